Source: an optimization exercise on an open RTL-to-GDS flow (aim: small area). Production flows keep margins and buffers that such runs may drop.
Where RTL was checked, it was by simulation tests only, not by an equivalence proof against the original.
The runs stand in the order in which they began. Some may have run side by side, so a run need not build on the results above it, and the first need not be the original design.
The series may have gaps, and a smaller design here may also do less where the tests do not look.
Only the layout flow was run in runs 4 to 7 and 12; the RTL was not checked for function there.
No activity file was given, so power comes from the tool's default toggle rates.

$ cat config.mk
export PLATFORM = sky130hd
export DESIGN_NAME = AVS
export DESIGN_NICKNAME = AVS
export VERILOG_FILES = /design/flow/design.v
export SDC_FILE = /design/flow/constraint.sdc
export NUM_CORES = 4
export LEC_CHECK = 0
export CAP_MARGIN = 20
export CORE_MARGIN = 2
export CORE_UTILIZATION = 40
export PLACE_DENSITY = 0.6
export SLEW_MARGIN = 20
$ cat constraint.sdc
create_clock -name core_clock -period 20.0 [get_ports {clk}]
set_input_delay 4.0000 -clock core_clock [delete_from_list [all_inputs] [get_ports {clk}]]
set_output_delay 4.0000 -clock core_clock [all_outputs]
set_load 0.01 [all_outputs]
$ cat design.v
module AVS(
	clk,
	rst,
	rx,
	led_data,
	servo_out,
	hexout0,
	hexout1,
	hexout2,
	hexout3,
	knight
	);
	input clk;
	input rst;
	input rx;
	output reg 	[7:0] led_data;
	output 		[5:0] servo_out;
	output  	[6:0] hexout0;
	output		[6:0] hexout1;
	output		[6:0] hexout2;
	output		[6:0] hexout3;
	output		[9:0] knight;
	wire [5:0] 	servo_out_reg;
	reg	 [7:0]	sv1_pos, sv2_pos, sv3_pos, sv4_pos, sv5_pos, sv6_pos;
	reg  [3:0]	sv_no, sv_pos;
	localparam TOW1 = 8'h40 , TOW2 = 8'hC0;
	localparam RECYC1 = 8'h00, DISP1 = 8'hFF, HOME = 8'h88;
	localparam RECYC2 = 8'hFF, DISP2 = 8'h00;
	wire [7:0]	rx_data;
	wire		rx_new_data;
	reg [7:0]	fsm_mode;
	reg 	[3:0] state_c;
	wire 	[3:0] state_q;
	parameter IDLE = 4'b0000, SORT = 4'b0001, RUN = 4'b0010, SVRD = 4'b0011;
	reg [7:0] rx_data_sort;
	reg [7:0] rx_data_run;
	wire [6:0] hexdisp;
	reg en;
	serial_rx 	rx1(.clk(clk), .rst(rst), .rx(rx), .data(rx_data), .new_data(rx_new_data));
	Servo		sv1(.clk(clk), .rst(rst), .svr_pos(sv1_pos), .svr_out(servo_out_reg[0]));
	Servo		sv2(.clk(clk), .rst(rst), .svr_pos(sv2_pos), .svr_out(servo_out_reg[1]));
	Servo		sv3(.clk(clk), .rst(rst), .svr_pos(sv3_pos), .svr_out(servo_out_reg[2]));
	Servo		sv4(.clk(clk), .rst(rst), .svr_pos(sv4_pos), .svr_out(servo_out_reg[3]));
	Servo		sv5(.clk(clk), .rst(rst), .svr_pos(sv5_pos), .svr_out(servo_out_reg[4]));
	Servo		sv6(.clk(clk), .rst(rst), .svr_pos(sv6_pos), .svr_out(servo_out_reg[5]));
	sev_seg		ss1(.data_in(state_q), .sevenseg_out(hexdisp));
	kitt		kr1(.clk(clk), .rst(rst), .en(en), .led_out(knight));
	assign servo_out  = servo_out_reg;
	assign state_q = state_c;
	assign hexout0 = hexdisp;
	assign hexout1 = hexdisp;
	assign hexout2 = hexdisp;
	assign hexout3 = hexdisp;
	always @(posedge clk)
	begin
		if(rst)
		begin
			state_c <= IDLE;
			led_data <= 8'h00;
			en <= 0;
			sv1_pos <= HOME;
			sv2_pos <= HOME;
			sv3_pos <= HOME;
			sv4_pos <= HOME;
			sv5_pos <= HOME;
			sv6_pos <= HOME;
		end
		else
		case(state_c)
			IDLE:	 
			begin
				en <= 0;
				if(rx_new_data)
				begin
					led_data <= rx_data;
					fsm_mode = rx_data;
					case(fsm_mode)
					8'hAA:
						begin
							sv2_pos <= HOME;
							sv3_pos <= HOME;
							state_c <= SORT;
						end
					8'hBB:
						begin
							sv1_pos <= HOME;
							state_c <= RUN;
						end
					default: 
						begin
							state_c <= SVRD;
						end
					endcase
				end
			end	
			SORT:  
			begin
				en <= 0;
				if(rx_new_data) 
				begin
					sv2_pos <= HOME;
					sv3_pos <= HOME;
					led_data <= rx_data;
					rx_data_sort = rx_data;
					case(rx_data_sort)
						8'hAA: 
						begin
							sv1_pos <= HOME;
							sv2_pos <= HOME;
							sv3_pos <= HOME;
						end
						8'h1F: 
						begin
							sv1_pos <= TOW1;
						end
						8'hF1: 
						begin
							sv1_pos <= TOW2;
						end
						8'hFF: 
						begin
							sv1_pos <= HOME;
							state_c <= IDLE;
						end
						8'hBB:
						begin
							state_c <= RUN;
						end
						default: 
						begin
							sv1_pos <= HOME;							
							state_c <= SORT;
						end
					endcase
				end
			end
			RUN:  
			begin
				en <= 1;
				if(rx_new_data)
				begin
					led_data <= rx_data;
					rx_data_run = rx_data;
					sv1_pos <= HOME;
					case(rx_data_run)
						8'hBB: 
						begin
							sv2_pos <= HOME; 
							sv3_pos <= HOME;
						end
						8'hFF: 
						begin
							sv2_pos <= DISP1; 
							sv3_pos <= DISP2;
						end
						8'hF0: 
						begin
							sv2_pos <= DISP1; 
							sv3_pos <= RECYC2;
						end
						8'h0F: 
						begin							
							sv2_pos <= RECYC1; 
							sv3_pos <= DISP2;
						end
						8'h00: 
						begin
							sv2_pos <= RECYC1; 
							sv3_pos <= RECYC2;
						end
						8'hF8:
						begin
							sv2_pos <= DISP1;
							sv3_pos <= HOME;
						end
						8'h08:
						begin
							sv2_pos <= RECYC1;
							sv3_pos <= HOME;
						end
						8'h8F:
						begin
							sv2_pos <= HOME;
							sv3_pos <= DISP2;
						end
						8'h80:
						begin
							sv2_pos <= HOME;
							sv3_pos <= RECYC2;
						end
						8'h99: 
						begin
							sv1_pos <= HOME;
							sv2_pos <= HOME;
							sv3_pos <= HOME;
							state_c <= IDLE;
						end
						default:
						begin
							sv2_pos <= HOME;
							sv3_pos <= HOME;
							state_c <= RUN;
						end
					endcase
				end
			end
		SVRD:
			begin
				en <= 0;
				sv_no  = rx_data[7:4];
				sv_pos = rx_data[3:0];
				case(sv_no)
					4'b0001: 
					begin
						sv1_pos <= {sv_pos, 4'b0000};  
						state_c <= IDLE;
					end
					4'b0010: 
					begin
						sv2_pos <= {sv_pos, 4'b0000};  
						state_c <= IDLE;
					end
					4'b0011: 
					begin
						sv3_pos <= {sv_pos, 4'b0000};  
						state_c <= IDLE;
					end
					4'b0100: 
					begin
						sv4_pos <= {sv_pos, 4'b0000};  
						state_c <= IDLE;
					end
					4'b0101: 
					begin
						sv5_pos <= {sv_pos, 4'b0000};  
						state_c <= IDLE;
					end
					4'b0110: 
					begin
						sv6_pos <= {sv_pos, 4'b0000};  
						state_c <= IDLE;
					end
					4'hE:  
					begin
						sv1_pos <= 8'd255;
						sv2_pos <= 8'd255;
						sv3_pos <= 8'd255;
						sv4_pos <= 8'd255;
						sv5_pos <= 8'd255;
						sv6_pos <= 8'd255;
						state_c <= IDLE;
					end
					4'b0000:  
					begin
						sv1_pos <= 8'd0;
						sv2_pos <= 8'd0;
						sv3_pos <= 8'd0;
						sv4_pos <= 8'd0;
						sv5_pos <= 8'd0;
						sv6_pos <= 8'd0;
						state_c <= IDLE;
					end
				endcase
			end
		default: 
			begin
				state_c <= IDLE;
			end
		endcase
	end
endmodule
module Servo
	(
		clk,
		rst,
		svr_pos,
		svr_out
	);
	input clk;
	input rst;
	input [7:0] svr_pos;
	output reg svr_out;
	parameter clkDiv = 390;
	reg [7:0] 	svr_pos_reg;
	reg [11:0]	pulseCount;
	reg [8:0]	clkCount;
	reg [7:0]	svr_out_reg;
	reg clkTick;
	always@(posedge clk)
	if(rst)
	begin
		clkTick <= 0;
		clkCount <= 0;
		pulseCount <= 0;
		svr_out_reg <= 0;
		svr_out <= 0;
	end
	else
	begin
		clkTick <= (clkCount == clkDiv -2);
		if(clkTick)
		begin
			clkCount <= 0;
		end
		else
		begin
			clkCount <= clkCount +1;
		end
		if(clkTick)
		begin
			if(pulseCount != 2564)
			begin
				pulseCount <= pulseCount + 1;
			end
			else 
			begin
				pulseCount <= 0;
			end
		end
		if(pulseCount == 0)
		begin
			svr_out_reg <= svr_pos;
		end
		svr_out <= (pulseCount < (50 + svr_out_reg));
	end
endmodule
module serial_rx #(
		parameter CLK_PER_BIT = 434
	)(
		input clk,
		input rst,
		input rx,
		output [7:0] data,
		output new_data
	);
	parameter CTR_SIZE = $clog2(CLK_PER_BIT);
	localparam STATE_SIZE = 2;
	localparam IDLE = 2'd0,
		WAIT_HALF = 2'd1,
		WAIT_FULL = 2'd2,
		WAIT_HIGH = 2'd3;
	reg [CTR_SIZE-1:0] ctr_d, ctr_q;
	reg [2:0] bit_ctr_d, bit_ctr_q;
	reg [7:0] data_d, data_q;
	reg new_data_d, new_data_q;
	reg [STATE_SIZE-1:0] state_d, state_q;
	reg rx_d, rx_q;
	assign new_data = new_data_q;
	assign data = data_q;
	always @(*) begin
		rx_d = rx;
		state_d = state_q;
		ctr_d = ctr_q;
		bit_ctr_d = bit_ctr_q;
		data_d = data_q;
		new_data_d = 1'b0;
		case (state_q)
		IDLE: begin
			bit_ctr_d = 3'b0;
			ctr_d = 1'b0;
			if (rx_q == 1'b0) begin
			state_d = WAIT_HALF;
			end
		end
		WAIT_HALF: begin
			ctr_d = ctr_q + 1'b1;
			if (ctr_q == (CLK_PER_BIT >> 1)) begin
			ctr_d = 1'b0;
			state_d = WAIT_FULL;
			end
		end
		WAIT_FULL: begin
			ctr_d = ctr_q + 1'b1;
			if (ctr_q == CLK_PER_BIT - 1) begin
			data_d = {rx_q, data_q[7:1]};
			bit_ctr_d = bit_ctr_q + 1'b1;
			ctr_d = 1'b0;
			if (bit_ctr_q == 3'd7) begin
				state_d = WAIT_HIGH;
				new_data_d = 1'b1;
			end
			end
		end
		WAIT_HIGH: begin
			if (rx_q == 1'b1) begin
			state_d = IDLE;
			end
		end
		default: begin
			state_d = IDLE;
		end
		endcase
	end
	always @(posedge clk) begin
		if (rst) begin
		ctr_q <= 1'b0;
		bit_ctr_q <= 3'b0;
		new_data_q <= 1'b0;
		state_q <= IDLE;
		end else begin
		ctr_q <= ctr_d;
		bit_ctr_q <= bit_ctr_d;
		new_data_q <= new_data_d;
		state_q <= state_d;
		end
		if (rst) begin
		rx_q <= 1'b1;
		data_q <= 8'h00;
		end else begin
		rx_q <= rx_d;
		data_q <= data_d;
		end
	end
endmodule
module sev_seg
(
	data_in,
	sevenseg_out
);
	input 		[3:0] data_in;
	output 	reg [6:0] sevenseg_out;
	parameter IDLE = 4'b0000, SORT = 4'b0001, RUN = 4'b0010, SVRD = 4'b0011;
	always @(*)
	begin
		case(data_in) 
			IDLE: sevenseg_out = 7'b1001111;
			RUN	: sevenseg_out = 7'b0010010;
			SORT: sevenseg_out = 7'b0000110;
			SVRD: sevenseg_out = 7'b1001100;
			default: sevenseg_out = 7'b1111111;
		endcase
	end
endmodule
module kitt
(
	clk,
	rst,
	en,
	led_out
);
	parameter clkcount = 5000000;
	input 	clk;
	input 	rst;
	input 	en;
	output	[9:0] led_out;
	reg [23:0] count;
	reg 	   direction;
	parameter LEDS_init = 10'b1100000000;
	parameter DIR_init = 1;
	reg [9:0] leds;
	reg [3:0] position;
	assign led_out = leds;
	always@(posedge clk)
	begin
		if(rst)
		begin
			leds <= LEDS_init;
			position <= DIR_init*8;
			count = 0;
		end
		else if(en == 1)
		begin
			if(count == clkcount)
			begin
				if(direction == 0)
				begin
					leds <= leds << 1;
				end
				else
				begin
					leds <= leds >> 1;
				end
				position <= position +1;
				count = 0;
			end
			else
			begin
				count = count + 1;
			end
		end
	end
	always@(*)
	begin
		if(position < 8)
		begin
			direction = 0;
		end
		else 
		begin
			direction = 1;
		end
	end
endmodule
$ cat run.sh
#!/bin/bash
# synth_recipe.tcl (not shown) runs the flow's synth.tcl, then flattens the netlist and writes it again
# the make line also repeats each setting of config.mk as NAME=value (left out here)
make -C /OpenROAD-flow-scripts/flow DESIGN_CONFIG=/design/flow/config.mk WORK_HOME=/design/flow/orfs CLKGATE_MAP_FILE= SYNTH_SCRIPT=/design/flow/synth_recipe.tcl finish
==> results of run 1 <==
## final timing paths
path                       to  slack (ns)
max                hexout2[5]       13.27
min          rx1.bit_ctr_q[1]        0.46
max reg2reg        sv2_pos[4]       17.22
min reg2reg  rx1.bit_ctr_q[1]        0.46
## logic make-up after synthesis
kind of cell / synth area share [%]
AOI/OAI and AO/OA: 9.67
xor gates and xnor gates: 8.41
adders and majority gates: 8.61
buffers and inverters: 4.39
DFF: 40.6
muxes: 4.81
and+or+nand+nor: 23.5
## critical path, cell delays in order (launching register included)
cell,delay (ns)
dfxtp_1,0.38
inv_1,0.11
ha_1,0.39
nor4_1,0.69
clkdlybuf4s50_1,0.66
## cell type report
cell class	count	area, µm²	area share [%]
clock inverter	15	144	0.913
sequential	283	5670	36.0
clock buffer	46	947	6.01
timing repair buffer	57	564	3.58
tap	455	569	3.61
inverter	51	191	1.22
multi-input combinational	1172	7670	48.7
## power groups by stage
stage          Combinational (µW)  Sequential, µW  Clock [µW]
3_3_place_gp                  126             601           0
6_report                      127             589         598
4_1_cts                       129             589         618
2_1_floorplan                 100             596           0
3_5_place_dp                  128             602           0
5_1_grt                       140             591         639
## per-layer routing
layer  GRT usage [%]  wire (µm)
met2            25.2      12600
met3            2.56       1060
met5               0          0
met4            4.62        585
met1            20.9      13800
## per-stage QoR
step / hold WS, ns / util (%) / setup slack (ns) / power [µW] / area [µm²]
after floorplan: 0.420 / - / 14.14 / 696 / 14000
after global placement: 0.442 / 42.5 / 13.77 / 727 / 14700
after detailed placement: 0.449 / 42.5 / 13.73 / 730 / 14700
after CTS: 0.457 / 45.7 / 13.21 / 1340 / 15700
after global routing: 0.481 / 45.7 / 13.05 / 1370 / 15800
final: 0.455 / 45.7 / 13.27 / 1310 / 15800
## placed cells by master (no fill, tap or decap), types with 7 or more instances in the layout
master	Yosys	layout
clkbuf_1	45	8
mux2i_1	67	67
dfxtp_1	283	283
nand2_1	123	123
xnor2_1	40	40
o311ai_0	8	8
clkbuf_16	0	35
or3_1	35	35
nor2b_1	11	11
a31oi_1	7	7
inv_1	51	51
nor4_1	16	16
nor3_1	22	22
ha_1	96	96
clkinv_2	0	7
nand3_1	74	74
and3_1	19	19
and2_1	11	11
a21o_1	15	15
nand2b_1	18	18
nor2_1	242	242
xor2_1	94	94
and4b_1	8	8
clkdlybuf4s50_1	0	53
o21ai_0	43	43
a211oi_1	26	26
nand4_1	41	41
or2_2	10	10
a21oi_1	66	66
nand3b_1	8	8
==> reports/metrics.yaml, run 1 <==
run_status:
  status: "timing/DRC/antenna clean"
die:
  start_util_pct: 40.5
  num_io_pins: 55
  fp.dieH_um: 191
  design.core.area_mm2: 0.0345
  die-area_mm2: 0.0364
  dieWidth_um: 191
  fp-row-count: 68
pwr:
  clock_power_share_pct: 45.5
  power_frac_seq_pct: 44.9
  p_sw_share_pct: 24.4
  power_density_mw_per_mm2: 83.4
  peakVddDrop_mv: 0.0490
  p_int_uw: 993
  pwr-share-comb_pct: 9.7
  p_switching_uw: 321
  power_leakage_uw: 0.00621
routing:
  wl_mm: 28.0
  drc: 0
  vias: 10800
  dr.first_iter.drc_count: 470
  viasPerCell: 5.18
  dr.pass1.iters: 5
  wl_per_cell_um: 13.5
  ant_nets: 0
worst_setup_path:
  path_class: "flip-flop to output port"
  crit_start: "state_c[0]"
  cp-end-kind: "output port"
  reg2reg_from: "rx1.data_q[5]"
  worst_ep_required_time_ns: 16.00
  r2r_cells: 6
  critPathArrivalTime_ns: 2.73
  start_kind: "flip-flop"
  path_max_fanout: 15
cts:
  clk_pin_slew_ns: 0.06
  cts_tree: "yes"
  post_cts_buffers: 0
  hold_buffers: 0
  ctsLongestPathBuffers: 3
  clock_latency_ns: 0.50
  htreeDepth: 2
  ctsRootBufferMaster: "clkbuf_16"
  clock_sinks: 283
  cts_resized: 0
  cts_buffers: 35
min_path:
  hp-start: "rx1.bit_ctr_q[1]"
  hold_class: "flip-flop to flip-flop"
  holdPathStages: 2
yosys:
  yosysSeqAreaShare_pct: 40.6
  synth_edf_count: 0
  syn-cell-area_mm2: 0.0140
  ys_types: 59
  ys_ff_latch: 283
  synthArstFlopShare_pct: 0
  ys_warn_count: 5
  netlist_top_cells_area: "dfxtp_1 41%, ha_1 8.6%, nor2_1 6.5%"
  syn_inst: 1589
  yosysTopAreaCellShare_pct: 40.6
  post-synth-top-area-cell: "dfxtp_1"
  post_synth.cell_area_avg_um2: 8.78
  synth_most_common_cell: "dfxtp_1"
  synth_ff_type: "dfxtp_1"
  synth_common_cells: "283 x dfxtp_1, 242 x nor2_1, 123 x nand2_1"
global_route:
  overflow: 0
  antenna_found_initial: 0
  grt_start_max_net_pins: 81
  grt_usage_pct: 15.5
  grt_pass1_vias: 10200
  grt_pass1_wl_mm: 48.0
placed_design:
  placedCellCount: 2017
  hpwlAfterDp_mm: 19.2
  place.gp.congestion: 0.773
  place.port_buffers: 54
layout:
  fill_cells: 3352
  antenna_cells: 0
  area_delta_synth_final_pct: 12.9
  largest_reg_flops: 24
  final_nets: 1699
  finalNonFillerCells: 2079
  layout-drive-gt1-share_pct: 4.80
sta:
  rsz0062_at_grt: "no"
  slew_headroom_pct: 38.1
  finalHoldViolCount: 0
  slew_violations: 0
  setup_viol: 0
  tightestPinTransition_ns: 0.927
  tns_ns: 0
  fmax_mhz: 149
  fin_crit_sh_pct: 33.7
  finClkSkew_ns: 0.0136
  finalCriticalPeriod_ns: 6.73
job:
  maxCapViolCount: 0
==> inputs of run 2 (changes only) <==
==> design.v (replaced) <==
module AVS(
	clk,
	rst,
	rx,
	led_data,
	servo_out,
	hexout0,
	hexout1,
	hexout2,
	hexout3,
	knight
	);
	input clk;
	input rst;
	input rx;
	output reg	[7:0] led_data;
	output		[5:0] servo_out;
	output		[6:0] hexout0;
	output		[6:0] hexout1;
	output		[6:0] hexout2;
	output		[6:0] hexout3;
	output		[9:0] knight;
	localparam R_IDLE = 2'd0, R_HALF = 2'd1, R_FULL = 2'd2, R_HIGH = 2'd3;
	reg		rx_q;
	reg [1:0]	rs;
	reg [8:0]	ctr;
	reg [2:0]	bit_ctr;
	reg [7:0]	rx_data;
	wire ctr_end = ctr[8] & ctr[7] & ctr[5] & ctr[4] & ctr[0];
	wire new_data = (rs == R_HIGH) & ~ctr[0];
	always @(posedge clk) begin
		if (rst) begin
			rx_q <= 1'b1;
			rs <= R_IDLE;
		end else begin
			rx_q <= rx;
			case (rs)
			R_IDLE: if (!rx_q) rs <= R_HALF;
			R_HALF: if (ctr_end) rs <= R_FULL;
			R_FULL: if (ctr_end && bit_ctr == 3'd7) rs <= R_HIGH;
			R_HIGH: if (rx_q) rs <= R_IDLE;
			endcase
		end
		case (rs)
		R_IDLE: begin
			ctr <= 9'd216;
			bit_ctr <= 3'd0;
		end
		R_HIGH: ctr <= 9'd1;
		default: begin
			ctr <= ctr_end ? 9'd0 : ctr + 9'd1;
			if (rs == R_FULL && ctr_end) begin
				bit_ctr <= bit_ctr + 3'd1;
				rx_data <= {rx_q, rx_data[7:1]};
			end
		end
		endcase
	end
	localparam IDLE = 2'd0, SORT = 2'd1, RUN = 2'd2, SVRD = 2'd3;
	reg [1:0]	state;
	reg		en;
	reg [3:0]	ph [0:5];	 
	reg [5:0]	ps;		 
	wire [3:0] dh = rx_data[7:4];
	wire [3:0] dl = rx_data[3:0];
	wire hi_0 = dh == 4'h0, hi_8 = dh == 4'h8, hi_F = dh == 4'hF;
	wire lo_0 = dl == 4'h0, lo_8 = dl == 4'h8, lo_F = dl == 4'hF;
	wire is_AA = rx_data == 8'hAA;
	wire is_BB = rx_data == 8'hBB;
	wire is_99 = rx_data == 8'h99;
	wire is_FF = hi_F & lo_F;
	wire is_1F = dh == 4'h1 && lo_F;
	wire is_F1 = hi_F && dl == 4'h1;
	wire run_cmd = (hi_0 | hi_8 | hi_F) & (lo_0 | lo_8 | lo_F);
	wire sv_act = ~dh[3] & ~(dh[2] & dh[1] & dh[0]) | (dh == 4'hE);
	integer i;
	always @(posedge clk) begin
		if (rst) begin
			state <= IDLE;
			led_data <= 8'h00;
			en <= 1'b0;
			for (i = 0; i < 6; i = i + 1)
				ph[i] <= 4'h8;
			ps <= 6'b111111;
		end else begin
			en <= state == RUN;
			case (state)
			IDLE: if (new_data) begin
				led_data <= rx_data;
				if (is_AA) begin
					ph[1] <= 4'h8; ps[1] <= 1'b1;
					ph[2] <= 4'h8; ps[2] <= 1'b1;
					state <= SORT;
				end else if (is_BB) begin
					ph[0] <= 4'h8; ps[0] <= 1'b1;
					state <= RUN;
				end else
					state <= SVRD;
			end
			SORT: if (new_data) begin
				led_data <= rx_data;
				ph[1] <= 4'h8; ps[1] <= 1'b1;
				ph[2] <= 4'h8; ps[2] <= 1'b1;
				if (is_1F) begin
					ph[0] <= 4'h4; ps[0] <= 1'b0;
				end else if (is_F1) begin
					ph[0] <= 4'hC; ps[0] <= 1'b0;
				end else if (is_BB)
					state <= RUN;
				else begin
					ph[0] <= 4'h8; ps[0] <= 1'b1;
					if (is_FF)
						state <= IDLE;
				end
			end
			RUN: if (new_data) begin
				led_data <= rx_data;
				ph[0] <= 4'h8; ps[0] <= 1'b1;
				ps[1] <= 1'b1;
				ps[2] <= 1'b1;
				if (run_cmd) begin
					ph[1] <= dh;
					ph[2] <= lo_8 ? 4'h8 : ~dl;
				end else begin
					ph[1] <= 4'h8;
					ph[2] <= 4'h8;
				end
				if (is_99)
					state <= IDLE;
			end
			SVRD: if (sv_act) begin
				state <= IDLE;
				for (i = 0; i < 6; i = i + 1)
					if (dh == i + 1 || dh == 4'h0 || dh == 4'hE) begin
						ph[i] <= (dh == 4'h0) ? 4'h0 :
						         (dh == 4'hE) ? 4'hF : dl;
						ps[i] <= dh == 4'hE;
					end
			end
			endcase
		end
	end
	reg [8:0]	pre;
	reg [11:0]	fc;
	reg [3:0]	lh [0:5];	 
	reg [5:0]	ls;
	wire tick = pre[8] & pre[7] & pre[2] & pre[0];		 
	wire fc_end = fc[11] & fc[9] & fc[7] & fc[6] & fc[4] & fc[1];	 
	wire fc_start = fc == 12'd206;
	wire below = fc[11:8] == 4'd0;
	wire window = fc[11:8] == 4'd1;
	wire [3:0] qh = fc[7:4];
	wire [3:0] ql = fc[3:0];
	always @(posedge clk) begin
		if (rst) begin
			pre <= 9'd389;
			fc <= 12'd2770;
		end else begin
			pre <= tick ? 9'd0 : pre + 9'd1;
			if (tick)
				fc <= fc_end ? 12'd206 : fc + 12'd1;
		end
		if (fc_start && !tick)
			for (i = 0; i < 6; i = i + 1) begin
				lh[i] <= ph[i];
				ls[i] <= ps[i];
			end
	end
	genvar g;
	generate for (g = 0; g < 6; g = g + 1) begin : sv
		wire lo_lt = ls[g] & lh[g][3] & (~ql[3] | (lh[g][0] & ~(&ql[2:0])));
		assign servo_out[g] = below | window & ((qh < lh[g]) | (qh == lh[g]) & lo_lt);
	end endgenerate
	reg [6:0] hexdisp;
	always @(*)
		case (state)
		IDLE: hexdisp = 7'b1001111;
		SORT: hexdisp = 7'b0000110;
		RUN:  hexdisp = 7'b0010010;
		default: hexdisp = 7'b1001100;
		endcase
	assign hexout0 = hexdisp;
	assign hexout1 = hexdisp;
	assign hexout2 = hexdisp;
	assign hexout3 = hexdisp;
	reg [22:0]	kcount;
	reg [3:0]	pos;
	wire k_end = kcount[22] & kcount[19] & kcount[18] & kcount[14] &
	             kcount[11] & kcount[9] & kcount[8] & kcount[6];
	always @(posedge clk)
		if (rst) begin
			kcount <= 23'd0;
			pos <= 4'd8;
		end else if (en) begin
			if (k_end) begin
				kcount <= 23'd0;
				pos <= pos + 4'd1;
			end else
				kcount <= kcount + 23'd1;
		end
	wire [3:0] j = pos[3] ? (5'd16 - {1'b0, pos}) : pos;
	genvar b;
	generate for (b = 0; b < 10; b = b + 1) begin : kl
		assign knight[b] = (j == b) | (j == b - 1);
	end endgenerate
endmodule
==> reports/metrics.yaml, run 2 <==
worst_setup_path:
  start_kind: "flip-flop"
  path_class: "flip-flop to output port"
  cp-end-kind: "output port"
  worst_ep_required_time_ns: 16.00  # about the same
  critPathArrivalTime_ns: 3.04  # +0.31 ns
  rrSetupSlack_ns: 17.84  # +0.62 ns
  path_max_fanout: 13  # -2
  r2r_cells: 5  # -1
  reg2reg_from: "rx_data[6]"
  r2r-end: "ps[0]"
routing:
  m1WireLength_mm: 7.13  # -48%
  dr.max_layer_used: "met4"
  wl_mm: 14.1  # -50%
  wl_per_cell_um: 13.6  # +0.83%
  ant_nets: 0  # unchanged
  viasPerCell: 5.09  # -1.7%
  drc: 0  # unchanged
  dr.pass1.iters: 4  # -1
  met2_wirelength_mm: 6.25  # -50%
  wl_met3_um: 486  # -54%
  vias: 5290  # -51%
  dr.first_iter.drc_count: 253  # -46%
yosys:
  ys_types: 73  # +24%
  syn_inst: 778  # -51%
  synth_most_common_cell: "dfxtp_1"
  netlist_top_cells_area: "dfxtp_1 28%, edfxtp_1 17%, ha_1 7.7%"
  ys_ff_latch: 142  # -50%
  synthArstFlopShare_pct: 0  # unchanged
  synth_common_cells: "101 x dfxtp_1, 72 x nor2_1, 65 x nand2_1"
  syn-cell-area_mm2: 0.00735  # -47%
  synth_edf_count: 41  # +41
  yosysTopAreaCellShare_pct: 27.5  # -13 points
  post-synth-top-area-cell: "dfxtp_1"
  synth_ff_type: "dfxtp_1"
  yosysSeqAreaShare_pct: 44.3  # +3.6 points
  ys_warn_count: 3  # -2
  post_synth.cell_area_avg_um2: 9.45  # +7.6%
sta:
  slew_violations: 0  # unchanged
  slew_headroom_pct: 54.2  # +16 points
  setup_viol: 0  # unchanged
  finalCriticalPeriod_ns: 7.04  # +0.310 ns
  finalHoldViolCount: 0  # unchanged
  fmax_mhz: 142  # -4.4%
  finClkSkew_ns: 0.00734  # -0.00625 ns
  finalWorstSetupSlack_ns: 12.96  # -0.310 ns
  tns_ns: 0  # unchanged
  fin_crit_sh_pct: 35.2  # +1.6 points
  rsz0062_at_grt: "no"
  tightestPinTransition_ns: 0.683  # -0.244 ns
placed_design:
  hpwlAfterDp_mm: 9.98  # -48%
  place.gp.congestion: 0.789  # +2.1%
  dp_slack_ns: 13.40  # -0.330 ns
  place_area_mm2: 0.00784  # -47%
  place.port_buffers: 50  # -7.4%
  placedCellCount: 1007  # -50%
die:
  die-area_mm2: 0.0195  # -46%
  fp.dieH_um: 140  # -27%
  fp-row-count: 49  # -28%
  design.core.area_mm2: 0.0180  # -48%
  start_util_pct: 40.8  # +0.29 points
  dieWidth_um: 140  # -27%
  num_io_pins: 55  # unchanged
pwr:
  p_switching_uw: 219  # -32%
  peakVddDrop_mv: 0.0694  # +42%
  power_frac_seq_pct: 43.1  # -1.8 points
  clock_power_share_pct: 39.1  # -6.4 points
  power_density_mw_per_mm2: 94.8  # +14%
  p_sw_share_pct: 27.4  # +3.0 points
  pwr-share-comb_pct: 17.8  # +8.1 points
  p_int_uw: 579  # -42%
  power_leakage_uw: 0.00309  # -50%
cts:
  clock_latency_ns: 0.42  # -0.08 ns
  htreeDepth: 4  # +2
  clock_sinks: 142  # -50%
  ctsLongestPathBuffers: 2  # -1
  cts_resized: 0  # unchanged
  cts_buffers: 17  # -51%
  post_cts_buffers: 0  # unchanged
  cts_tree: "yes"
  hold_buffers: 0  # unchanged
  clk_pin_slew_ns: 0.06  # about the same
  ctsRootBufferMaster: "clkbuf_16"
min_path:
  hold_end: "lh[3][0]"
  hold_class: "flip-flop to flip-flop"
  holdPathStages: 0  # -2
  hp-start: "ph[3][0]"
layout:
  finalNonFillerCells: 1039  # -50%
  final_cell_mix: "101 x dfxtp_1, 72 x nor2_1, 65 x nand2_1, 49 x clkdlybuf4s50_1, 45 x ha_1"
  layout_commonest_cell: "dfxtp_1"
  area_delta_synth_final_pct: 14.6
  reg.largest.list: "lh: 24 flops, ph: 24 flops, kcount: 23 flops"
  final_nets: 845  # -50%
  fin_util_pct: 46.7  # +0.99 points
  final_cell_area_mm2: 0.00842  # -47%
  layout-drive-gt1-share_pct: 7.28  # +2.5 points
  antenna_cells: 0  # unchanged
global_route:
  overflow: 0  # unchanged
  grt_pass1_vias: 4962  # -51%
  grt_start_max_net_pins: 46  # -43%
  antenna_found_initial: 0  # unchanged
  grt_usage_pct: 15.2  # -0.30 points
  grt_pass1_wl_mm: 24.2  # -50%
job:
  maxCapViolCount: 0  # unchanged
run_status:
  status: "timing/DRC/antenna clean"
[run 2: metal layers]
| layer | track usage (%) | up-vias |
|---|---|---|
| met5 | 0 | - |
| li1 | - | 2758 |
| met4 | 4.74 | 0 |
| met2 | 23.2 | 79 |
| met3 | 3.96 | 17 |
| met1 | 21.1 | 2436 |
[run 2: kinds of logic after synthesis]
family,count (synthesis),synth area share [%]
AND/OR/NAND/NOR,287,20.5
AO/OA/AOI/OAI,144,13.3
flip-flops,142,44.3
buffers and inverters,99,6.72
adder cells (fa/ha/maj),45,7.66
XOR/XNOR,41,4.89
multiplexers,19,2.60
other,1,0.0510
[run 2: power by group through the flow]
| stage | clock [µW] | combinational, µW | sequential, µW |
|---|---|---|---|
| floorplan | 0 | 113 | 341 |
| global placement | 0 | 142 | 350 |
| detailed placement | 0 | 143 | 350 |
| CTS | 319 | 145 | 344 |
| global route | 331 | 161 | 349 |
| finish | 312 | 142 | 344 |
[run 2: worst max path at each step]
stage / start / endpoint / slack [ns]
4_1_cts: pos[0] / knight[4] / 12.95
2_1_floorplan: pos[0] / knight[4] / 13.77
3_3_place_gp: pos[0] / knight[4] / 13.45
6_report: pos[0] / knight[4] / 12.96
3_5_place_dp: pos[0] / knight[4] / 13.40
5_1_grt: pos[0] / knight[4] / 12.72
[run 2: layout make-up]
cell class	count	area [µm²]
repair buffers	52	510
clock inverters	11	114
inverters	44	165
well taps	229	287
flip-flops and latches	142	3250
clock buffers	21	472
multi-input cells	540	3620
fillers	1735	9600
[run 2: per-stage QoR]
step	hold slack, ns	total power [µW]
6_report	0.431	798
5_1_grt	0.446	841
4_1_cts	0.433	808
2_1_floorplan	0.402	454
3_3_place_gp	0.418	492
3_5_place_dp	0.419	493
[run 2: critical path, cell delays in order, from the launching register on]
cell,delay (ns)
dfxtp_1,0.56
inv_1,0.22
ha_1,0.56
nand3b_1,0.20
o21ai_0,0.14
nand2_1,0.10
o41ai_1,0.08
mux2_2,0.28
clkdlybuf4s50_1,0.48
==> inputs of run 3 (changes only) <==
--- a/config.mk
+++ b/config.mk
@@ -8,5 +8,8 @@
 export CAP_MARGIN = 20
 export CORE_MARGIN = 2
 export CORE_UTILIZATION = 40
+export CTS_BUF_LIST = sky130_fd_sc_hd__clkbuf_4
+export CTS_CLUSTER_DIAMETER = 100
+export CTS_CLUSTER_SIZE = 40
 export PLACE_DENSITY = 0.6
 export SLEW_MARGIN = 20
==> reports/metrics.yaml, run 3 <==
run_status:
  status: "timing/DRC/antenna clean"
routing:
  wl_mm: 14.0  # -0.63%
  ant_nets: 0  # unchanged
  vias: 5316  # +0.49%
  drc: 0  # unchanged
  dr.first_iter.drc_count: 249  # -1.6%
  viasPerCell: 5.11  # +0.39%
  dr.pass1.iters: 6  # +2
  wl_per_cell_um: 13.5  # -0.73%
die:
  num_io_pins: 55  # unchanged
  fp.dieH_um: 140  # unchanged
  die-area_mm2: 0.0195  # unchanged
  design.core.area_mm2: 0.0180  # unchanged
  dieWidth_um: 140  # unchanged
  start_util_pct: 40.8  # unchanged
  fp-row-count: 49  # unchanged
min_path:
  hp-start: "ph[0][1]"
  hold_class: "flip-flop to flip-flop"
  holdPathStages: 0  # unchanged
  hold_end: "lh[0][1]"
placed_design:
  place.gp.congestion: 0.789  # unchanged
  place.port_buffers: 50  # unchanged
  hpwlAfterDp_mm: 9.98  # unchanged
sta:
  finalHoldViolCount: 0  # unchanged
  tns_ns: 0  # unchanged
  fin_crit_sh_pct: 35.8  # +0.64 points
  finClkSkew_ns: 0.0159  # +0.00852 ns
  setup_viol: 0  # unchanged
  slew_headroom_pct: 55.7  # +1.5 points
  slew_violations: 0  # unchanged
  rsz0062_at_grt: "no"
  finalCriticalPeriod_ns: 7.17  # +0.129 ns
  fmax_mhz: 139  # -1.8%
  tightestPinTransition_ns: 0.661  # -0.0222 ns
worst_setup_path:
  r2r_cells: 6  # +1
  cp_num_buf_inv: 2  # unchanged
  path_max_fanout: 13  # unchanged
  cpPeakStageDelay_ns: 0.58  # +0.02 ns
  cp_top_family: "buffers and inverters"
  worst_ep_required_time_ns: 16.00  # about the same
  cp_cell_sequence: "inv_1 -> ha_1 -> nand3b_1 -> o21ai_0 -> nand2_1 -> o41ai_1 -> mux2_2 -> clkdlybuf4s50_1"
  cp_slowest_cell: "dfxtp_1"
  reg2reg_from: "state[0]"
  start_kind: "flip-flop"
  r2r-end: "ph[0][3]"
  cp-end-kind: "output port"
  critPathArrivalTime_ns: 3.17  # +0.13 ns
  path_class: "flip-flop to output port"
  rrSetupSlack_ns: 17.82  # -0.02 ns
yosys:
  syn-cell-area_mm2: 0.00735  # unchanged
  yosysTopAreaCellShare_pct: 27.5  # unchanged
  synthArstFlopShare_pct: 0  # unchanged
  ys_warn_count: 3  # unchanged
  synth_edf_count: 41  # unchanged
  post-synth-top-area-cell: "dfxtp_1"
  synth_common_cells: "101 x dfxtp_1, 72 x nor2_1, 65 x nand2_1"
  netlist_top_cells_area: "dfxtp_1 28%, edfxtp_1 17%, ha_1 7.7%"
  ys_types: 73  # unchanged
  syn_inst: 778  # unchanged
  ys_ff_latch: 142  # unchanged
  yosysSeqAreaShare_pct: 44.3  # unchanged
  synth_ff_type: "dfxtp_1"
  post_synth.cell_area_avg_um2: 9.45  # unchanged
  synth_most_common_cell: "dfxtp_1"
pwr:
  power_leakage_uw: 0.00296  # -4.1%
  power_density_mw_per_mm2: 83.1  # -12%
  total_power_uw: 675  # -15%
  peakVddDrop_mv: 0.0694  # about the same
global_route:
  grt_pass1_vias: 4906  # -1.1%
  antenna_found_initial: 1  # +1
  overflow: 0  # unchanged
  grt_usage_pct: 15.0  # -0.11 points
  grt_start_max_net_pins: 46  # unchanged
  grt_pass1_wl_mm: 24.1  # -0.54%
cts:
  ctsRootBufferMaster: "clkbuf_4"
  clock_latency_ns: 0.54  # +0.12 ns
  post_cts_buffers: 0  # unchanged
  clock_sinks: 142  # unchanged
  hold_buffers: 0  # unchanged
  cts_resized: 0  # unchanged
  cts_tree: "yes"
  ctsLongestPathBuffers: 2  # unchanged
  cts_buffers: 17  # unchanged
  htreeDepth: 4  # unchanged
  clk_pin_slew_ns: 0.12  # +0.06 ns
layout:
  area_delta_synth_final_pct: 10.6
  layout-drive-gt1-share_pct: 7.41  # +0.12 points
  layout_commonest_cell: "dfxtp_1"
  fill_cells: 1775  # +2.3%
  final_nets: 845  # unchanged
  reg.largest.list: "lh: 24 flops, ph: 24 flops, kcount: 23 flops"
  final_cell_mix: "101 x dfxtp_1, 72 x nor2_1, 65 x nand2_1, 49 x clkdlybuf4s50_1, 45 x ha_1"
job:
  maxCapViolCount: 0  # unchanged
[run 3: cell counts after synthesis]
No cell type changed its count.
[run 3: cell families (layout without fill, tap and decap cells)]
kind of cell	count (synthesis)	count (layout)	share of synthesized area (%)
compound gates	144	144	13.3
mux	19	19	2.60
other cells	1	5	0.0510
fa+ha+maj	45	45	7.66
flops	142	142	44.3
simple gates	287	287	20.5
xor+xnor	41	41	4.89
buf+inv	99	128	6.72
[run 3: where the power goes]
group	internal, µW	switching (µW)
Sequential	320	23.5
Clock	88.0	102
Combinational	65.6	76.2
[run 3: worst max-delay path by stage]
stage,cells past startpoint,end,from,slack [ns]
6_report,8,knight[4],pos[0],12.83
4_1_cts,8,knight[4],pos[0],12.78
3_5_place_dp,8,knight[4],pos[0],13.40
5_1_grt,8,knight[4],pos[0],12.53
2_1_floorplan,6,knight[4],pos[0],13.77
3_3_place_gp,8,knight[4],pos[0],13.45
[run 3: metal layers]
layer / share of wire, % / track usage [%] / up-vias
met1: 52 / 21.1 / 2465
li1: - / - / 2759
met5: 0 / 0 / -
met2: 44 / 23.1 / 84
met3: 3.5 / 3.92 / 8
met4: 0.90 / 4.00 / 0
[run 3: per-stage QoR]
step | setup WS (ns) | instances | hold slack, ns | cell area (µm²) | util (%)
finish | 12.83 | 1040 | 0.436 | 8130 | 45.1
global route | 12.53 | 1040 | 0.458 | 8130 | 45.1
CTS | 12.78 | 1039 | 0.438 | 8130 | 45.1
detailed placement | 13.40 | 1007 | 0.419 | 7840 | 43.5
global placement | 13.45 | 1007 | 0.418 | 7840 | 43.5
floorplan | 13.77 | 781 | 0.402 | 7360 | -
[run 3: cell type report]
class / count / area, µm² / share of cell area (%)
Sequential cell: 142 / 3250 / 40.0
Timing Repair Buffer: 52 / 510 / 6.28
Clock buffer: 19 / 143 / 1.75
Inverter: 44 / 165 / 2.03
Tap cell: 229 / 287 / 3.53
Multi-Input combinational cell: 540 / 3620 / 44.5
Antenna cell: 1 / 2.50 / 0.0308
Clock inverter: 13 / 148 / 1.82
==> inputs of run 4 (changes only) <==
--- a/design.v
+++ b/design.v
@@ -26,7 +26,9 @@
 	reg [8:0]	ctr;
 	reg [2:0]	bit_ctr;
 	reg [7:0]	rx_data;
-	wire ctr_end = ctr[8] & ctr[7] & ctr[5] & ctr[4] & ctr[0];
+	localparam [8:0] C0 = 9'h00c, C216 = 9'h0d0, C433 = 9'h10f, CMASK = 9'h0f7;
+	wire ctr_end = (ctr & CMASK) == (C433 & CMASK);
+	wire [8:0] ctr_nx = {ctr[7:0], ~(ctr[8] ^ ctr[4])};
 	wire new_data = (rs == R_HIGH) & ~ctr[0];
 	always @(posedge clk) begin
 		if (rst) begin
@@ -43,12 +45,12 @@
 		end
 		case (rs)
 		R_IDLE: begin
-			ctr <= 9'd216;
+			ctr <= C216;
 			bit_ctr <= 3'd0;
 		end
 		R_HIGH: ctr <= 9'd1;
 		default: begin
-			ctr <= ctr_end ? 9'd0 : ctr + 9'd1;
+			ctr <= ctr_end ? C0 : ctr_nx;
 			if (rs == R_FULL && ctr_end) begin
 				bit_ctr <= bit_ctr + 3'd1;
 				rx_data <= {rx_q, rx_data[7:1]};
@@ -144,7 +146,9 @@
 	reg [11:0]	fc;
 	reg [3:0]	lh [0:5];	 
 	reg [5:0]	ls;
-	wire tick = pre[8] & pre[7] & pre[2] & pre[0];		 
+	localparam [8:0] P0 = 9'h004, P389 = 9'h0e3, PMASK = 9'h1bb;
+	wire tick = (pre & PMASK) == (P389 & PMASK);
+	wire [8:0] pre_nx = {pre[7:0], ~(pre[8] ^ pre[4])};
 	wire fc_end = fc[11] & fc[9] & fc[7] & fc[6] & fc[4] & fc[1];	 
 	wire fc_start = fc == 12'd206;
 	wire below = fc[11:8] == 4'd0;
@@ -153,12 +157,11 @@
 	wire [3:0] ql = fc[3:0];
 	always @(posedge clk) begin
 		if (rst) begin
-			pre <= 9'd389;
+			pre <= P389;
 			fc <= 12'd2770;
 		end else begin
-			pre <= tick ? 9'd0 : pre + 9'd1;
-			if (tick)
-				fc <= fc_end ? 12'd206 : fc + 12'd1;
+			pre <= tick ? P0 : pre_nx;
+			fc <= (tick & fc_end) ? 12'd206 : fc + {11'd0, tick};
 		end
 		if (fc_start && !tick)
 			for (i = 0; i < 6; i = i + 1) begin
@@ -169,7 +172,12 @@
 	genvar g;
 	generate for (g = 0; g < 6; g = g + 1) begin : sv
 		wire lo_lt = ls[g] & lh[g][3] & (~ql[3] | (lh[g][0] & ~(&ql[2:0])));
-		assign servo_out[g] = below | window & ((qh < lh[g]) | (qh == lh[g]) & lo_lt);
+		wire [3:0] a = qh, b = lh[g];
+		wire lt = ~a[3] & b[3] | (~a[3] | b[3]) & (
+		          ~a[2] & b[2] | (~a[2] | b[2]) & (
+		          ~a[1] & b[1] | (~a[1] | b[1]) & (
+		          ~a[0] & b[0] | (~a[0] | b[0]) & lo_lt)));
+		assign servo_out[g] = below | window & lt;
 	end endgenerate
 	reg [6:0] hexdisp;
 	always @(*)
@@ -191,12 +199,9 @@
 		if (rst) begin
 			kcount <= 23'd0;
 			pos <= 4'd8;
-		end else if (en) begin
-			if (k_end) begin
-				kcount <= 23'd0;
-				pos <= pos + 4'd1;
-			end else
-				kcount <= kcount + 23'd1;
+		end else begin
+			kcount <= (en & k_end) ? 23'd0 : kcount + {22'd0, en};
+			pos <= pos + {3'd0, en & k_end};
 		end
 	wire [3:0] j = pos[3] ? (5'd16 - {1'b0, pos}) : pos;
 	genvar b;
--- a/config.mk
+++ b/config.mk
@@ -8,8 +8,7 @@
 export CAP_MARGIN = 20
 export CORE_MARGIN = 2
 export CORE_UTILIZATION = 40
-export CTS_BUF_LIST = sky130_fd_sc_hd__clkbuf_4
-export CTS_CLUSTER_DIAMETER = 100
-export CTS_CLUSTER_SIZE = 40
+export CTS_BUF_LIST = sky130_fd_sc_hd__clkbuf_8
+export CTS_CLUSTER_SIZE = 30
 export PLACE_DENSITY = 0.6
 export SLEW_MARGIN = 20
==> reports/metrics.yaml, run 4 <==
run_status:
  status: "timing/DRC/antenna clean"
cts:
  cts_tree: "yes"
  post_cts_buffers: 0  # unchanged
  cts_resized: 0  # unchanged
  ctsRootBufferMaster: "clkbuf_8"
  clock_latency_ns: 0.44  # -0.10 ns
  hold_buffers: 0  # unchanged
  clock_sinks: 142  # unchanged
  htreeDepth: 4  # unchanged
  clk_pin_slew_ns: 0.07  # -0.05 ns
  ctsLongestPathBuffers: 2  # unchanged
  cts_buffers: 17  # unchanged
sta:
  slew_headroom_pct: 43.9  # -12 points
  finClkSkew_ns: 0.0157  # -0.000138 ns
  tns_ns: 0  # unchanged
  fmax_mhz: 149  # +6.9%
  finalCriticalPeriod_ns: 6.71  # -0.464 ns
  tightestPinTransition_ns: 0.837  # +0.176 ns
  setup_viol: 0  # unchanged
  rsz0062_at_grt: "no"
  slew_violations: 0  # unchanged
  fin_crit_sh_pct: 33.5  # -2.3 points
  finalHoldViolCount: 0  # unchanged
yosys:
  synth_most_common_cell: "dfxtp_1"
  synthAdderAreaFrac_pct: 5.38  # -2.3 points
  synth_ff_type: "dfxtp_1"
  synth_top_family_by_area: "simple AND/OR/NAND/NOR gates"
  synth_common_cells: "101 x dfxtp_1, 80 x nor2_1, 59 x nand2_1"
  synthSimpleGateAreaFrac_pct: 21.0  # +0.51 points
  yosysTopAreaCellShare_pct: 29.8  # +2.2 points
  ys_types: 69  # -5.5%
  ys_ff_latch: 142  # unchanged
  post-synth-top-area-cell: "dfxtp_1"
  synth_compound_area_share_pct: 12.2  # -1.2 points
  synthArstFlopShare_pct: 0  # unchanged
  synth_edf_count: 41  # unchanged
  syn_inst: 712  # -8.5%
  synthMuxAreaShare_pct: 2.80  # +0.19 points
  post_synth.cell_area_avg_um2: 9.54  # +1.0%
  syn-cell-area_mm2: 0.00680  # -7.6%
  netlist_top_cells_area: "dfxtp_1 30%, edfxtp_1 18%, nor2_1 4.4%"
  synth_xor_area_share_pct: 4.25  # -0.63 points
  yosysSeqAreaShare_pct: 47.9  # +3.6 points
  ys_warn_count: 3  # unchanged
die:
  num_io_pins: 55  # unchanged
  fp-row-count: 47  # -4.1%
  start_util_pct: 41.0  # +0.19 points
  fp.dieH_um: 134  # -3.7%
  design.core.area_mm2: 0.0166  # -8.0%
  dieWidth_um: 134  # -3.7%
  die-area_mm2: 0.0180  # -7.3%
min_path:
  holdPathStages: 1  # +1
  hold_class: "flip-flop to flip-flop"
  hp-start: "pre[6]"
  hold_end: "pre[7]"
worst_setup_path:
  worst_ep_required_time_ns: 16.00  # about the same
  path_class: "flip-flop to output port"
  r2r_cells: 7  # +1
  start_kind: "flip-flop"
  rrSetupSlack_ns: 17.41  # -0.41 ns
  r2r-end: "ph[0][3]"
  path_max_fanout: 12  # -1
  cp-end-kind: "output port"
  reg2reg_from: "state[0]"
  critPathArrivalTime_ns: 2.71  # -0.46 ns
global_route:
  antenna_found_initial: 0  # -1
  grt_pass1_wl_mm: 23.6  # -2.1%
  use_met2_pct: 26.1  # +3.0 points
  grt_usage_pct: 16.2  # +1.2 points
  grt_pass1_vias: 4985  # +1.6%
  overflow: 0  # unchanged
  grt_start_max_net_pins: 58  # +26%
  use_met3_pct: 3.74  # -0.18 points
  met1_usage_pct: 20.9  # -0.24 points
  grt_busiest_layer: "met2"
placed_design:
  place.gp.congestion: 0.867  # +9.8%
  place.port_buffers: 50  # unchanged
  place_area_mm2: 0.00728  # -7.1%
  hpwlAfterDp_mm: 9.99  # +0.14%
routing:
  viasPerCell: 5.26  # +3.0%
  wl_mm: 14.1  # +0.84%
  ant_nets: 0  # unchanged
  dr.first_iter.drc_count: 247  # -0.80%
  vias: 5070  # -4.6%
  drc: 0  # unchanged
  wl_per_cell_um: 14.7  # +8.9%
  dr.pass1.iters: 5  # -1
pwr:
  power_density_mw_per_mm2: 89.9  # +8.2%
  peakVddDrop_mv: 0.0652  # -6.1%
  power_leakage_uw: 0.00282  # -4.7%
layout:
  antenna_cells: 0  # -1
  final_nets: 753  # -11%
  reg.largest.list: "lh: 24 flops, ph: 24 flops, kcount: 23 flops"
  layout-drive-gt1-share_pct: 7.81  # +0.40 points
  final_cell_area_mm2: 0.00771  # -5.1%
  layout_commonest_cell: "dfxtp_1"
  final_cell_mix: "101 x dfxtp_1, 80 x nor2_1, 59 x nand2_1, 49 x clkdlybuf4s50_1, 41 x edfxtp_1"
  area_delta_synth_final_pct: 13.5
job:
  maxCapViolCount: 0  # unchanged
-- run 4: cell families (layout without fill, tap and decap cells) --
| kind of cell | count (synthesis) | count (layout) |
|---|---|---|
| DFF | 142 | 142 |
| and+or+nand+nor | 277 | 277 |
| buffers and inverters | 88 | 116 |
| muxes | 19 | 19 |
| xor gates and xnor gates | 33 | 33 |
| AOI/OAI and AO/OA | 121 | 121 |
| adders and majority gates | 31 | 31 |
| other | 1 | 4 |
-- run 4: how the worst max path moves through the flow --
stage	from	endpoint	slack, ns	cells past startpoint
final	fc[4]	servo_out[2]	13.29	6
after global routing	fc[4]	servo_out[2]	13.16	6
after CTS	fc[4]	servo_out[2]	13.25	6
after detailed placement	fc[4]	servo_out[2]	13.76	6
after global placement	fc[4]	servo_out[0]	13.78	6
after floorplan	fc[5]	servo_out[0]	14.38	5
-- run 4: layer usage --
layer  part of all wire, %  up-vias
li1                      -     2523
met3                   4.3       22
met2                    46      135
met1                    47     2390
met5                     0        -
met4                   2.0        0
-- run 4: per-stage QoR --
stage	util [%]	power [µW]	setup WS [ns]	hold slack [ns]	cells
2_1_floorplan	-	423	14.38	0.403	715
3_5_place_dp	43.9	453	13.76	0.415	931
4_1_cts	46.5	701	13.25	0.430	963
3_3_place_gp	43.9	450	13.78	0.411	931
6_report	46.5	693	13.29	0.428	963
5_1_grt	46.5	725	13.16	0.450	963
-- run 4: critical path, stage by stage, from the launching register on --
cell	delay, ns
dfxtp_1	0.56
nor2b_1	0.10
maj3_2	0.32
maj3_2	0.31
maj3_1	0.34
o21a_1	0.18
clkdlybuf4s50_1	0.47
-- run 4: layout make-up --
class	count	area, µm²
clock buffers	19	262
flip-flops and latches	142	3250
inverters	32	120
clock inverters	13	173
multi-input cells	485	3120
fillers	1588	8870
repair buffers	52	510
well taps	220	275
-- run 4: where the power goes --
group          switching (µW)  internal [µW]  leakage [µW]
logic                    61.9           54.3       0.00138
registers                14.4            317       0.00121
clock network             105            141      0.000228
==> inputs of run 5 (changes only) <==
--- a/config.mk
+++ b/config.mk
@@ -8,7 +8,6 @@
 export CAP_MARGIN = 20
 export CORE_MARGIN = 2
 export CORE_UTILIZATION = 40
-export CTS_BUF_LIST = sky130_fd_sc_hd__clkbuf_8
-export CTS_CLUSTER_SIZE = 30
+export CTS_BUF_LIST = sky130_fd_sc_hd__clkbuf_4 sky130_fd_sc_hd__clkbuf_8
 export PLACE_DENSITY = 0.6
 export SLEW_MARGIN = 20
==> reports/metrics.yaml, run 5 <==
run_status:
  status: "timing/DRC/antenna clean"
yosys:
  synthSimpleGateAreaFrac_pct: 21.0  # unchanged
  yosysSeqAreaShare_pct: 47.9  # unchanged
  synth_common_cells: "101 x dfxtp_1, 80 x nor2_1, 59 x nand2_1"
  synth_most_common_cell: "dfxtp_1"
  ys_ff_latch: 142  # unchanged
  synthAdderAreaFrac_pct: 5.38  # unchanged
  synthMuxAreaShare_pct: 2.80  # unchanged
  syn_inst: 712  # unchanged
  synth_edf_count: 41  # unchanged
  synth_compound_area_share_pct: 12.2  # unchanged
  post-synth-top-area-cell: "dfxtp_1"
  synth_top_family_by_area: "simple AND/OR/NAND/NOR gates"
  netlist_top_cells_area: "dfxtp_1 30%, edfxtp_1 18%, nor2_1 4.4%"
  yosysTopAreaCellShare_pct: 29.8  # unchanged
  synth_ff_type: "dfxtp_1"
  syn-cell-area_mm2: 0.00680  # unchanged
  synthArstFlopShare_pct: 0  # unchanged
  ys_types: 69  # unchanged
  post_synth.cell_area_avg_um2: 9.54  # unchanged
  ys_warn_count: 3  # unchanged
  synth_xor_area_share_pct: 4.25  # unchanged
cts:
  htreeDepth: 4  # unchanged
  clock_sinks: 142  # unchanged
  ctsRootBufferMaster: "clkbuf_8"
  ctsLongestPathBuffers: 2  # unchanged
  clock_latency_ns: 0.44  # about the same
  cts_buffers: 17  # unchanged
  post_cts_buffers: 0  # unchanged
  cts_resized: 0  # unchanged
  clk_pin_slew_ns: 0.07  # about the same
  hold_buffers: 0  # unchanged
  cts_tree: "yes"
die:
  fp-row-count: 47  # unchanged
  die-area_mm2: 0.0180  # unchanged
  start_util_pct: 41.0  # unchanged
  num_io_pins: 55  # unchanged
  fp.dieH_um: 134  # unchanged
  dieWidth_um: 134  # unchanged
  design.core.area_mm2: 0.0166  # unchanged
routing:
  dr.pass1.iters: 5  # unchanged
  ant_nets: 0  # unchanged
  viasPerCell: 5.26  # unchanged
  dr.first_iter.drc_count: 272  # +10%
  vias: 5070  # unchanged
  drc: 0  # unchanged
  wl_per_cell_um: 14.7  # +0.11%
  wl_mm: 14.1  # +0.11%
global_route:
  grt_pass1_wl_mm: 23.6  # +0.17%
  antenna_found_initial: 0  # unchanged
  grt_start_max_net_pins: 58  # unchanged
  overflow: 0  # unchanged
  grt_pass1_vias: 4993  # +0.16%
  grt_usage_pct: 16.2  # +0.024 points
sta:
  tns_ns: 0  # unchanged
  setup_viol: 0  # unchanged
  fin_crit_sh_pct: 33.5  # about the same
  rsz0062_at_grt: "no"
  fmax_mhz: 149  # about the same
  finalCriticalPeriod_ns: 6.71  # +0.00340 ns
  slew_headroom_pct: 44.0  # about the same
  hold-worst-slack_ns: 0.427  # -0.000125 ns
  slew_violations: 0  # unchanged
  tightestPinTransition_ns: 0.836  # -0.000607 ns
  finClkSkew_ns: 0.0170  # +0.00127 ns
  finalHoldViolCount: 0  # unchanged
worst_setup_path:
  critPathArrivalTime_ns: 2.71  # about the same
  path_max_fanout: 12  # unchanged
  path_common_cell: "maj3_2"
  cp-end-kind: "output port"
  cpPeakStageDelay_ns: 0.56  # about the same
  r2r_cells: 7  # unchanged
  rrSetupSlack_ns: 17.41  # about the same
  start_kind: "flip-flop"
  r2r-end: "ph[0][3]"
  worst_ep_required_time_ns: 16.00  # about the same
  cp_slowest_cell: "dfxtp_1"
  reg2reg_from: "state[0]"
  path_class: "flip-flop to output port"
  cp_cell_sequence: "nor2b_1 -> maj3_2 -> maj3_2 -> maj3_1 -> o21a_1 -> clkdlybuf4s50_1"
min_path:
  hold_end: "pre[7]"
  hp-start: "pre[6]"
  hold_class: "flip-flop to flip-flop"
  holdPathStages: 1  # unchanged
layout:
  area_delta_synth_final_pct: 13.6  # about the same
  final_nets: 753  # unchanged
  final_cell_mix: "101 x dfxtp_1, 80 x nor2_1, 59 x nand2_1, 49 x clkdlybuf4s50_1, 41 x edfxtp_1"
  reg.largest.list: "lh: 24 flops, ph: 24 flops, kcount: 23 flops"
  layout_commonest_cell: "dfxtp_1"
  antenna_cells: 0  # unchanged
  layout-drive-gt1-share_pct: 8.08  # +0.27 points
job:
  maxCapViolCount: 0  # unchanged
placed_design:
  place.port_buffers: 50  # unchanged
  place.gp.congestion: 0.867  # unchanged
  hpwlAfterDp_mm: 9.99  # unchanged
pwr:
  power_density_mw_per_mm2: 90.3  # +0.44%
  power_leakage_uw: 0.00282  # about the same
  peakVddDrop_mv: 0.0652  # about the same
==> run 5: cell counts after synthesis <==
No cell type changed its count.
==> run 5: how the worst max path moves through the flow <==
stage,depth (start not counted),endpoint,from
after global routing,6,servo_out[2],fc[4]
final,6,servo_out[2],fc[4]
after CTS,6,servo_out[2],fc[4]
after detailed placement,6,servo_out[2],fc[4]
after global placement,6,servo_out[0],fc[4]
after floorplan,5,servo_out[0],fc[5]
==> run 5: cell type report <==
type,count,area (µm²)
Clock inverter,11,165
Sequential cell,142,3250
Multi-Input combinational cell,485,3120
Inverter,32,120
Timing Repair Buffer,52,510
Tap cell,220,275
Fill cell,1589,8860
Clock buffer,21,277
==> run 5: cells by family after synthesis <==
| logic type | Yosys count |
|---|---|
| compound gates | 121 |
| flops | 142 |
| mux | 19 |
| simple gates | 277 |
| fa+ha+maj | 31 |
| buf+inv | 88 |
| other cells | 1 |
| xor+xnor | 33 |
==> run 5: power by group <==
part	leakage [µW]	internal, µW	switching [µW]	total, µW
Combinational	0.00138	54.3	61.9	116
Sequential	0.00121	317	14.4	331
Clock	0.000226	145	105	250
==> run 5: metal layers <==
layer  routed length [µm]  vias up  global-route usage (%)
li1                     -     2524                       -
met1                 6660     2392                    20.9
met2                 6590      132                    26.2
met3                  600       22                    3.74
met4                  286        0                    6.96
met5                    0        -                       0
==> run 5: worst max-delay path, delay by kind of cell (launching register included) <==
kind,cells,cell delay [ns]
buffers and inverters,1,0.47
AO/OA/AOI/OAI,1,0.18
AND/OR/NAND/NOR,1,0.10
flip-flops,1,0.56
adder cells (fa/ha/maj),3,0.97
==> run 5: metrics by stage <==
stage	power [µW]	util, %	instances	instance area [µm²]	setup slack [ns]
final	697	46.5	963	7720	13.29
after global routing	729	46.5	963	7720	13.16
after CTS	705	46.5	963	7720	13.25
after detailed placement	453	43.9	931	7280	13.76
after global placement	450	43.9	931	7280	13.78
after floorplan	423	-	715	6810	14.38
==> inputs of run 6 (changes only) <==
--- a/config.mk
+++ b/config.mk
@@ -8,6 +8,8 @@
 export CAP_MARGIN = 20
 export CORE_MARGIN = 2
 export CORE_UTILIZATION = 40
-export CTS_BUF_LIST = sky130_fd_sc_hd__clkbuf_4 sky130_fd_sc_hd__clkbuf_8
+export CTS_BUF_LIST = sky130_fd_sc_hd__clkbuf_8
+export CTS_CLUSTER_DIAMETER = 200
+export CTS_CLUSTER_SIZE = 50
 export PLACE_DENSITY = 0.6
 export SLEW_MARGIN = 20
==> reports/metrics.yaml, run 6 <==
die:
  start_util_pct: 41.0  # unchanged
  die-area_mm2: 0.0180  # unchanged
  num_io_pins: 55  # unchanged
  fp.dieH_um: 134  # unchanged
  fp-row-count: 47  # unchanged
  dieWidth_um: 134  # unchanged
  design.core.area_mm2: 0.0166  # unchanged
global_route:
  overflow: 0  # unchanged
  grt_start_max_net_pins: 58  # unchanged
  antenna_found_initial: 0  # unchanged
  grt_usage_pct: 16.2  # -0.024 points
  grt_pass1_wl_mm: 23.6  # -0.17%
  grt_pass1_vias: 4985  # -0.16%
sta:
  finalHoldViolCount: 0  # unchanged
  finClkSkew_ns: 0.0157  # -0.00127 ns
  hold-worst-slack_ns: 0.428  # +0.000125 ns
  finalWorstSetupSlack_ns: 13.29  # +0.00340 ns
  fmax_mhz: 149  # about the same
  slew_violations: 0  # unchanged
  setup_viol: 0  # unchanged
  fin_crit_sh_pct: 33.5  # about the same
  rsz0062_at_grt: "no"
  tns_ns: 0  # unchanged
  tightestPinTransition_ns: 0.837  # +0.000607 ns
  finalCriticalPeriod_ns: 6.71  # -0.00340 ns
  slew_headroom_pct: 43.9  # about the same
worst_setup_path:
  start_kind: "flip-flop"
  cp_slowest_cell: "dfxtp_1"
  cp_cell_sequence: "nor2b_1 -> maj3_2 -> maj3_2 -> maj3_1 -> o21a_1 -> clkdlybuf4s50_1"
  path_max_fanout: 12  # unchanged
  path_class: "flip-flop to output port"
  path_common_cell: "maj3_2"
  cp_top_family: "adder cells"
  critPathArrivalTime_ns: 2.71  # about the same
  cp_num_buf_inv: 1  # unchanged
  r2r_cells: 7  # unchanged
  cpPeakStageDelay_ns: 0.56  # about the same
  worst_ep_required_time_ns: 16.00  # about the same
  worstSetupPathDepth: 6  # unchanged
  cp-end-kind: "output port"
layout:
  final_cell_mix: "101 x dfxtp_1, 80 x nor2_1, 59 x nand2_1, 49 x clkdlybuf4s50_1, 41 x edfxtp_1"
  antenna_cells: 0  # unchanged
  layout-drive-gt1-share_pct: 7.81  # -0.27 points
  final_nets: 753  # unchanged
  area_delta_synth_final_pct: 13.5  # about the same
  reg.largest.list: "lh: 24 flops, ph: 24 flops, kcount: 23 flops"
  layout_commonest_cell: "dfxtp_1"
  final_cell_area_mm2: 0.00771  # about the same
yosys:
  ys_warn_count: 3  # unchanged
  netlist_top_cells_area: "dfxtp_1 30%, edfxtp_1 18%, nor2_1 4.4%"
  post_synth.cell_area_avg_um2: 9.54  # unchanged
  yosysSeqAreaShare_pct: 47.9  # unchanged
  synth_ff_type: "dfxtp_1"
  syn-cell-area_mm2: 0.00680  # unchanged
  synth_edf_count: 41  # unchanged
  synth_common_cells: "101 x dfxtp_1, 80 x nor2_1, 59 x nand2_1"
  synth_most_common_cell: "dfxtp_1"
  syn_inst: 712  # unchanged
  synthArstFlopShare_pct: 0  # unchanged
  yosysTopAreaCellShare_pct: 29.8  # unchanged
  ys_types: 69  # unchanged
  ys_ff_latch: 142  # unchanged
  post-synth-top-area-cell: "dfxtp_1"
cts:
  clock_latency_ns: 0.44  # about the same
  cts_resized: 0  # unchanged
  htreeDepth: 4  # unchanged
  clk_pin_slew_ns: 0.07  # about the same
  hold_buffers: 0  # unchanged
  cts_tree: "yes"
  ctsLongestPathBuffers: 2  # unchanged
  clock_sinks: 142  # unchanged
  cts_buffers: 17  # unchanged
  post_cts_buffers: 0  # unchanged
  ctsRootBufferMaster: "clkbuf_8"
placed_design:
  dp_slack_ns: 13.76  # unchanged
  place_area_mm2: 0.00728  # unchanged
  hpwlAfterDp_mm: 9.99  # unchanged
  place.gp.congestion: 0.867  # unchanged
  place.port_buffers: 50  # unchanged
pwr:
  power_density_mw_per_mm2: 89.9  # -0.44%
  peakVddDrop_mv: 0.0652  # about the same
  total_power_uw: 693  # -0.54%
  power_leakage_uw: 0.00282  # about the same
routing:
  met2_wirelength_mm: 6.55  # -0.67%
  wl_per_cell_um: 14.7  # -0.11%
  viasPerCell: 5.26  # unchanged
  drc: 0  # unchanged
  wl_met3_um: 613  # +2.2%
  m1WireLength_mm: 6.67  # +0.23%
  vias: 5070  # unchanged
  wl_mm: 14.1  # -0.11%
  dr.first_iter.drc_count: 247  # -9.2%
  ant_nets: 0  # unchanged
  dr.pass1.iters: 5  # unchanged
  dr.max_layer_used: "met4"
min_path:
  holdPathStages: 1  # unchanged
  hold_class: "flip-flop to flip-flop"
job:
  maxCapViolCount: 0  # unchanged
run_status:
  status: "timing/DRC/antenna clean"
==> run 6: cell counts after synthesis <==
No cell type changed its count.
==> run 6: routing by layer <==
layer | global-route usage [%] | vias up
met5 | 0 | -
met4 | 6.96 | 0
met3 | 3.74 | 22
met2 | 26.1 | 135
met1 | 20.9 | 2390
li1 | - | 2523
==> run 6: worst register-to-register path: stages, from the launching register on <==
cell       delay (ns)
dfxtp_1          0.42
inv_1            0.11
ha_1             0.42
nor3_1           0.34
o221a_2          0.28
nand4b_1         0.31
a2111oi_0        0.51
a21oi_1          0.07
==> run 6: cell type report <==
type	count	area [µm²]
clock inverter	13	173
sequential	142	3250
multi-input combinational	485	3120
timing repair buffer	52	510
inverter	32	120
clock buffer	19	262
tap	220	275
fill	1588	8870
==> run 6: path summary, 6_finish.rpt <==
kind / start / end / slack (ns)
setup / recovery: fc[4] / servo_out[2] / 13.29
setup reg to reg: state[0] / ph[0][3] / 17.41
hold / removal: pre[6] / pre[7] / 0.43
hold reg to reg: pre[6] / pre[7] / 0.43
==> run 6: logic make-up after synthesis <==
family / after synthesis / synth area share [%]
AO/OA/AOI/OAI: 121 / 12.2
XOR/XNOR: 33 / 4.25
buffers and inverters: 88 / 6.50
flip-flops: 142 / 47.9
AND/OR/NAND/NOR: 277 / 21.0
multiplexers: 19 / 2.80
other: 1 / 0.0552
adder cells (fa/ha/maj): 31 / 5.38
==> run 6: through the flow <==
| stage | util, % | instances |
|---|---|---|
| 2_1_floorplan | - | 715 |
| 3_3_place_gp | 43.9 | 931 |
| 3_5_place_dp | 43.9 | 931 |
| 4_1_cts | 46.5 | 963 |
| 5_1_grt | 46.5 | 963 |
| 6_report | 46.5 | 963 |
==> run 6: power breakdown <==
group	internal (µW)	switching (µW)	leakage [µW]
clock network	141	105	0.000228
registers	317	14.4	0.00121
logic	54.3	61.9	0.00138
total	512	181	0.00282
==> inputs of run 7 (changes only) <==
--- a/config.mk
+++ b/config.mk
@@ -8,8 +8,8 @@
 export CAP_MARGIN = 20
 export CORE_MARGIN = 2
 export CORE_UTILIZATION = 40
-export CTS_BUF_LIST = sky130_fd_sc_hd__clkbuf_8
-export CTS_CLUSTER_DIAMETER = 200
-export CTS_CLUSTER_SIZE = 50
+export CTS_BUF_LIST = sky130_fd_sc_hd__clkbuf_16
+export CTS_CLUSTER_DIAMETER = 300
+export CTS_CLUSTER_SIZE = 80
 export PLACE_DENSITY = 0.6
 export SLEW_MARGIN = 20
==> reports/metrics.yaml, run 7 <==
sta:
  setup_viol: 0  # unchanged
  rsz0062_at_grt: "no"
  tns_ns: 0  # unchanged
  fmax_mhz: 149  # +0.13%
  tightestPinTransition_ns: 0.818  # -0.0188 ns
  finalHoldViolCount: 0  # unchanged
  finalCriticalPeriod_ns: 6.70  # -0.00880 ns
  slew_violations: 0  # unchanged
  finClkSkew_ns: 0.00818  # -0.00755 ns
  fin_crit_sh_pct: 33.5  # -0.044 points
  slew_headroom_pct: 45.2  # +1.3 points
yosys:
  post_synth.cell_area_avg_um2: 9.54  # unchanged
  yosysSeqAreaShare_pct: 47.9  # unchanged
  syn_inst: 712  # unchanged
  ys_ff_latch: 142  # unchanged
  ys_warn_count: 3  # unchanged
  synth_common_cells: "101 x dfxtp_1, 80 x nor2_1, 59 x nand2_1"
  ys_types: 69  # unchanged
  synth_edf_count: 41  # unchanged
  synthArstFlopShare_pct: 0  # unchanged
  netlist_top_cells_area: "dfxtp_1 30%, edfxtp_1 18%, nor2_1 4.4%"
  synth_ff_type: "dfxtp_1"
  yosysTopAreaCellShare_pct: 29.8  # unchanged
  synth_most_common_cell: "dfxtp_1"
  post-synth-top-area-cell: "dfxtp_1"
  syn-cell-area_mm2: 0.00680  # unchanged
worst_setup_path:
  rrSetupSlack_ns: 17.43  # +0.02 ns
  path_class: "flip-flop to output port"
  cpPeakStageDelay_ns: 0.56  # about the same
  cp_slowest_cell: "dfxtp_1"
  cp_cell_sequence: "nor2b_1 -> maj3_2 -> maj3_2 -> maj3_1 -> o21a_1 -> clkdlybuf4s50_1"
  path_max_fanout: 12  # unchanged
  cp-end-kind: "output port"
  critPathArrivalTime_ns: 2.70  # about the same
  worst_ep_required_time_ns: 16.00  # about the same
  path_common_cell: "maj3_2"
  start_kind: "flip-flop"
min_path:
  hold_class: "flip-flop to flip-flop"
cts:
  ctsRootBufferMaster: "clkbuf_16"
  post_cts_buffers: 0  # unchanged
  ctsLongestPathBuffers: 2  # unchanged
  cts_tree: "yes"
  clock_latency_ns: 0.42  # -0.02 ns
  hold_buffers: 0  # unchanged
  cts_resized: 0  # unchanged
  clk_pin_slew_ns: 0.05  # -0.02 ns
  htreeDepth: 4  # unchanged
  clock_sinks: 142  # unchanged
  cts_buffers: 17  # unchanged
die:
  fp-row-count: 47  # unchanged
  fp.dieH_um: 134  # unchanged
  dieWidth_um: 134  # unchanged
  design.core.area_mm2: 0.0166  # unchanged
  num_io_pins: 55  # unchanged
  die-area_mm2: 0.0180  # unchanged
  start_util_pct: 41.0  # unchanged
layout:
  layout_commonest_cell: "dfxtp_1"
  area_delta_synth_final_pct: 15.7
  multi_input_area_mm2: 0.00312  # unchanged
  layout-drive-gt1-share_pct: 7.54  # -0.27 points
  final_cell_mix: "101 x dfxtp_1, 80 x nor2_1, 59 x nand2_1, 49 x clkdlybuf4s50_1, 41 x edfxtp_1"
  fill_cells: 1559  # -1.8%
  reg.largest.list: "lh: 24 flops, ph: 24 flops, kcount: 23 flops"
  final_nets: 753  # unchanged
  seqCellArea_mm2: 0.00325  # unchanged
  antenna_cells: 0  # unchanged
  final_cell_area_mm2: 0.00786  # +2.0%
placed_design:
  hpwlAfterDp_mm: 9.99  # unchanged
  place.gp.congestion: 0.867  # unchanged
  place.port_buffers: 50  # unchanged
  place_area_mm2: 0.00728  # unchanged
routing:
  viasPerCell: 5.29  # +0.47%
  vias: 5094  # +0.47%
  drc: 0  # unchanged
  dr.first_iter.drc_count: 281  # +14%
  wl_per_cell_um: 14.8  # +0.93%
  dr.pass1.iters: 5  # unchanged
  ant_nets: 0  # unchanged
  wl_mm: 14.3  # +0.93%
pwr:
  peakVddDrop_mv: 0.0653  # +0.17%
  total_power_uw: 752  # +8.4%
  power_leakage_uw: 0.00289  # +2.4%
  power_density_mw_per_mm2: 95.6  # +6.3%
global_route:
  grt_pass1_wl_mm: 23.9  # +1.3%
  antenna_found_initial: 0  # unchanged
  grt_pass1_vias: 5019  # +0.68%
  overflow: 0  # unchanged
  grt_start_max_net_pins: 58  # unchanged
  grt_usage_pct: 16.6  # +0.35 points
run_status:
  status: "timing/DRC/antenna clean"
job:
  maxCapViolCount: 0  # unchanged
run 7: cell types whose count changed in the layout (fill, tap and decap cells not counted):
| cell | change |
|---|---|
| bufinv_16 | -4 |
| clkbuf_16 | +21 |
| clkbuf_8 | -19 |
| clkinv_1 | +2 |
run 7: final cells by class:
cell class	instances	area share, %
multi-input cells	485	39.7
clock inverters	11	0.764
flip-flops and latches	142	41.4
well taps	220	3.50
inverters	32	1.53
repair buffers	52	6.49
clock buffers	21	6.68
run 7: where the power goes:
| part | total, µW | internal, µW | leakage, µW | switching [µW] |
|---|---|---|---|---|
| combinational | 116 | 54.3 | 0.00138 | 62.0 |
| sequential | 332 | 317 | 0.00121 | 14.4 |
| clock | 304 | 186 | 0.000297 | 118 |
run 7: worst paths after layout:
| check | start | to | cells after the start |
|---|---|---|---|
| worst min-delay path | pre[6] | pre[7] | 1 |
| worst min register to register | pre[6] | pre[7] | 1 |
| worst max-delay path | fc[4] | servo_out[2] | 6 |
| worst max register to register | state[0] | ph[0][3] | 7 |
run 7: kinds of logic (layout without fill, tap and decap cells):
kind of cell / count (synthesis) / count (layout) / synth area share [%]
buffers and inverters: 88 / 116 / 6.50
AND/OR/NAND/NOR: 277 / 277 / 21.0
XOR/XNOR: 33 / 33 / 4.25
flip-flops: 142 / 142 / 47.9
AO/OA/AOI/OAI: 121 / 121 / 12.2
other: 1 / 4 / 0.0552
multiplexers: 19 / 19 / 2.80
adder cells (fa/ha/maj): 31 / 31 / 5.38
run 7: critical path: cells and delay by family (launching register included):
family	cells	cell delay (ns)
adder cells (fa/ha/maj)	3	0.97
flip-flops	1	0.56
buffers and inverters	1	0.47
AO/OA/AOI/OAI	1	0.18
AND/OR/NAND/NOR	1	0.10
run 7: per-stage QoR:
| step | hold WS (ns) | utilization (%) | worst slack, ns | cells |
|---|---|---|---|---|
| finish | 0.424 | 47.4 | 13.30 | 963 |
| floorplan | 0.403 | - | 14.38 | 715 |
| CTS | 0.426 | 47.4 | 13.29 | 963 |
| global route | 0.446 | 47.4 | 13.19 | 963 |
| detailed placement | 0.415 | 43.9 | 13.76 | 931 |
| global placement | 0.411 | 43.9 | 13.78 | 931 |
run 7: routing by layer:
metal,GRT usage [%],up-vias,share of wire (%)
met5,0,-,0
met3,4.65,29,4.5
met1,21.0,2396,47
met4,6.67,0,2.3
li1,-,2528,-
met2,26.7,141,47
==> inputs of run 8 (changes only) <==
--- a/design.v
+++ b/design.v
@@ -75,73 +75,66 @@
 	wire is_F1 = hi_F && dl == 4'h1;
 	wire run_cmd = (hi_0 | hi_8 | hi_F) & (lo_0 | lo_8 | lo_F);
 	wire sv_act = ~dh[3] & ~(dh[2] & dh[1] & dh[0]) | (dh == 4'hE);
-	integer i;
+	wire nd = new_data;
+	wire in_idle = state == IDLE, in_sort = state == SORT;
+	wire in_run = state == RUN, in_svrd = state == SVRD;
 	always @(posedge clk) begin
 		if (rst) begin
 			state <= IDLE;
 			led_data <= 8'h00;
 			en <= 1'b0;
-			for (i = 0; i < 6; i = i + 1)
-				ph[i] <= 4'h8;
-			ps <= 6'b111111;
-		end else begin
-			en <= state == RUN;
+		end else begin
+			en <= in_run;
+			if (nd && !in_svrd)
+				led_data <= rx_data;
 			case (state)
-			IDLE: if (new_data) begin
-				led_data <= rx_data;
-				if (is_AA) begin
-					ph[1] <= 4'h8; ps[1] <= 1'b1;
-					ph[2] <= 4'h8; ps[2] <= 1'b1;
-					state <= SORT;
-				end else if (is_BB) begin
-					ph[0] <= 4'h8; ps[0] <= 1'b1;
+			IDLE: if (nd)
+				state <= is_AA ? SORT : is_BB ? RUN : SVRD;
+			SORT: if (nd) begin
+				if (is_BB)
 					state <= RUN;
-				end else
-					state <= SVRD;
-			end
-			SORT: if (new_data) begin
-				led_data <= rx_data;
-				ph[1] <= 4'h8; ps[1] <= 1'b1;
-				ph[2] <= 4'h8; ps[2] <= 1'b1;
-				if (is_1F) begin
-					ph[0] <= 4'h4; ps[0] <= 1'b0;
-				end else if (is_F1) begin
-					ph[0] <= 4'hC; ps[0] <= 1'b0;
-				end else if (is_BB)
-					state <= RUN;
-				else begin
-					ph[0] <= 4'h8; ps[0] <= 1'b1;
-					if (is_FF)
-						state <= IDLE;
-				end
-			end
-			RUN: if (new_data) begin
-				led_data <= rx_data;
-				ph[0] <= 4'h8; ps[0] <= 1'b1;
-				ps[1] <= 1'b1;
-				ps[2] <= 1'b1;
-				if (run_cmd) begin
-					ph[1] <= dh;
-					ph[2] <= lo_8 ? 4'h8 : ~dl;
-				end else begin
-					ph[1] <= 4'h8;
-					ph[2] <= 4'h8;
-				end
-				if (is_99)
+				else if (is_FF)
 					state <= IDLE;
 			end
-			SVRD: if (sv_act) begin
+			RUN: if (nd && is_99)
 				state <= IDLE;
-				for (i = 0; i < 6; i = i + 1)
-					if (dh == i + 1 || dh == 4'h0 || dh == 4'hE) begin
-						ph[i] <= (dh == 4'h0) ? 4'h0 :
-						         (dh == 4'hE) ? 4'hF : dl;
-						ps[i] <= dh == 4'hE;
-					end
-			end
+			SVRD: if (sv_act)
+				state <= IDLE;
 			endcase
 		end
 	end
+	wire sv_all = hi_0 | (dh == 4'hE);		 
+	wire [3:0] sv_h = hi_0 ? 4'h0 : (dh == 4'hE) ? 4'hF : dl;
+	wire sv_s = dh == 4'hE;
+	wire sort_tow = in_sort & (is_1F | is_F1);
+	wire run_set = in_run & run_cmd;
+	wire [5:0] w;
+	wire [3:0] dph [0:5];
+	wire [5:0] dps;
+	assign w[0] = in_svrd & ((dh == 4'h1) | sv_all) |
+	              nd & (in_idle & is_BB | in_sort & ~is_BB | in_run);
+	assign dph[0] = in_svrd ? sv_h : sort_tow ? {dh[0], 3'b100} : 4'h8;
+	assign dps[0] = in_svrd ? sv_s : ~sort_tow;
+	wire w_home = nd & (in_idle & is_AA | in_sort | in_run);
+	assign w[1] = in_svrd & ((dh == 4'h2) | sv_all) | w_home;
+	assign dph[1] = in_svrd ? sv_h : run_set ? dh : 4'h8;
+	assign dps[1] = in_svrd ? sv_s : 1'b1;
+	assign w[2] = in_svrd & ((dh == 4'h3) | sv_all) | w_home;
+	assign dph[2] = in_svrd ? sv_h : run_set ? (lo_8 ? 4'h8 : ~dl) : 4'h8;
+	assign dps[2] = in_svrd ? sv_s : 1'b1;
+	genvar k;
+	generate for (k = 3; k < 6; k = k + 1) begin : svw
+		assign w[k] = in_svrd & ((dh == k + 1) | sv_all);
+		assign dph[k] = sv_h;
+		assign dps[k] = sv_s;
+	end endgenerate
+	integer i;
+	always @(posedge clk)
+		for (i = 0; i < 6; i = i + 1)
+			if (rst | w[i]) begin
+				ph[i] <= rst ? 4'h8 : dph[i];
+				ps[i] <= rst | dps[i];
+			end
 	reg [8:0]	pre;
 	reg [11:0]	fc;
 	reg [3:0]	lh [0:5];	 
@@ -203,9 +196,14 @@
 			kcount <= (en & k_end) ? 23'd0 : kcount + {22'd0, en};
 			pos <= pos + {3'd0, en & k_end};
 		end
-	wire [3:0] j = pos[3] ? (5'd16 - {1'b0, pos}) : pos;
-	genvar b;
-	generate for (b = 0; b < 10; b = b + 1) begin : kl
-		assign knight[b] = (j == b) | (j == b - 1);
-	end endgenerate
+	assign knight[0] = (pos == 4'd0);
+	assign knight[1] = (pos == 4'd0) | (pos == 4'd1) | (pos == 4'd15);
+	assign knight[2] = (pos == 4'd1) | (pos == 4'd2) | (pos == 4'd14) | (pos == 4'd15);
+	assign knight[3] = (pos == 4'd2) | (pos == 4'd3) | (pos == 4'd13) | (pos == 4'd14);
+	assign knight[4] = (pos == 4'd3) | (pos == 4'd4) | (pos == 4'd12) | (pos == 4'd13);
+	assign knight[5] = (pos == 4'd4) | (pos == 4'd5) | (pos == 4'd11) | (pos == 4'd12);
+	assign knight[6] = (pos == 4'd5) | (pos == 4'd6) | (pos == 4'd10) | (pos == 4'd11);
+	assign knight[7] = (pos == 4'd6) | (pos == 4'd7) | (pos == 4'd9) | (pos == 4'd10);
+	assign knight[8] = (pos == 4'd7) | (pos == 4'd8) | (pos == 4'd9);
+	assign knight[9] = (pos == 4'd8);
 endmodule
==> flow/run.sh (new file) <==
#!/bin/bash
# Standard ORFS layout with a leaner clock tree (no dummy loads, fewer and
# smaller clock buffers) and the smallest buffer on the ports.
set -euo pipefail
cd "$(dirname "$0")/.."
export CTS_ARGS="-sink_clustering_enable -repair_clock_nets -dont_use_dummy_load -buf_list sky130_fd_sc_hd__clkbuf_8 -sink_clustering_size 30 -sink_clustering_max_diameter 100"
export BUFFER_PORTS_ARGS="-buffer_cell sky130_fd_sc_hd__buf_1"
bash standard.sh > flow/../standard.log 2>&1
==> standard.sh (new file) <==
#!/bin/bash
# synth_recipe.tcl (not shown) runs the flow's synth.tcl, then flattens the netlist and writes it again
# the make line also repeats each setting of config.mk as NAME=value (left out here)
make -C /OpenROAD-flow-scripts/flow DESIGN_CONFIG=/design/flow/config.mk WORK_HOME=/design/flow/orfs CLKGATE_MAP_FILE= SYNTH_SCRIPT=/design/flow/synth_recipe.tcl "${@:-finish}"
--- a/config.mk
+++ b/config.mk
@@ -8,8 +8,5 @@
 export CAP_MARGIN = 20
 export CORE_MARGIN = 2
 export CORE_UTILIZATION = 40
-export CTS_BUF_LIST = sky130_fd_sc_hd__clkbuf_16
-export CTS_CLUSTER_DIAMETER = 300
-export CTS_CLUSTER_SIZE = 80
 export PLACE_DENSITY = 0.6
 export SLEW_MARGIN = 20
removed: run.sh
==> reports/metrics.yaml, run 8 <==
run_status:
  status: "timing/DRC/antenna clean"
placed_design:
  dp_slack_ns: 14.27  # +0.515 ns
  place.port_buffers: 50  # unchanged
  place.gp.congestion: 0.853  # -1.6%
  hpwlAfterDp_mm: 9.19  # -8.0%
worst_setup_path:
  reg2reg_from: "rx_data[6]"
  worst_ep_required_time_ns: 16.00  # about the same
  critPathArrivalTime_ns: 2.17  # -0.53 ns
  crit_start: "fc[4]"
  cp_cell_sequence: "nor2_1 -> o2111a_1 -> a221oi_1 -> maj3_1 -> a221oi_1 -> buf_1"
  cpPeakStageDelay_ns: 0.41  # -0.15 ns
  path_common_cell: "a221oi_1"
  cp_slowest_cell: "dfxtp_1"
  path_class: "flip-flop to output port"
  start_kind: "flip-flop"
  path_max_fanout: 10  # -2
  r2r_cells: 5  # -2
  cp-end-kind: "output port"
pwr:
  p_int_uw: 424  # -24%
  peakVddDrop_mv: 0.0454  # -31%
  power_leakage_uw: 0.00248  # -14%
  p_sw_share_pct: 25.2  # -0.65 points
  power_density_mw_per_mm2: 81.6  # -15%
  pwr-share-comb_pct: 12.1  # -3.4 points
  p_switching_uw: 143  # -26%
  power_frac_seq_pct: 59.2  # +15 points
  clock_power_share_pct: 28.8  # -12 points
yosys:
  synth_common_cells: "71 x dfxtp_1, 71 x edfxtp_1, 65 x nand2_1"
  post_synth.cell_area_avg_um2: 10.1  # +5.7%
  ys_types: 60  # -13%
  post-synth-top-area-cell: "edfxtp_1"
  ys_warn_count: 3  # unchanged
  yosysTopAreaCellShare_pct: 32.8  # +3.1 points
  synth_edf_count: 71  # +73%
  netlist_top_cells_area: "edfxtp_1 33%, dfxtp_1 22%, nand2_1 3.8%"
  syn-cell-area_mm2: 0.00650  # -4.4%
  yosysSeqAreaShare_pct: 54.7  # +6.8 points
  synth_ff_type: "edfxtp_1"
  syn_inst: 644  # -9.6%
  synthArstFlopShare_pct: 0  # unchanged
  ys_ff_latch: 142  # unchanged
die:
  fp-row-count: 46  # -2.1%
  num_io_pins: 55  # unchanged
  dieWidth_um: 131  # -2.2%
  fp.dieH_um: 131  # -2.2%
  start_util_pct: 40.9  # -0.074 points
  die-area_mm2: 0.0173  # -4.3%
  design.core.area_mm2: 0.0159  # -4.2%
layout:
  final_cell_mix: "71 x edfxtp_1, 71 x dfxtp_1, 65 x nand2_1, 59 x nor2_1, 50 x buf_1"
  layout-drive-gt1-share_pct: 5.56  # -2.0 points
  final_nets: 689  # -8.5%
  reg.largest.list: "lh: 24 flops, ph: 24 flops, kcount: 23 flops"
  area_delta_synth_final_pct: 6.87
  antenna_cells: 0  # unchanged
routing:
  ant_nets: 0  # unchanged
  drc: 0  # unchanged
  dr.first_iter.drc_count: 249  # -11%
  wl_mm: 12.7  # -11%
  vias: 4606  # -9.6%
  viasPerCell: 5.22  # -1.3%
  dr.pass1.iters: 4  # -1
  wl_per_cell_um: 14.4  # -2.6%
sta:
  finClkSkew_ns: 0.0342  # +0.0260 ns
  tightestPinTransition_ns: 0.869  # +0.0516 ns
  setup_viol: 0  # unchanged
  rsz0062_at_grt: "no"
  finalWorstSetupSlack_ns: 13.83  # +0.522 ns
  finalCriticalPeriod_ns: 6.17  # -0.522 ns
  finalHoldViolCount: 0  # unchanged
  fin_crit_sh_pct: 30.9  # -2.6 points
  slew_violations: 0  # unchanged
  tns_ns: 0  # unchanged
  slew_headroom_pct: 41.6  # -3.6 points
  fmax_mhz: 162  # +8.5%
global_route:
  overflow: 0  # unchanged
  grt_usage_pct: 15.3  # -1.2 points
  grt_busiest_layer: "met2"
  antenna_found_initial: 0  # unchanged
  use_met2_pct: 25.0  # -1.7 points
  use_met3_pct: 3.74  # -0.91 points
  met1_usage_pct: 19.8  # -1.2 points
  grt_pass1_wl_mm: 21.7  # -9.2%
  grt_start_max_net_pins: 33  # -43%
  grt_pass1_vias: 4437  # -12%
cts:
  clock_latency_ns: 0.44  # +0.02 ns
  cts_tree: "yes"
  post_cts_buffers: 0  # unchanged
  cts_buffers: 17  # unchanged
  clk_pin_slew_ns: 0.07  # +0.02 ns
  hold_buffers: 0  # unchanged
  clock_sinks: 142  # unchanged
  ctsRootBufferMaster: "clkbuf_8"
  cts_resized: 0  # unchanged
  htreeDepth: 4  # unchanged
  ctsLongestPathBuffers: 2  # unchanged
min_path:
  hold_class: "flip-flop to flip-flop"
  hp-start: "ph[4][3]"
  holdPathStages: 0  # -1
job:
  maxCapViolCount: 0  # unchanged
-- run 8: cell count changes in the layout (fill, tap and decap cells not counted), moves of 15 or more --
cell	delta
buf_1	+50
clkdlybuf4s50_1	-49
dfxtp_1	-30
edfxtp_1	+30
clkbuf_16	-21
nor2_1	-21
clkbuf_8	+17
mux2i_1	-15
-- run 8: power groups by stage --
| stage | combinational (µW) | sequential [µW] | clock [µW] |
|---|---|---|---|
| floorplan | 59.8 | 337 | 0 |
| global placement | 66.0 | 340 | 0 |
| detailed placement | 69.1 | 341 | 0 |
| CTS | 69.6 | 335 | 168 |
| global route | 77.5 | 337 | 181 |
| finish | 68.5 | 335 | 163 |
-- run 8: area by class of cell --
class	instances	area, µm²
Clock buffer	17	234
Fill cell	1552	8940
Sequential cell	142	3550
Tap cell	216	270
Timing Repair Buffer	52	203
Inverter	33	124
Multi-Input combinational cell	422	2560
-- run 8: cell families (layout without fill, tap and decap cells) --
logic type	count (synthesis)	in the layout	synth area share (%)
buf+inv	83	102	6.18
mux	5	5	0.790
flops	142	142	54.7
xor+xnor	31	31	4.18
compound gates	104	104	9.82
other cells	1	4	0.0577
fa+ha+maj	25	25	4.54
simple gates	253	253	19.7
-- run 8: per-layer routing --
| metal | share of wire (%) | wire [µm] |
|---|---|---|
| met4 | 1.6 | 198 |
| met3 | 3.6 | 456 |
| met2 | 48 | 6160 |
| met5 | 0 | 0 |
| met1 | 46 | 5900 |
-- run 8: per-stage QoR --
step                      total power, µW  hold slack [ns]  utilization [%]  cell area [µm²]  instances
after CTS                             573            0.407             43.7             6940        882
after floorplan                       396            0.400                -             6510        647
final                                 567            0.401             43.7             6940        882
after global placement                406            0.406             42.2             6710        865
after detailed placement              410            0.406             42.2             6710        865
after global routing                  596            0.410             43.7             6940        882
-- run 8: critical path: cells and delay by family (launching register included) --
kind,cells,cell delay [ns]
compound gates,3,0.57
flops,1,0.41
fa+ha+maj,1,0.37
simple gates,1,0.22
buf+inv,1,0.18
-- run 8: final timing paths --
check	end	slack, ns
worst max-delay path	servo_out[0]	13.83
worst min-delay path	lh[4][3]	0.40
worst max register to register	ph[0][0]	17.46
worst min register to register	lh[4][3]	0.40
==> inputs of run 9 (changes only) <==
--- a/design.v
+++ b/design.v
@@ -184,17 +184,18 @@
 	assign hexout1 = hexdisp;
 	assign hexout2 = hexdisp;
 	assign hexout3 = hexdisp;
+	localparam [22:0] K_END = 23'h413053;
 	reg [22:0]	kcount;
 	reg [3:0]	pos;
-	wire k_end = kcount[22] & kcount[19] & kcount[18] & kcount[14] &
-	             kcount[11] & kcount[9] & kcount[8] & kcount[6];
+	wire k_end = kcount == K_END;
+	wire [22:0] k_nx = {kcount[21:0], ~(kcount[22] ^ kcount[17])};
 	always @(posedge clk)
 		if (rst) begin
 			kcount <= 23'd0;
 			pos <= 4'd8;
-		end else begin
-			kcount <= (en & k_end) ? 23'd0 : kcount + {22'd0, en};
-			pos <= pos + {3'd0, en & k_end};
+		end else if (en) begin
+			kcount <= k_end ? 23'd0 : k_nx;
+			pos <= pos + {3'd0, k_end};
 		end
 	assign knight[0] = (pos == 4'd0);
 	assign knight[1] = (pos == 4'd0) | (pos == 4'd1) | (pos == 4'd15);
==> flow/run.sh (replaced) <==
#!/bin/bash
# Standard ORFS layout, with an area-oriented re-mapping of the logic after
# floorplan, a leaner clock tree (no dummy loads, clkbuf_8 only) and the
# smallest buffer on the ports. standard.sh's output goes to standard.log.
set -euo pipefail
cd "$(dirname "$0")/.."
export POST_FLOORPLAN_TCL="$PWD/flow/restructure.tcl"
export CTS_ARGS="-sink_clustering_enable -repair_clock_nets -dont_use_dummy_load -buf_list sky130_fd_sc_hd__clkbuf_8"
export BUFFER_PORTS_ARGS="-buffer_cell sky130_fd_sc_hd__buf_1"
bash standard.sh > standard.log 2>&1
==> flow/restructure.tcl (new file) <==
# Area-oriented re-mapping of the combinational logic (registers untouched),
# run at the end of floorplan, before placement. ABC maps onto a copy of the
# library without the platform's don't-use cells.
set wd $::env(OBJECTS_DIR)/restructure
file mkdir $wd
set lib $wd/mapping.lib
set in [open [lindex $::env(LIB_FILES) 0] r]
set out [open $lib w]
set skip 0
set depth 0
while {[gets $in line] >= 0} {
  if {!$skip && [regexp {^\s*cell\s*\(\s*"?([^")]+)"?\s*\)} $line -> name]} {
    foreach pat $::env(DONT_USE_CELLS) {
      if {[string match $pat $name]} { set skip 1; set depth 0; break }
    }
  }
  if {$skip} {
    incr depth [expr {[regexp -all {\{} $line] - [regexp -all {\}} $line]}]
    if {$depth <= 0 && [regexp {\}} $line]} { set skip 0 }
    continue
  }
  puts $out $line
}
close $in
close $out

report_design_area
for {set i 0} {$i < 2} {incr i} {
  restructure -liberty_file $lib -target area \
    -tielo_port sky130_fd_sc_hd__conb_1/LO -tiehi_port sky130_fd_sc_hd__conb_1/HI \
    -work_dir $wd
  # give this pass's tie cells names the next pass will not reuse
  foreach inst [[ord::get_db_block] getInsts] {
    if {[string match rmp_const_* [$inst getName]]} { $inst rename "tie${i}_[$inst getName]" }
  }
  report_design_area
}
# every net with a load must still have a driver
foreach net [[ord::get_db_block] getNets] {
  if {[$net getSigType] ne "SIGNAL"} continue
  set drv 0; set ld 0
  foreach it [$net getITerms] { if {[$it isOutputSignal]} { incr drv } else { incr ld } }
  foreach bt [$net getBTerms] { if {[$bt getIoType] eq "INPUT"} { incr drv } else { incr ld } }
  if {$ld > 0 && $drv == 0} { error "restructure left net [$net getName] without a driver" }
}
==> reports/metrics.yaml, run 9 <==
cts:
  htreeDepth: 4  # unchanged
  hold_buffers: 0  # unchanged
  cts_buffers: 17  # unchanged
  clk_pin_slew_ns: 0.06  # about the same
  post_cts_buffers: 0  # unchanged
  cts_tree: "yes"
  cts_resized: 0  # unchanged
  ctsLongestPathBuffers: 2  # unchanged
  ctsRootBufferMaster: "clkbuf_8"
  clock_sinks: 142  # unchanged
  clock_latency_ns: 0.42  # -0.02 ns
sta:
  fin_crit_sh_pct: 34.9  # +4.0 points
  finClkSkew_ns: 0.0157  # -0.0185 ns
  slew_violations: 0  # unchanged
  setup_viol: 0  # unchanged
  rsz0062_at_grt: "no"
  finalCriticalPeriod_ns: 6.98  # +0.810 ns
  finalHoldViolCount: 0  # unchanged
  fmax_mhz: 143  # -12%
  tns_ns: 0  # unchanged
  hold-worst-slack_ns: 0.422  # +0.0209 ns
  slew_headroom_pct: 36.7  # -4.9 points
  tightestPinTransition_ns: 0.941  # +0.0714 ns
layout:
  reg.largest.list: "lh: 24 flops, ph: 24 flops, kcount: 23 flops"
  finalNonFillerCells: 829  # -6.0%
  antenna_cells: 0  # unchanged
  layout-drive-gt1-share_pct: 3.43  # -2.1 points
  area_delta_synth_final_pct: -1.75
  final_cell_mix: "71 x edfxtp_1, 71 x dfxtp_1, 71 x nor2_1, 67 x clkinv_1, 50 x buf_1"
  final_nets: 618  # -10%
global_route:
  grt_pass1_wl_mm: 20.3  # -6.5%
  grt_start_max_net_pins: 34  # +3.0%
  grt_busiest_layer: "met2"
  antenna_found_initial: 0  # unchanged
  grt_usage_pct: 14.5  # -0.85 points
  met1_usage_pct: 19.0  # -0.73 points
  overflow: 0  # unchanged
  grt_pass1_vias: 4158  # -6.3%
  use_met2_pct: 22.8  # -2.2 points
  use_met3_pct: 4.78  # +1.0 points
yosys:
  ys_warn_count: 3  # unchanged
  ys_types: 66  # +10%
  synth_common_cells: "71 x dfxtp_1, 71 x edfxtp_1, 62 x nor2_1"
  post_synth.cell_area_avg_um2: 10.6  # +4.8%
  syn_inst: 614  # -4.7%
  netlist_top_cells_area: "edfxtp_1 33%, dfxtp_1 22%, mux2i_1 5.1%"
  ys_ff_latch: 142  # unchanged
  yosysTopAreaCellShare_pct: 32.8  # about the same
  synth_edf_count: 71  # unchanged
  synth_ff_type: "edfxtp_1"
  syn-cell-area_mm2: 0.00649  # about the same
  yosysSeqAreaShare_pct: 54.7  # about the same
  synthArstFlopShare_pct: 0  # unchanged
  post-synth-top-area-cell: "edfxtp_1"
job:
  maxCapViolCount: 0  # unchanged
pwr:
  peakVddDrop_mv: 0.0389  # -14%
  power_leakage_uw: 0.00210  # -16%
  total_power_uw: 522  # -7.9%
  power_density_mw_per_mm2: 81.8  # +0.27%
worst_setup_path:
  reg2reg_from: "fc[1]"
  path_class: "flip-flop to output port"
  rrSetupSlack_ns: 16.79  # -0.67 ns
  worst_ep_required_time_ns: 16.00  # about the same
  r2r_cells: 11  # +6
  critPathArrivalTime_ns: 2.98  # +0.81 ns
  r2r-end: "fc[11]"
  path_max_fanout: 5  # -5
  start_kind: "flip-flop"
  cp-end-kind: "output port"
routing:
  wl_mm: 12.1  # -4.7%
  wl_per_cell_um: 14.6  # +1.4%
  ant_nets: 0  # unchanged
  dr.pass1.iters: 5  # +1
  drc: 0  # unchanged
  vias: 4351  # -5.5%
  viasPerCell: 5.25  # +0.50%
  dr.first_iter.drc_count: 429  # +72%
die:
  fp.dieH_um: 131  # about the same
  design.core.area_mm2: 0.0159  # unchanged
  fp-row-count: 46  # unchanged
  die-area_mm2: 0.0173  # about the same
  dieWidth_um: 131  # about the same
  num_io_pins: 55  # unchanged
  start_util_pct: 40.9  # about the same
min_path:
  holdPathStages: 0  # unchanged
  hold_end: "lh[0][1]"
  hp-start: "ph[0][1]"
  hold_class: "flip-flop to flip-flop"
run_status:
  status: "timing/DRC/antenna clean"
placed_design:
  place.port_buffers: 50  # unchanged
  place.gp.congestion: 0.895  # +4.9%
  placedCellCount: 812  # -6.1%
  hpwlAfterDp_mm: 8.69  # -5.5%
-- run 9: cell types whose count changed in the layout (fill, tap and decap cells not counted), moves of 15 or more --
cell / change
inv_1: -31
nand2_1: -44
nand3_1: -16
ha_1: -18
xor2_1: -16
xnor2_1: -15
o21ai_0: +18
clkinv_1: +66
-- run 9: layout make-up --
cell class,instances,area (µm²)
timing repair buffer,53,210
multi-input combinational,334,1860
inverter,67,251
sequential,142,3550
fill,1562,9510
clock buffer,17,234
tap,216,270
-- run 9: worst max-delay path, stage by stage, from the launching register on --
cell      delay (ns)
dfxtp_1         0.39
clkinv_1        0.12
nor4_1          0.83
clkinv_1        0.29
a222oi_1        0.31
o22ai_1         0.13
a222oi_1        0.26
clkinv_1        0.10
buf_1           0.14
-- run 9: layer usage --
layer / share of wire [%] / vias to the layer above
met1: 46 / 2062
met4: 1.4 / 0
met3: 6.0 / 19
li1: - / 2122
met5: 0 / -
met2: 47 / 148
-- run 9: report_power, final --
| group | leakage (µW) | switching [µW] | internal [µW] |
|---|---|---|---|
| clock network | 0.000122 | 85.0 | 74.8 |
| logic | 0.000712 | 26.4 | 13.1 |
| registers | 0.00126 | 7.49 | 315 |
| total | 0.00210 | 119 | 403 |
-- run 9: how the worst max path moves through the flow --
stage,from,endpoint,slack [ns],cells after the start
2_1_floorplan,fc[2],servo_out[3],14.54,6
3_3_place_gp,fc[1],servo_out[5],13.66,8
3_5_place_dp,fc[1],servo_out[5],13.52,8
4_1_cts,fc[1],servo_out[5],13.05,8
5_1_grt,fc[1],servo_out[2],12.68,8
6_report,fc[1],servo_out[5],13.02,8
-- run 9: stage by stage --
step	util (%)	worst slack [ns]	instance area, µm²
global route	40.2	12.68	6380
global placement	38.7	13.66	6150
CTS	40.2	13.05	6380
finish	40.2	13.02	6380
detailed placement	38.7	13.52	6150
floorplan	-	14.54	6500
-- run 9: kinds of logic after synthesis --
kind of cell	share of synthesized area (%)
simple gates	18.0
compound gates	10.0
mux	5.26
xor+xnor	2.02
other cells	0.0577
flops	54.7
fa+ha+maj	3.70
buf+inv	6.17
==> inputs of run 10 (changes only) <==
==> flow/run.sh (replaced) <==
#!/bin/bash
# Standard ORFS layout, with an area-oriented re-mapping of the logic after
# floorplan, a leaner clock tree (no dummy loads, clkbuf_4 below a clkbuf_8 root) and the
# smallest buffer on the ports. standard.sh's output goes to standard.log.
set -euo pipefail
cd "$(dirname "$0")/.."
export POST_FLOORPLAN_TCL="$PWD/flow/restructure.tcl"
export CTS_ARGS="-sink_clustering_enable -repair_clock_nets -dont_use_dummy_load -buf_list sky130_fd_sc_hd__clkbuf_4 -root_buf sky130_fd_sc_hd__clkbuf_8"
export BUFFER_PORTS_ARGS="-buffer_cell sky130_fd_sc_hd__buf_1"
bash standard.sh > standard.log 2>&1
--- a/flow/restructure.tcl
+++ b/flow/restructure.tcl
@@ -35,6 +35,30 @@
   }
   report_design_area
 }
+# remove cells (tie cells included) left driving nothing
+set removed 1
+while {$removed} {
+  set removed 0
+  foreach inst [[ord::get_db_block] getInsts] {
+    set m [$inst getMaster]
+    if {[$m isSequential] || [$m getType] ne "CORE"} continue
+    set used 0
+    set outs {}
+    foreach it [$inst getITerms] {
+      if {![$it isOutputSignal]} continue
+      set n [$it getNet]
+      if {$n eq "NULL"} continue
+      lappend outs $n
+      if {[llength [$n getITerms]] > 1 || [llength [$n getBTerms]] > 0} { set used 1 }
+    }
+    if {!$used} {
+      odb::dbInst_destroy $inst
+      foreach n $outs { odb::dbNet_destroy $n }
+      incr removed
+    }
+  }
+}
+report_design_area
 # every net with a load must still have a driver
 foreach net [[ord::get_db_block] getNets] {
   if {[$net getSigType] ne "SIGNAL"} continue
==> reports/metrics.yaml, run 10 <==
worst_setup_path:
  cp_slowest_cell: "nor4_1"
  r2r-end: "fc[11]"
  cp_num_buf_inv: 4  # unchanged
  path_common_cell: "clkinv_1"
  reg2reg_from: "pre[5]"
  rrSetupSlack_ns: 16.77  # -0.02 ns
  cpPeakStageDelay_ns: 0.75  # -0.08 ns
  worst_ep_required_time_ns: 16.00  # about the same
  cp-end-kind: "output port"
  path_class: "flip-flop to output port"
  start_kind: "flip-flop"
  path_max_fanout: 5  # unchanged
  cp_cell_sequence: "clkinv_1 -> nor4_1 -> clkinv_1 -> a222oi_1 -> o22ai_1 -> a222oi_1 -> clkinv_1 -> buf_1"
  r2r_cells: 11  # unchanged
  critPathArrivalTime_ns: 2.83  # -0.15 ns
  cp_top_family: "simple AND/OR/NAND/NOR gates"
routing:
  vias: 4369  # +0.41%
  ant_nets: 0  # unchanged
  dr.first_iter.drc_count: 421  # -1.9%
  drc: 0  # unchanged
  viasPerCell: 5.30  # +1.0%
  wl_per_cell_um: 14.8  # +1.5%
  dr.pass1.iters: 5  # unchanged
  wl_mm: 12.2  # +0.93%
yosys:
  synth_edf_count: 71  # unchanged
  ys_types: 66  # unchanged
  netlist_top_cells_area: "edfxtp_1 33%, dfxtp_1 22%, mux2i_1 5.1%"
  post_synth.cell_area_avg_um2: 10.6  # unchanged
  post-synth-top-area-cell: "edfxtp_1"
  synth_ff_type: "edfxtp_1"
  ys_ff_latch: 142  # unchanged
  syn_inst: 614  # unchanged
  syn-cell-area_mm2: 0.00649  # unchanged
  synthArstFlopShare_pct: 0  # unchanged
  ys_warn_count: 3  # unchanged
  yosysTopAreaCellShare_pct: 32.8  # unchanged
  synth_common_cells: "71 x dfxtp_1, 71 x edfxtp_1, 62 x nor2_1"
  yosysSeqAreaShare_pct: 54.7  # unchanged
placed_design:
  place.port_buffers: 50  # unchanged
  place_area_mm2: 0.00612  # -0.37%
  hpwlAfterDp_mm: 8.73  # +0.46%
  place.gp.congestion: 0.863  # -3.5%
sta:
  slew_violations: 0  # unchanged
  finalHoldViolCount: 0  # unchanged
  tightestPinTransition_ns: 0.879  # -0.0617 ns
  tns_ns: 0  # unchanged
  finClkSkew_ns: 0.0227  # +0.00705 ns
  finalCriticalPeriod_ns: 6.83  # -0.150 ns
  setup_viol: 0  # unchanged
  fmax_mhz: 146  # +2.2%
  fin_crit_sh_pct: 34.2  # -0.75 points
  slew_headroom_pct: 41.0  # +4.3 points
  rsz0062_at_grt: "no"
die:
  die-area_mm2: 0.0173  # unchanged
  fp-row-count: 46  # unchanged
  dieWidth_um: 131  # unchanged
  design.core.area_mm2: 0.0159  # unchanged
  fp.dieH_um: 131  # unchanged
  start_util_pct: 40.9  # unchanged
  num_io_pins: 55  # unchanged
layout:
  fill_cells: 1603  # +2.6%
  antenna_cells: 0  # unchanged
  final_cell_mix: "71 x edfxtp_1, 71 x dfxtp_1, 71 x nor2_1, 67 x clkinv_1, 50 x buf_1"
  fin_util_pct: 39.4  # -0.77 points
  final_nets: 613  # -0.81%
  layout-drive-gt1-share_pct: 3.29  # -0.14 points
  reg.largest.list: "lh: 24 flops, ph: 24 flops, kcount: 23 flops"
  final_cell_area_mm2: 0.00626  # -1.9%
  area_delta_synth_final_pct: -3.64
cts:
  clock_sinks: 142  # unchanged
  cts_tree: "yes"
  post_cts_buffers: 0  # unchanged
  cts_buffers: 17  # unchanged
  ctsRootBufferMaster: "clkbuf_8"
  ctsLongestPathBuffers: 2  # unchanged
  clk_pin_slew_ns: 0.10  # +0.04 ns
  cts_resized: 0  # unchanged
  clock_latency_ns: 0.40  # -0.02 ns
  hold_buffers: 0  # unchanged
  htreeDepth: 4  # unchanged
min_path:
  hp-start: "pre[7]"
  holdPathStages: 2  # +2
  hold_end: "pre[8]"
  hold_class: "flip-flop to flip-flop"
pwr:
  peakVddDrop_mv: 0.0322  # -17%
  power_leakage_uw: 0.00204  # -2.8%
  total_power_uw: 483  # -7.4%
  power_density_mw_per_mm2: 77.3  # -5.6%
job:
  maxCapViolCount: 0  # unchanged
run_status:
  status: "timing/DRC/antenna clean"
global_route:
  grt_pass1_vias: 4142  # -0.38%
  grt_usage_pct: 14.4  # -0.11 points
  grt_pass1_wl_mm: 20.1  # -1.1%
  overflow: 0  # unchanged
  grt_start_max_net_pins: 35  # +2.9%
  antenna_found_initial: 0  # unchanged
[run 10: cell counts after synthesis]
No cell type changed its count.
[run 10: cells by family (layout without fill, tap and decap cells)]
logic type,after synthesis,count (layout),share of synthesized area (%)
and+or+nand+nor,226,162,18.0
DFF,142,142,54.7
AOI/OAI and AO/OA,97,164,10.0
buffers and inverters,79,136,6.17
muxes,34,0,5.26
adders and majority gates,20,0,3.70
xor gates and xnor gates,15,0,2.02
other,1,4,0.0577
[run 10: metal layers]
layer | global-route usage [%] | wire length (µm)
met1 | 18.7 | 5580
met2 | 23.1 | 5740
met3 | 4.17 | 777
met4 | 4.59 | 135
met5 | 0 | 0
[run 10: cell type report]
type | count | area [µm²] | area share, %
timing repair buffer | 52 | 203 | 3.24
multi-input combinational | 330 | 1850 | 29.5
tap | 216 | 270 | 4.32
inverter | 67 | 251 | 4.02
clock buffer | 17 | 134 | 2.14
sequential | 142 | 3550 | 56.8
[run 10: worst max path at each step]
stage / start / end / slack (ns) / cells after the start
floorplan: fc[2] / servo_out[3] / 14.54 / 6
global placement: fc[1] / servo_out[2] / 13.67 / 8
detailed placement: fc[1] / servo_out[5] / 13.57 / 8
CTS: fc[1] / servo_out[5] / 13.16 / 8
global route: fc[1] / servo_out[5] / 12.86 / 8
finish: fc[1] / servo_out[5] / 13.17 / 8
[run 10: worst reg2reg max path: stages, from the launching register on]
cell and delay [ns]:
dfxtp_1 0.33, clkinv_1 0.07, nor4_1 0.74, clkinv_1 0.46, nor2_1 0.32, nand2_1 0.14, nor2_1 0.20, clkinv_1 0.11
nor3_1 0.33, and3_1 0.25, nor2_1 0.05, o21ai_0 0.15
[run 10: power breakdown]
group          switching (µW)  total [µW]  internal (µW)  leakage [µW]
Sequential               7.62         322            315       0.00126
Combinational            26.7        39.7           13.0      0.000694
Clock                    79.7         121           41.7     0.0000808
[run 10: through the flow]
stage | cells | worst slack (ns) | hold slack, ns
6_report | 824 | 13.17 | 0.422
5_1_grt | 824 | 12.86 | 0.443
4_1_cts | 824 | 13.16 | 0.426
3_5_place_dp | 807 | 13.57 | 0.406
3_3_place_gp | 807 | 13.67 | 0.409
2_1_floorplan | 617 | 14.54 | 0.400
==> inputs of run 11 (changes only) <==
--- a/config.mk
+++ b/config.mk
@@ -7,6 +7,6 @@
 export LEC_CHECK = 0
 export CAP_MARGIN = 20
 export CORE_MARGIN = 2
-export CORE_UTILIZATION = 40
-export PLACE_DENSITY = 0.6
+export CORE_UTILIZATION = 60
+export PLACE_DENSITY = 0.75
 export SLEW_MARGIN = 20
==> reports/metrics.yaml, run 11 <==
die:
  start_util_pct: 62.3  # +21 points
  dieWidth_um: 108  # -18%
  fp-row-count: 37  # -20%
  num_io_pins: 55  # unchanged
  design.core.area_mm2: 0.0104  # -34%
  fp.dieH_um: 108  # -18%
  die-area_mm2: 0.0117  # -32%
global_route:
  grt_pass1_wl_mm: 18.8  # -6.2%
  grt_pass1_vias: 4028  # -2.8%
  overflow: 0  # unchanged
  antenna_found_initial: 0  # unchanged
  grt_start_max_net_pins: 35  # unchanged
  grt_usage_pct: 20.9  # +6.5 points
placed_design:
  place.gp.congestion: 0.962  # +11%
  hpwlAfterDp_mm: 8.07  # -7.6%
  place_area_mm2: 0.00602  # -1.6%
  place.port_buffers: 50  # unchanged
yosys:
  synth_compound_area_share_pct: 10.0  # unchanged
  ys_types: 66  # unchanged
  synth_xor_area_share_pct: 2.02  # unchanged
  ys_ff_latch: 142  # unchanged
  synthAdderAreaFrac_pct: 3.70  # unchanged
  yosysSeqAreaShare_pct: 54.7  # unchanged
  synth_ff_type: "edfxtp_1"
  synthArstFlopShare_pct: 0  # unchanged
  synthMuxAreaShare_pct: 5.26  # unchanged
  netlist_top_cells_area: "edfxtp_1 33%, dfxtp_1 22%, mux2i_1 5.1%"
  ys_warn_count: 3  # unchanged
  post_synth.cell_area_avg_um2: 10.6  # unchanged
  synthSimpleGateAreaFrac_pct: 18.0  # unchanged
  synth_top_family_by_area: "simple AND/OR/NAND/NOR gates"
  synth_common_cells: "71 x dfxtp_1, 71 x edfxtp_1, 62 x nor2_1"
  syn_inst: 614  # unchanged
  synth_edf_count: 71  # unchanged
  yosysTopAreaCellShare_pct: 32.8  # unchanged
  post-synth-top-area-cell: "edfxtp_1"
  syn-cell-area_mm2: 0.00649  # unchanged
routing:
  dr.pass1.iters: 5  # unchanged
  vias: 4354  # -0.34%
  wl_mm: 11.4  # -6.6%
  viasPerCell: 5.85  # +10%
  dr.first_iter.drc_count: 220  # -48%
  drc: 0  # unchanged
  ant_nets: 0  # unchanged
  wl_per_cell_um: 15.3  # +3.4%
cts:
  cts_tree: "yes"
  cts_buffers: 17  # unchanged
  clk_pin_slew_ns: 0.09  # about the same
  htreeDepth: 4  # unchanged
  clock_sinks: 142  # unchanged
  ctsLongestPathBuffers: 2  # unchanged
  post_cts_buffers: 0  # unchanged
  ctsRootBufferMaster: "clkbuf_8"
  cts_resized: 0  # unchanged
  hold_buffers: 0  # unchanged
  clock_latency_ns: 0.40  # about the same
worst_setup_path:
  path_common_cell: "clkinv_1"
  cpPeakStageDelay_ns: 0.69  # -0.06 ns
  cp-end-kind: "output port"
  r2r_cells: 11  # unchanged
  worst_ep_required_time_ns: 16.00  # about the same
  cp_slowest_cell: "nor4_1"
  rrSetupSlack_ns: 16.68  # -0.09 ns
  path_class: "flip-flop to output port"
  start_kind: "flip-flop"
  worstSetupPathDepth: 8  # unchanged
  cp_cell_sequence: "clkinv_1 -> nor4_1 -> clkinv_1 -> a222oi_1 -> o22ai_1 -> a222oi_1 -> clkinv_1 -> buf_1"
  cp_num_buf_inv: 4  # unchanged
  path_max_fanout: 5  # unchanged
  critPathArrivalTime_ns: 2.79  # -0.04 ns
  cp_top_family: "compound AO/OA/AOI/OAI gates"
sta:
  finalHoldViolCount: 0  # unchanged
  rsz0062_at_grt: "no"
  slew_violations: 0  # unchanged
  finClkSkew_ns: 0.0276  # +0.00486 ns
  fmax_mhz: 147  # +0.72%
  tns_ns: 0  # unchanged
  fin_crit_sh_pct: 33.9  # -0.24 points
  slew_headroom_pct: 33.3  # -7.8 points
  tightestPinTransition_ns: 0.992  # +0.113 ns
  setup_viol: 0  # unchanged
  finalCriticalPeriod_ns: 6.79  # -0.0488 ns
layout:
  antenna_cells: 0  # unchanged
  final_nets: 613  # unchanged
  reg.largest.list: "lh: 24 flops, ph: 24 flops, kcount: 23 flops"
  area_delta_synth_final_pct: -5.18
  final_cell_mix: "71 x edfxtp_1, 71 x dfxtp_1, 71 x nor2_1, 67 x clkinv_1, 50 x buf_1"
  layout-drive-gt1-share_pct: 3.29  # unchanged
  final_cell_area_mm2: 0.00616  # -1.6%
pwr:
  total_power_uw: 481  # -0.57%
  power_density_mw_per_mm2: 78.1  # +1.1%
  power_leakage_uw: 0.00204  # unchanged
  peakVddDrop_mv: 0.0477  # +48%
min_path:
  hold_class: "flip-flop to flip-flop"
  holdPathStages: 0  # -2
run_status:
  status: "timing/DRC/antenna clean"
job:
  maxCapViolCount: 0  # unchanged
==> run 11: cell counts after synthesis <==
Identical to the previous run, type by type.
==> run 11: per-layer routing <==
| layer | share of wire (%) | routed length, µm | global-route usage (%) |
|---|---|---|---|
| met1 | 45 | 5120 | 26.6 |
| met3 | 5.9 | 673 | 7.05 |
| met2 | 47 | 5410 | 32.6 |
| met4 | 1.9 | 216 | 9.34 |
| met5 | 0 | 0 | 0 |
==> run 11: logic make-up (layout without fill, tap and decap cells) <==
| group | after synthesis | in the layout |
|---|---|---|
| xor gates and xnor gates | 15 | 0 |
| DFF | 142 | 142 |
| AOI/OAI and AO/OA | 97 | 164 |
| buffers and inverters | 79 | 136 |
| muxes | 34 | 0 |
| other | 1 | 4 |
| adders and majority gates | 20 | 0 |
| and+or+nand+nor | 226 | 162 |
==> run 11: worst register-to-register path, delay by kind of cell (launching register included) <==
kind / cells / cell delay, ns
buffers and inverters: 3 / 0.67
AND/OR/NAND/NOR: 7 / 2.11
AO/OA/AOI/OAI: 1 / 0.14
flip-flops: 1 / 0.31
==> run 11: path summary, 6_finish.rpt <==
check                       to      from
setup / recovery  servo_out[5]     fc[1]
hold / removal        lh[3][1]  ph[3][1]
setup reg to reg        fc[11]    pre[5]
hold reg to reg       lh[3][1]  ph[3][1]
==> run 11: cell type report <==
class / instances / area (µm²)
Clock buffer: 17 / 134
Fill cell: 883 / 4260
Inverter: 67 / 251
Multi-Input combinational cell: 330 / 1850
Sequential cell: 142 / 3550
Tap cell: 136 / 170
Timing Repair Buffer: 52 / 203
==> run 11: power breakdown <==
| group | total [µW] | internal, µW | switching (µW) |
|---|---|---|---|
| clock network | 119 | 41.7 | 77.5 |
| registers | 322 | 315 | 7.51 |
| logic | 39.4 | 13.0 | 26.4 |
==> run 11: through the flow <==
step | setup slack, ns | utilization, % | hold slack (ns) | cells
2_1_floorplan | 14.54 | - | 0.400 | 617
4_1_cts | 13.20 | 59.1 | 0.427 | 744
3_3_place_gp | 13.70 | 57.8 | 0.407 | 727
6_report | 13.21 | 59.1 | 0.424 | 744
5_1_grt | 12.94 | 59.1 | 0.444 | 744
3_5_place_dp | 13.64 | 57.8 | 0.405 | 727
==> inputs of run 12 (changes only) <==
--- a/design.v
+++ b/design.v
@@ -131,9 +131,9 @@
 	integer i;
 	always @(posedge clk)
 		for (i = 0; i < 6; i = i + 1)
-			if (rst | w[i]) begin
-				ph[i] <= rst ? 4'h8 : dph[i];
-				ps[i] <= rst | dps[i];
+			begin
+				ph[i] <= rst ? 4'h8 : ({4{w[i]}} & dph[i]) | ({4{~w[i]}} & ph[i]);
+				ps[i] <= rst | (w[i] & dps[i]) | (~w[i] & ps[i]);
 			end
 	reg [8:0]	pre;
 	reg [11:0]	fc;
--- a/config.mk
+++ b/config.mk
@@ -7,6 +7,6 @@
 export LEC_CHECK = 0
 export CAP_MARGIN = 20
 export CORE_MARGIN = 2
-export CORE_UTILIZATION = 60
-export PLACE_DENSITY = 0.75
+export CORE_UTILIZATION = 40
+export PLACE_DENSITY = 0.6
 export SLEW_MARGIN = 20
==> reports/metrics.yaml, run 12 <==
run_status:
  status: "timing/DRC/antenna clean"
global_route:
  antenna_found_initial: 0  # unchanged
  grt_usage_pct: 14.5  # -6.5 points
  grt_pass1_wl_mm: 20.6  # +9.2%
  overflow: 0  # unchanged
  grt_start_max_net_pins: 41  # +17%
  grt_pass1_vias: 4102  # +1.8%
layout:
  layout_commonest_cell: "dfxtp_1"
  layout-drive-gt1-share_pct: 3.63  # +0.34 points
  multi_input_area_mm2: 0.00205  # +11%
  seqCellArea_mm2: 0.00325  # -8.5%
  fin_util_pct: 39.1  # -20 points
  finalNonFillerCells: 850  # +14%
  final_cell_mix: "101 x dfxtp_1, 83 x clkinv_1, 63 x nor2_1, 49 x buf_1, 43 x o21ai_0"
  final_cell_area_mm2: 0.00625  # +1.5%
  area_delta_synth_final_pct: -5.27  # about the same
  fill_cells: 1631  # +85%
  final_nets: 639  # +4.2%
  antenna_cells: 0  # unchanged
die:
  design.core.area_mm2: 0.0160  # +54%
  num_io_pins: 55  # unchanged
  start_util_pct: 41.2  # -21 points
  fp.dieH_um: 132  # +23%
  fp-row-count: 46  # +24%
  dieWidth_um: 132  # +23%
  die-area_mm2: 0.0175  # +50%
sta:
  tns_ns: 0  # unchanged
  finalHoldViolCount: 0  # unchanged
  finalCriticalPeriod_ns: 6.09  # -0.695 ns
  finClkSkew_ns: 0.0249  # -0.00265 ns
  tightestPinTransition_ns: 1.00  # +0.0121 ns
  setup_viol: 0  # unchanged
  slew_violations: 0  # unchanged
  rsz0062_at_grt: "no"
  fin_crit_sh_pct: 30.5  # -3.5 points
  slew_headroom_pct: 32.6  # -0.71 points
  fmax_mhz: 164  # +11%
cts:
  clock_sinks: 142  # unchanged
  ctsRootBufferMaster: "clkbuf_8"
  htreeDepth: 4  # unchanged
  cts_buffers: 17  # unchanged
  clock_latency_ns: 0.41  # about the same
  cts_tree: "yes"
  ctsLongestPathBuffers: 2  # unchanged
  hold_buffers: 0  # unchanged
  cts_resized: 0  # unchanged
  post_cts_buffers: 0  # unchanged
  clk_pin_slew_ns: 0.11  # +0.02 ns
placed_design:
  place_area_mm2: 0.00612  # +1.5%
  hpwlAfterDp_mm: 8.92  # +11%
  place.port_buffers: 50  # unchanged
  place.gp.congestion: 0.849  # -12%
  placedCellCount: 833  # +15%
yosys:
  syn-cell-area_mm2: 0.00660  # +1.6%
  yosysSeqAreaShare_pct: 49.3  # -5.4 points
  synth_common_cells: "101 x dfxtp_1, 62 x nand2_1, 55 x nor2_1"
  synth_edf_count: 41  # -42%
  ys_ff_latch: 142  # unchanged
  netlist_top_cells_area: "dfxtp_1 31%, edfxtp_1 19%, mux2i_1 5.2%"
  yosysTopAreaCellShare_pct: 30.6  # -2.2 points
  post_synth.cell_area_avg_um2: 9.65  # -8.8%
  synth_most_common_cell: "dfxtp_1"
  synth_ff_type: "dfxtp_1"
  ys_warn_count: 3  # unchanged
  ys_types: 65  # -1.5%
  synthArstFlopShare_pct: 0  # unchanged
  post-synth-top-area-cell: "dfxtp_1"
  syn_inst: 684  # +11%
pwr:
  peakVddDrop_mv: 0.0545  # +14%
  power_density_mw_per_mm2: 72.4  # -7.3%
  power_leakage_uw: 0.00199  # -2.3%
worst_setup_path:
  worst_ep_required_time_ns: 16.00  # about the same
  cp_cell_sequence: "clkinv_1 -> nor4_1 -> buf_4 -> o22ai_1 -> a222oi_1 -> o221ai_1 -> buf_1"
  start_kind: "flip-flop"
  cp_slowest_cell: "dfxtp_1"
  critPathArrivalTime_ns: 2.09  # -0.70 ns
  cpPeakStageDelay_ns: 0.37  # -0.32 ns
  path_max_fanout: 8  # +3
  cp-end-kind: "output port"
  path_class: "flip-flop to output port"
min_path:
  hold_class: "flip-flop to flip-flop"
job:
  maxCapViolCount: 0  # unchanged
routing:
  viasPerCell: 5.31  # -9.3%
  vias: 4512  # +3.6%
  drc: 0  # unchanged
  wl_per_cell_um: 14.7  # -4.1%
  dr.pass1.iters: 5  # unchanged
  wl_mm: 12.5  # +9.6%
  ant_nets: 0  # unchanged
  dr.first_iter.drc_count: 270  # +23%
## run 12: cell types whose count changed after synthesis, moves of 5 or more
cell and change:
a21oi_1 +15, a31oi_1 +9, dfxtp_1 +30, edfxtp_1 -30, nand2_1 +15, nand2b_1 +8
nand3_1 -5, nor2_1 -7, o2111ai_1 +13, o21ai_0 +23, o21ai_1 -5
## run 12: cell families (layout without fill, tap and decap cells)
logic type	Yosys count	in the layout	share of synthesized area (%)
AND/OR/NAND/NOR	246	154	19.6
flip-flops	142	142	49.3
buffers and inverters	85	155	6.37
adder cells (fa/ha/maj)	16	0	3.03
other	1	4	0.0568
XOR/XNOR	14	1	1.86
AO/OA/AOI/OAI	146	178	14.7
multiplexers	34	0	5.16
## run 12: worst max-delay path: cells and delay by family, from the launching register on
kind / cells / cell delay [ns]
buffers and inverters: 3 / 0.56
DFF: 1 / 0.37
AOI/OAI and AO/OA: 3 / 0.54
and+or+nand+nor: 1 / 0.22
## run 12: where the power goes
group	total [µW]	switching [µW]	internal [µW]	leakage [µW]
registers	307	5.15	301	0.00118
logic	22.4	14.0	8.38	0.000725
clock network	123	81.6	41.7	0.0000808
total	452	101	352	0.00199
## run 12: metrics by stage
step | hold slack, ns | worst slack, ns | power, µW
after floorplan | 0.400 | 14.80 | 414
after global placement | 0.414 | 14.35 | 334
after detailed placement | 0.414 | 14.35 | 335
after CTS | 0.430 | 13.87 | 459
after global routing | 0.454 | 13.68 | 474
final | 0.432 | 13.91 | 452
## run 12: final timing paths
check / from / endpoint / slack (ns) / cells after the start
worst min register to register: flip-flop / lh[2][1] / 0.43 / 0
worst min-delay path: flip-flop / lh[2][1] / 0.43 / 0
worst max register to register: state[1] / flip-flop / 16.64 / 8
worst max-delay path: fc[3] / servo_out[0] / 13.91 / 7
## run 12: layout make-up
cell class,count,area share [%]
flip-flops and latches,142,52.1
multi-input cells,337,32.9
inverters,83,4.98
well taps,216,4.32
repair buffers,55,3.62
clock buffers,17,2.14
## run 12: layer usage
layer  wire (µm)  global-route usage (%)
met1        6210                    20.3
met2        5450                    21.6
met3         730                    3.91
met4         122                    4.78
met5           0                       0
==> inputs of run 13 (changes only) <==
--- a/design.v
+++ b/design.v
@@ -58,7 +58,7 @@
 		end
 		endcase
 	end
-	localparam IDLE = 2'd0, SORT = 2'd1, RUN = 2'd2, SVRD = 2'd3;
+	localparam IDLE = 2'd1, SORT = 2'd0, RUN = 2'd2, SVRD = 2'd3;
 	reg [1:0]	state;
 	reg		en;
 	reg [3:0]	ph [0:5];	 
==> reports/metrics.yaml, run 13 <==
yosys:
  yosysTopAreaCellShare_pct: 30.4  # -0.29 points
  synthArstFlopShare_pct: 0  # unchanged
  netlist_top_cells_area: "dfxtp_1 30%, edfxtp_1 18%, mux2i_1 5.0%"
  synth_common_cells: "101 x dfxtp_1, 67 x nor2_1, 62 x nand2_1"
  synth_most_common_cell: "dfxtp_1"
  synth_ff_type: "dfxtp_1"
  post-synth-top-area-cell: "dfxtp_1"
  ys_warn_count: 3  # unchanged
  post_synth.cell_area_avg_um2: 9.75  # +1.1%
  yosysSeqAreaShare_pct: 48.8  # -0.46 points
  ys_types: 76  # +17%
  syn-cell-area_mm2: 0.00666  # +0.95%
  synth_edf_count: 41  # unchanged
  ys_ff_latch: 142  # unchanged
  syn_inst: 683  # -0.15%
routing:
  vias: 4547  # +0.78%
  wl_mm: 12.7  # +1.4%
  ant_nets: 0  # unchanged
  wl_per_cell_um: 14.8  # +0.46%
  viasPerCell: 5.30  # -0.16%
  dr.first_iter.drc_count: 386  # +43%
  drc: 0  # unchanged
  dr.pass1.iters: 5  # unchanged
cts:
  cts_resized: 0  # unchanged
  clk_pin_slew_ns: 0.10  # about the same
  ctsRootBufferMaster: "clkbuf_8"
  cts_buffers: 17  # unchanged
  htreeDepth: 4  # unchanged
  post_cts_buffers: 0  # unchanged
  cts_tree: "yes"
  clock_sinks: 142  # unchanged
  clock_latency_ns: 0.41  # about the same
  ctsLongestPathBuffers: 2  # unchanged
  hold_buffers: 0  # unchanged
pwr:
  p_switching_uw: 130  # +29%
  power_density_mw_per_mm2: 80.3  # +11%
  p_int_uw: 375  # +6.6%
  peakVddDrop_mv: 0.0444  # -19%
  power_leakage_uw: 0.00211  # +5.8%
  pwr-share-comb_pct: 11.3  # +6.4 points
  clock_power_share_pct: 24.4  # -2.9 points
  p_sw_share_pct: 25.7  # +3.4 points
  power_frac_seq_pct: 64.3  # -3.5 points
sta:
  fmax_mhz: 161  # -1.9%
  setup_viol: 0  # unchanged
  slew_headroom_pct: 37.6  # +5.1 points
  slew_violations: 0  # unchanged
  finalCriticalPeriod_ns: 6.21  # +0.116 ns
  finClkSkew_ns: 0.0248  # -0.000112 ns
  tightestPinTransition_ns: 0.927  # -0.0767 ns
  rsz0062_at_grt: "no"
  fin_crit_sh_pct: 31.0  # +0.58 points
  finalHoldViolCount: 0  # unchanged
  hold-worst-slack_ns: 0.436  # +0.00438 ns
  tns_ns: 0  # unchanged
global_route:
  overflow: 0  # unchanged
  antenna_found_initial: 0  # unchanged
  grt_usage_pct: 14.7  # +0.23 points
  grt_pass1_wl_mm: 20.9  # +1.5%
  grt_start_max_net_pins: 54  # +32%
  grt_pass1_vias: 4168  # +1.6%
worst_setup_path:
  worst_ep_required_time_ns: 16.00  # about the same
  reg2reg_from: "pre[5]"
  path_class: "flip-flop to output port"
  start_kind: "flip-flop"
  path_max_fanout: 14  # +6
  r2r_cells: 13  # +5
  r2r-end: "fc[11]"
  rrSetupSlack_ns: 16.66  # +0.02 ns
  critPathArrivalTime_ns: 2.21  # +0.12 ns
  cp-end-kind: "output port"
placed_design:
  place.port_buffers: 50  # unchanged
  place.gp.congestion: 0.912  # +7.3%
  hpwlAfterDp_mm: 8.92  # about the same
die:
  fp-row-count: 47  # +2.2%
  design.core.area_mm2: 0.0164  # +2.5%
  die-area_mm2: 0.0177  # +0.92%
  dieWidth_um: 133  # +0.46%
  fp.dieH_um: 133  # +0.46%
  num_io_pins: 55  # unchanged
  start_util_pct: 40.6  # -0.64 points
min_path:
  hold_class: "flip-flop to flip-flop"
  holdPathStages: 2  # +2
  hp-start: "pre[3]"
  hold_end: "pre[4]"
layout:
  area_delta_synth_final_pct: -5.71
  antenna_cells: 0  # unchanged
  layout-drive-gt1-share_pct: 3.61  # -0.023 points
  final_cell_mix: "101 x dfxtp_1, 74 x clkinv_1, 73 x nor2_1, 50 x buf_1, 46 x o21ai_0"
  layout_commonest_cell: "dfxtp_1"
  final_nets: 643  # +0.63%
run_status:
  status: "timing/DRC/antenna clean"
job:
  maxCapViolCount: 0  # unchanged
==> run 13: worst max-delay path by stage <==
stage                   from           end  slack [ns]  cells after the start
floorplan              fc[2]  servo_out[1]       14.37                      5
global placement       fc[0]  servo_out[1]       14.33                      7
detailed placement  state[0]    hexout2[1]       14.29                      4
CTS                    fc[0]  servo_out[4]       13.80                      7
global route        state[0]    hexout1[1]       13.55                      4
finish              state[0]    hexout2[1]       13.79                      4
==> run 13: power groups by stage <==
stage | logic, µW | registers, µW | clock network [µW]
2_1_floorplan | 60.6 | 328 | 0
3_3_place_gp | 55.5 | 330 | 0
3_5_place_dp | 57.0 | 331 | 0
4_1_cts | 57.3 | 325 | 130
5_1_grt | 65.2 | 327 | 142
6_report | 57.0 | 324 | 123
==> run 13: per-stage QoR <==
stage                     std cells  total power (µW)  util, %  instance area, µm²  setup WS (ns)
after detailed placement        841               388     37.4                6140          14.29
final                           858               504     38.3                6280          13.79
after global routing            858               535     38.3                6280          13.55
after CTS                       858               512     38.3                6280          13.80
after floorplan                 686               388        -                6670          14.37
after global placement          841               386     37.4                6140          14.33
==> run 13: cell families after synthesis <==
family	after synthesis	share of synthesized area (%)
flip-flops	142	48.8
multiplexers	33	4.96
buffers and inverters	86	7.50
other	1	0.0563
adder cells (fa/ha/maj)	18	3.08
XOR/XNOR	16	2.10
AO/OA/AOI/OAI	125	12.9
AND/OR/NAND/NOR	262	20.6
==> run 13: worst max-delay path, cell delays in order, from the launching register on <==
cell	delay (ns)
dfxtp_1	0.56
clkinv_1	0.23
nor2_1	0.42
clkinv_1	0.39
buf_1	0.22
==> run 13: area by class of cell <==
class / instances / area (µm²)
fill: 1623 / 10100
sequential: 142 / 3250
multi-input combinational: 351 / 2120
inverter: 74 / 278
tap: 220 / 275
timing repair buffer: 54 / 218
clock buffer: 17 / 134
==> run 13: metal layers <==
metal / global-route usage (%) / routed length [µm] / vias up
li1: - / - / 2256
met1: 20.0 / 6160 / 2148
met2: 22.3 / 5770 / 131
met3: 3.87 / 610 / 12
met4: 5.68 / 155 / 0
met5: 0 / 0 / -
==> inputs of run 14 (changes only) <==
--- a/flow/restructure.tcl
+++ b/flow/restructure.tcl
@@ -35,6 +35,10 @@
   }
   report_design_area
 }
+# drop the buffers the mapping inserted; placement is not timing driven
+remove_buffers
+report_design_area
+
 # remove cells (tie cells included) left driving nothing
 set removed 1
 while {$removed} {
--- a/config.mk
+++ b/config.mk
@@ -8,5 +8,6 @@
 export CAP_MARGIN = 20
 export CORE_MARGIN = 2
 export CORE_UTILIZATION = 40
+export GPL_TIMING_DRIVEN = 0
 export PLACE_DENSITY = 0.6
 export SLEW_MARGIN = 20
==> reports/metrics.yaml, run 14 <==
routing:
  wl_mm: 12.8  # +0.60%
  drc: 0  # unchanged
  vias: 4577  # +0.66%
  dr.pass1.iters: 5  # unchanged
  wl_met3_um: 594  # -2.6%
  met2_wirelength_mm: 5.96  # +3.3%
  ant_nets: 0  # unchanged
  viasPerCell: 5.33  # +0.66%
  m1WireLength_mm: 6.09  # -1.1%
  dr.max_layer_used: "met4"
  wl_per_cell_um: 14.9  # +0.60%
  dr.first_iter.drc_count: 331  # -14%
layout:
  area_delta_synth_final_pct: -5.79  # about the same
  finalNonFillerCells: 858  # unchanged
  final_cell_area_mm2: 0.00627  # about the same
  final_cell_mix: "101 x dfxtp_1, 74 x nor2_1, 73 x clkinv_1, 49 x buf_1, 46 x o21ai_0"
  antenna_cells: 0  # unchanged
  layout_commonest_cell: "dfxtp_1"
  layout-drive-gt1-share_pct: 3.92  # +0.31 points
  final_nets: 643  # unchanged
placed_design:
  place.port_buffers: 50  # unchanged
  placedCellCount: 841  # unchanged
  place_area_mm2: 0.00614  # about the same
  hpwlAfterDp_mm: 8.93  # +0.13%
  place.gp.congestion: 0.879  # -3.6%
yosys:
  syn_inst: 683  # unchanged
  synth_common_cells: "101 x dfxtp_1, 67 x nor2_1, 62 x nand2_1"
  netlist_top_cells_area: "dfxtp_1 30%, edfxtp_1 18%, mux2i_1 5.0%"
  ys_ff_latch: 142  # unchanged
  post_synth.cell_area_avg_um2: 9.75  # unchanged
  synth_edf_count: 41  # unchanged
  yosysSeqAreaShare_pct: 48.8  # unchanged
  ys_types: 76  # unchanged
  synth_most_common_cell: "dfxtp_1"
  synth_ff_type: "dfxtp_1"
  synthArstFlopShare_pct: 0  # unchanged
  syn-cell-area_mm2: 0.00666  # unchanged
  ys_warn_count: 3  # unchanged
  yosysTopAreaCellShare_pct: 30.4  # unchanged
  post-synth-top-area-cell: "dfxtp_1"
sta:
  fmax_mhz: 158  # -1.8%
  slew_headroom_pct: 33.6  # -4.1 points
  rsz0062_at_grt: "no"
  hold-worst-slack_ns: 0.432  # -0.00458 ns
  fin_crit_sh_pct: 31.6  # +0.56 points
  tightestPinTransition_ns: 0.989  # +0.0620 ns
  finClkSkew_ns: 0.0421  # +0.0173 ns
  setup_viol: 0  # unchanged
  finalCriticalPeriod_ns: 6.32  # +0.112 ns
  tns_ns: 0  # unchanged
  slew_violations: 0  # unchanged
  finalHoldViolCount: 0  # unchanged
cts:
  cts_buffers: 17  # unchanged
  clock_sinks: 142  # unchanged
  htreeDepth: 4  # unchanged
  hold_buffers: 0  # unchanged
  clock_latency_ns: 0.41  # about the same
  ctsLongestPathBuffers: 2  # unchanged
  ctsRootBufferMaster: "clkbuf_8"
  clk_pin_slew_ns: 0.09  # about the same
  cts_resized: 0  # unchanged
  post_cts_buffers: 0  # unchanged
  cts_tree: "yes"
pwr:
  power_density_mw_per_mm2: 80.6  # +0.34%
  power_leakage_uw: 0.00211  # +0.37%
  peakVddDrop_mv: 0.0465  # +4.8%
  total_power_uw: 506  # +0.26%
worst_setup_path:
  path_max_fanout: 14  # unchanged
  path_class: "flip-flop to output port"
  worst_ep_required_time_ns: 16.00  # about the same
  critPathArrivalTime_ns: 2.32  # +0.11 ns
  start_kind: "flip-flop"
  cp-end-kind: "output port"
global_route:
  grt_pass1_wl_mm: 21.3  # +2.0%
  grt_pass1_vias: 4381  # +5.1%
  grt_start_max_net_pins: 57  # +5.6%
  grt_usage_pct: 14.8  # +0.082 points
  overflow: 0  # unchanged
  antenna_found_initial: 0  # unchanged
die:
  fp-row-count: 47  # unchanged
  fp.dieH_um: 133  # unchanged
  dieWidth_um: 133  # unchanged
  design.core.area_mm2: 0.0164  # unchanged
  num_io_pins: 55  # unchanged
  start_util_pct: 40.6  # unchanged
  die-area_mm2: 0.0177  # unchanged
job:
  maxCapViolCount: 0  # unchanged
min_path:
  hold_class: "flip-flop to flip-flop"
run_status:
  status: "timing/DRC/antenna clean"
-- run 14: cell count changes in the layout (fill, tap and decap cells not counted) --
cell	delta
clkinv_2	+1
nor3b_2	+1
nor2_1	+1
buf_1	-1
buf_4	-4
buf_2	+5
clkinv_1	-1
nor3b_1	-1
nor2_2	-1
-- run 14: layout make-up --
cell class | count | area, µm²
sequential | 142 | 3250
tap | 220 | 275
inverter | 74 | 279
fill | 1608 | 10100
clock buffer | 17 | 134
timing repair buffer | 54 | 209
multi-input combinational | 351 | 2120
-- run 14: cells by family after synthesis --
group | Yosys count | share of synthesized area (%)
simple gates | 262 | 20.6
flops | 142 | 48.8
compound gates | 125 | 12.9
buf+inv | 86 | 7.50
mux | 33 | 4.96
fa+ha+maj | 18 | 3.08
xor+xnor | 16 | 2.10
other cells | 1 | 0.0563
-- run 14: worst max-delay path, stage by stage, from the launching register on --
cell	delay, ns
dfxtp_1	0.59
clkinv_1	0.25
nor2_1	0.46
clkinv_1	0.41
buf_1	0.22
-- run 14: power by group --
group	leakage, µW	internal [µW]	switching [µW]	total, µW
Clock	0.0000808	41.8	81.7	124
Sequential	0.00125	313	12.5	325
Combinational	0.000786	20.2	36.9	57.1
-- run 14: metrics by stage --
stage | util, % | worst slack, ns
after floorplan | - | 14.37
after global placement | 37.2 | 12.37
after detailed placement | 37.4 | 14.03
after CTS | 38.2 | 13.64
after global routing | 38.2 | 13.35
final | 38.2 | 13.68
-- run 14: layer usage --
layer | GRT usage [%] | vias up
met2 | 23.5 | 139
met4 | 5.14 | 0
met5 | 0 | -
met1 | 19.3 | 2171
li1 | - | 2252
met3 | 4.10 | 15
-- run 14: final timing paths --
kind / start / end / slack [ns] / cells after the start
setup / recovery: state[0] / hexout1[1] / 13.68 / 4
hold reg to reg: pre[6] / pre[7] / 0.43 / 1
setup reg to reg: state[0] / flip-flop / 16.47 / 8
hold / removal: pre[6] / pre[7] / 0.43 / 1
==> inputs of run 15 (changes only) <==
--- a/flow/restructure.tcl
+++ b/flow/restructure.tcl
@@ -24,6 +24,8 @@
 close $in
 close $out
 
+# start from the logic without synthesis buffers
+remove_buffers
 report_design_area
 for {set i 0} {$i < 2} {incr i} {
   restructure -liberty_file $lib -target area \
@@ -35,7 +37,7 @@
   }
   report_design_area
 }
-# drop the buffers the mapping inserted; placement is not timing driven
+# drop the buffers the mapping inserted
 remove_buffers
 report_design_area
 
--- a/config.mk
+++ b/config.mk
@@ -8,6 +8,5 @@
 export CAP_MARGIN = 20
 export CORE_MARGIN = 2
 export CORE_UTILIZATION = 40
-export GPL_TIMING_DRIVEN = 0
 export PLACE_DENSITY = 0.6
 export SLEW_MARGIN = 20
==> reports/metrics.yaml, run 15 <==
die:
  fp-row-count: 47  # unchanged
  dieWidth_um: 133  # unchanged
  fp.dieH_um: 133  # unchanged
  die-area_mm2: 0.0177  # unchanged
  design.core.area_mm2: 0.0164  # unchanged
  num_io_pins: 55  # unchanged
  start_util_pct: 40.6  # unchanged
yosys:
  synthArstFlopShare_pct: 0  # unchanged
  synth_ff_type: "dfxtp_1"
  synth_edf_count: 41  # unchanged
  yosysSeqAreaShare_pct: 48.8  # unchanged
  synth_common_cells: "101 x dfxtp_1, 67 x nor2_1, 62 x nand2_1"
  syn-cell-area_mm2: 0.00666  # unchanged
  ys_types: 76  # unchanged
  yosysTopAreaCellShare_pct: 30.4  # unchanged
  ys_warn_count: 3  # unchanged
  netlist_top_cells_area: "dfxtp_1 30%, edfxtp_1 18%, mux2i_1 5.0%"
  ys_ff_latch: 142  # unchanged
  post_synth.cell_area_avg_um2: 9.75  # unchanged
  syn_inst: 683  # unchanged
  post-synth-top-area-cell: "dfxtp_1"
  synth_most_common_cell: "dfxtp_1"
worst_setup_path:
  worst_ep_required_time_ns: 16.00  # about the same
  start_kind: "flip-flop"
  cp-end-kind: "output port"
  path_max_fanout: 13  # -1
  cp_top_family: "buffers and inverters"
  cpPeakStageDelay_ns: 0.58  # about the same
  cp_slowest_cell: "dfxtp_1"
  path_class: "flip-flop to output port"
  critPathArrivalTime_ns: 2.31  # about the same
  cp_cell_sequence: "clkinv_1 -> nor2_1 -> clkinv_1 -> buf_1"
  cp_num_buf_inv: 3  # unchanged
  path_common_cell: "clkinv_1"
  rrSetupSlack_ns: 16.51  # +0.04 ns
cts:
  cts_resized: 0  # unchanged
  cts_buffers: 17  # unchanged
  htreeDepth: 4  # unchanged
  clock_latency_ns: 0.41  # about the same
  clock_sinks: 142  # unchanged
  hold_buffers: 0  # unchanged
  ctsRootBufferMaster: "clkbuf_8"
  ctsLongestPathBuffers: 2  # unchanged
  clk_pin_slew_ns: 0.11  # +0.02 ns
  cts_tree: "yes"
  post_cts_buffers: 0  # unchanged
routing:
  wl_per_cell_um: 13.8  # -7.1%
  dr.pass1.iters: 5  # unchanged
  ant_nets: 0  # unchanged
  wl_mm: 12.3  # -3.3%
  drc: 0  # unchanged
  viasPerCell: 5.25  # -1.5%
  vias: 4690  # +2.5%
  dr.first_iter.drc_count: 342  # +3.3%
layout:
  final_nets: 678  # +5.4%
  antenna_cells: 0  # unchanged
  fill_cells: 1648  # +2.5%
  layout_commonest_cell: "dfxtp_1"
  final_cell_mix: "101 x dfxtp_1, 91 x nor2_1, 82 x clkinv_1, 55 x o21ai_0, 49 x buf_1"
  final_cell_area_mm2: 0.00623  # -0.64%
  area_delta_synth_final_pct: -6.39
  layout-drive-gt1-share_pct: 3.27  # -0.65 points
  fin_util_pct: 38.0  # -0.24 points
pwr:
  power_density_mw_per_mm2: 80.9  # +0.38%
  p_sw_share_pct: 25.9  # -0.056 points
  clock_power_share_pct: 24.2  # -0.2 points
  power_frac_seq_pct: 64.3  # about the same
  p_switching_uw: 131  # -0.48%
  power_leakage_uw: 0.00207  # -2.0%
  p_int_uw: 374  # -0.19%
  peakVddDrop_mv: 0.0402  # -14%
  pwr-share-comb_pct: 11.5  # +0.2 points
run_status:
  status: "timing/DRC/antenna clean"
sta:
  slew_headroom_pct: 34.1  # +0.55 points
  tns_ns: 0  # unchanged
  finalHoldViolCount: 0  # unchanged
  hold-worst-slack_ns: 0.421  # -0.0111 ns
  finalWorstSetupSlack_ns: 13.69  # +0.0111 ns
  fin_crit_sh_pct: 31.5  # -0.055 points
  tightestPinTransition_ns: 0.985  # -0.00434 ns
  fmax_mhz: 159  # +0.18%
  slew_violations: 0  # unchanged
  setup_viol: 0  # unchanged
  finalCriticalPeriod_ns: 6.31  # -0.0111 ns
  finClkSkew_ns: 0.0458  # +0.00369 ns
  rsz0062_at_grt: "no"
global_route:
  grt_start_max_net_pins: 49  # -14%
  grt_usage_pct: 14.8  # +0.045 points
  grt_pass1_wl_mm: 21.2  # -0.65%
  grt_pass1_vias: 4352  # -0.66%
  antenna_found_initial: 0  # unchanged
  overflow: 0  # unchanged
job:
  maxCapViolCount: 0  # unchanged
placed_design:
  place_area_mm2: 0.00610  # -0.65%
  dp_slack_ns: 13.93  # -0.0999 ns
  place.port_buffers: 50  # unchanged
  hpwlAfterDp_mm: 8.87  # -0.75%
  place.gp.congestion: 0.904  # +2.9%
min_path:
  hold_class: "flip-flop to flip-flop"
[run 15: final timing paths]
path,start,to,cells after the start
min,pre[3],pre[4],2
max reg2reg,pre[7],fc[11],11
min reg2reg,pre[3],pre[4],2
max,state[0],hexout1[1],4
[run 15: layout make-up]
class	count	area, µm²	share of cell area [%]
sequential	142	3250	52.2
tap	220	275	4.42
inverter	82	308	4.94
clock buffer	17	134	2.15
timing repair buffer	53	211	3.39
multi-input combinational	379	2050	32.9
[run 15: worst register-to-register path, stage by stage (launching register included)]
cell and delay (ns):
dfxtp_1 0.34, clkinv_1 0.08, nor4_1 0.80, clkinv_1 0.41
nor2_1 0.28, clkinv_1 0.12, nor3_1 0.35, nand4_1 0.24
nor3_1 0.33, and2_0 0.23, nor2_1 0.06, o21ai_0 0.16
[run 15: kinds of logic after synthesis]
| kind of cell | after synthesis | synth area share (%) |
|---|---|---|
| xor gates and xnor gates | 16 | 2.10 |
| muxes | 33 | 4.96 |
| buffers and inverters | 86 | 7.50 |
| AOI/OAI and AO/OA | 125 | 12.9 |
| DFF | 142 | 48.8 |
| adders and majority gates | 18 | 3.08 |
| and+or+nand+nor | 262 | 20.6 |
| other | 1 | 0.0563 |
[run 15: layer usage]
layer | vias up | track usage, % | part of all wire [%]
met1 | 2178 | 20.3 | 49
met4 | 0 | 5.62 | 1.3
met5 | - | 0 | 0
met2 | 148 | 22.3 | 44
li1 | 2351 | - | -
met3 | 13 | 4.25 | 5.8
[run 15: stage by stage]
| step | total power (µW) | instances |
|---|---|---|
| 2_1_floorplan | 388 | 686 |
| 3_3_place_gp | 387 | 876 |
| 3_5_place_dp | 389 | 876 |
| 4_1_cts | 512 | 893 |
| 5_1_grt | 534 | 893 |
| 6_report | 504 | 893 |
[run 15: power groups by stage]
stage / clock network [µW] / registers, µW / logic, µW
after detailed placement: 0 / 331 / 57.8
after CTS: 129 / 325 / 58.2
after global placement: 0 / 330 / 56.7
after global routing: 141 / 327 / 66.2
final: 122 / 324 / 57.8
after floorplan: 0 / 328 / 60.6

afterwards: timing with drivers on the ports:
Ports are ideal in the flow. The routed layouts listed here were re-timed in OpenROAD.
Step 1 (the two cells are an assumption about what drives the block):
set clk [get_ports {clk}]
set_driving_cell -lib_cell sky130_fd_sc_hd__clkbuf_16 $clk
set_driving_cell -lib_cell sky130_fd_sc_hd__buf_2 [delete_from_list [all_inputs] $clk]
Step 2 times the ports against the registers' clock, not the clock port: input delays grow and output delays shrink by t, the midpoint of the rising clock arrivals with the driver on.
a / b / c = ideal / step 1 / step 2; a / b = the first two.
| run | shift t [ns] | slack for setup (ns) | worst hold slack (ns) | latest minus earliest clock arrival (ns) |
|---|---|---|---|---|
| run 1 | 0.544 | 13.269 / 13.217 / 13.761 | 0.455 / 0.455 / 0.455 | 0.016 / 0.016 |
| run 2 | 0.460 | 12.959 / 12.918 / 13.378 | 0.431 / 0.431 / 0.431 | 0.010 / 0.011 |
| run 3 | 0.567 | 12.830 / 12.792 / 13.359 | 0.436 / 0.436 / 0.436 | 0.021 / 0.020 |
| run 4 | 0.476 | 13.294 / 13.253 / 13.729 | 0.428 / 0.428 / 0.428 | 0.016 / 0.016 |
| run 5 | 0.477 | 13.291 / 13.250 / 13.726 | 0.427 / 0.427 / 0.427 | 0.017 / 0.017 |
| run 6 | 0.476 | 13.294 / 13.253 / 13.729 | 0.428 / 0.428 / 0.428 | 0.016 / 0.016 |
| run 7 | 0.465 | 13.303 / 13.257 / 13.722 | 0.424 / 0.424 / 0.424 | 0.008 / 0.009 |
| run 8 | 0.456 | 13.825 / 13.791 / 14.246 | 0.401 / 0.401 / 0.401 | 0.035 / 0.035 |
| run 9 | 0.449 | 13.015 / 12.981 / 13.430 | 0.422 / 0.422 / 0.422 | 0.017 / 0.017 |
| run 10 | 0.422 | 13.165 / 13.132 / 13.554 | 0.422 / 0.422 / 0.422 | 0.031 / 0.031 |
| run 11 | 0.424 | 13.214 / 13.179 / 13.604 | 0.424 / 0.424 / 0.424 | 0.040 / 0.041 |
| run 12 | 0.432 | 13.909 / 13.874 / 14.307 | 0.432 / 0.432 / 0.432 | 0.025 / 0.025 |
| run 13 | 0.431 | 13.793 / 13.760 / 14.191 | 0.436 / 0.436 / 0.436 | 0.026 / 0.025 |
| run 14 | 0.423 | 13.681 / 13.643 / 14.066 | 0.432 / 0.432 / 0.432 | 0.042 / 0.042 |
| run 15 | 0.430 | 13.692 / 13.653 / 13.964 | 0.421 / 0.421 / 0.421 | 0.047 / 0.047 |
After both steps every run listed still meets setup and hold.
